What follows belongs to an exercise in optimizing a design on an open flow for small area; a production flow would make more cautious choices.
Function was checked by simulation only, so behaviour that the tests miss may differ from the original.
Runs are listed by start time; runs that overlapped did not see each other's results, and the first one shown may already differ from the original design.
Not every run is shown, and edits may drop behaviour that the tests do not exercise.
Power is estimated from default activity; no workload was simulated.

`config.mk`:
```
export PLATFORM = sky130hd
export DESIGN_NAME = rsb_pixel_top
export DESIGN_NICKNAME = rsb_pixel_top
export VERILOG_FILES = /design/flow/design.v
export SDC_FILE = /design/flow/constraint.sdc
export NUM_CORES = 4
export LEC_CHECK = 0
export CAP_MARGIN = 20
export CORE_MARGIN = 2
export CORE_UTILIZATION = 40
export SLEW_MARGIN = 20
```
`design.v`:
```
module Video_Engine (
    input      [7:0] x,
    input      [8:0] y,
    input      [5:0] st,
    output reg [2:0] ci
);
    reg cA, cB, cG, kt, kb, w17, gtxt; reg [3:0] gsid;
    always @* begin
        cA = 1'b0; cB = 1'b0; cG = 1'b0; kt = 1'b0; kb = 1'b0; w17 = 1'b0; gtxt = 1'b0; gsid = 4'd6;
        case (st)
        6'd1: cA = 1'b1;
        6'd2, 6'd3: cB = 1'b1;
        6'd4, 6'd20: begin cG = 1'b1; gsid = 4'd5; gtxt = 1'b1; end
        6'd6, 6'd22: begin cG = 1'b1; gsid = 4'd0; gtxt = 1'b1; end
        6'd8, 6'd24: begin cG = 1'b1; gsid = 4'd1; gtxt = 1'b1; end
        6'd10, 6'd26: begin cG = 1'b1; gsid = 4'd2; gtxt = 1'b1; end
        6'd5, 6'd7, 6'd9, 6'd21, 6'd23, 6'd25: cG = 1'b1;
        6'd11, 6'd27: begin cG = 1'b1; kt = 1'b1; end
        6'd12, 6'd28: begin cG = 1'b1; kb = 1'b1; end
        6'd13, 6'd29: begin cG = 1'b1; kt = 1'b1; kb = 1'b1; end
        6'd14, 6'd30: begin cG = 1'b1; kt = 1'b1; gtxt = 1'b1; end
        6'd15, 6'd31: begin cG = 1'b1; kb = 1'b1; gtxt = 1'b1; end
        6'd16, 6'd32: begin cG = 1'b1; kt = 1'b1; kb = 1'b1; gtxt = 1'b1; end
        6'd17, 6'd33: begin cG = 1'b1; w17 = 1'b1; gsid = 4'd7; gtxt = 1'b1; end
        6'd18, 6'd34: begin cG = 1'b1; w17 = 1'b1; gsid = 4'd8; gtxt = 1'b1; end
        default: ;
        endcase
    end
    wire bgw = cB || cG;                 
    reg [7:0] gx0; reg [8:0] gy0; reg gmag;
    always @* begin
        gx0 = 8'd111; gy0 = 9'd50; gmag = 1'b0;
        if (cA) begin
            gy0 = 9'd200;
            if (x[7]) begin gx0 = 8'd141; gmag = 1'b1; end
            else gx0 = 8'd81;
        end
        else if (cB) begin
            gy0 = 9'd150;
            if (x < 8'd96) gx0 = 8'd46;
            else if (x < 8'd160) begin gx0 = 8'd126; gmag = 1'b1; end
            else begin gx0 = 8'd166; gmag = 1'b1; end
        end
        else if (y[8] || y[7]) gy0 = 9'd250;
        else gmag = 1'b1;
    end
    wire [7:0] gdx = x - gx0;
    wire [8:0] gdy = y - gy0;
    wire gin = (cA || cB || cG) && (gdx < 8'd26) && (gdy < 9'd34);
    wire [4:0] dx = gdx[4:0];
    wire [5:0] dy = gdy[5:0];
    wire [2:0] spr; wire exm;
    spr_rom SPR (.dy(dy), .dx(dx), .spr(spr));
    ex_rom  EXP (.dy(dy[3:0]), .dx(dx), .exm(exm));
    wire hat = (dy <= 6'd10);
    wire kil = cG && (gmag ? kt : kb);
    reg [7:0] tx0; reg [8:0] ty0; reg [3:0] sid;
    always @* begin
        tx0 = 8'd105; ty0 = 9'd150; sid = gsid;
        if (cA) begin
            if (y < 9'd148) begin ty0 = 9'd130; tx0 = 8'd100; sid = 4'd0; end
            else if (y < 9'd168) begin ty0 = 9'd150; tx0 = 8'd95; sid = 4'd1; end
            else begin ty0 = 9'd170; tx0 = 8'd105; sid = 4'd2; end
        end
        else if (cB) begin
            ty0 = 9'd120;
            if (x >= 8'd150) begin tx0 = 8'd150; sid = 4'd4; end
            else begin tx0 = 8'd53; sid = 4'd3; end
        end
        else if (w17) tx0 = 8'd80;
    end
    wire [7:0] xr = x - tx0;
    wire [8:0] yr = y - ty0;
    wire tv = (cA || cB || gtxt) && (xr < 8'd90) && (yr < 9'd16);
    wire [3:0] k, cx; wire [4:0] code; wire gp;
    div10     DIV (.xr(xr[6:0]), .k(k), .cx(cx));
    str_rom   STR (.sid(sid), .k(k), .code(code));
    glyph_rom GLY (.code(code), .cy(yr[3:0]), .cx(cx), .gp(gp));
    wire txt = tv && gp;
    wire boxv = st[0] ? (x == 8'd122 || x == 8'd196) : (x == 8'd42 || x == 8'd76);
    wire boxh = st[0] ? (x >= 8'd122 && x <= 8'd196) : (x >= 8'd42 && x <= 8'd76);
    wire box  = cB && ((boxv && y >= 9'd145 && y <= 9'd188) || (boxh && (y == 9'd145 || y == 9'd188)));
    always @* begin
        if (gin && kil && hat) ci = exm ? 3'd5 : {3{bgw}};
        else if (gin) begin
            case (spr)
            3'd1: ci = {3{~bgw}};
            3'd2: ci = gmag ? 3'd6 : 3'd2;
            3'd3: ci = 3'd3;
            3'd4: ci = 3'd4;
            3'd5: ci = 3'd1;
            default: ci = {3{bgw}};
            endcase
        end
        else if (txt || box) ci = {3{~bgw}};
        else ci = {3{bgw}};
    end
endmodule
module spr_rom (
  input  [5:0] dy,
  input  [4:0] dx,
  output [2:0] spr
);
  wire new_n15, new_n16, new_n17, new_n18, new_n19, new_n20, new_n21,
    new_n22, new_n23, new_n24, new_n25, new_n26, new_n27, new_n28, new_n29,
    new_n30, new_n31, new_n32, new_n33, new_n34, new_n35, new_n36, new_n37,
    new_n38, new_n39, new_n40, new_n41, new_n42, new_n43, new_n44, new_n45,
    new_n46, new_n47, new_n48, new_n49, new_n50, new_n51, new_n52, new_n53,
    new_n54, new_n55, new_n56, new_n57, new_n58, new_n59, new_n60, new_n61,
    new_n62, new_n63, new_n64, new_n65, new_n66, new_n67, new_n68, new_n69,
    new_n70, new_n71, new_n72, new_n73, new_n74, new_n75, new_n76, new_n77,
    new_n78, new_n79, new_n80, new_n81, new_n82, new_n83, new_n84, new_n85,
    new_n86, new_n87, new_n88, new_n89, new_n90, new_n91, new_n92, new_n93,
    new_n94, new_n95, new_n96, new_n97, new_n98, new_n99, new_n100,
    new_n101, new_n102, new_n103, new_n104, new_n105, new_n106, new_n107,
    new_n108, new_n109, new_n110, new_n111, new_n112, new_n113, new_n114,
    new_n115, new_n116, new_n117, new_n118, new_n119, new_n120, new_n121,
    new_n122, new_n123, new_n124, new_n125, new_n126, new_n127, new_n128,
    new_n129, new_n130, new_n131, new_n132, new_n133, new_n134, new_n135,
    new_n136, new_n137, new_n138, new_n139, new_n140, new_n141, new_n142,
    new_n143, new_n144, new_n145, new_n146, new_n147, new_n148, new_n149,
    new_n150, new_n151, new_n152, new_n153, new_n154, new_n155, new_n156,
    new_n157, new_n158, new_n159, new_n160, new_n161, new_n162, new_n163,
    new_n164, new_n165, new_n166, new_n167, new_n168, new_n169, new_n170,
    new_n171, new_n172, new_n173, new_n174, new_n175, new_n176, new_n177,
    new_n178, new_n179, new_n180, new_n181, new_n182, new_n183, new_n184,
    new_n185, new_n186, new_n187, new_n188, new_n189, new_n190, new_n191,
    new_n192, new_n193, new_n194, new_n195, new_n196, new_n197, new_n198,
    new_n199, new_n200, new_n201, new_n202, new_n203, new_n204, new_n205,
    new_n206, new_n207, new_n208, new_n209, new_n210, new_n211, new_n212,
    new_n213, new_n214, new_n215, new_n216, new_n217, new_n218, new_n219,
    new_n220, new_n221, new_n222, new_n223, new_n224, new_n225, new_n226,
    new_n227, new_n228, new_n229, new_n230, new_n231, new_n232, new_n233,
    new_n234, new_n235, new_n236, new_n237, new_n238, new_n239, new_n240,
    new_n241, new_n242, new_n243, new_n244, new_n245, new_n246, new_n247,
    new_n248, new_n249, new_n250, new_n251, new_n252, new_n253, new_n254,
    new_n255, new_n256, new_n257, new_n258, new_n259, new_n260, new_n261,
    new_n262, new_n263, new_n264, new_n265, new_n266, new_n267, new_n268,
    new_n269, new_n270, new_n271, new_n272, new_n273, new_n274, new_n275,
    new_n276, new_n277, new_n278, new_n279, new_n280, new_n281, new_n282,
    new_n283, new_n284, new_n285, new_n286, new_n287, new_n288, new_n289,
    new_n290, new_n291, new_n292, new_n293, new_n294, new_n295, new_n296,
    new_n297, new_n298, new_n299, new_n300, new_n301, new_n302, new_n303,
    new_n304, new_n305, new_n306, new_n307, new_n308, new_n309, new_n311,
    new_n312, new_n313, new_n315, new_n316;
  assign new_n15 = dx[4]  & dx[1];
  assign new_n16 = dx[2]  & new_n15;
  assign new_n17 = dx[4]  & dx[2];
  assign new_n18 = dx[1]  & new_n17;
  assign new_n19 = ~dy[3]  & ~dy[2];
  assign new_n20 = dy[1]  & dy[0];
  assign new_n21 = ~dy[1]  & ~dy[0];
  assign new_n22 = ~new_n20 & ~new_n21;
  assign new_n23 = new_n19 & new_n22;
  assign new_n24 = new_n297 & ~new_n23;
  assign new_n25 = dy[4]  & dy[0];
  assign new_n26 = dy[2]  & dy[1];
  assign new_n27 = new_n25 & new_n26;
  assign new_n28 = ~dy[3]  & new_n27;
  assign new_n29 = ~dy[2]  & ~dy[0];
  assign new_n30 = dy[4]  & new_n29;
  assign new_n31 = dy[4]  & ~dy[0];
  assign new_n32 = ~dy[2]  & new_n31;
  assign new_n33 = ~dy[1]  & new_n298;
  assign new_n34 = ~dy[2]  & ~dy[1];
  assign new_n35 = new_n31 & new_n34;
  assign new_n36 = ~new_n28 & ~new_n299;
  assign new_n37 = dx[4]  & new_n36;
  assign new_n38 = new_n19 & ~new_n20;
  assign new_n39 = dy[0]  & new_n34;
  assign new_n40 = ~new_n38 & ~new_n39;
  assign new_n41 = ~dx[4]  & new_n40;
  assign new_n42 = ~dx[4]  & ~new_n39;
  assign new_n43 = ~new_n38 & new_n42;
  assign new_n44 = ~dx[2]  & ~dx[1];
  assign new_n45 = ~dx[3]  & new_n44;
  assign new_n46 = ~new_n300 & new_n45;
  assign new_n47 = ~new_n37 & new_n46;
  assign new_n48 = ~dx[4]  & ~dx[3];
  assign new_n49 = dx[2]  & new_n48;
  assign new_n50 = ~dx[2]  & new_n15;
  assign new_n51 = dx[4]  & ~dx[2];
  assign new_n52 = dx[1]  & new_n51;
  assign new_n53 = ~new_n49 & ~new_n301;
  assign new_n54 = new_n19 & ~new_n53;
  assign new_n55 = dy[2]  & dx[1];
  assign new_n56 = dx[2]  & ~dx[1];
  assign new_n57 = ~new_n55 & ~new_n56;
  assign new_n58 = ~dy[0]  & ~dx[3];
  assign new_n59 = ~new_n57 & new_n58;
  assign new_n60 = dy[4]  & new_n59;
  assign new_n61 = ~dx[3]  & new_n31;
  assign new_n62 = ~new_n57 & new_n61;
  assign new_n63 = new_n29 & new_n48;
  assign new_n64 = ~dx[1]  & new_n63;
  assign new_n65 = ~dx[1]  & new_n48;
  assign new_n66 = new_n29 & new_n65;
  assign new_n67 = ~new_n302 & ~new_n303;
  assign new_n68 = ~new_n54 & new_n67;
  assign new_n69 = dy[1]  & ~new_n68;
  assign new_n70 = ~new_n47 & ~new_n69;
  assign new_n71 = ~new_n24 & new_n70;
  assign new_n72 = ~dy[3]  & new_n22;
  assign new_n73 = ~dx[2]  & new_n48;
  assign new_n74 = ~new_n72 & new_n73;
  assign new_n75 = dx[1]  & new_n74;
  assign new_n76 = dx[1]  & new_n73;
  assign new_n77 = ~new_n72 & new_n76;
  assign new_n78 = dx[3]  & new_n299;
  assign new_n79 = ~dx[4]  & new_n78;
  assign new_n80 = dx[1]  & ~new_n26;
  assign new_n81 = ~dy[4]  & ~new_n20;
  assign new_n82 = ~new_n80 & new_n81;
  assign new_n83 = dy[3]  & dx[3];
  assign new_n84 = ~new_n44 & new_n83;
  assign new_n85 = ~new_n82 & new_n84;
  assign new_n86 = dx[3]  & dx[1];
  assign new_n87 = ~dy[2]  & new_n86;
  assign new_n88 = new_n31 & new_n87;
  assign new_n89 = new_n298 & new_n86;
  assign new_n90 = new_n19 & new_n56;
  assign new_n91 = dx[3]  & new_n90;
  assign new_n92 = ~new_n305 & ~new_n91;
  assign new_n93 = ~new_n85 & new_n92;
  assign new_n94 = ~new_n79 & new_n93;
  assign new_n95 = dx[4]  & ~new_n29;
  assign new_n96 = ~dy[3]  & dx[3];
  assign new_n97 = ~dx[4]  & ~new_n27;
  assign new_n98 = new_n96 & ~new_n97;
  assign new_n99 = ~new_n95 & new_n98;
  assign new_n100 = new_n34 & new_n86;
  assign new_n101 = ~dy[4]  & ~dx[3];
  assign new_n102 = ~new_n44 & new_n101;
  assign new_n103 = ~dy[5]  & ~dy[1];
  assign new_n104 = new_n102 & new_n103;
  assign new_n105 = dx[4]  & dx[3];
  assign new_n106 = ~dy[2]  & new_n105;
  assign new_n107 = new_n22 & new_n106;
  assign new_n108 = ~new_n104 & ~new_n107;
  assign new_n109 = ~new_n100 & new_n108;
  assign new_n110 = ~new_n99 & new_n109;
  assign new_n111 = new_n94 & new_n110;
  assign new_n112 = ~new_n304 & new_n111;
  assign new_n113 = new_n25 & ~new_n53;
  assign new_n114 = ~dx[3]  & new_n55;
  assign new_n115 = ~new_n113 & ~new_n114;
  assign new_n116 = ~dy[3]  & ~new_n115;
  assign new_n117 = ~dy[4]  & dx[2];
  assign new_n118 = dx[4]  & new_n117;
  assign new_n119 = ~dy[4]  & new_n17;
  assign new_n120 = ~new_n116 & ~new_n306;
  assign new_n121 = ~dy[1]  & ~new_n120;
  assign new_n122 = new_n25 & ~new_n57;
  assign new_n123 = dy[0]  & ~dx[1];
  assign new_n124 = new_n26 & ~new_n123;
  assign new_n125 = ~dx[2]  & ~new_n124;
  assign new_n126 = ~dy[4]  & new_n125;
  assign new_n127 = ~dy[4]  & ~dx[2];
  assign new_n128 = ~new_n124 & new_n127;
  assign new_n129 = ~new_n122 & ~new_n307;
  assign new_n130 = dy[3]  & ~new_n129;
  assign new_n131 = ~new_n73 & ~new_n105;
  assign new_n132 = dy[3]  & ~new_n29;
  assign new_n133 = dy[4]  & ~new_n132;
  assign new_n134 = ~new_n131 & ~new_n133;
  assign new_n135 = ~dy[0]  & dx[3];
  assign new_n136 = dy[4]  & new_n135;
  assign new_n137 = dy[2]  & ~new_n96;
  assign new_n138 = ~new_n136 & ~new_n137;
  assign new_n139 = dy[0]  & dx[4];
  assign new_n140 = ~dx[0]  & new_n101;
  assign new_n141 = ~new_n139 & ~new_n140;
  assign new_n142 = new_n138 & new_n141;
  assign new_n143 = ~new_n136 & ~new_n139;
  assign new_n144 = ~new_n137 & ~new_n140;
  assign new_n145 = new_n143 & new_n144;
  assign new_n146 = ~dy[1]  & new_n56;
  assign new_n147 = ~new_n308 & new_n146;
  assign new_n148 = dy[4]  & dx[1];
  assign new_n149 = ~dy[2]  & dy[1];
  assign new_n150 = ~new_n148 & new_n149;
  assign new_n151 = ~new_n44 & new_n150;
  assign new_n152 = ~dx[3]  & new_n151;
  assign new_n153 = ~new_n44 & ~new_n148;
  assign new_n154 = ~dx[3]  & new_n149;
  assign new_n155 = new_n153 & new_n154;
  assign new_n156 = ~dx[3]  & ~new_n44;
  assign new_n157 = new_n150 & new_n156;
  assign new_n158 = ~new_n147 & ~new_n309;
  assign new_n159 = ~new_n134 & new_n158;
  assign new_n160 = ~new_n130 & new_n159;
  assign new_n161 = ~new_n121 & new_n160;
  assign new_n162 = new_n112 & new_n161;
  assign new_n163 = new_n71 & new_n162;
  assign new_n164 = ~new_n100 & ~new_n107;
  assign new_n165 = ~new_n104 & ~new_n309;
  assign new_n166 = new_n164 & new_n165;
  assign new_n167 = ~new_n147 & new_n166;
  assign new_n168 = ~new_n24 & ~new_n305;
  assign new_n169 = ~new_n130 & new_n168;
  assign new_n170 = new_n167 & new_n169;
  assign new_n171 = ~new_n85 & ~new_n134;
  assign new_n172 = ~new_n304 & new_n171;
  assign new_n173 = ~new_n69 & new_n172;
  assign new_n174 = new_n170 & new_n173;
  assign new_n175 = ~dx[4]  & ~new_n36;
  assign new_n176 = ~dy[0]  & dx[4];
  assign new_n177 = ~new_n56 & ~new_n176;
  assign new_n178 = new_n19 & ~new_n177;
  assign new_n179 = ~new_n175 & ~new_n178;
  assign new_n180 = dx[3]  & ~new_n179;
  assign new_n181 = ~new_n47 & ~new_n180;
  assign new_n182 = ~new_n121 & new_n181;
  assign new_n183 = new_n174 & new_n182;
  assign new_n184 = ~new_n24 & ~new_n85;
  assign new_n185 = dy[3]  & ~new_n57;
  assign new_n186 = new_n25 & new_n185;
  assign new_n187 = ~new_n304 & ~new_n186;
  assign new_n188 = new_n184 & new_n187;
  assign new_n189 = ~new_n69 & new_n188;
  assign new_n190 = ~new_n47 & new_n189;
  assign new_n191 = ~new_n305 & ~new_n104;
  assign new_n192 = ~dy[4]  & dy[3];
  assign new_n193 = ~dx[2]  & new_n192;
  assign new_n194 = ~new_n124 & new_n193;
  assign new_n195 = ~new_n309 & ~new_n194;
  assign new_n196 = new_n191 & new_n195;
  assign new_n197 = ~new_n134 & new_n164;
  assign new_n198 = new_n196 & new_n197;
  assign new_n199 = ~new_n147 & new_n198;
  assign new_n200 = ~new_n180 & new_n199;
  assign new_n201 = new_n190 & new_n200;
  assign new_n202 = ~new_n121 & new_n201;
  assign new_n203 = dy[2]  & dy[0];
  assign new_n204 = dy[4]  & ~new_n83;
  assign new_n205 = ~new_n203 & ~new_n204;
  assign new_n206 = dy[2]  & dx[3];
  assign new_n207 = ~new_n44 & ~new_n206;
  assign new_n208 = new_n25 & ~new_n207;
  assign new_n209 = ~new_n205 & ~new_n208;
  assign new_n210 = ~dy[1]  & new_n19;
  assign new_n211 = new_n44 & ~new_n210;
  assign new_n212 = ~dy[0]  & new_n211;
  assign new_n213 = ~dy[0]  & new_n44;
  assign new_n214 = ~new_n210 & new_n213;
  assign new_n215 = new_n96 & new_n203;
  assign new_n216 = ~new_n311 & ~new_n215;
  assign new_n217 = new_n209 & new_n216;
  assign new_n218 = ~dy[3]  & ~new_n44;
  assign new_n219 = ~dx[1]  & ~new_n34;
  assign new_n220 = ~new_n218 & ~new_n219;
  assign new_n221 = ~dy[0]  & ~new_n220;
  assign new_n222 = ~dy[3]  & dx[1];
  assign new_n223 = ~new_n123 & ~new_n222;
  assign new_n224 = ~dy[2]  & ~new_n223;
  assign new_n225 = ~dy[2]  & new_n123;
  assign new_n226 = dx[1]  & new_n19;
  assign new_n227 = ~new_n225 & ~new_n226;
  assign new_n228 = dy[3]  & dy[0];
  assign new_n229 = ~new_n57 & new_n228;
  assign new_n230 = new_n312 & ~new_n229;
  assign new_n231 = ~new_n221 & new_n230;
  assign new_n232 = ~new_n221 & new_n312;
  assign new_n233 = ~new_n229 & new_n232;
  assign new_n234 = ~dx[3]  & ~new_n313;
  assign new_n235 = new_n86 & new_n149;
  assign new_n236 = ~dy[3]  & new_n44;
  assign new_n237 = ~new_n235 & ~new_n236;
  assign new_n238 = dy[0]  & ~new_n237;
  assign new_n239 = ~new_n102 & ~new_n238;
  assign new_n240 = new_n55 & new_n135;
  assign new_n241 = new_n131 & ~new_n240;
  assign new_n242 = dy[2]  & new_n22;
  assign new_n243 = ~new_n297 & ~new_n242;
  assign new_n244 = new_n241 & new_n243;
  assign new_n245 = new_n239 & new_n244;
  assign new_n246 = ~new_n234 & new_n245;
  assign new_n247 = new_n217 & new_n246;
  assign new_n248 = ~new_n205 & ~new_n242;
  assign new_n249 = ~new_n311 & new_n248;
  assign new_n250 = ~new_n102 & ~new_n215;
  assign new_n251 = ~new_n208 & new_n250;
  assign new_n252 = ~new_n238 & new_n251;
  assign new_n253 = new_n249 & new_n252;
  assign new_n254 = ~new_n297 & ~new_n240;
  assign new_n255 = new_n131 & new_n254;
  assign new_n256 = ~new_n234 & new_n255;
  assign new_n257 = new_n253 & new_n256;
  assign new_n258 = ~dx[3]  & new_n185;
  assign new_n259 = new_n237 & ~new_n258;
  assign new_n260 = dy[0]  & ~new_n259;
  assign new_n261 = ~dx[3]  & ~new_n232;
  assign new_n262 = ~new_n297 & ~new_n102;
  assign new_n263 = new_n131 & new_n262;
  assign new_n264 = ~new_n205 & ~new_n311;
  assign new_n265 = new_n263 & new_n264;
  assign new_n266 = dx[3]  & new_n25;
  assign new_n267 = ~new_n22 & ~new_n266;
  assign new_n268 = dy[2]  & ~new_n267;
  assign new_n269 = new_n25 & new_n44;
  assign new_n270 = ~new_n215 & ~new_n240;
  assign new_n271 = ~new_n269 & new_n270;
  assign new_n272 = ~new_n268 & new_n271;
  assign new_n273 = new_n265 & new_n272;
  assign new_n274 = ~new_n261 & new_n273;
  assign new_n275 = ~new_n260 & new_n274;
  assign new_n276 = dy[4]  & dy[3];
  assign new_n277 = ~new_n27 & ~new_n276;
  assign new_n278 = new_n44 & ~new_n277;
  assign new_n279 = dy[5]  & ~new_n86;
  assign new_n280 = ~dx[2]  & new_n279;
  assign new_n281 = dy[5]  & ~dx[2];
  assign new_n282 = ~new_n86 & new_n281;
  assign new_n283 = ~new_n278 & ~new_n315;
  assign new_n284 = ~new_n48 & ~new_n105;
  assign new_n285 = ~new_n283 & new_n284;
  assign new_n286 = new_n299 & new_n83;
  assign new_n287 = new_n27 & new_n96;
  assign new_n288 = ~new_n286 & ~new_n287;
  assign new_n289 = ~new_n44 & ~new_n288;
  assign new_n290 = ~dx[1]  & ~dx[0];
  assign new_n291 = new_n49 & ~new_n290;
  assign new_n292 = dy[5]  & new_n291;
  assign new_n293 = dy[5]  & ~new_n290;
  assign new_n294 = new_n49 & new_n293;
  assign new_n295 = ~new_n289 & ~new_n316;
  assign new_n296 = ~new_n285 & new_n295;
  assign new_n297 = new_n18 | new_n16;
  assign new_n298 = new_n32 | new_n30;
  assign new_n299 = new_n35 | new_n33;
  assign new_n300 = new_n43 | new_n41;
  assign new_n301 = new_n52 | new_n50;
  assign new_n302 = new_n62 | new_n60;
  assign new_n303 = new_n66 | new_n64;
  assign new_n304 = new_n77 | new_n75;
  assign new_n305 = new_n89 | new_n88;
  assign new_n306 = new_n119 | new_n118;
  assign new_n307 = new_n128 | new_n126;
  assign new_n308 = new_n145 | new_n142;
  assign new_n309 = new_n152 | new_n157 | new_n155;
  assign spr[0]  = new_n163 | new_n202 | new_n183;
  assign new_n311 = new_n214 | new_n212;
  assign new_n312 = new_n227 | ~new_n224;
  assign new_n313 = new_n233 | new_n231;
  assign spr[1]  = new_n247 | new_n275 | new_n257;
  assign new_n315 = new_n282 | new_n280;
  assign new_n316 = new_n294 | new_n292;
  assign spr[2]  = ~new_n296;
endmodule
module ex_rom (
  input  [3:0] dy,
  input  [4:0] dx,
  output exm
);
  wire new_n11, new_n12, new_n13, new_n14, new_n15, new_n16, new_n17,
    new_n18, new_n19, new_n20, new_n21, new_n22, new_n23, new_n24, new_n25,
    new_n26, new_n27, new_n28, new_n29, new_n30, new_n31, new_n32, new_n33,
    new_n34, new_n35, new_n36, new_n37;
  assign new_n11 = dy[1]  & dy[0];
  assign new_n12 = dy[2]  & ~new_n11;
  assign new_n13 = dx[1]  & ~new_n12;
  assign new_n14 = dx[2]  & new_n13;
  assign new_n15 = ~dx[2]  & ~dx[1];
  assign new_n16 = dx[3]  & new_n15;
  assign new_n17 = ~new_n14 & ~new_n16;
  assign new_n18 = dx[0]  & ~new_n17;
  assign new_n19 = ~dx[2]  & ~dx[0];
  assign new_n20 = ~new_n11 & ~new_n19;
  assign new_n21 = dx[3]  & ~new_n12;
  assign new_n22 = ~new_n20 & new_n21;
  assign new_n23 = ~new_n18 & ~new_n22;
  assign new_n24 = ~dx[4]  & ~new_n23;
  assign new_n25 = new_n13 & new_n19;
  assign new_n26 = dx[0]  & new_n12;
  assign new_n27 = ~dx[3]  & new_n15;
  assign new_n28 = ~new_n26 & new_n27;
  assign new_n29 = ~new_n25 & ~new_n28;
  assign new_n30 = dx[4]  & ~new_n29;
  assign new_n31 = dx[3]  & ~new_n15;
  assign new_n32 = dy[2]  & new_n31;
  assign new_n33 = dy[2]  & dx[3];
  assign new_n34 = ~new_n15 & new_n33;
  assign new_n35 = ~new_n30 & ~new_n37;
  assign new_n36 = ~new_n24 & new_n35;
  assign new_n37 = new_n34 | new_n32;
  assign exm = ~new_n36;
endmodule
module div10 (
  input  [6:0] xr,
  output [3:0] k,
  output [3:0] cx
);
  wire new_n16, new_n17, new_n18, new_n19, new_n20, new_n21, new_n22,
    new_n23, new_n24, new_n25, new_n26, new_n27, new_n28, new_n29, new_n30,
    new_n31, new_n32, new_n33, new_n34, new_n35, new_n36, new_n37, new_n38,
    new_n39, new_n40, new_n41, new_n42, new_n43, new_n44, new_n45, new_n46,
    new_n47, new_n48, new_n49, new_n50, new_n51, new_n52, new_n53, new_n54,
    new_n55, new_n56, new_n57, new_n58, new_n59, new_n60, new_n61, new_n63,
    new_n64, new_n65, new_n66, new_n67, new_n68, new_n69, new_n70, new_n71,
    new_n72, new_n73, new_n74, new_n75, new_n76, new_n77, new_n78, new_n79,
    new_n80, new_n81, new_n82, new_n83, new_n84, new_n85, new_n86, new_n87,
    new_n88, new_n89, new_n90, new_n91, new_n92, new_n93, new_n94, new_n95,
    new_n96, new_n97, new_n98, new_n99, new_n100, new_n101, new_n102,
    new_n103, new_n104, new_n105, new_n106, new_n107, new_n108, new_n109,
    new_n110, new_n111, new_n112, new_n113, new_n114, new_n115, new_n116,
    new_n117, new_n118, new_n119, new_n120, new_n121, new_n122, new_n123,
    new_n124, new_n125, new_n126, new_n127, new_n128, new_n129, new_n130,
    new_n131, new_n132, new_n133, new_n134, new_n135, new_n136, new_n137,
    new_n138, new_n139, new_n140, new_n141, new_n142, new_n143, new_n144,
    new_n145, new_n146, new_n147, new_n148, new_n149, new_n150, new_n151,
    new_n152, new_n153, new_n154, new_n155, new_n156, new_n157, new_n158,
    new_n159, new_n160, new_n161, new_n162, new_n163, new_n164, new_n165,
    new_n166, new_n168, new_n169, new_n170, new_n171, new_n172, new_n173,
    new_n174, new_n175;
  assign new_n16 = xr[6]  & xr[2];
  assign new_n17 = xr[1]  & new_n16;
  assign new_n18 = ~xr[4]  & new_n17;
  assign new_n19 = xr[4]  & ~xr[2];
  assign new_n20 = ~xr[5]  & ~new_n19;
  assign new_n21 = ~xr[6]  & ~xr[5];
  assign new_n22 = new_n19 & ~new_n21;
  assign new_n23 = ~new_n20 & ~new_n22;
  assign new_n24 = ~xr[3]  & ~new_n23;
  assign new_n25 = ~xr[4]  & xr[2];
  assign new_n26 = ~xr[1]  & ~new_n25;
  assign new_n27 = new_n20 & ~new_n26;
  assign new_n28 = xr[5]  & ~xr[2];
  assign new_n29 = xr[4]  & new_n28;
  assign new_n30 = xr[5]  & new_n19;
  assign new_n31 = xr[6]  & ~xr[4];
  assign new_n32 = ~new_n160 & ~new_n31;
  assign new_n33 = xr[3]  & new_n32;
  assign new_n34 = xr[3]  & ~new_n31;
  assign new_n35 = ~new_n160 & new_n34;
  assign new_n36 = ~new_n27 & new_n161;
  assign new_n37 = ~new_n24 & ~new_n36;
  assign new_n38 = ~xr[3]  & xr[1];
  assign new_n39 = xr[5]  & new_n38;
  assign new_n40 = ~new_n37 & ~new_n39;
  assign new_n41 = ~new_n18 & new_n40;
  assign new_n42 = ~new_n18 & ~new_n39;
  assign new_n43 = ~new_n37 & new_n42;
  assign new_n44 = ~xr[3]  & ~xr[2];
  assign new_n45 = xr[4]  & ~new_n44;
  assign new_n46 = new_n21 & new_n45;
  assign new_n47 = xr[4]  & new_n21;
  assign new_n48 = ~new_n44 & new_n47;
  assign new_n49 = xr[4]  & xr[2];
  assign new_n50 = xr[3]  & new_n49;
  assign new_n51 = ~xr[4]  & ~xr[3];
  assign new_n52 = xr[5]  & new_n51;
  assign new_n53 = ~new_n50 & ~new_n52;
  assign new_n54 = ~new_n163 & new_n53;
  assign new_n55 = ~new_n31 & new_n54;
  assign new_n56 = ~new_n31 & new_n53;
  assign new_n57 = ~new_n31 & ~new_n52;
  assign new_n58 = ~new_n50 & new_n57;
  assign new_n59 = ~new_n163 & new_n164;
  assign new_n60 = xr[5]  & ~new_n51;
  assign new_n61 = ~new_n31 & ~new_n60;
  assign k[3]  = xr[6]  & xr[4];
  assign new_n63 = xr[3]  & ~xr[1];
  assign new_n64 = new_n160 & ~new_n63;
  assign new_n65 = new_n19 & new_n38;
  assign new_n66 = ~xr[4]  & ~xr[2];
  assign new_n67 = new_n63 & new_n66;
  assign new_n68 = ~new_n65 & ~new_n67;
  assign new_n69 = ~xr[6]  & ~new_n68;
  assign new_n70 = ~new_n64 & ~new_n69;
  assign new_n71 = ~xr[3]  & ~xr[1];
  assign new_n72 = xr[6]  & new_n71;
  assign new_n73 = ~new_n39 & ~new_n72;
  assign new_n74 = ~xr[5]  & ~xr[4];
  assign new_n75 = ~new_n28 & ~new_n74;
  assign new_n76 = new_n63 & new_n75;
  assign new_n77 = new_n63 & ~new_n74;
  assign new_n78 = ~new_n28 & new_n77;
  assign new_n79 = xr[3]  & xr[1];
  assign new_n80 = ~new_n71 & ~new_n79;
  assign new_n81 = new_n20 & ~new_n80;
  assign new_n82 = ~new_n166 & ~new_n81;
  assign new_n83 = ~new_n18 & new_n82;
  assign new_n84 = new_n73 & new_n83;
  assign new_n85 = new_n70 & new_n84;
  assign new_n86 = ~new_n18 & ~new_n69;
  assign new_n87 = new_n73 & ~new_n166;
  assign new_n88 = ~new_n64 & ~new_n81;
  assign new_n89 = new_n87 & new_n88;
  assign new_n90 = new_n86 & new_n89;
  assign new_n91 = ~new_n64 & ~new_n166;
  assign new_n92 = new_n73 & new_n91;
  assign new_n93 = ~new_n18 & ~new_n81;
  assign new_n94 = ~new_n69 & new_n93;
  assign new_n95 = new_n92 & new_n94;
  assign new_n96 = ~new_n16 & ~new_n160;
  assign new_n97 = new_n63 & ~new_n96;
  assign new_n98 = new_n21 & new_n25;
  assign new_n99 = xr[1]  & new_n98;
  assign new_n100 = xr[1]  & new_n21;
  assign new_n101 = new_n25 & new_n100;
  assign new_n102 = ~xr[6]  & ~xr[1];
  assign new_n103 = ~new_n79 & ~new_n102;
  assign new_n104 = ~xr[5]  & new_n19;
  assign new_n105 = ~new_n103 & new_n104;
  assign new_n106 = ~new_n168 & ~new_n105;
  assign new_n107 = ~new_n97 & new_n106;
  assign new_n108 = ~xr[2]  & ~new_n79;
  assign new_n109 = ~xr[3]  & new_n102;
  assign new_n110 = xr[5]  & xr[3];
  assign new_n111 = new_n25 & ~new_n110;
  assign new_n112 = ~new_n109 & new_n111;
  assign new_n113 = ~xr[6]  & ~new_n25;
  assign new_n114 = ~new_n112 & ~new_n113;
  assign new_n115 = ~new_n108 & new_n114;
  assign new_n116 = xr[6]  & new_n79;
  assign new_n117 = ~new_n16 & ~new_n25;
  assign new_n118 = ~new_n116 & new_n117;
  assign new_n119 = ~new_n108 & ~new_n113;
  assign new_n120 = ~new_n112 & new_n169;
  assign new_n121 = new_n31 & new_n44;
  assign new_n122 = ~new_n49 & ~new_n66;
  assign new_n123 = ~new_n19 & ~new_n25;
  assign new_n124 = new_n39 & new_n171;
  assign new_n125 = ~new_n121 & ~new_n124;
  assign new_n126 = ~new_n170 & new_n125;
  assign new_n127 = new_n107 & new_n126;
  assign new_n128 = ~new_n170 & ~new_n124;
  assign new_n129 = ~new_n105 & ~new_n121;
  assign new_n130 = ~new_n168 & new_n129;
  assign new_n131 = ~new_n97 & new_n130;
  assign new_n132 = new_n128 & new_n131;
  assign new_n133 = ~new_n168 & ~new_n121;
  assign new_n134 = ~new_n105 & ~new_n124;
  assign new_n135 = new_n133 & new_n134;
  assign new_n136 = ~new_n97 & ~new_n170;
  assign new_n137 = new_n135 & new_n136;
  assign new_n138 = new_n21 & ~new_n68;
  assign new_n139 = ~new_n38 & new_n64;
  assign new_n140 = new_n160 & ~new_n80;
  assign new_n141 = ~new_n138 & ~new_n173;
  assign new_n142 = new_n49 & new_n63;
  assign new_n143 = ~xr[5]  & new_n142;
  assign new_n144 = ~xr[5]  & new_n63;
  assign new_n145 = new_n49 & new_n144;
  assign new_n146 = ~xr[5]  & new_n49;
  assign new_n147 = new_n63 & new_n146;
  assign new_n148 = ~new_n17 & ~k[3];
  assign new_n149 = xr[3]  & ~new_n148;
  assign new_n150 = new_n25 & ~new_n73;
  assign new_n151 = ~new_n149 & ~new_n150;
  assign new_n152 = ~new_n174 & new_n151;
  assign new_n153 = new_n141 & new_n152;
  assign new_n154 = ~new_n138 & ~new_n149;
  assign new_n155 = ~new_n173 & ~new_n174;
  assign new_n156 = ~new_n150 & new_n155;
  assign new_n157 = new_n154 & new_n156;
  assign new_n158 = ~new_n138 & new_n155;
  assign new_n159 = new_n151 & new_n158;
  assign new_n160 = new_n30 | new_n29;
  assign new_n161 = new_n35 | new_n33;
  assign new_n162 = new_n43 | new_n41;
  assign new_n163 = new_n48 | new_n46;
  assign new_n164 = new_n58 | new_n56;
  assign new_n165 = new_n59 | new_n55;
  assign new_n166 = new_n78 | new_n76;
  assign cx[1]  = new_n85 | new_n95 | new_n90;
  assign new_n168 = new_n101 | new_n99;
  assign new_n169 = new_n119 | ~new_n118;
  assign new_n170 = new_n120 | new_n115;
  assign new_n171 = new_n123 | ~new_n122;
  assign new_n172 = new_n127 | new_n137 | new_n132;
  assign new_n173 = new_n140 | new_n139;
  assign new_n174 = new_n143 | new_n147 | new_n145;
  assign new_n175 = new_n153 | new_n159 | new_n157;
  assign k[0]  = ~new_n162;
  assign k[1]  = ~new_n165;
  assign k[2]  = ~new_n61;
  assign cx[0]  = xr[0];
  assign cx[2]  = ~new_n172;
  assign cx[3]  = ~new_n175;
endmodule
module str_rom (
  input  [3:0] sid,
  input  [3:0] k,
  output [4:0] code
);
  wire new_n14, new_n15, new_n16, new_n17, new_n18, new_n19, new_n20,
    new_n21, new_n22, new_n23, new_n24, new_n25, new_n26, new_n27, new_n28,
    new_n29, new_n30, new_n31, new_n32, new_n33, new_n34, new_n35, new_n36,
    new_n37, new_n38, new_n39, new_n40, new_n41, new_n42, new_n43, new_n44,
    new_n45, new_n46, new_n47, new_n48, new_n49, new_n50, new_n51, new_n52,
    new_n53, new_n54, new_n55, new_n56, new_n57, new_n58, new_n59, new_n60,
    new_n61, new_n62, new_n63, new_n64, new_n65, new_n66, new_n67, new_n68,
    new_n69, new_n70, new_n71, new_n72, new_n73, new_n74, new_n75, new_n76,
    new_n77, new_n78, new_n79, new_n80, new_n81, new_n82, new_n83, new_n84,
    new_n85, new_n86, new_n87, new_n88, new_n89, new_n90, new_n91, new_n92,
    new_n93, new_n94, new_n95, new_n96, new_n97, new_n98, new_n99,
    new_n100, new_n101, new_n102, new_n103, new_n104, new_n105, new_n106,
    new_n107, new_n108, new_n109, new_n110, new_n111, new_n112, new_n113,
    new_n114, new_n115, new_n116, new_n117, new_n118, new_n119, new_n120,
    new_n121, new_n122, new_n123, new_n124, new_n125, new_n126, new_n127,
    new_n128, new_n129, new_n130, new_n131, new_n132, new_n133, new_n134,
    new_n135, new_n136, new_n137, new_n138, new_n139, new_n140, new_n141,
    new_n142, new_n143, new_n144, new_n145, new_n146, new_n147, new_n148,
    new_n149, new_n150, new_n151, new_n152, new_n153, new_n154, new_n155,
    new_n156, new_n157, new_n158, new_n159, new_n160, new_n161, new_n162,
    new_n163, new_n164, new_n165, new_n166, new_n167, new_n168, new_n169,
    new_n170, new_n171, new_n172, new_n173, new_n174, new_n175, new_n176,
    new_n177, new_n178, new_n179, new_n180, new_n181, new_n182, new_n183,
    new_n184, new_n185, new_n186, new_n187, new_n188, new_n189, new_n190,
    new_n191, new_n192, new_n193, new_n194, new_n195, new_n196, new_n197,
    new_n198, new_n199, new_n200, new_n201, new_n202, new_n203, new_n204,
    new_n205, new_n206, new_n207, new_n208, new_n209, new_n210, new_n211,
    new_n212, new_n213, new_n214, new_n215, new_n216, new_n217, new_n218,
    new_n219, new_n220, new_n221, new_n222, new_n224, new_n225, new_n226,
    new_n227;
  assign new_n14 = ~k[2]  & ~k[1];
  assign new_n15 = ~sid[2]  & sid[0];
  assign new_n16 = ~new_n14 & ~new_n15;
  assign new_n17 = ~sid[1]  & sid[0];
  assign new_n18 = new_n14 & ~new_n17;
  assign new_n19 = ~new_n16 & ~new_n18;
  assign new_n20 = ~new_n14 & new_n15;
  assign new_n21 = new_n14 & new_n17;
  assign new_n22 = ~new_n20 & ~new_n21;
  assign new_n23 = ~sid[2]  & sid[1];
  assign new_n24 = ~sid[0]  & new_n23;
  assign new_n25 = sid[3]  & ~k[3];
  assign new_n26 = ~k[1]  & ~new_n25;
  assign new_n27 = ~new_n24 & new_n26;
  assign new_n28 = sid[2]  & ~sid[0];
  assign new_n29 = k[1]  & ~new_n28;
  assign new_n30 = ~new_n27 & ~new_n29;
  assign new_n31 = new_n209 & ~new_n30;
  assign new_n32 = k[1]  & new_n28;
  assign new_n33 = ~new_n24 & ~new_n25;
  assign new_n34 = ~k[1]  & ~new_n33;
  assign new_n35 = new_n209 & ~new_n34;
  assign new_n36 = ~new_n32 & new_n35;
  assign new_n37 = ~k[2]  & new_n17;
  assign new_n38 = ~new_n25 & ~new_n37;
  assign new_n39 = ~new_n24 & new_n38;
  assign new_n40 = ~k[1]  & ~new_n39;
  assign new_n41 = ~new_n20 & ~new_n32;
  assign new_n42 = ~new_n40 & new_n41;
  assign new_n43 = ~k[0]  & ~new_n210;
  assign new_n44 = sid[1]  & ~sid[0];
  assign new_n45 = sid[2]  & k[0];
  assign new_n46 = ~sid[1]  & new_n45;
  assign new_n47 = ~k[1]  & ~new_n46;
  assign new_n48 = ~new_n44 & new_n47;
  assign new_n49 = ~k[1]  & ~new_n44;
  assign new_n50 = ~new_n46 & new_n49;
  assign new_n51 = k[2]  & ~new_n211;
  assign new_n52 = k[3]  & new_n15;
  assign new_n53 = k[2]  & new_n28;
  assign new_n54 = ~new_n52 & ~new_n53;
  assign new_n55 = ~sid[3]  & ~sid[0];
  assign new_n56 = k[3]  & new_n55;
  assign new_n57 = k[2]  & ~k[0];
  assign new_n58 = sid[1]  & new_n57;
  assign new_n59 = ~new_n56 & ~new_n58;
  assign new_n60 = new_n54 & new_n59;
  assign new_n61 = ~new_n51 & new_n60;
  assign new_n62 = ~new_n43 & new_n61;
  assign new_n63 = ~k[1]  & new_n28;
  assign new_n64 = ~k[3]  & ~new_n63;
  assign new_n65 = ~sid[1]  & new_n55;
  assign new_n66 = ~sid[0]  & ~k[1];
  assign new_n67 = new_n23 & ~new_n66;
  assign new_n68 = ~new_n65 & ~new_n67;
  assign new_n69 = new_n64 & new_n68;
  assign new_n70 = k[0]  & ~new_n69;
  assign new_n71 = sid[2]  & sid[0];
  assign new_n72 = ~k[3]  & new_n14;
  assign new_n73 = ~k[0]  & new_n72;
  assign new_n74 = ~k[0]  & new_n14;
  assign new_n75 = ~k[3]  & new_n74;
  assign new_n76 = new_n71 & new_n212;
  assign new_n77 = ~k[3]  & new_n71;
  assign new_n78 = new_n74 & new_n77;
  assign new_n79 = ~new_n70 & ~new_n213;
  assign new_n80 = new_n62 & new_n79;
  assign new_n81 = ~new_n51 & ~new_n213;
  assign new_n82 = new_n60 & ~new_n70;
  assign new_n83 = new_n81 & new_n82;
  assign new_n84 = ~new_n44 & ~new_n46;
  assign new_n85 = k[2]  & ~new_n84;
  assign new_n86 = k[2]  & k[1];
  assign new_n87 = ~new_n58 & ~new_n86;
  assign new_n88 = ~new_n56 & new_n87;
  assign new_n89 = new_n54 & ~new_n213;
  assign new_n90 = new_n88 & new_n89;
  assign new_n91 = ~new_n85 & new_n90;
  assign new_n92 = ~new_n70 & new_n91;
  assign new_n93 = ~new_n43 & new_n214;
  assign new_n94 = k[0]  & new_n72;
  assign new_n95 = ~k[1]  & new_n57;
  assign new_n96 = ~new_n94 & ~new_n95;
  assign new_n97 = new_n17 & ~new_n96;
  assign new_n98 = sid[1]  & new_n71;
  assign new_n99 = ~sid[3]  & ~new_n98;
  assign new_n100 = k[0]  & ~new_n99;
  assign new_n101 = new_n86 & new_n100;
  assign new_n102 = ~new_n97 & ~new_n101;
  assign new_n103 = ~sid[2]  & ~k[0];
  assign new_n104 = ~new_n45 & ~new_n103;
  assign new_n105 = new_n17 & new_n104;
  assign new_n106 = new_n17 & ~new_n103;
  assign new_n107 = ~new_n45 & new_n106;
  assign new_n108 = new_n17 & ~new_n45;
  assign new_n109 = ~new_n103 & new_n108;
  assign new_n110 = ~sid[2]  & new_n65;
  assign new_n111 = sid[2]  & new_n44;
  assign new_n112 = k[0]  & new_n111;
  assign new_n113 = new_n44 & new_n45;
  assign new_n114 = ~new_n110 & ~new_n217;
  assign new_n115 = ~new_n216 & new_n114;
  assign new_n116 = ~new_n216 & ~new_n217;
  assign new_n117 = ~new_n110 & new_n116;
  assign new_n118 = ~k[2]  & k[1];
  assign new_n119 = ~new_n218 & new_n118;
  assign new_n120 = ~new_n23 & ~new_n46;
  assign new_n121 = new_n72 & ~new_n120;
  assign new_n122 = ~new_n25 & ~new_n98;
  assign new_n123 = ~k[2]  & ~k[0];
  assign new_n124 = ~new_n122 & new_n123;
  assign new_n125 = ~k[1]  & new_n124;
  assign new_n126 = new_n74 & ~new_n122;
  assign new_n127 = ~new_n121 & ~new_n219;
  assign new_n128 = ~new_n119 & new_n127;
  assign new_n129 = new_n102 & new_n128;
  assign new_n130 = ~new_n101 & new_n127;
  assign new_n131 = ~new_n119 & new_n130;
  assign new_n132 = ~new_n97 & new_n131;
  assign new_n133 = ~new_n97 & new_n130;
  assign new_n134 = ~new_n119 & new_n133;
  assign new_n135 = ~sid[1]  & ~new_n28;
  assign new_n136 = ~sid[3]  & new_n135;
  assign new_n137 = k[2]  & ~new_n136;
  assign new_n138 = sid[1]  & ~new_n64;
  assign new_n139 = ~new_n137 & ~new_n138;
  assign new_n140 = ~k[3]  & ~new_n23;
  assign new_n141 = sid[0]  & ~new_n140;
  assign new_n142 = new_n15 & new_n57;
  assign new_n143 = k[1]  & ~new_n111;
  assign new_n144 = ~new_n142 & ~new_n143;
  assign new_n145 = ~new_n141 & new_n144;
  assign new_n146 = ~new_n141 & ~new_n143;
  assign new_n147 = ~new_n142 & new_n146;
  assign new_n148 = ~k[2]  & new_n110;
  assign new_n149 = k[2]  & k[0];
  assign new_n150 = ~k[3]  & ~new_n149;
  assign new_n151 = sid[2]  & ~new_n150;
  assign new_n152 = k[0]  & ~new_n17;
  assign new_n153 = ~k[1]  & new_n152;
  assign new_n154 = ~k[1]  & k[0];
  assign new_n155 = ~new_n17 & new_n154;
  assign new_n156 = ~new_n151 & ~new_n222;
  assign new_n157 = ~new_n148 & new_n156;
  assign new_n158 = new_n221 & new_n157;
  assign new_n159 = new_n139 & new_n158;
  assign new_n160 = ~new_n137 & new_n221;
  assign new_n161 = ~new_n138 & ~new_n148;
  assign new_n162 = new_n156 & new_n161;
  assign new_n163 = new_n160 & new_n162;
  assign new_n164 = ~new_n142 & ~new_n222;
  assign new_n165 = ~new_n151 & new_n164;
  assign new_n166 = new_n146 & new_n165;
  assign new_n167 = ~new_n137 & new_n161;
  assign new_n168 = new_n166 & new_n167;
  assign new_n169 = k[1]  & new_n100;
  assign new_n170 = new_n44 & new_n118;
  assign new_n171 = ~new_n169 & ~new_n170;
  assign new_n172 = ~k[2]  & new_n44;
  assign new_n173 = ~new_n100 & ~new_n172;
  assign new_n174 = k[1]  & ~new_n173;
  assign new_n175 = new_n28 & new_n212;
  assign new_n176 = ~new_n99 & new_n123;
  assign new_n177 = sid[1]  & ~new_n15;
  assign new_n178 = ~new_n135 & ~new_n177;
  assign new_n179 = new_n72 & new_n178;
  assign new_n180 = ~new_n176 & ~new_n179;
  assign new_n181 = ~new_n175 & new_n180;
  assign new_n182 = ~new_n175 & ~new_n179;
  assign new_n183 = ~k[0]  & new_n28;
  assign new_n184 = ~new_n178 & ~new_n183;
  assign new_n185 = new_n72 & ~new_n184;
  assign new_n186 = ~new_n176 & ~new_n225;
  assign new_n187 = ~new_n224 & new_n226;
  assign new_n188 = ~k[3]  & ~new_n86;
  assign new_n189 = new_n17 & ~new_n188;
  assign new_n190 = new_n54 & ~new_n189;
  assign new_n191 = ~new_n57 & ~new_n178;
  assign new_n192 = k[1]  & ~new_n191;
  assign new_n193 = new_n190 & ~new_n192;
  assign new_n194 = new_n14 & new_n100;
  assign new_n195 = k[2]  & ~new_n120;
  assign new_n196 = new_n55 & ~new_n150;
  assign new_n197 = ~new_n195 & ~new_n196;
  assign new_n198 = ~new_n194 & new_n197;
  assign new_n199 = new_n193 & new_n198;
  assign new_n200 = ~new_n189 & ~new_n194;
  assign new_n201 = new_n54 & ~new_n196;
  assign new_n202 = ~new_n195 & new_n201;
  assign new_n203 = ~new_n192 & new_n202;
  assign new_n204 = new_n200 & new_n203;
  assign new_n205 = new_n190 & ~new_n196;
  assign new_n206 = ~new_n195 & new_n205;
  assign new_n207 = ~new_n192 & ~new_n194;
  assign new_n208 = new_n206 & new_n207;
  assign new_n209 = new_n22 | ~new_n19;
  assign new_n210 = new_n31 | new_n42 | new_n36;
  assign new_n211 = new_n50 | new_n48;
  assign new_n212 = new_n75 | new_n73;
  assign new_n213 = new_n78 | new_n76;
  assign new_n214 = new_n92 | new_n83;
  assign new_n215 = new_n93 | new_n80;
  assign new_n216 = new_n105 | new_n109 | new_n107;
  assign new_n217 = new_n113 | new_n112;
  assign new_n218 = new_n117 | new_n115;
  assign new_n219 = new_n126 | new_n125;
  assign new_n220 = new_n129 | new_n134 | new_n132;
  assign new_n221 = new_n147 | new_n145;
  assign new_n222 = new_n155 | new_n153;
  assign code[2]  = new_n159 | new_n168 | new_n163;
  assign new_n224 = new_n174 | ~new_n171;
  assign new_n225 = new_n185 | ~new_n182;
  assign new_n226 = new_n186 | new_n181;
  assign new_n227 = new_n199 | new_n208 | new_n204;
  assign code[0]  = ~new_n215;
  assign code[1]  = ~new_n220;
  assign code[3]  = ~new_n187;
  assign code[4]  = ~new_n227;
endmodule
module glyph_rom (
  input  [4:0] code,
  input  [3:0] cy,
  input  [3:0] cx,
  output gp
);
  wire new_n15, new_n16, new_n17, new_n18, new_n19, new_n20, new_n21,
    new_n22, new_n23, new_n24, new_n25, new_n26, new_n27, new_n28, new_n29,
    new_n30, new_n31, new_n32, new_n33, new_n34, new_n35, new_n36, new_n37,
    new_n38, new_n39, new_n40, new_n41, new_n42, new_n43, new_n44, new_n45,
    new_n46, new_n47, new_n48, new_n49, new_n50, new_n51, new_n52, new_n53,
    new_n54, new_n55, new_n56, new_n57, new_n58, new_n59, new_n60, new_n61,
    new_n62, new_n63, new_n64, new_n65, new_n66, new_n67, new_n68, new_n69,
    new_n70, new_n71, new_n72, new_n73, new_n74, new_n75, new_n76, new_n77,
    new_n78, new_n79, new_n80, new_n81, new_n82, new_n83, new_n84, new_n85,
    new_n86, new_n87, new_n88, new_n89, new_n90, new_n91, new_n92, new_n93,
    new_n94, new_n95, new_n96, new_n97, new_n98, new_n99, new_n100,
    new_n101, new_n102, new_n103, new_n104, new_n105, new_n106, new_n107,
    new_n108, new_n109, new_n110, new_n111, new_n112, new_n113, new_n114,
    new_n115, new_n116, new_n117, new_n118, new_n119, new_n120, new_n121,
    new_n122, new_n123, new_n124, new_n125, new_n126, new_n127, new_n128,
    new_n129, new_n130, new_n131, new_n132, new_n133, new_n134, new_n135,
    new_n136, new_n137, new_n138, new_n139, new_n140, new_n141, new_n142,
    new_n143, new_n144, new_n145, new_n146, new_n147, new_n148, new_n149,
    new_n150, new_n151, new_n152, new_n153, new_n154, new_n155, new_n156,
    new_n157, new_n158, new_n159, new_n160, new_n161, new_n162, new_n163,
    new_n164, new_n165, new_n166, new_n167, new_n168, new_n169, new_n170,
    new_n171, new_n172, new_n173, new_n174, new_n175, new_n176, new_n177,
    new_n178, new_n179, new_n180, new_n181, new_n182, new_n183, new_n184,
    new_n185, new_n186, new_n187, new_n188, new_n189, new_n190, new_n191,
    new_n192, new_n193, new_n194, new_n195, new_n196, new_n197, new_n198,
    new_n199, new_n200, new_n201, new_n202, new_n203, new_n204, new_n205,
    new_n206, new_n207, new_n208, new_n209, new_n210, new_n211, new_n212,
    new_n213, new_n214, new_n215, new_n216, new_n217, new_n218, new_n219,
    new_n220, new_n221, new_n222, new_n223, new_n224, new_n225, new_n226,
    new_n227, new_n228, new_n229, new_n230, new_n231, new_n232, new_n233,
    new_n234, new_n235, new_n236, new_n237, new_n238, new_n239, new_n240,
    new_n241, new_n242, new_n243, new_n244, new_n245, new_n246, new_n247,
    new_n248, new_n249, new_n250, new_n251, new_n252, new_n253, new_n254,
    new_n255, new_n256, new_n257, new_n258, new_n259, new_n260, new_n261,
    new_n262, new_n263, new_n264, new_n265, new_n266, new_n267, new_n268,
    new_n269, new_n270, new_n271, new_n272, new_n273, new_n274, new_n275,
    new_n276, new_n277, new_n278, new_n279, new_n280, new_n281, new_n282,
    new_n283, new_n284, new_n285, new_n286, new_n287, new_n288, new_n289,
    new_n290, new_n291, new_n292, new_n293, new_n294, new_n295, new_n296,
    new_n297, new_n298, new_n299, new_n300, new_n301, new_n302, new_n303,
    new_n304, new_n305, new_n306, new_n307, new_n308, new_n309, new_n310,
    new_n311, new_n312, new_n313, new_n314, new_n315, new_n316, new_n317,
    new_n318, new_n319, new_n320, new_n321, new_n322, new_n323, new_n324,
    new_n325, new_n326, new_n327, new_n328, new_n329, new_n330, new_n331,
    new_n332, new_n333, new_n334, new_n335, new_n336, new_n337, new_n338,
    new_n339, new_n340, new_n341, new_n342, new_n343, new_n344, new_n345,
    new_n346, new_n347, new_n348, new_n349, new_n350, new_n351, new_n352,
    new_n353, new_n354, new_n355, new_n356, new_n357, new_n358, new_n359,
    new_n360, new_n361, new_n362, new_n363, new_n364, new_n365, new_n366,
    new_n367, new_n368, new_n369, new_n370, new_n371, new_n372, new_n373,
    new_n374, new_n375, new_n376, new_n377, new_n378, new_n379, new_n380,
    new_n381, new_n382, new_n383, new_n384, new_n385, new_n386, new_n387,
    new_n388, new_n389, new_n390, new_n391, new_n392, new_n393, new_n394,
    new_n395, new_n396, new_n397, new_n398, new_n399, new_n400, new_n401,
    new_n402, new_n403, new_n404, new_n405, new_n406, new_n407, new_n408,
    new_n409, new_n410, new_n411, new_n412, new_n413, new_n414, new_n415,
    new_n416, new_n417, new_n418, new_n419, new_n420, new_n421, new_n422,
    new_n423, new_n424, new_n425, new_n426, new_n427, new_n428, new_n429,
    new_n430, new_n431, new_n432, new_n433, new_n434, new_n435, new_n436,
    new_n437, new_n438, new_n439, new_n440, new_n441, new_n442, new_n443,
    new_n444, new_n445, new_n446, new_n447, new_n448, new_n449, new_n450,
    new_n451, new_n452, new_n453, new_n454, new_n455, new_n456, new_n457,
    new_n458, new_n459, new_n460, new_n461, new_n462, new_n463, new_n464,
    new_n465, new_n466, new_n467, new_n468, new_n469, new_n470, new_n471,
    new_n472, new_n473, new_n474;
  assign new_n15 = cx[2]  & cx[0];
  assign new_n16 = code[1]  & new_n15;
  assign new_n17 = code[0]  & new_n16;
  assign new_n18 = code[1]  & code[0];
  assign new_n19 = new_n15 & new_n18;
  assign new_n20 = ~code[2]  & cy[2];
  assign new_n21 = ~code[3]  & ~new_n20;
  assign new_n22 = new_n435 & ~new_n21;
  assign new_n23 = ~cy[3]  & new_n22;
  assign new_n24 = ~cy[3]  & new_n435;
  assign new_n25 = ~new_n21 & new_n24;
  assign new_n26 = cy[3]  & new_n15;
  assign new_n27 = ~code[3]  & ~code[1];
  assign new_n28 = code[2]  & new_n27;
  assign new_n29 = cy[1]  & cy[0];
  assign new_n30 = cy[2]  & new_n29;
  assign new_n31 = ~code[4]  & ~code[1];
  assign new_n32 = new_n30 & new_n31;
  assign new_n33 = ~new_n28 & ~new_n32;
  assign new_n34 = new_n26 & ~new_n33;
  assign new_n35 = ~code[3]  & ~code[2];
  assign new_n36 = code[1]  & new_n35;
  assign new_n37 = cy[3]  & ~cy[2];
  assign new_n38 = code[0]  & ~new_n37;
  assign new_n39 = new_n15 & ~new_n38;
  assign new_n40 = new_n36 & new_n39;
  assign new_n41 = new_n16 & new_n35;
  assign new_n42 = ~new_n38 & new_n41;
  assign new_n43 = code[3]  & cy[3];
  assign new_n44 = ~code[2]  & new_n43;
  assign new_n45 = code[3]  & ~code[2];
  assign new_n46 = cy[3]  & new_n45;
  assign new_n47 = ~code[1]  & new_n15;
  assign new_n48 = new_n438 & new_n47;
  assign new_n49 = ~code[1]  & new_n26;
  assign new_n50 = new_n45 & new_n49;
  assign new_n51 = ~new_n437 & ~new_n439;
  assign new_n52 = ~new_n34 & new_n51;
  assign new_n53 = ~new_n436 & new_n52;
  assign new_n54 = ~new_n436 & new_n51;
  assign new_n55 = ~new_n436 & ~new_n439;
  assign new_n56 = ~new_n437 & new_n55;
  assign new_n57 = ~new_n34 & new_n440;
  assign new_n58 = cx[1]  & ~new_n441;
  assign new_n59 = cy[2]  & ~cy[1];
  assign new_n60 = cy[0]  & ~cx[1];
  assign new_n61 = new_n59 & new_n60;
  assign new_n62 = ~cy[1]  & cy[0];
  assign new_n63 = cy[2]  & ~cx[1];
  assign new_n64 = new_n62 & new_n63;
  assign new_n65 = ~code[1]  & ~code[0];
  assign new_n66 = ~code[4]  & new_n35;
  assign new_n67 = cy[3]  & new_n66;
  assign new_n68 = new_n65 & new_n67;
  assign new_n69 = cy[3]  & new_n35;
  assign new_n70 = ~code[4]  & new_n65;
  assign new_n71 = new_n69 & new_n70;
  assign new_n72 = new_n442 & new_n443;
  assign new_n73 = ~cy[2]  & new_n29;
  assign new_n74 = ~cy[3]  & new_n59;
  assign new_n75 = ~new_n73 & ~new_n74;
  assign new_n76 = code[3]  & ~code[1];
  assign new_n77 = code[2]  & code[0];
  assign new_n78 = ~cx[1]  & new_n77;
  assign new_n79 = new_n76 & new_n78;
  assign new_n80 = ~new_n75 & new_n79;
  assign new_n81 = ~new_n72 & ~new_n80;
  assign new_n82 = new_n15 & ~new_n81;
  assign new_n83 = cx[1]  & new_n77;
  assign new_n84 = cx[2]  & ~cx[0];
  assign new_n85 = new_n83 & new_n84;
  assign new_n86 = ~cx[3]  & ~cx[2];
  assign new_n87 = ~cx[1]  & new_n86;
  assign new_n88 = cx[0]  & new_n87;
  assign new_n89 = new_n77 & new_n88;
  assign new_n90 = ~new_n85 & ~new_n89;
  assign new_n91 = new_n43 & new_n59;
  assign new_n92 = ~cy[1]  & ~cy[0];
  assign new_n93 = ~cy[3]  & ~cy[2];
  assign new_n94 = new_n76 & new_n93;
  assign new_n95 = ~new_n92 & new_n94;
  assign new_n96 = ~new_n92 & new_n93;
  assign new_n97 = new_n76 & new_n96;
  assign new_n98 = new_n76 & ~new_n92;
  assign new_n99 = new_n93 & new_n98;
  assign new_n100 = ~new_n91 & ~new_n444;
  assign new_n101 = ~new_n90 & ~new_n100;
  assign new_n102 = ~cy[3]  & new_n30;
  assign new_n103 = code[0]  & cx[2];
  assign new_n104 = ~cx[3]  & new_n18;
  assign new_n105 = ~new_n103 & ~new_n104;
  assign new_n106 = new_n45 & ~new_n105;
  assign new_n107 = code[1]  & ~code[0];
  assign new_n108 = new_n35 & new_n107;
  assign new_n109 = ~code[4]  & new_n27;
  assign new_n110 = ~new_n108 & ~new_n109;
  assign new_n111 = ~cx[3]  & ~new_n110;
  assign new_n112 = ~new_n106 & ~new_n111;
  assign new_n113 = new_n102 & ~new_n112;
  assign new_n114 = ~new_n101 & ~new_n113;
  assign new_n115 = ~new_n82 & new_n114;
  assign new_n116 = ~new_n58 & new_n115;
  assign new_n117 = cy[1]  & ~cy[0];
  assign new_n118 = cy[2]  & new_n84;
  assign new_n119 = cx[1]  & new_n443;
  assign new_n120 = new_n118 & new_n119;
  assign new_n121 = new_n35 & new_n93;
  assign new_n122 = new_n435 & new_n121;
  assign new_n123 = ~cx[1]  & new_n122;
  assign new_n124 = ~new_n120 & ~new_n123;
  assign new_n125 = ~cx[1]  & new_n435;
  assign new_n126 = new_n121 & new_n125;
  assign new_n127 = ~new_n120 & ~new_n126;
  assign new_n128 = new_n117 & ~new_n445;
  assign new_n129 = ~cx[1]  & new_n84;
  assign new_n130 = ~new_n43 & new_n129;
  assign new_n131 = cx[2]  & new_n27;
  assign new_n132 = ~cx[3]  & new_n65;
  assign new_n133 = ~new_n131 & ~new_n132;
  assign new_n134 = ~new_n130 & new_n133;
  assign new_n135 = code[2]  & ~new_n134;
  assign new_n136 = ~code[2]  & new_n31;
  assign new_n137 = code[0]  & ~cx[3];
  assign new_n138 = new_n136 & new_n137;
  assign new_n139 = cy[3]  & new_n138;
  assign new_n140 = cy[3]  & new_n137;
  assign new_n141 = new_n136 & new_n140;
  assign new_n142 = ~new_n135 & ~new_n446;
  assign new_n143 = new_n30 & ~new_n142;
  assign new_n144 = cy[2]  & ~new_n92;
  assign new_n145 = ~cy[3]  & new_n144;
  assign new_n146 = cx[1]  & new_n65;
  assign new_n147 = new_n45 & new_n146;
  assign new_n148 = new_n145 & new_n147;
  assign new_n149 = cx[0]  & new_n148;
  assign new_n150 = cx[0]  & new_n147;
  assign new_n151 = new_n145 & new_n150;
  assign new_n152 = cx[0]  & new_n145;
  assign new_n153 = new_n147 & new_n152;
  assign new_n154 = code[3]  & ~cx[0];
  assign new_n155 = new_n107 & new_n154;
  assign new_n156 = ~code[0]  & ~cx[3];
  assign new_n157 = ~new_n27 & new_n156;
  assign new_n158 = ~new_n155 & ~new_n157;
  assign new_n159 = new_n92 & new_n93;
  assign new_n160 = ~cy[1]  & new_n93;
  assign new_n161 = ~cy[2]  & ~cy[1];
  assign new_n162 = ~cy[3]  & new_n161;
  assign new_n163 = ~cy[0]  & new_n448;
  assign new_n164 = code[2]  & new_n449;
  assign new_n165 = ~new_n158 & new_n164;
  assign new_n166 = cx[1]  & new_n18;
  assign new_n167 = new_n29 & new_n84;
  assign new_n168 = new_n166 & new_n167;
  assign new_n169 = new_n121 & new_n168;
  assign new_n170 = ~new_n165 & ~new_n169;
  assign new_n171 = ~new_n447 & new_n170;
  assign new_n172 = ~new_n143 & new_n171;
  assign new_n173 = ~new_n128 & new_n172;
  assign new_n174 = new_n116 & new_n173;
  assign new_n175 = new_n65 & new_n87;
  assign new_n176 = new_n37 & new_n62;
  assign new_n177 = new_n66 & new_n176;
  assign new_n178 = new_n175 & new_n177;
  assign new_n179 = ~code[2]  & ~code[0];
  assign new_n180 = ~new_n77 & ~new_n179;
  assign new_n181 = new_n161 & ~new_n180;
  assign new_n182 = new_n43 & new_n181;
  assign new_n183 = new_n43 & new_n161;
  assign new_n184 = ~new_n180 & new_n183;
  assign new_n185 = ~new_n31 & ~new_n66;
  assign new_n186 = ~new_n102 & ~new_n185;
  assign new_n187 = ~code[0]  & ~new_n186;
  assign new_n188 = new_n18 & new_n117;
  assign new_n189 = new_n65 & new_n92;
  assign new_n190 = ~new_n188 & ~new_n189;
  assign new_n191 = cy[2]  & new_n69;
  assign new_n192 = ~new_n190 & new_n191;
  assign new_n193 = cy[0]  & new_n448;
  assign new_n194 = new_n62 & new_n93;
  assign new_n195 = new_n18 & new_n451;
  assign new_n196 = new_n35 & new_n195;
  assign new_n197 = new_n18 & new_n35;
  assign new_n198 = new_n451 & new_n197;
  assign new_n199 = ~new_n192 & ~new_n452;
  assign new_n200 = ~new_n187 & new_n199;
  assign new_n201 = ~new_n450 & new_n200;
  assign new_n202 = ~new_n450 & ~new_n452;
  assign new_n203 = ~new_n192 & new_n202;
  assign new_n204 = ~new_n187 & new_n203;
  assign new_n205 = new_n129 & ~new_n453;
  assign new_n206 = ~new_n178 & ~new_n205;
  assign new_n207 = new_n435 & new_n442;
  assign new_n208 = new_n118 & new_n166;
  assign new_n209 = new_n92 & new_n208;
  assign new_n210 = ~new_n207 & ~new_n209;
  assign new_n211 = new_n92 & new_n166;
  assign new_n212 = new_n118 & new_n211;
  assign new_n213 = ~new_n207 & ~new_n212;
  assign new_n214 = new_n69 & ~new_n454;
  assign new_n215 = cx[0]  & new_n29;
  assign new_n216 = cy[1]  & cx[0];
  assign new_n217 = cy[0]  & new_n216;
  assign new_n218 = ~cx[0]  & new_n117;
  assign new_n219 = ~new_n455 & ~new_n218;
  assign new_n220 = ~cy[2]  & ~new_n219;
  assign new_n221 = new_n119 & new_n220;
  assign new_n222 = new_n76 & new_n83;
  assign new_n223 = ~new_n147 & ~new_n222;
  assign new_n224 = ~cx[0]  & new_n74;
  assign new_n225 = ~new_n223 & new_n224;
  assign new_n226 = ~new_n221 & ~new_n225;
  assign new_n227 = ~cx[2]  & ~new_n226;
  assign new_n228 = ~new_n214 & ~new_n227;
  assign new_n229 = new_n206 & new_n228;
  assign new_n230 = new_n174 & new_n229;
  assign new_n231 = new_n76 & new_n145;
  assign new_n232 = ~new_n102 & ~new_n231;
  assign new_n233 = cx[0]  & ~new_n232;
  assign new_n234 = ~cy[2]  & new_n43;
  assign new_n235 = code[3]  & new_n37;
  assign new_n236 = ~cx[0]  & new_n92;
  assign new_n237 = ~new_n216 & ~new_n236;
  assign new_n238 = new_n456 & new_n237;
  assign new_n239 = ~new_n233 & ~new_n238;
  assign new_n240 = ~cx[2]  & ~new_n239;
  assign new_n241 = ~new_n43 & ~new_n76;
  assign new_n242 = new_n73 & ~new_n241;
  assign new_n243 = ~cx[0]  & new_n242;
  assign new_n244 = ~cx[0]  & new_n73;
  assign new_n245 = ~new_n241 & new_n244;
  assign new_n246 = code[1]  & ~cy[3];
  assign new_n247 = new_n154 & ~new_n246;
  assign new_n248 = new_n73 & new_n247;
  assign new_n249 = new_n15 & new_n448;
  assign new_n250 = code[3]  & new_n249;
  assign new_n251 = code[3]  & new_n448;
  assign new_n252 = new_n15 & new_n251;
  assign new_n253 = ~new_n457 & ~new_n458;
  assign new_n254 = cy[3]  & new_n144;
  assign new_n255 = new_n47 & new_n254;
  assign new_n256 = new_n49 & new_n144;
  assign new_n257 = ~new_n29 & new_n93;
  assign new_n258 = ~new_n144 & ~new_n161;
  assign new_n259 = ~new_n257 & new_n258;
  assign new_n260 = ~new_n144 & ~new_n257;
  assign new_n261 = ~new_n161 & new_n260;
  assign new_n262 = ~code[3]  & ~new_n460;
  assign new_n263 = new_n16 & ~new_n262;
  assign new_n264 = ~new_n459 & ~new_n263;
  assign new_n265 = new_n253 & new_n264;
  assign new_n266 = ~new_n458 & ~new_n459;
  assign new_n267 = ~new_n457 & ~new_n263;
  assign new_n268 = new_n266 & new_n267;
  assign new_n269 = ~new_n16 & ~new_n249;
  assign new_n270 = code[3]  & ~new_n269;
  assign new_n271 = ~new_n93 & ~new_n161;
  assign new_n272 = ~new_n29 & ~new_n271;
  assign new_n273 = new_n16 & ~new_n144;
  assign new_n274 = ~new_n272 & new_n273;
  assign new_n275 = ~new_n457 & ~new_n459;
  assign new_n276 = ~new_n274 & new_n275;
  assign new_n277 = ~new_n270 & new_n276;
  assign new_n278 = ~new_n240 & new_n461;
  assign new_n279 = new_n83 & ~new_n278;
  assign new_n280 = new_n45 & new_n93;
  assign new_n281 = ~cx[2]  & cx[1];
  assign new_n282 = ~cx[0]  & new_n281;
  assign new_n283 = ~new_n88 & ~new_n282;
  assign new_n284 = new_n29 & ~new_n283;
  assign new_n285 = code[1]  & new_n281;
  assign new_n286 = new_n237 & new_n285;
  assign new_n287 = ~new_n284 & ~new_n286;
  assign new_n288 = new_n280 & ~new_n287;
  assign new_n289 = ~code[0]  & new_n288;
  assign new_n290 = ~code[0]  & new_n280;
  assign new_n291 = ~new_n287 & new_n290;
  assign new_n292 = ~new_n86 & ~new_n129;
  assign new_n293 = ~code[3]  & new_n77;
  assign new_n294 = ~new_n292 & new_n293;
  assign new_n295 = ~code[0]  & cx[2];
  assign new_n296 = ~new_n86 & ~new_n295;
  assign new_n297 = new_n66 & ~new_n296;
  assign new_n298 = ~new_n28 & ~new_n136;
  assign new_n299 = new_n103 & ~new_n298;
  assign new_n300 = new_n45 & new_n137;
  assign new_n301 = ~new_n299 & ~new_n300;
  assign new_n302 = ~new_n297 & new_n301;
  assign new_n303 = ~new_n297 & ~new_n300;
  assign new_n304 = ~new_n299 & new_n303;
  assign new_n305 = ~new_n294 & new_n463;
  assign new_n306 = ~new_n294 & new_n303;
  assign new_n307 = ~new_n299 & new_n306;
  assign new_n308 = new_n449 & ~new_n464;
  assign new_n309 = new_n37 & new_n92;
  assign new_n310 = cy[2]  & new_n117;
  assign new_n311 = ~new_n451 & ~new_n310;
  assign new_n312 = ~new_n309 & new_n311;
  assign new_n313 = ~new_n309 & ~new_n310;
  assign new_n314 = ~new_n451 & new_n313;
  assign new_n315 = ~code[3]  & new_n16;
  assign new_n316 = ~new_n465 & new_n315;
  assign new_n317 = ~cx[3]  & new_n455;
  assign new_n318 = new_n456 & new_n317;
  assign new_n319 = new_n455 & new_n456;
  assign new_n320 = ~cx[3]  & new_n319;
  assign new_n321 = ~cx[3]  & new_n456;
  assign new_n322 = new_n455 & new_n321;
  assign new_n323 = ~new_n316 & ~new_n466;
  assign new_n324 = new_n78 & ~new_n323;
  assign new_n325 = ~new_n308 & ~new_n324;
  assign new_n326 = ~new_n462 & new_n325;
  assign new_n327 = ~code[4]  & new_n15;
  assign new_n328 = ~cy[3]  & new_n327;
  assign new_n329 = ~code[4]  & ~cy[3];
  assign new_n330 = new_n15 & new_n329;
  assign new_n331 = ~new_n59 & ~new_n73;
  assign new_n332 = cx[2]  & new_n438;
  assign new_n333 = ~new_n331 & new_n332;
  assign new_n334 = ~new_n467 & ~new_n333;
  assign new_n335 = new_n146 & ~new_n334;
  assign new_n336 = new_n62 & ~new_n93;
  assign new_n337 = new_n93 & new_n117;
  assign new_n338 = ~new_n336 & ~new_n337;
  assign new_n339 = new_n85 & ~new_n338;
  assign new_n340 = code[1]  & new_n339;
  assign new_n341 = code[1]  & new_n85;
  assign new_n342 = ~new_n338 & new_n341;
  assign new_n343 = cy[3]  & new_n18;
  assign new_n344 = ~new_n77 & ~new_n343;
  assign new_n345 = new_n30 & ~new_n344;
  assign new_n346 = new_n86 & new_n345;
  assign new_n347 = new_n30 & new_n86;
  assign new_n348 = ~new_n344 & new_n347;
  assign new_n349 = ~new_n468 & ~new_n469;
  assign new_n350 = ~code[3]  & ~new_n349;
  assign new_n351 = ~new_n335 & ~new_n350;
  assign new_n352 = ~cy[3]  & new_n28;
  assign new_n353 = ~new_n136 & ~new_n352;
  assign new_n354 = code[0]  & ~new_n144;
  assign new_n355 = new_n43 & ~new_n107;
  assign new_n356 = ~new_n354 & new_n355;
  assign new_n357 = new_n77 & new_n448;
  assign new_n358 = ~new_n18 & ~new_n36;
  assign new_n359 = ~new_n357 & new_n358;
  assign new_n360 = ~new_n356 & new_n359;
  assign new_n361 = new_n353 & new_n360;
  assign new_n362 = new_n77 & new_n161;
  assign new_n363 = ~new_n28 & ~new_n362;
  assign new_n364 = ~cy[3]  & ~new_n363;
  assign new_n365 = ~new_n18 & ~new_n136;
  assign new_n366 = ~new_n36 & new_n365;
  assign new_n367 = ~new_n364 & new_n366;
  assign new_n368 = ~new_n356 & new_n367;
  assign new_n369 = ~cx[0]  & new_n87;
  assign new_n370 = ~new_n470 & new_n369;
  assign new_n371 = new_n175 & new_n280;
  assign new_n372 = ~code[2]  & new_n65;
  assign new_n373 = ~new_n78 & ~new_n372;
  assign new_n374 = new_n15 & new_n456;
  assign new_n375 = ~new_n373 & new_n374;
  assign new_n376 = ~new_n371 & ~new_n375;
  assign new_n377 = ~new_n92 & ~new_n376;
  assign new_n378 = cx[3]  & cx[0];
  assign new_n379 = new_n30 & new_n438;
  assign new_n380 = ~new_n378 & new_n379;
  assign new_n381 = new_n30 & ~new_n378;
  assign new_n382 = new_n438 & new_n381;
  assign new_n383 = new_n45 & new_n88;
  assign new_n384 = new_n74 & new_n383;
  assign new_n385 = ~new_n471 & ~new_n384;
  assign new_n386 = new_n45 & new_n74;
  assign new_n387 = new_n88 & new_n386;
  assign new_n388 = ~new_n471 & ~new_n387;
  assign new_n389 = new_n107 & ~new_n472;
  assign new_n390 = ~new_n377 & ~new_n389;
  assign new_n391 = ~new_n370 & new_n390;
  assign new_n392 = new_n351 & new_n391;
  assign new_n393 = new_n326 & new_n392;
  assign new_n394 = ~new_n279 & new_n393;
  assign new_n395 = new_n230 & new_n394;
  assign new_n396 = ~new_n335 & ~new_n389;
  assign new_n397 = ~new_n377 & new_n396;
  assign new_n398 = ~new_n205 & new_n397;
  assign new_n399 = ~new_n58 & new_n398;
  assign new_n400 = ~new_n279 & new_n399;
  assign new_n401 = ~new_n350 & ~new_n370;
  assign new_n402 = ~new_n82 & ~new_n101;
  assign new_n403 = ~new_n128 & new_n402;
  assign new_n404 = new_n401 & new_n403;
  assign new_n405 = ~new_n143 & ~new_n227;
  assign new_n406 = new_n121 & new_n166;
  assign new_n407 = new_n167 & new_n406;
  assign new_n408 = ~new_n178 & ~new_n407;
  assign new_n409 = ~new_n447 & new_n408;
  assign new_n410 = ~new_n169 & ~new_n178;
  assign new_n411 = ~new_n447 & new_n410;
  assign new_n412 = ~new_n165 & new_n473;
  assign new_n413 = ~new_n113 & ~new_n214;
  assign new_n414 = new_n412 & new_n413;
  assign new_n415 = new_n405 & new_n414;
  assign new_n416 = new_n404 & new_n415;
  assign new_n417 = new_n326 & new_n416;
  assign new_n418 = new_n400 & new_n417;
  assign new_n419 = ~new_n101 & ~new_n214;
  assign new_n420 = ~new_n82 & ~new_n335;
  assign new_n421 = new_n419 & new_n420;
  assign new_n422 = ~new_n143 & new_n412;
  assign new_n423 = new_n421 & new_n422;
  assign new_n424 = ~new_n113 & ~new_n389;
  assign new_n425 = ~new_n377 & new_n424;
  assign new_n426 = ~new_n58 & new_n425;
  assign new_n427 = new_n423 & new_n426;
  assign new_n428 = ~new_n128 & ~new_n462;
  assign new_n429 = ~new_n205 & ~new_n227;
  assign new_n430 = new_n428 & new_n429;
  assign new_n431 = new_n325 & new_n401;
  assign new_n432 = new_n430 & new_n431;
  assign new_n433 = new_n427 & new_n432;
  assign new_n434 = ~new_n279 & new_n433;
  assign new_n435 = new_n19 | new_n17;
  assign new_n436 = new_n25 | new_n23;
  assign new_n437 = new_n42 | new_n40;
  assign new_n438 = new_n46 | new_n44;
  assign new_n439 = new_n50 | new_n48;
  assign new_n440 = new_n56 | new_n54;
  assign new_n441 = new_n57 | new_n53;
  assign new_n442 = new_n64 | new_n61;
  assign new_n443 = new_n71 | new_n68;
  assign new_n444 = new_n95 | new_n99 | new_n97;
  assign new_n445 = new_n127 | new_n124;
  assign new_n446 = new_n141 | new_n139;
  assign new_n447 = new_n149 | new_n153 | new_n151;
  assign new_n448 = new_n162 | new_n160;
  assign new_n449 = new_n163 | new_n159;
  assign new_n450 = new_n184 | new_n182;
  assign new_n451 = new_n194 | new_n193;
  assign new_n452 = new_n198 | new_n196;
  assign new_n453 = new_n204 | new_n201;
  assign new_n454 = new_n213 | new_n210;
  assign new_n455 = new_n217 | new_n215;
  assign new_n456 = new_n235 | new_n234;
  assign new_n457 = new_n243 | new_n248 | new_n245;
  assign new_n458 = new_n252 | new_n250;
  assign new_n459 = new_n256 | new_n255;
  assign new_n460 = new_n261 | new_n259;
  assign new_n461 = new_n265 | new_n277 | new_n268;
  assign new_n462 = new_n291 | new_n289;
  assign new_n463 = new_n304 | new_n302;
  assign new_n464 = new_n307 | new_n305;
  assign new_n465 = new_n314 | new_n312;
  assign new_n466 = new_n318 | new_n322 | new_n320;
  assign new_n467 = new_n330 | new_n328;
  assign new_n468 = new_n342 | new_n340;
  assign new_n469 = new_n348 | new_n346;
  assign new_n470 = new_n368 | new_n361;
  assign new_n471 = new_n382 | new_n380;
  assign new_n472 = new_n388 | new_n385;
  assign new_n473 = new_n411 | new_n409;
  assign new_n474 = new_n395 | new_n434 | new_n418;
  assign gp = ~new_n474;
endmodule
module rsb_pixel_top (
    input             clock,
    input             reset,         
    input             pixel_ready,   
    input      [ 7:0] x_addr,
    input      [ 8:0] y_addr,
    input      [ 5:0] game_state,
    output reg [15:0] pixel_data
);
    wire [2:0] ci;
    Video_Engine VIDEO_GENERATOR (.x(x_addr), .y(y_addr), .st(game_state), .ci(ci));
    reg [2:0] pix;
    always @ (posedge clock or posedge reset) begin
        if (reset)
            pix <= 3'd0;
        else if (pixel_ready)
            pix <= ci;
    end
    always @* begin
        case (pix)
        3'd0: pixel_data = 16'h0000;
        3'd1: pixel_data = 16'h001F;
        3'd2: pixel_data = 16'h07E0;
        3'd3: pixel_data = 16'hA516;
        3'd4: pixel_data = 16'hDA22;
        3'd5: pixel_data = 16'hF800;
        3'd6: pixel_data = 16'hF81F;
        default: pixel_data = 16'hFFFF;
        endcase
    end
endmodule
```
`constraint.sdc`:
```
create_clock -name core_clock -period 10.0 [get_ports {clock}]
set_input_delay 2.0000 -clock core_clock [delete_from_list [all_inputs] [get_ports {clock}]]
set_output_delay 2.0000 -clock core_clock [all_outputs]
set_load 0.01 [all_outputs]
```
`run.sh`:
```
#!/bin/bash
# synth_recipe.tcl (not shown) runs the flow's synth.tcl, then flattens the netlist and writes it again
# the make line also repeats each setting of config.mk as NAME=value (left out here)
make -C /OpenROAD-flow-scripts/flow DESIGN_CONFIG=/design/flow/config.mk WORK_HOME=/design/flow/orfs CLKGATE_MAP_FILE= SYNTH_SCRIPT=/design/flow/synth_recipe.tcl finish
```
==> impl_metrics.toml, run 1 <==
[clock_tree]
hold_buffers = 0
clk_pin_slew_ns = 0.03
cts-root-buf = "clkbuf_16"
clock-sinks = 3
numCtsBuffers = 3
cts_tree = "built"
cts.repair.resized = 0
htreeDepth = 1
clk_latency_ns = 0.23
post_cts_buffers = 0
cts_max_path_buffers = 2

[timing]
fin_crit_ns = 9.50
setup_viol = 0
min_period_over_period_pct = 95.0
final.setup_skew_ns = 0
rsz0062_at_grt = "false"
setup_tns_ns = 0
hold_violations = 0
slew_headroom_pct = 37.9
tightest_slew_ns = 0.928
maxSlewViolCount = 0
fmax_ghz = 0.105

[power]
clock_power_share_pct = 9.5
switching_share_pct = 57.8
power.density_mw_per_mm2 = 109
p_switching_w = 0.000398
p_seq_share_pct = 2.5
internal_power_w = 0.000290
combinationalPowerShare_pct = 88.1
leakage_nw = 2.38
peakVddDrop_mv = 0.0671

[min_path]
hold_path_depth = 2
hp-class = "reg2reg"
hold_end = "pix[0]"
worstHoldStart = "pix[0]"

[detailed_routing]
via_per_inst = 6.62
detail_route.wl_per_cell_um = 18.3
wirelength_um = 19500
num_vias = 7066
postRouteAntennaNets = 0
drt_iter0_markers = 959
drc_errors = 0
dr.pass1.iters = 9

[synthesis]
postSynthCellCount = 874
synth_nets = 952
yosysSeqAreaShare_pct = 1.33
ys_top_cells_by_area = "ha_1 11%, nand2_1 6.1%, nor2_1 5.7%"
yosysTopAreaCell = "ha_1"
ys_ff_latch = 3
synth_edf_count = 0
ys_types = 93
yosys_warnings = 2
async_flop_share_pct = 100
netlist_area_mm2 = 0.00564
synth_top_cell_area_share_pct = 10.7
synthFlopType = "dfrtp_1"
avgSynthCellArea_um2 = 6.45

[setup_path]
worstPathArrival_ns = 9.63
end_kind = "register"
startpoint_type = "input pin"
crit_path_max_fanout = 23
ff2ff_path_depth = 2
path_class = "in2reg"
critPathSlowestCell = "clkdlybuf4s50_1"
reg2reg_slack_ns = 9.14
crit_required_ns = 10.14
critical_path.max_stage_delay_ns = 0.63
r2r-start = "pix[1]"
cpMostUsedCell = "ha_1"
r2r_end = "pix[1]"

[floorplanning]
coreArea_mm2 = 0.0138
start_util_pct = 40.8
rows = 43
pin_count = 42
fp.dieH_um = 123
die_x_um = 123
die-area_mm2 = 0.0151

[finish]
top_register = "pix"
diodes = 0
fin_cells = 1068
fin_nets = 967
areaGrowthSynthToFinish_pct = 11.9
final_layout_size_suffix_gt1_share_pct = 7.66
largest_reg_flops = 3
reg.largest.list = "pix x3"

[global_routing]
grt_max_degree = 27
grt_pass1_wl_um = 31200
grtUsageMet3_pct = 2.04
met2_usage_pct = 42.5
antenna_found_initial = 0
grtUsageTotal_pct = 24.9
grt.busiest_layer = "met2"
use_met1_pct = 33.4
grt-ovfl-total = 0
grt_pass1_vias = 6244

[placement]
io_buffers = 41
finalWeightedCongestion = 0.959
hpwlAfterDp_um = 14700
post-place-cells = 1064

[run_status]
status = "finished clean"

[run]
cap_viol_max_count = 0
[power by group through the flow]
| stage | logic, W | registers (W) | clock network [W] |
|---|---|---|---|
| final | 0.000606 | 0.0000169 | 0.0000650 |
| after global routing | 0.000656 | 0.0000174 | 0.0000664 |
| after CTS | 0.000590 | 0.0000169 | 0.0000651 |
| after detailed placement | 0.000587 | 0.0000170 | 0 |
| after global placement | 0.000593 | 0.0000169 | 0 |
| after floorplan | 0.000431 | 0.0000151 | 0 |
[layer usage]
layer  part of all wire (%)  wire length, um
met4                    2.1              417
met3                    7.9             1540
met1                     43             8470
met5                      0                0
met2                     47             9100
[how the worst max path moves through the flow]
stage | from | to | slack (ns) | cells after the start
6_report | game_state[1] | pix[2] | 0.50 | 30
5_1_grt | game_state[1] | pix[2] | 0.005 | 30
4_1_cts | game_state[1] | pix[2] | 0.63 | 30
3_5_place_dp | game_state[1] | pix[2] | 0.46 | 30
3_3_place_gp | game_state[1] | pix[2] | 0.67 | 28
2_1_floorplan | game_state[4] | pix[2] | 1.31 | 31
[critical path: cells and delay by family]
kind                     cells  cell delay (ns)
AO/OA/AOI/OAI                9             2.10
adder cells (fa/ha/maj)      4             1.37
buffers and inverters        6             1.64
multiplexers                 2             0.59
AND/OR/NAND/NOR              9             1.91
[layout make-up]
class / count / area, um^2
Clock buffer: 4 / 78.8
Fill cell: 1432 / 7510
Inverter: 34 / 130
Multi-Input combinational cell: 772 / 5140
Sequential cell: 3 / 75.1
Tap cell: 180 / 225
Timing Repair Buffer: 75 / 666
[Yosys cell counts (all sizes together) (13+ instances only)]
master,count
clkbuf,43
buf,22
a21oi,59
nor3,44
nand2b,13
xor2,13
ha,48
xnor2,14
o21ai,62
inv,33
nand3,39
a211oi,18
nand2,91
nor2,87
o211ai,19
a31oi,16
[placed cells by master (no fill, tap or decap), types with 6 or more instances in the layout]
| cell | count |
|---|---|
| o22ai_1 | 7 |
| o211ai_1 | 18 |
| nor4_1 | 10 |
| nor3_1 | 42 |
| nand3b_1 | 6 |
| nand4_1 | 11 |
| or3_1 | 8 |
| a22oi_1 | 8 |
| nor2_1 | 86 |
| a41oi_1 | 6 |
| xnor2_1 | 13 |
| a211oi_1 | 17 |
| o21a_1 | 9 |
| a21o_1 | 10 |
| ha_1 | 48 |
| a21oi_1 | 59 |
| a311oi_1 | 6 |
| and2_1 | 9 |
| o311ai_0 | 6 |
| nand2_1 | 91 |
| o21ai_0 | 60 |
| o31ai_1 | 12 |
| mux2i_1 | 6 |
| a221oi_1 | 6 |
| and3_1 | 8 |
| nand2b_1 | 13 |
| o2111ai_1 | 8 |
| nor2b_1 | 11 |
| xor2_1 | 13 |
| clkdlybuf4s50_1 | 41 |
| buf_4 | 34 |
| nand3_1 | 39 |
| inv_1 | 31 |
| o32ai_1 | 6 |
| a31oi_1 | 16 |
[kinds of logic after synthesis]
group / share of synthesized area, %
AOI/OAI and AO/OA: 40.2
xor gates and xnor gates: 4.33
adders and majority gates: 12.1
buffers and inverters: 7.70
DFF: 1.33
muxes: 2.00
and+or+nand+nor: 32.4
[through the flow]
stage	utilization, %	worst slack, ns	power, W	hold slack, ns	instance area [um^2]
after floorplan	-	1.31	0.000446	0.615	5640
after global placement	45.1	0.670	0.000610	0.681	6230
after detailed placement	45.1	0.463	0.000604	0.691	6230
after CTS	45.7	0.630	0.000672	0.695	6310
after global routing	45.7	0.00497	0.000740	0.764	6310
final	45.7	0.505	0.000688	0.697	6310
==> inputs of run 2 (changes only) <==
==> flow/run.sh (new file) <==
#!/bin/bash
# Layout flow: the standard synthesis, then an area-oriented re-mapping of the
# combinational logic (flip-flops kept as the standard synthesis made them), then the
# standard ORFS flow from floorplan to finish.
set -euo pipefail
WORK=$(pwd)
R=$WORK/orfs/results/$FLOW_PLATFORM/rsb_pixel_top/base
YOSYS=$(command -v yosys || echo "$FLOW_HOME/../tools/install/yosys/bin/yosys")

bash standard.sh synth > "$WORK/log_1_standard_synth.log" 2>&1

cp "$R/1_2_yosys.v" "$WORK/standard_synth.v"
SEQ=$(grep -oE '^ *sky130_fd_sc_hd__(df|edf|sdf|dl|sdl|lpflow_inputisolatch)[a-z0-9_]*' "$WORK/standard_synth.v" | sort -u | tr '\n' ' ')
sed -e "s#@IN@#$WORK/standard_synth.v#" -e "s#@OUT@#$WORK/remapped.v#" \
    -e "s#@ABC@#$WORK/flow/remap.abc#" -e "s#@TOP@#$FLOW_TOP#" \
    -e "s#@LIB@#$FLOW_HOME/platforms/sky130hd/lib/sky130_fd_sc_hd__tt_025C_1v80.lib#g" \
    -e "s#@DONTUSE@#$(cat flow/dont_use.txt | tr '\n' ' ')#" \
    -e "s#@SEQ@#$SEQ#" \
    flow/remap.ys.in > "$WORK/remap.ys"
"$YOSYS" -l "$WORK/log_2_remap.log" -s "$WORK/remap.ys" > /dev/null 2>&1

# the remapped netlist replaces the synthesis result; make rebuilds 1_synth.odb from it
cp "$WORK/remapped.v" "$R/1_2_yosys.v"
rm -f "$R/1_synth.odb" "$R/1_synth.sdc"
bash standard.sh > "$WORK/log_3_standard_layout.log" 2>&1
test -s "$FLOW_OUT/final.def"
==> flow/dont_use.txt (new file) <==
-dont_use sky130_fd_sc_hd__lpflow_bleeder_1
-dont_use sky130_fd_sc_hd__lpflow_clkbufkapwr_1
-dont_use sky130_fd_sc_hd__lpflow_clkbufkapwr_16
-dont_use sky130_fd_sc_hd__lpflow_clkbufkapwr_2
-dont_use sky130_fd_sc_hd__lpflow_clkbufkapwr_4
-dont_use sky130_fd_sc_hd__lpflow_clkbufkapwr_8
-dont_use sky130_fd_sc_hd__lpflow_clkinvkapwr_1
-dont_use sky130_fd_sc_hd__lpflow_clkinvkapwr_16
-dont_use sky130_fd_sc_hd__lpflow_clkinvkapwr_2
-dont_use sky130_fd_sc_hd__lpflow_clkinvkapwr_4
-dont_use sky130_fd_sc_hd__lpflow_clkinvkapwr_8
-dont_use sky130_fd_sc_hd__lpflow_decapkapwr_12
-dont_use sky130_fd_sc_hd__lpflow_decapkapwr_3
-dont_use sky130_fd_sc_hd__lpflow_decapkapwr_4
-dont_use sky130_fd_sc_hd__lpflow_decapkapwr_6
-dont_use sky130_fd_sc_hd__lpflow_decapkapwr_8
-dont_use sky130_fd_sc_hd__lpflow_inputiso0n_1
-dont_use sky130_fd_sc_hd__lpflow_inputiso0p_1
-dont_use sky130_fd_sc_hd__lpflow_inputiso1n_1
-dont_use sky130_fd_sc_hd__lpflow_inputiso1p_1
-dont_use sky130_fd_sc_hd__lpflow_inputisolatch_1
-dont_use sky130_fd_sc_hd__lpflow_isobufsrc_1
-dont_use sky130_fd_sc_hd__lpflow_isobufsrc_16
-dont_use sky130_fd_sc_hd__lpflow_isobufsrc_2
-dont_use sky130_fd_sc_hd__lpflow_isobufsrc_4
-dont_use sky130_fd_sc_hd__lpflow_isobufsrc_8
-dont_use sky130_fd_sc_hd__lpflow_isobufsrckapwr_16
-dont_use sky130_fd_sc_hd__lpflow_lsbuf_lh_hl_isowell_tap_1
-dont_use sky130_fd_sc_hd__lpflow_lsbuf_lh_hl_isowell_tap_2
-dont_use sky130_fd_sc_hd__lpflow_lsbuf_lh_hl_isowell_tap_4
-dont_use sky130_fd_sc_hd__lpflow_lsbuf_lh_isowell_4
-dont_use sky130_fd_sc_hd__lpflow_lsbuf_lh_isowell_tap_1
-dont_use sky130_fd_sc_hd__lpflow_lsbuf_lh_isowell_tap_2
-dont_use sky130_fd_sc_hd__lpflow_lsbuf_lh_isowell_tap_4
-dont_use sky130_fd_sc_hd__probe_p_8
-dont_use sky130_fd_sc_hd__probec_p_8
==> flow/remap.abc (new file) <==
strash
&get -n
&deepsyn -T 300 -S 1
&put
dch
map -a
topo
==> flow/remap.ys.in (new file) <==
# Area-oriented re-mapping of the standard synthesis's combinational logic.
read_liberty -ignore_miss_func @LIB@
read_verilog @IN@
hierarchy -top @TOP@
# the flip-flops stay as they are: same cells, same instance names
blackbox @SEQ@
flatten
hierarchy -top @TOP@
opt_clean -purge
stat
abc -liberty @LIB@ @DONTUSE@ -script @ABC@
# cell port directions for the checks below
read_liberty -lib -overwrite @LIB@
opt_clean -purge
hilomap -singleton -hicell sky130_fd_sc_hd__conb_1 HI -locell sky130_fd_sc_hd__conb_1 LO
insbuf -buf sky130_fd_sc_hd__buf_4 A X
splitnets
rename -hide w:*
opt_clean -purge
check -assert
stat -liberty @LIB@
write_verilog -noattr -nohex -nodec @OUT@
==> standard.sh (new file) <==
#!/bin/bash
# synth_recipe.tcl (not shown) runs the flow's synth.tcl, then flattens the netlist and writes it again
# the make line also repeats each setting of config.mk as NAME=value (left out here)
make -C /OpenROAD-flow-scripts/flow DESIGN_CONFIG=/design/flow/config.mk WORK_HOME=/design/flow/orfs CLKGATE_MAP_FILE= SYNTH_SCRIPT=/design/flow/synth_recipe.tcl "${@:-finish}"
removed: run.sh
==> impl_metrics.toml, run 2 <==
[setup_path]
startpoint_type = "input pin"
r2r_end = "pix[2]"
critical_path.max_stage_delay_ns = 0.47
worstPathArrival_ns = 9.76
ff2ff_path_depth = 2
crit_path_max_fanout = 5
end_kind = "register"
r2r-start = "pix[2]"
path_class = "in2reg"
crit_required_ns = 10.14
cpMostUsedCell = "nor2_2"
reg2reg_slack_ns = 9.13
critPathSlowestCell = "o41ai_1"

[finish]
top_register = "pix"
final_cell_mix = "134 x nor2_1, 130 x buf_4, 104 x nand2_1"
diodes = 0
largest_reg_flops = 3
final_layout_size_suffix_gt1_share_pct = 26.7
areaGrowthSynthToFinish_pct = 53.2
mostFrequentLayoutCell = "nor2_1"
reg.largest.list = "pix x3"
fin_nets = 867

[clock_tree]
cts_tree = "built"
htreeDepth = 1
clk_latency_ns = 0.22
cts-root-buf = "clkbuf_8"
cts_max_path_buffers = 2
clk_pin_slew_ns = 0.03
clock-sinks = 3
numCtsBuffers = 3

[detailed_routing]
drt_iter0_markers = 386
via_per_inst = 5.83
dr.pass1.iters = 5
drc_errors = 0
wirelength_um = 15200
detail_route.wl_per_cell_um = 16.1
num_vias = 5507
postRouteAntennaNets = 0

[power]
power.density_mw_per_mm2 = 119
internal_power_w = 0.000285
switching_share_pct = 52.4
peakVddDrop_mv = 0.0901
p_switching_w = 0.000314
power_w = 0.000600
p_seq_share_pct = 2.6
leakage_nw = 2.14
combinationalPowerShare_pct = 91.2
clock_power_share_pct = 6.2

[run]
cap_viol_max_count = 0

[timing]
fin_crit_ns = 9.63
min_period_over_period_pct = 96.3
maxSlewViolCount = 0
setup_viol = 0
hold_violations = 0
fmax_ghz = 0.104
setup_tns_ns = 0
tightest_slew_ns = 0.903
slew_headroom_pct = 39.3
final.setup_skew_ns = 0

[global_routing]
grt_max_degree = 13
grt_pass1_vias = 5055
grt-ovfl-total = 0
grtUsageTotal_pct = 32.9
grt_pass1_wl_um = 23900
antenna_found_initial = 0

[placement]
finalWeightedCongestion = 1.00
io_buffers = 41
hpwlAfterDp_um = 12100

[floorplanning]
die_x_um = 94.8
rows = 33
start_util_pct = 40.8
die-area_mm2 = 0.00899
pin_count = 42
fp.dieH_um = 94.8
coreArea_mm2 = 0.00809

[min_path]
hp-class = "reg2reg"
hold_path_depth = 2
hold_end = "pix[0]"
worstHoldStart = "pix[0]"

[synthesis]
avgSynthCellArea_um2 = 4.86
synth_nets = 705
yosys_warnings = 2
postSynthCellCount = 679
netlist_area_mm2 = 0.00330

[run_status]
status = "finished clean"
-- run 2: area by class of cell --
type,count,area (um^2)
timing repair buffer,173,1410
sequential,3,75.1
inverter,122,459
multi-input combinational,538,2930
clock buffer,4,45.0
fill,815,3040
tap,105,131
-- run 2: routing by layer --
metal / up-vias / routed length [um] / share of wire, % / GRT usage (%)
li1: 2649 / - / - / -
met1: 2480 / 6170 / 41 / 41.7
met2: 315 / 7140 / 47 / 57.4
met3: 63 / 1180 / 7.8 / 2.31
met4: 0 / 737 / 4.8 / 14.0
met5: - / 0 / 0 / 0
-- run 2: what timing repair did --
| action | 4_1_cts | 5_1_grt |
|---|---|---|
| endpoints found under the setup margin | 3 | 3 |
| pin swaps | 2 | 33 |
| resized for setup | 9 | 95 |
| hold buffers | 0 | 0 |
| setup buffers | 2 | 14 |
-- run 2: metrics by stage --
stage | cells | hold WS, ns | cell area (um^2) | worst slack [ns] | util (%)
5_1_grt | 945 | 0.601 | 5050 | -0.179 | 62.4
6_report | 945 | 0.563 | 5050 | 0.372 | 62.4
3_3_place_gp | 925 | 0.559 | 4610 | -0.263 | 57.0
4_1_cts | 931 | 0.567 | 4700 | 0.00607 | 58.0
3_5_place_dp | 925 | 0.557 | 4610 | -0.523 | 57.0
2_1_floorplan | 679 | 0.517 | 3320 | 0.0505 | -
-- run 2: power by group through the flow --
stage               clock network (W)  logic, W  registers [W]
finish                      0.0000370  0.000547      0.0000158
global route                0.0000375  0.000594      0.0000162
CTS                         0.0000372  0.000481      0.0000158
detailed placement                  0  0.000472      0.0000159
global placement                    0  0.000472      0.0000159
floorplan                           0  0.000254      0.0000153
-- run 2: worst max path at each step --
| stage | from | endpoint | slack, ns | cells past startpoint |
|---|---|---|---|---|
| 6_report | game_state[4] | pix[0] | 0.37 | 55 |
| 5_1_grt | game_state[4] | pix[2] | -0.18 | 60 |
| 4_1_cts | game_state[2] | pix[0] | 0.006 | 66 |
| 3_5_place_dp | game_state[5] | pix[1] | -0.52 | 66 |
| 3_3_place_gp | game_state[2] | pix[1] | -0.26 | 66 |
| 2_1_floorplan | game_state[5] | pix[2] | 0.05 | 64 |
-- run 2: worst max-delay path, delay by kind of cell --
family / cells / cell delay (ns)
compound gates: 21 / 3.17
simple gates: 22 / 2.91
buf+inv: 12 / 1.66
==> inputs of run 3 (changes only) <==
--- a/config.mk
+++ b/config.mk
@@ -10,2 +10,3 @@
 export CORE_UTILIZATION = 40
+export GPL_TIMING_DRIVEN = 0
 export SLEW_MARGIN = 20
==> impl_metrics.toml, run 3 <==
[setup_path]
critPathSlowestCell = "nor4_4"
worstPathArrival_ns = 9.91
crit_required_ns = 10.14
startpoint_type = "input pin"
critical_path.max_stage_delay_ns = 0.34
end_kind = "register"
crit_buf_inv = 18
cpMostUsedCell = "buf_4"
critical-path-top-delay-family = "compound AO/OA/AOI/OAI gates"
path_class = "in2reg"
cp-startpoint = "game_state[3]"
r2r-start = "pix[2]"
crit_path_max_fanout = 5

[clock_tree]
cts-root-buf = "clkbuf_8"
hold_buffers = 0
clk_pin_slew_ns = 0.03
clk_latency_ns = 0.22
numCtsBuffers = 3
htreeDepth = 1
clock-sinks = 3
cts_max_path_buffers = 2
cts_tree = "built"

[detailed_routing]
num_vias = 5362
dr.pass1.iters = 5
detail_route.wl_per_cell_um = 17.6
postRouteAntennaNets = 0
wirelength_um = 15700
drc_errors = 0
via_per_inst = 6.00
drt_iter0_markers = 486

[floorplanning]
coreArea_mm2 = 0.00809
pin_count = 42
die_x_um = 94.8
fp.dieH_um = 94.8
rows = 33
start_util_pct = 40.8
die-area_mm2 = 0.00899

[min_path]
worstHoldStart = "pix[0]"
hp-class = "reg2reg"

[run]
cap_viol_max_count = 0

[finish]
final_layout_size_suffix_gt1_share_pct = 27.7
top_register = "pix"
areaGrowthSynthToFinish_pct = 50.6
fin_nets = 815
design_area_mm2 = 0.00497
mostFrequentLayoutCell = "nor2_1"
diodes = 0
reg.largest.list = "pix x3"
largest_reg_flops = 3
final_cell_mix = "123 x nor2_1, 100 x nand2_1, 91 x clkinv_1"

[power]
peakVddDrop_mv = 0.0944
leakage_nw = 2.00
power_w = 0.000607
power.density_mw_per_mm2 = 122

[global_routing]
grt-ovfl-total = 0
grt_pass1_vias = 4773
grtUsageTotal_pct = 33.0
antenna_found_initial = 0
grt_max_degree = 13
grt_pass1_wl_um = 23700

[placement]
place_ws_ns = -3.40
io_buffers = 41
dpl_cell_area_mm2 = 0.00386
hpwlAfterDp_um = 11000
finalWeightedCongestion = 0.991

[timing]
maxSlewViolCount = 0
tightest_slew_ns = 0.714
fin_crit_ns = 9.77
fin_ws_ns = 0.229
final.setup_skew_ns = 0
min_period_over_period_pct = 97.7
setup_viol = 0
slew_headroom_pct = 52.0
hold_ws_ns = 0.571
hold_violations = 0
fmax_ghz = 0.102

[synthesis]
postSynthCellCount = 679
yosys_warnings = 2
netlist_area_mm2 = 0.00330
synth_nets = 705
avgSynthCellArea_um2 = 4.86

[run_status]
status = "finished clean"
## run 3: cell count changes in the layout (fill, tap and decap cells not counted), sizes merged
cell           delta
buf              -48
clkbuf            +2
clkdlybuf4s50     -8
clkinv            +4
dlymetal6s2s      +2
inv               -4
## run 3: tightest hold or removal path, delay by kind of cell, from the launching register on
kind | cells | cell delay, ns
compound gates | 1 | 0.07
buf+inv | 1 | 0.09
flops | 1 | 0.37
## run 3: layout make-up
class	count	area, um^2
Buffer	16	120
Clock buffer	4	45.0
Fill cell	778	3120
Inverter	122	510
Multi-Input combinational cell	538	3170
Sequential cell	3	75.1
Tap cell	105	131
Timing Repair Buffer	105	912
## run 3: where the power goes
| part | total (W) | switching (W) | internal (W) |
|---|---|---|---|
| Sequential | 0.0000158 | 0.00000198 | 0.0000138 |
| Combinational | 0.000554 | 0.000332 | 0.000222 |
| Clock | 0.0000371 | 0.00000979 | 0.0000273 |
| Total | 0.000607 | 0.000343 | 0.000263 |
## run 3: final timing paths
path | end | depth (start not counted) | slack, ns
worst min-delay path | pix[0] | 2 | 0.57
worst max-delay path | pix[1] | 64 | 0.23
min in group asynchronous | pix[1] | 2 | 1.93
worst max register to register | pix[2] | 2 | 9.10
worst min register to register | pix[0] | 2 | 0.57
max in group asynchronous | pix[0] | 2 | 7.96
## run 3: repair_timing
action,CTS,global route
gates resized for setup,105,109
endpoints found under the hold margin,0,0
endpoints found under the setup margin,3,3
pin swaps,25,46
setup buffers,33,33
## run 3: metal layers
metal	GRT usage, %	part of all wire (%)	vias up
li1	-	-	2540
met5	0	0	-
met3	1.68	8.1	90
met4	15.1	5.6	0
met1	41.4	39	2415
met2	57.9	47	317
## run 3: metrics by stage
step	util [%]	cells	TNS [ns]
6_report	61.4	893	0
5_1_grt	61.4	893	-0.562
3_5_place_dp	47.8	825	-10.18
3_3_place_gp	47.7	825	-10.44
2_1_floorplan	-	679	0
4_1_cts	55.6	862	0
==> inputs of run 4 (changes only) <==
--- a/config.mk
+++ b/config.mk
@@ -9,3 +9,3 @@
 export CORE_MARGIN = 2
-export CORE_UTILIZATION = 40
+export CORE_UTILIZATION = 60
 export GPL_TIMING_DRIVEN = 0
==> impl_metrics.toml, run 4 <==
[global_routing]
grt-ovfl-total = 86
grt_max_degree = 13
grt_pass1_vias = 6949
grt_pass1_wl_um = 35700
grtUsageTotal_pct = 73.0

[clock_tree]
htreeDepth = 1
numCtsBuffers = 3
cts-root-buf = "clkbuf_8"
cts_max_path_buffers = 2

[synthesis]
netlist_area_mm2 = 0.00330
yosys_warnings = 2
synth_nets = 705
postSynthCellCount = 679
avgSynthCellArea_um2 = 4.86

[placement]
hpwlAfterDp_um = 10100
io_buffers = 41
finalWeightedCongestion = 1.09
place_ws_ns = -3.11

[run_status]
status = "stopped before the end"
failed_stage = "5_1_grt"
error_line = "[ERROR GRT-0116] Global routing finished with congestion. Check the congestion regions in the DRC Viewer."

[floorplanning]
fp.dieH_um = 78.1
die_x_um = 78.1
pin_count = 42
rows = 26
start_util_pct = 63.4
run 4: worst min-delay path by stage:
stage / endpoint / from / slack, ns
4_1_cts: pix[0] / pix[0] / 0.58
3_5_place_dp: pix[0] / pix[0] / 0.56
3_3_place_gp: pix[0] / pix[0] / 0.55
2_1_floorplan: pix[0] / pix[0] / 0.52
run 4: layer usage:
metal | overflow | GRT usage [%]
met2 | 57 | 97.5
met4 | 28 | 73.3
met5 | 0 | 9.09
met1 | 1 | 72.4
met3 | 0 | 49.3
run 4: through the flow:
step	total power, W	std cells	cell area [um^2]
after floorplan	0.000269	679	3320
after CTS	0.000523	874	4780
after global placement	0.000371	790	3810
after detailed placement	0.000378	790	3810
run 4: power by group through the flow:
stage	clock network, W	registers (W)	logic (W)
after floorplan	0	0.0000153	0.000254
after detailed placement	0	0.0000158	0.000362
after global placement	0	0.0000158	0.000355
after CTS	0.0000370	0.0000157	0.000470
run 4: timing repair:
item                                    4_1_cts
endpoints found under the setup margin        3
hold buffers                                  0
resized for setup                           107
setup buffers                                80
pin swaps                                    28
endpoints found under the hold margin         0
==> inputs of run 5 (changes only) <==
==> flow/remap.abc (replaced) <==
strash
&get -n
&deepsyn -T 300 -S 1
&put
dch
map -D 5000
topo
--- a/config.mk
+++ b/config.mk
@@ -9,3 +9,3 @@
 export CORE_MARGIN = 2
-export CORE_UTILIZATION = 60
+export CORE_UTILIZATION = 40
 export GPL_TIMING_DRIVEN = 0
==> impl_metrics.toml, run 5 <==
[synthesis]
avgSynthCellArea_um2 = 4.97
yosys_warnings = 2
netlist_area_mm2 = 0.00341
postSynthCellCount = 686
synth_nets = 712

[power]
peakVddDrop_mv = 0.0823
clock_power_share_pct = 6.9
combinationalPowerShare_pct = 90.0
p_switching_w = 0.000311
switching_share_pct = 59.0
internal_power_w = 0.000216
power.density_mw_per_mm2 = 122
leakage_nw = 1.65
p_seq_share_pct = 3.1

[setup_path]
crit_path_max_fanout = 14
worstPathArrival_ns = 9.64
critPathSlowestCell = "clkdlybuf4s50_1"
critical-path-top-delay-family = "simple AND/OR/NAND/NOR gates"
crit_required_ns = 10.13
cpMostUsedCell = "nand2_1"
critical_path.max_stage_delay_ns = 0.53
startpoint_type = "input pin"
path_class = "in2reg"
crit_buf_inv = 5
end_kind = "register"

[detailed_routing]
postRouteAntennaNets = 0
num_vias = 5233
detail_route.wl_per_cell_um = 17.3
drc_errors = 0
dr.pass1.iters = 5
via_per_inst = 6.16
wirelength_um = 14700
drt_iter0_markers = 482

[finish]
reg.largest.list = "pix x3"
fin_nets = 771
largest_reg_flops = 3
final_util_pct = 52.4
final_cell_mix = "122 x nor2_1, 117 x nand2_1, 99 x clkinv_1"
final_layout_size_suffix_gt1_share_pct = 12.6
areaGrowthSynthToFinish_pct = 26.7
mostFrequentLayoutCell = "nor2_1"
top_register = "pix"
diodes = 0

[placement]
hpwlAfterDp_um = 11400
place_ws_ns = -2.10
finalWeightedCongestion = 1.01
io_buffers = 41

[floorplanning]
start_util_pct = 41.3
coreArea_mm2 = 0.00826
die-area_mm2 = 0.00929
rows = 33
die_x_um = 96.4
fp.dieH_um = 96.4
pin_count = 42

[clock_tree]
numCtsBuffers = 3
cts_max_path_buffers = 2
clk_pin_slew_ns = 0.03
htreeDepth = 1
cts-root-buf = "clkbuf_8"
clock-sinks = 3
clk_latency_ns = 0.22
hold_buffers = 0
cts_tree = "built"

[timing]
final.setup_skew_ns = 0
tightest_slew_ns = 0.992
fin_ws_ns = 0.489
maxSlewViolCount = 0
hold_violations = 0
slew_headroom_pct = 33.2
fin_crit_ns = 9.51
fmax_ghz = 0.105
setup_viol = 0
min_period_over_period_pct = 95.1

[global_routing]
grt_pass1_wl_um = 23300
grt_max_degree = 15
grtUsageTotal_pct = 31.5
antenna_found_initial = 0
grt-ovfl-total = 0
grt_pass1_vias = 4778

[min_path]
hp-class = "reg2reg"

[run]
cap_viol_max_count = 0

[run_status]
status = "finished clean"
-- run 5: layer usage --
layer	share of wire, %	global-route usage [%]	vias to the layer above
met1	40	39.5	2351
met4	3.9	12.4	0
met3	8.5	1.33	58
li1	-	-	2502
met5	0	0	-
met2	48	56.1	322
-- run 5: worst paths after layout --
kind                                from  endpoint  slack, ns  depth (start not counted)
setup / recovery           game_state[5]    pix[1]       0.49                         47
hold / removal                    pix[0]    pix[0]       0.64                          2
setup reg to reg                  pix[2]    pix[2]       9.14                          2
hold reg to reg                   pix[0]    pix[0]       0.64                          2
max in group asynchronous          reset    pix[1]       7.94                          2
min in group asynchronous          reset    pix[2]       1.94                          2
-- run 5: stage by stage --
step	hold WS (ns)	setup TNS, ns	instances	area [um^2]	total power, W
after global placement	0.638	-6.43	832	3950	0.000413
final	0.644	0	849	4320	0.000526
after global routing	0.705	-0.282	849	4320	0.000569
after floorplan	0.570	0	686	3410	0.000291
after CTS	0.654	0	842	4170	0.000487
after detailed placement	0.648	-6.29	832	3950	0.000413
-- run 5: cell type report --
type                            count  area (um^2)
Tap cell                          105          131
Buffer                             16          120
Multi-Input combinational cell    561         3040
Timing Repair Buffer               53          498
Inverter                          107          412
Sequential cell                     3         75.1
Clock buffer                        4         45.0
Fill cell                         893         3930
-- run 5: repair_timing --
action                     4_1_cts  5_1_grt
gates cloned                     1        0
gates resized for setup         37       42
pin swaps                        6        8
buffers inserted                 5        7
setup endpoints to repair        3        3
-- run 5: power by group through the flow --
stage          clock network (W)  registers [W]  logic [W]
6_report               0.0000361      0.0000164   0.000474
5_1_grt                0.0000397      0.0000167   0.000513
4_1_cts                0.0000378      0.0000165   0.000433
3_5_place_dp                   0      0.0000164   0.000397
3_3_place_gp                   0      0.0000166   0.000397
2_1_floorplan                  0      0.0000155   0.000275
-- run 5: tightest hold or removal path: stages (launching register included) --
cell and delay (ns):
dfrtp_1 0.40, o21ai_0 0.15, a31oi_1 0.05
==> inputs of run 6 (changes only) <==
--- a/flow/run.sh
+++ b/flow/run.sh
@@ -24,3 +24,3 @@
 rm -f "$R/1_synth.odb" "$R/1_synth.sdc"
-bash standard.sh > "$WORK/log_3_standard_layout.log" 2>&1
+bash standard.sh BUFFER_PORTS_ARGS="-buffer_cell sky130_fd_sc_hd__buf_1" finish > "$WORK/log_3_standard_layout.log" 2>&1
 test -s "$FLOW_OUT/final.def"
==> impl_metrics.toml, run 6 <==
[synthesis]
postSynthCellCount = 686
yosys_warnings = 2
netlist_area_mm2 = 0.00341
avgSynthCellArea_um2 = 4.97
synth_nets = 712

[floorplanning]
pin_count = 42
coreArea_mm2 = 0.00826
die-area_mm2 = 0.00929
rows = 33
fp.dieH_um = 96.4
die_x_um = 96.4
start_util_pct = 41.3

[finish]
final_cell_mix = "125 x nor2_1, 121 x nand2_1, 101 x clkinv_1"
fin_nets = 770
largest_reg_flops = 3
reg.largest.list = "pix x3"
areaGrowthSynthToFinish_pct = 17.0
diodes = 0
top_register = "pix"
mostFrequentLayoutCell = "nor2_1"
final_layout_size_suffix_gt1_share_pct = 11.0

[timing]
fmax_ghz = 0.106
fin_ws_ns = 0.574
maxSlewViolCount = 0
final.setup_skew_ns = 0
setup_viol = 0
setup_tns_ns = 0
tightest_slew_ns = 1.01
slew_headroom_pct = 32.4
fin_crit_ns = 9.43
hold_violations = 0
hold_ws_ns = 0.670
min_period_over_period_pct = 94.3

[setup_path]
crit_required_ns = 10.13
critical_path.max_stage_delay_ns = 0.30
critPathSlowestCell = "a32o_1"
worstPathArrival_ns = 9.56
cpMostUsedCell = "nand2_1"
path_class = "in2reg"
crit_path_max_fanout = 14
startpoint_type = "input pin"
end_kind = "register"

[detailed_routing]
postRouteAntennaNets = 0
drt_iter0_markers = 439
drc_errors = 0
wirelength_um = 13800
via_per_inst = 6.11
num_vias = 5185
detail_route.wl_per_cell_um = 16.3
dr.pass1.iters = 5

[power]
peakVddDrop_mv = 0.137
leakage_nw = 1.51
power.density_mw_per_mm2 = 123

[global_routing]
grt_pass1_wl_um = 21700
grt_pass1_vias = 4459
grtUsageTotal_pct = 29.2
grt-ovfl-total = 0
antenna_found_initial = 0
grt_max_degree = 15

[clock_tree]
cts_max_path_buffers = 2
cts_tree = "built"
numCtsBuffers = 3
htreeDepth = 1
hold_buffers = 0
clock-sinks = 3
clk_pin_slew_ns = 0.03
clk_latency_ns = 0.22
cts-root-buf = "clkbuf_8"

[min_path]
hp-class = "reg2reg"

[placement]
place_ws_ns = -1.97
finalWeightedCongestion = 1.03
hpwlAfterDp_um = 11000
io_buffers = 41

[run]
cap_viol_max_count = 0

[run_status]
status = "finished clean"
run 6: metrics by stage:
stage	power, W	instance area, um^2	instances	utilization [%]
floorplan	0.000291	3410	686	-
global placement	0.000390	3700	832	44.8
detailed placement	0.000391	3700	832	44.8
CTS	0.000450	3840	841	46.5
global route	0.000534	3990	848	48.3
finish	0.000491	3990	848	48.3
run 6: path summary, 6_finish.rpt:
check / start / to / slack, ns / cells after the start
worst min register to register: pix[0] / pix[0] / 0.67 / 2
worst min-delay path: pix[0] / pix[0] / 0.67 / 2
worst max register to register: pix[1] / pix[1] / 9.17 / 2
max in group asynchronous: reset / pix[0] / 8.29 / 2
worst max-delay path: game_state[3] / pix[0] / 0.57 / 51
min in group asynchronous: reset / pix[1] / 1.61 / 2
run 6: repair_timing:
action,4_1_cts,5_1_grt
resized for setup,21,35
setup endpoints to repair,3,3
buffers inserted,5,7
pin swaps,4,6
run 6: per-layer routing:
metal	global-route usage [%]	wire, um	up-vias
li1	-	-	2500
met4	9.74	478	0
met1	39.7	5600	2311
met5	0	0	-
met3	0.783	1390	49
met2	49.7	6310	325
run 6: report_power, final:
group	switching [W]	total (W)	internal, W	leakage [nW]
sequential	0.00000242	0.0000162	0.0000138	0.0341
clock	0.00000805	0.0000352	0.0000272	0.0228
combinational	0.000289	0.000440	0.000151	1.45
total	0.000300	0.000491	0.000192	1.51
run 6: worst max-delay path: cells and delay by family:
kind / cells / cell delay (ns)
AND/OR/NAND/NOR: 28 / 3.57
AO/OA/AOI/OAI: 18 / 3.27
buffers and inverters: 5 / 0.69
run 6: cell type report:
class,count,area (um^2)
Timing Repair Buffer,53,246
Fill cell,942,4270
Multi-Input combinational cell,560,2960
Clock buffer,4,45.0
Sequential cell,3,75.1
Tap cell,105,131
Inverter,107,412
Buffer,16,120
==> inputs of run 7 (changes only) <==
==> design.v (replaced) <==
module Video_Engine (
    input      [7:0] x,
    input      [8:0] y,
    input      [5:0] st,
    output reg [2:0] ci
);
    reg cA, cB, cG, kt, kb, w17, gtxt; reg [3:0] gsid; reg [7:0] gX0;
    always @* begin
        cA = 1'b0; cB = 1'b0; cG = 1'b0; kt = 1'b0; kb = 1'b0; w17 = 1'b0; gtxt = 1'b0; gsid = 4'd6; gX0 = 8'd105;
        case (st)
        6'd1: cA = 1'b1;
        6'd2, 6'd3: cB = 1'b1;
        6'd4, 6'd20: begin cG = 1'b1; gsid = 4'd4; gtxt = 1'b1; end
        6'd6, 6'd22: begin cG = 1'b1; gsid = 4'd7; gtxt = 1'b1; gX0 = 8'd95; end
        6'd8, 6'd24: begin cG = 1'b1; gsid = 4'd1; gtxt = 1'b1; end
        6'd10, 6'd26: begin cG = 1'b1; gsid = 4'd2; gtxt = 1'b1; end
        6'd5, 6'd7, 6'd9, 6'd21, 6'd23, 6'd25: cG = 1'b1;
        6'd11, 6'd27: begin cG = 1'b1; kt = 1'b1; end
        6'd12, 6'd28: begin cG = 1'b1; kb = 1'b1; end
        6'd13, 6'd29: begin cG = 1'b1; kt = 1'b1; kb = 1'b1; end
        6'd14, 6'd30: begin cG = 1'b1; kt = 1'b1; gtxt = 1'b1; end
        6'd15, 6'd31: begin cG = 1'b1; kb = 1'b1; gtxt = 1'b1; end
        6'd16, 6'd32: begin cG = 1'b1; kt = 1'b1; kb = 1'b1; gtxt = 1'b1; end
        6'd17, 6'd33: begin cG = 1'b1; w17 = 1'b1; gsid = 4'd0; gtxt = 1'b1; gX0 = 8'd80; end
        6'd18, 6'd34: begin cG = 1'b1; w17 = 1'b1; gsid = 4'd8; gtxt = 1'b1; gX0 = 8'd80; end
        default: ;
        endcase
    end
    wire bgw = cB || cG;                 
    reg [7:0] X0; reg [8:0] Y0; reg gmag, isg; reg [3:0] sid;
    always @* begin
        X0 = 8'd105; Y0 = 9'd150; gmag = 1'b0; isg = 1'b0; sid = gsid;
        if (cA) begin
            if (y >= 9'd192) begin
                isg = 1'b1; Y0 = 9'd200;
                if (x[7]) begin X0 = 8'd138; gmag = 1'b1; end
                else X0 = 8'd78;
            end
            else if (y < 9'd148) begin Y0 = 9'd130; X0 = 8'd90; sid = 4'd7; end
            else if (y < 9'd168) begin Y0 = 9'd150; X0 = 8'd95; sid = 4'd1; end
            else begin Y0 = 9'd170; X0 = 8'd105; sid = 4'd2; end
        end
        else if (cB) begin
            if (y >= 9'd144) begin
                isg = 1'b1; Y0 = 9'd150;
                if (x < 8'd96) X0 = 8'd43;
                else if (x < 8'd160) begin X0 = 8'd123; gmag = 1'b1; end
                else begin X0 = 8'd163; gmag = 1'b1; end
            end
            else begin
                Y0 = 9'd120;
                if (x[7]) begin X0 = 8'd150; sid = 4'd14; end
                else begin X0 = 8'd53; sid = 4'd9; end
            end
        end
        else begin
            if (y < 9'd128) begin isg = 1'b1; Y0 = 9'd50; X0 = 8'd108; gmag = 1'b1; end
            else if (y >= 9'd192) begin isg = 1'b1; Y0 = 9'd250; X0 = 8'd108; end
            else X0 = gX0;
        end
    end
    wire [7:0] xo = x - X0;
    wire [8:0] yo = y - Y0;
    wire       side = xo[4];
    wire [3:0] f = side ? ~xo[3:0] : xo[3:0];
    wire gin = isg && (cA || cB || cG) && (xo[7:5] == 3'd0) && (f >= 4'd3) && (yo < 9'd34);
    wire [5:0] dy = yo[5:0];
    wire [2:0] sprf; wire exm;
    spr_rom SPR (.dy(dy), .f(f), .spr(sprf));
    ex_rom  EXP (.dy(dy[3:0]), .f(f), .exm(exm));
    wire [2:0] spr = (side && f == 4'd8 && dy[5]) ? 3'd0 : sprf;
    wire hat = (dy <= 6'd10);
    wire kil = cG && (gmag ? kt : kb);
    wire tv = !isg && (cA || cB || gtxt) && (xo < 8'd90) && (yo < 9'd16);
    wire [3:0] k, cx; wire [4:0] code; wire gp;
    div10     DIV (.xr(xo[6:0]), .k(k), .cx(cx));
    str_rom   STR (.sid(sid), .k(k), .code(code));
    glyph_rom GLY (.code(code), .cy(yo[3:0]), .cx(cx), .gp(gp));
    wire txt = tv && gp;
    wire boxv = st[0] ? (x == 8'd122 || x == 8'd196) : (x == 8'd42 || x == 8'd76);
    wire boxh = st[0] ? (x >= 8'd122 && x <= 8'd196) : (x >= 8'd42 && x <= 8'd76);
    wire box  = cB && ((boxv && y >= 9'd145 && y <= 9'd188) || (boxh && (y == 9'd145 || y == 9'd188)));
    always @* begin
        if (gin && kil && hat) ci = exm ? 3'd5 : {3{bgw}};
        else if (gin) begin
            case (spr)
            3'd1: ci = {3{~bgw}};
            3'd2: ci = gmag ? 3'd6 : 3'd2;
            3'd3: ci = 3'd3;
            3'd4: ci = 3'd4;
            3'd5: ci = 3'd1;
            default: ci = {3{bgw}};
            endcase
        end
        else if (txt || box) ci = {3{~bgw}};
        else ci = {3{bgw}};
    end
endmodule
module spr_rom (
  input  [5:0] dy,
  input  [3:0] f,
  output [2:0] spr
);
  wire new_n14, new_n15, new_n16, new_n17, new_n18, new_n19, new_n20,
    new_n21, new_n22, new_n23, new_n24, new_n25, new_n26, new_n27, new_n28,
    new_n29, new_n30, new_n31, new_n32, new_n33, new_n34, new_n35, new_n36,
    new_n37, new_n38, new_n39, new_n40, new_n41, new_n42, new_n43, new_n44,
    new_n45, new_n46, new_n47, new_n48, new_n49, new_n50, new_n51, new_n52,
    new_n53, new_n54, new_n55, new_n56, new_n57, new_n58, new_n59, new_n60,
    new_n61, new_n62, new_n63, new_n64, new_n65, new_n66, new_n67, new_n68,
    new_n69, new_n70, new_n71, new_n72, new_n73, new_n74, new_n75, new_n76,
    new_n77, new_n78, new_n79, new_n80, new_n81, new_n82, new_n83, new_n84,
    new_n85, new_n86, new_n87, new_n88, new_n89, new_n90, new_n91, new_n92,
    new_n93, new_n94, new_n95, new_n96, new_n97, new_n98, new_n99,
    new_n100, new_n101, new_n102, new_n103, new_n104, new_n105, new_n106,
    new_n107, new_n108, new_n109, new_n110, new_n111, new_n112, new_n113,
    new_n114, new_n115, new_n116, new_n117, new_n118, new_n119, new_n120,
    new_n121, new_n122, new_n123, new_n124, new_n125, new_n126, new_n127,
    new_n128, new_n129, new_n130, new_n131, new_n132, new_n133, new_n134,
    new_n135, new_n136, new_n137, new_n138, new_n139, new_n140, new_n141,
    new_n142, new_n143, new_n144, new_n145, new_n146, new_n147, new_n148,
    new_n149, new_n150, new_n151, new_n152, new_n153, new_n154, new_n155,
    new_n156, new_n157, new_n158, new_n159, new_n160, new_n161, new_n162,
    new_n163, new_n164, new_n165, new_n166, new_n167, new_n168, new_n169,
    new_n170, new_n171, new_n172, new_n173, new_n174, new_n175, new_n176,
    new_n177, new_n178, new_n179, new_n180, new_n181, new_n182, new_n183,
    new_n184, new_n185, new_n186, new_n187, new_n188, new_n189, new_n190,
    new_n191, new_n192, new_n193, new_n194, new_n195, new_n196, new_n197,
    new_n198, new_n199, new_n200, new_n201, new_n202, new_n203, new_n204,
    new_n205, new_n206, new_n207, new_n208, new_n209, new_n210, new_n211,
    new_n212, new_n213, new_n214, new_n215, new_n216, new_n217, new_n218,
    new_n219, new_n220, new_n221;
  assign new_n14 = ~dy[3]  & f[3];
  assign new_n15 = ~f[1]  & ~f[0];
  assign new_n16 = f[2]  & ~new_n15;
  assign new_n17 = f[1]  & f[0];
  assign new_n18 = ~f[2]  & ~new_n17;
  assign new_n19 = ~new_n16 & ~new_n18;
  assign new_n20 = ~dy[4]  & new_n19;
  assign new_n21 = dy[1]  & ~dy[0];
  assign new_n22 = dy[4]  & ~new_n21;
  assign new_n23 = dy[2]  & ~new_n22;
  assign new_n24 = ~dy[2]  & f[2];
  assign new_n25 = dy[2]  & dy[1];
  assign new_n26 = dy[0]  & ~new_n25;
  assign new_n27 = ~new_n24 & new_n26;
  assign new_n28 = dy[0]  & ~new_n24;
  assign new_n29 = ~new_n25 & new_n28;
  assign new_n30 = ~new_n23 & ~new_n200;
  assign new_n31 = new_n17 & ~new_n30;
  assign new_n32 = ~new_n20 & ~new_n31;
  assign new_n33 = new_n14 & ~new_n32;
  assign new_n34 = ~dy[2]  & ~dy[0];
  assign new_n35 = new_n17 & ~new_n34;
  assign new_n36 = ~new_n24 & new_n35;
  assign new_n37 = ~new_n20 & ~new_n36;
  assign new_n38 = ~dy[1]  & ~dy[0];
  assign new_n39 = dy[1]  & dy[0];
  assign new_n40 = dy[2]  & new_n39;
  assign new_n41 = dy[0]  & new_n25;
  assign new_n42 = ~new_n38 & ~new_n201;
  assign new_n43 = dy[4]  & ~new_n42;
  assign new_n44 = new_n14 & ~new_n43;
  assign new_n45 = ~new_n37 & new_n44;
  assign new_n46 = ~dy[2]  & ~new_n39;
  assign new_n47 = ~dy[2]  & ~dy[1];
  assign new_n48 = ~new_n34 & ~new_n47;
  assign new_n49 = new_n16 & new_n203;
  assign new_n50 = ~new_n15 & ~new_n17;
  assign new_n51 = ~new_n38 & new_n50;
  assign new_n52 = ~new_n203 & ~new_n51;
  assign new_n53 = dy[4]  & ~dy[3];
  assign new_n54 = ~new_n52 & new_n53;
  assign new_n55 = ~new_n49 & new_n54;
  assign new_n56 = ~new_n49 & new_n53;
  assign new_n57 = ~new_n52 & new_n56;
  assign new_n58 = dy[4]  & ~dy[0];
  assign new_n59 = new_n47 & new_n58;
  assign new_n60 = ~dy[0]  & new_n47;
  assign new_n61 = ~dy[2]  & new_n38;
  assign new_n62 = ~dy[1]  & new_n34;
  assign new_n63 = dy[4]  & new_n205;
  assign new_n64 = dy[3]  & new_n206;
  assign new_n65 = dy[4]  & dy[3];
  assign new_n66 = new_n205 & new_n65;
  assign new_n67 = ~new_n50 & new_n207;
  assign new_n68 = ~new_n204 & ~new_n67;
  assign new_n69 = ~f[3]  & ~new_n68;
  assign new_n70 = ~new_n202 & ~new_n69;
  assign new_n71 = f[3]  & new_n19;
  assign new_n72 = new_n65 & new_n71;
  assign new_n73 = f[2]  & new_n14;
  assign new_n74 = ~dy[1]  & new_n73;
  assign new_n75 = new_n15 & new_n74;
  assign new_n76 = ~dy[1]  & new_n15;
  assign new_n77 = new_n73 & new_n76;
  assign new_n78 = ~new_n72 & ~new_n208;
  assign new_n79 = dy[0]  & ~new_n78;
  assign new_n80 = ~dy[0]  & ~new_n47;
  assign new_n81 = dy[4]  & new_n80;
  assign new_n82 = ~new_n47 & new_n58;
  assign new_n83 = new_n71 & new_n209;
  assign new_n84 = f[2]  & new_n17;
  assign new_n85 = ~f[3]  & new_n84;
  assign new_n86 = ~new_n18 & ~new_n85;
  assign new_n87 = ~dy[3]  & new_n201;
  assign new_n88 = ~dy[4]  & dy[1];
  assign new_n89 = dy[2]  & new_n88;
  assign new_n90 = ~dy[4]  & new_n25;
  assign new_n91 = ~new_n87 & ~new_n210;
  assign new_n92 = ~new_n206 & new_n91;
  assign new_n93 = ~new_n206 & ~new_n87;
  assign new_n94 = ~new_n210 & new_n93;
  assign new_n95 = ~new_n206 & ~new_n210;
  assign new_n96 = ~new_n87 & new_n95;
  assign new_n97 = ~new_n86 & ~new_n211;
  assign new_n98 = ~new_n83 & ~new_n97;
  assign new_n99 = ~new_n201 & new_n203;
  assign new_n100 = ~new_n88 & ~new_n99;
  assign new_n101 = ~new_n17 & new_n73;
  assign new_n102 = ~new_n100 & new_n101;
  assign new_n103 = dy[5]  & new_n18;
  assign new_n104 = ~new_n21 & ~new_n47;
  assign new_n105 = ~dy[4]  & f[3];
  assign new_n106 = dy[3]  & new_n105;
  assign new_n107 = new_n84 & new_n106;
  assign new_n108 = ~new_n104 & new_n107;
  assign new_n109 = ~new_n103 & ~new_n108;
  assign new_n110 = dy[2]  & ~new_n38;
  assign new_n111 = ~f[2]  & ~new_n110;
  assign new_n112 = new_n50 & new_n65;
  assign new_n113 = new_n111 & new_n112;
  assign new_n114 = ~new_n15 & new_n65;
  assign new_n115 = new_n18 & ~new_n110;
  assign new_n116 = new_n114 & new_n115;
  assign new_n117 = ~f[2]  & new_n65;
  assign new_n118 = new_n50 & new_n117;
  assign new_n119 = ~new_n110 & new_n118;
  assign new_n120 = new_n25 & new_n105;
  assign new_n121 = ~dy[0]  & new_n120;
  assign new_n122 = ~dy[0]  & new_n105;
  assign new_n123 = new_n25 & new_n122;
  assign new_n124 = ~dy[0]  & new_n25;
  assign new_n125 = new_n105 & new_n124;
  assign new_n126 = ~new_n212 & ~new_n213;
  assign new_n127 = new_n109 & new_n126;
  assign new_n128 = ~new_n102 & new_n127;
  assign new_n129 = new_n98 & new_n128;
  assign new_n130 = ~new_n79 & new_n129;
  assign new_n131 = new_n70 & new_n130;
  assign new_n132 = ~new_n83 & new_n109;
  assign new_n133 = ~new_n102 & new_n126;
  assign new_n134 = ~new_n97 & new_n133;
  assign new_n135 = ~new_n202 & new_n134;
  assign new_n136 = new_n132 & new_n135;
  assign new_n137 = ~new_n103 & ~new_n212;
  assign new_n138 = ~new_n83 & new_n137;
  assign new_n139 = ~new_n107 & ~new_n213;
  assign new_n140 = ~new_n104 & ~new_n139;
  assign new_n141 = ~new_n102 & ~new_n140;
  assign new_n142 = new_n138 & new_n141;
  assign new_n143 = ~new_n202 & ~new_n97;
  assign new_n144 = new_n142 & new_n143;
  assign new_n145 = ~new_n69 & ~new_n79;
  assign new_n146 = new_n214 & new_n145;
  assign new_n147 = new_n53 & ~new_n86;
  assign new_n148 = ~new_n18 & new_n106;
  assign new_n149 = ~new_n147 & ~new_n148;
  assign new_n150 = new_n201 & ~new_n149;
  assign new_n151 = new_n84 & ~new_n110;
  assign new_n152 = new_n16 & ~new_n203;
  assign new_n153 = ~new_n18 & new_n205;
  assign new_n154 = ~new_n152 & ~new_n153;
  assign new_n155 = ~new_n151 & new_n154;
  assign new_n156 = ~new_n84 & ~new_n153;
  assign new_n157 = ~new_n110 & ~new_n156;
  assign new_n158 = ~new_n205 & ~new_n84;
  assign new_n159 = ~new_n18 & ~new_n110;
  assign new_n160 = ~new_n158 & new_n159;
  assign new_n161 = ~new_n152 & ~new_n216;
  assign new_n162 = f[3]  & new_n53;
  assign new_n163 = ~new_n217 & new_n162;
  assign new_n164 = ~f[2]  & ~f[0];
  assign new_n165 = ~new_n85 & ~new_n164;
  assign new_n166 = new_n207 & ~new_n165;
  assign new_n167 = ~new_n212 & ~new_n166;
  assign new_n168 = ~new_n163 & new_n167;
  assign new_n169 = ~new_n150 & new_n168;
  assign new_n170 = ~new_n163 & ~new_n166;
  assign new_n171 = ~new_n212 & ~new_n150;
  assign new_n172 = new_n170 & new_n171;
  assign new_n173 = f[3]  & ~new_n217;
  assign new_n174 = new_n201 & ~new_n86;
  assign new_n175 = ~new_n173 & ~new_n174;
  assign new_n176 = new_n53 & ~new_n175;
  assign new_n177 = ~new_n18 & new_n201;
  assign new_n178 = new_n106 & new_n177;
  assign new_n179 = ~new_n212 & ~new_n178;
  assign new_n180 = ~new_n166 & new_n179;
  assign new_n181 = ~new_n176 & new_n180;
  assign new_n182 = f[3]  & ~f[2];
  assign new_n183 = new_n17 & new_n182;
  assign new_n184 = ~new_n73 & ~new_n183;
  assign new_n185 = dy[4]  & new_n201;
  assign new_n186 = ~new_n184 & new_n185;
  assign new_n187 = dy[3]  & f[2];
  assign new_n188 = dy[4]  & f[3];
  assign new_n189 = ~new_n187 & new_n188;
  assign new_n190 = new_n177 & new_n189;
  assign new_n191 = f[2]  & new_n207;
  assign new_n192 = new_n206 & new_n187;
  assign new_n193 = dy[5]  & ~new_n16;
  assign new_n194 = ~new_n220 & ~new_n193;
  assign new_n195 = f[3]  & ~new_n194;
  assign new_n196 = ~new_n72 & ~new_n195;
  assign new_n197 = ~new_n219 & new_n196;
  assign new_n198 = ~new_n72 & ~new_n219;
  assign new_n199 = ~new_n195 & new_n198;
  assign new_n200 = new_n29 | new_n27;
  assign new_n201 = new_n41 | new_n40;
  assign new_n202 = new_n45 | new_n33;
  assign new_n203 = new_n48 | ~new_n46;
  assign new_n204 = new_n57 | new_n55;
  assign new_n205 = new_n60 | new_n62 | new_n61;
  assign new_n206 = new_n63 | new_n59;
  assign new_n207 = new_n66 | new_n64;
  assign new_n208 = new_n77 | new_n75;
  assign new_n209 = new_n82 | new_n81;
  assign new_n210 = new_n90 | new_n89;
  assign new_n211 = new_n92 | new_n96 | new_n94;
  assign new_n212 = new_n113 | new_n119 | new_n116;
  assign new_n213 = new_n121 | new_n125 | new_n123;
  assign new_n214 = new_n144 | new_n136;
  assign new_n215 = new_n146 | new_n131;
  assign new_n216 = new_n160 | new_n157;
  assign new_n217 = new_n161 | new_n155;
  assign new_n218 = new_n169 | new_n181 | new_n172;
  assign new_n219 = new_n190 | new_n186;
  assign new_n220 = new_n192 | new_n191;
  assign new_n221 = new_n199 | new_n197;
  assign spr[0]  = ~new_n215;
  assign spr[1]  = ~new_n218;
  assign spr[2]  = ~new_n221;
endmodule
module ex_rom (
  input  [3:0] dy,
  input  [3:0] f,
  output exm
);
  wire new_n10, new_n11, new_n12, new_n13, new_n14, new_n15, new_n16,
    new_n17, new_n18, new_n19, new_n20, new_n21, new_n22, new_n24, new_n25;
  assign new_n10 = ~dy[2]  & f[1];
  assign new_n11 = f[2]  & ~new_n10;
  assign new_n12 = dy[1]  & f[1];
  assign new_n13 = dy[0]  & new_n12;
  assign new_n14 = dy[1]  & dy[0];
  assign new_n15 = f[1]  & new_n14;
  assign new_n16 = ~f[2]  & new_n10;
  assign new_n17 = ~new_n24 & ~new_n16;
  assign new_n18 = ~new_n11 & new_n17;
  assign new_n19 = f[2]  & new_n10;
  assign new_n20 = ~f[2]  & ~new_n10;
  assign new_n21 = ~new_n19 & ~new_n20;
  assign new_n22 = ~new_n24 & ~new_n21;
  assign exm = f[3]  & ~new_n25;
  assign new_n24 = new_n15 | new_n13;
  assign new_n25 = new_n22 | new_n18;
endmodule
module div10 (
  input  [6:0] xr,
  output [3:0] k,
  output [3:0] cx
);
  wire new_n16, new_n17, new_n18, new_n19, new_n20, new_n21, new_n22,
    new_n23, new_n24, new_n25, new_n26, new_n27, new_n28, new_n29, new_n30,
    new_n31, new_n32, new_n33, new_n34, new_n35, new_n36, new_n37, new_n38,
    new_n39, new_n40, new_n41, new_n42, new_n43, new_n44, new_n45, new_n46,
    new_n47, new_n48, new_n49, new_n50, new_n51, new_n52, new_n53, new_n54,
    new_n55, new_n56, new_n57, new_n58, new_n59, new_n60, new_n61, new_n63,
    new_n64, new_n65, new_n66, new_n67, new_n68, new_n69, new_n70, new_n71,
    new_n72, new_n73, new_n74, new_n75, new_n76, new_n77, new_n78, new_n79,
    new_n80, new_n81, new_n82, new_n83, new_n84, new_n85, new_n86, new_n87,
    new_n88, new_n89, new_n90, new_n91, new_n92, new_n93, new_n94, new_n95,
    new_n96, new_n97, new_n98, new_n99, new_n100, new_n101, new_n102,
    new_n103, new_n104, new_n105, new_n106, new_n107, new_n108, new_n109,
    new_n110, new_n111, new_n112, new_n113, new_n114, new_n115, new_n116,
    new_n117, new_n118, new_n119, new_n120, new_n121, new_n122, new_n123,
    new_n124, new_n125, new_n126, new_n127, new_n128, new_n129, new_n130,
    new_n131, new_n132, new_n133, new_n134, new_n135, new_n136, new_n137,
    new_n138, new_n139, new_n140, new_n141, new_n142, new_n143, new_n144,
    new_n145, new_n146, new_n147, new_n148, new_n149, new_n150, new_n151,
    new_n152, new_n153, new_n154, new_n155, new_n156, new_n157, new_n158,
    new_n159, new_n160, new_n161, new_n162, new_n163, new_n164, new_n165,
    new_n166, new_n168, new_n169, new_n170, new_n171, new_n172, new_n173,
    new_n174, new_n175;
  assign new_n16 = xr[6]  & xr[2];
  assign new_n17 = xr[1]  & new_n16;
  assign new_n18 = ~xr[4]  & new_n17;
  assign new_n19 = xr[4]  & ~xr[2];
  assign new_n20 = ~xr[5]  & ~new_n19;
  assign new_n21 = ~xr[6]  & ~xr[5];
  assign new_n22 = new_n19 & ~new_n21;
  assign new_n23 = ~new_n20 & ~new_n22;
  assign new_n24 = ~xr[3]  & ~new_n23;
  assign new_n25 = ~xr[4]  & xr[2];
  assign new_n26 = ~xr[1]  & ~new_n25;
  assign new_n27 = new_n20 & ~new_n26;
  assign new_n28 = xr[5]  & ~xr[2];
  assign new_n29 = xr[4]  & new_n28;
  assign new_n30 = xr[5]  & new_n19;
  assign new_n31 = xr[6]  & ~xr[4];
  assign new_n32 = ~new_n160 & ~new_n31;
  assign new_n33 = xr[3]  & new_n32;
  assign new_n34 = xr[3]  & ~new_n31;
  assign new_n35 = ~new_n160 & new_n34;
  assign new_n36 = ~new_n27 & new_n161;
  assign new_n37 = ~new_n24 & ~new_n36;
  assign new_n38 = ~xr[3]  & xr[1];
  assign new_n39 = xr[5]  & new_n38;
  assign new_n40 = ~new_n37 & ~new_n39;
  assign new_n41 = ~new_n18 & new_n40;
  assign new_n42 = ~new_n18 & ~new_n39;
  assign new_n43 = ~new_n37 & new_n42;
  assign new_n44 = ~xr[3]  & ~xr[2];
  assign new_n45 = xr[4]  & ~new_n44;
  assign new_n46 = new_n21 & new_n45;
  assign new_n47 = xr[4]  & new_n21;
  assign new_n48 = ~new_n44 & new_n47;
  assign new_n49 = xr[4]  & xr[2];
  assign new_n50 = xr[3]  & new_n49;
  assign new_n51 = ~xr[4]  & ~xr[3];
  assign new_n52 = xr[5]  & new_n51;
  assign new_n53 = ~new_n50 & ~new_n52;
  assign new_n54 = ~new_n163 & new_n53;
  assign new_n55 = ~new_n31 & new_n54;
  assign new_n56 = ~new_n31 & new_n53;
  assign new_n57 = ~new_n31 & ~new_n52;
  assign new_n58 = ~new_n50 & new_n57;
  assign new_n59 = ~new_n163 & new_n164;
  assign new_n60 = xr[5]  & ~new_n51;
  assign new_n61 = ~new_n31 & ~new_n60;
  assign k[3]  = xr[6]  & xr[4];
  assign new_n63 = xr[3]  & ~xr[1];
  assign new_n64 = new_n160 & ~new_n63;
  assign new_n65 = new_n19 & new_n38;
  assign new_n66 = ~xr[4]  & ~xr[2];
  assign new_n67 = new_n63 & new_n66;
  assign new_n68 = ~new_n65 & ~new_n67;
  assign new_n69 = ~xr[6]  & ~new_n68;
  assign new_n70 = ~new_n64 & ~new_n69;
  assign new_n71 = ~xr[3]  & ~xr[1];
  assign new_n72 = xr[6]  & new_n71;
  assign new_n73 = ~new_n39 & ~new_n72;
  assign new_n74 = ~xr[5]  & ~xr[4];
  assign new_n75 = ~new_n28 & ~new_n74;
  assign new_n76 = new_n63 & new_n75;
  assign new_n77 = new_n63 & ~new_n74;
  assign new_n78 = ~new_n28 & new_n77;
  assign new_n79 = xr[3]  & xr[1];
  assign new_n80 = ~new_n71 & ~new_n79;
  assign new_n81 = new_n20 & ~new_n80;
  assign new_n82 = ~new_n166 & ~new_n81;
  assign new_n83 = ~new_n18 & new_n82;
  assign new_n84 = new_n73 & new_n83;
  assign new_n85 = new_n70 & new_n84;
  assign new_n86 = ~new_n18 & ~new_n69;
  assign new_n87 = new_n73 & ~new_n166;
  assign new_n88 = ~new_n64 & ~new_n81;
  assign new_n89 = new_n87 & new_n88;
  assign new_n90 = new_n86 & new_n89;
  assign new_n91 = ~new_n64 & ~new_n166;
  assign new_n92 = new_n73 & new_n91;
  assign new_n93 = ~new_n18 & ~new_n81;
  assign new_n94 = ~new_n69 & new_n93;
  assign new_n95 = new_n92 & new_n94;
  assign new_n96 = ~new_n16 & ~new_n160;
  assign new_n97 = new_n63 & ~new_n96;
  assign new_n98 = new_n21 & new_n25;
  assign new_n99 = xr[1]  & new_n98;
  assign new_n100 = xr[1]  & new_n21;
  assign new_n101 = new_n25 & new_n100;
  assign new_n102 = ~xr[6]  & ~xr[1];
  assign new_n103 = ~new_n79 & ~new_n102;
  assign new_n104 = ~xr[5]  & new_n19;
  assign new_n105 = ~new_n103 & new_n104;
  assign new_n106 = ~new_n168 & ~new_n105;
  assign new_n107 = ~new_n97 & new_n106;
  assign new_n108 = ~xr[2]  & ~new_n79;
  assign new_n109 = ~xr[3]  & new_n102;
  assign new_n110 = xr[5]  & xr[3];
  assign new_n111 = new_n25 & ~new_n110;
  assign new_n112 = ~new_n109 & new_n111;
  assign new_n113 = ~xr[6]  & ~new_n25;
  assign new_n114 = ~new_n112 & ~new_n113;
  assign new_n115 = ~new_n108 & new_n114;
  assign new_n116 = xr[6]  & new_n79;
  assign new_n117 = ~new_n16 & ~new_n25;
  assign new_n118 = ~new_n116 & new_n117;
  assign new_n119 = ~new_n108 & ~new_n113;
  assign new_n120 = ~new_n112 & new_n169;
  assign new_n121 = new_n31 & new_n44;
  assign new_n122 = ~new_n49 & ~new_n66;
  assign new_n123 = ~new_n19 & ~new_n25;
  assign new_n124 = new_n39 & new_n171;
  assign new_n125 = ~new_n121 & ~new_n124;
  assign new_n126 = ~new_n170 & new_n125;
  assign new_n127 = new_n107 & new_n126;
  assign new_n128 = ~new_n170 & ~new_n124;
  assign new_n129 = ~new_n105 & ~new_n121;
  assign new_n130 = ~new_n168 & new_n129;
  assign new_n131 = ~new_n97 & new_n130;
  assign new_n132 = new_n128 & new_n131;
  assign new_n133 = ~new_n168 & ~new_n121;
  assign new_n134 = ~new_n105 & ~new_n124;
  assign new_n135 = new_n133 & new_n134;
  assign new_n136 = ~new_n97 & ~new_n170;
  assign new_n137 = new_n135 & new_n136;
  assign new_n138 = new_n21 & ~new_n68;
  assign new_n139 = ~new_n38 & new_n64;
  assign new_n140 = new_n160 & ~new_n80;
  assign new_n141 = ~new_n138 & ~new_n173;
  assign new_n142 = new_n49 & new_n63;
  assign new_n143 = ~xr[5]  & new_n142;
  assign new_n144 = ~xr[5]  & new_n63;
  assign new_n145 = new_n49 & new_n144;
  assign new_n146 = ~xr[5]  & new_n49;
  assign new_n147 = new_n63 & new_n146;
  assign new_n148 = ~new_n17 & ~k[3];
  assign new_n149 = xr[3]  & ~new_n148;
  assign new_n150 = new_n25 & ~new_n73;
  assign new_n151 = ~new_n149 & ~new_n150;
  assign new_n152 = ~new_n174 & new_n151;
  assign new_n153 = new_n141 & new_n152;
  assign new_n154 = ~new_n138 & ~new_n149;
  assign new_n155 = ~new_n173 & ~new_n174;
  assign new_n156 = ~new_n150 & new_n155;
  assign new_n157 = new_n154 & new_n156;
  assign new_n158 = ~new_n138 & new_n155;
  assign new_n159 = new_n151 & new_n158;
  assign new_n160 = new_n30 | new_n29;
  assign new_n161 = new_n35 | new_n33;
  assign new_n162 = new_n43 | new_n41;
  assign new_n163 = new_n48 | new_n46;
  assign new_n164 = new_n58 | new_n56;
  assign new_n165 = new_n59 | new_n55;
  assign new_n166 = new_n78 | new_n76;
  assign cx[1]  = new_n85 | new_n95 | new_n90;
  assign new_n168 = new_n101 | new_n99;
  assign new_n169 = new_n119 | ~new_n118;
  assign new_n170 = new_n120 | new_n115;
  assign new_n171 = new_n123 | ~new_n122;
  assign new_n172 = new_n127 | new_n137 | new_n132;
  assign new_n173 = new_n140 | new_n139;
  assign new_n174 = new_n143 | new_n147 | new_n145;
  assign new_n175 = new_n153 | new_n159 | new_n157;
  assign k[0]  = ~new_n162;
  assign k[1]  = ~new_n165;
  assign k[2]  = ~new_n61;
  assign cx[0]  = xr[0];
  assign cx[2]  = ~new_n172;
  assign cx[3]  = ~new_n175;
endmodule
module str_rom (
  input  [3:0] sid,
  input  [3:0] k,
  output [4:0] code
);
  wire new_n14, new_n15, new_n16, new_n17, new_n18, new_n19, new_n20,
    new_n21, new_n22, new_n23, new_n24, new_n25, new_n26, new_n27, new_n28,
    new_n29, new_n30, new_n31, new_n32, new_n33, new_n34, new_n35, new_n36,
    new_n37, new_n38, new_n39, new_n40, new_n41, new_n42, new_n43, new_n44,
    new_n45, new_n46, new_n47, new_n48, new_n49, new_n50, new_n51, new_n52,
    new_n53, new_n54, new_n55, new_n56, new_n57, new_n58, new_n59, new_n60,
    new_n61, new_n62, new_n63, new_n64, new_n65, new_n66, new_n67, new_n68,
    new_n69, new_n70, new_n71, new_n72, new_n73, new_n74, new_n75, new_n76,
    new_n77, new_n78, new_n79, new_n80, new_n81, new_n82, new_n83, new_n84,
    new_n85, new_n86, new_n87, new_n88, new_n89, new_n90, new_n91, new_n92,
    new_n93, new_n94, new_n95, new_n96, new_n97, new_n98, new_n99,
    new_n100, new_n101, new_n102, new_n103, new_n104, new_n105, new_n106,
    new_n107, new_n108, new_n109, new_n110, new_n111, new_n112, new_n113,
    new_n114, new_n115, new_n116, new_n117, new_n118, new_n119, new_n120,
    new_n121, new_n122, new_n123, new_n124, new_n125, new_n126, new_n127,
    new_n128, new_n129, new_n130, new_n131, new_n132, new_n133, new_n134,
    new_n135, new_n136, new_n137, new_n138, new_n139, new_n140, new_n141,
    new_n142, new_n143, new_n144, new_n145, new_n146, new_n147, new_n148,
    new_n149, new_n150, new_n151, new_n152, new_n153, new_n154, new_n155,
    new_n156, new_n157, new_n158, new_n159, new_n160, new_n161, new_n162,
    new_n163, new_n164, new_n165, new_n166, new_n167, new_n169;
  assign new_n14 = sid[1]  & k[0];
  assign new_n15 = ~sid[2]  & new_n14;
  assign new_n16 = ~k[2]  & ~new_n15;
  assign new_n17 = k[1]  & ~new_n16;
  assign new_n18 = ~sid[2]  & ~sid[1];
  assign new_n19 = ~sid[1]  & ~k[0];
  assign new_n20 = ~sid[0]  & ~new_n19;
  assign new_n21 = k[2]  & new_n20;
  assign new_n22 = ~new_n18 & new_n21;
  assign new_n23 = k[2]  & ~new_n18;
  assign new_n24 = ~new_n19 & new_n23;
  assign new_n25 = ~sid[0]  & new_n24;
  assign new_n26 = ~sid[0]  & k[2];
  assign new_n27 = ~new_n18 & ~new_n19;
  assign new_n28 = new_n26 & new_n27;
  assign new_n29 = ~k[3]  & ~new_n158;
  assign new_n30 = k[1]  & ~k[0];
  assign new_n31 = ~k[1]  & k[0];
  assign new_n32 = ~new_n30 & ~new_n31;
  assign new_n33 = sid[0]  & k[0];
  assign new_n34 = sid[2]  & sid[1];
  assign new_n35 = ~new_n33 & new_n34;
  assign new_n36 = ~new_n32 & new_n35;
  assign new_n37 = ~k[2]  & ~k[1];
  assign new_n38 = ~sid[1]  & new_n37;
  assign new_n39 = sid[0]  & ~k[0];
  assign new_n40 = ~new_n38 & new_n39;
  assign new_n41 = ~new_n36 & ~new_n40;
  assign new_n42 = ~new_n32 & new_n34;
  assign new_n43 = sid[0]  & ~new_n38;
  assign new_n44 = ~new_n42 & ~new_n43;
  assign new_n45 = ~new_n33 & ~new_n44;
  assign new_n46 = sid[3]  & sid[1];
  assign new_n47 = sid[3]  & sid[0];
  assign new_n48 = ~new_n46 & ~new_n47;
  assign new_n49 = ~sid[2]  & ~sid[0];
  assign new_n50 = ~k[0]  & new_n49;
  assign new_n51 = ~k[1]  & new_n50;
  assign new_n52 = new_n48 & ~new_n51;
  assign new_n53 = ~new_n159 & new_n52;
  assign new_n54 = new_n29 & new_n53;
  assign new_n55 = ~new_n17 & new_n54;
  assign new_n56 = new_n29 & new_n52;
  assign new_n57 = ~new_n17 & ~new_n159;
  assign new_n58 = new_n56 & new_n57;
  assign new_n59 = ~new_n17 & new_n56;
  assign new_n60 = ~new_n159 & new_n59;
  assign new_n61 = ~sid[3]  & new_n34;
  assign new_n62 = ~sid[0]  & ~k[2];
  assign new_n63 = k[1]  & new_n62;
  assign new_n64 = new_n61 & new_n63;
  assign new_n65 = k[0]  & new_n64;
  assign new_n66 = sid[2]  & new_n19;
  assign new_n67 = ~sid[3]  & new_n39;
  assign new_n68 = ~new_n66 & ~new_n67;
  assign new_n69 = ~k[1]  & ~new_n68;
  assign new_n70 = k[1]  & k[0];
  assign new_n71 = ~sid[0]  & new_n70;
  assign new_n72 = new_n18 & new_n71;
  assign new_n73 = ~sid[1]  & new_n70;
  assign new_n74 = new_n49 & new_n73;
  assign new_n75 = ~new_n69 & ~new_n161;
  assign new_n76 = k[2]  & ~new_n75;
  assign new_n77 = ~new_n65 & ~new_n76;
  assign new_n78 = new_n38 & new_n50;
  assign new_n79 = ~k[3]  & new_n37;
  assign new_n80 = ~sid[3]  & new_n14;
  assign new_n81 = new_n79 & ~new_n80;
  assign new_n82 = ~new_n61 & new_n81;
  assign new_n83 = ~new_n61 & ~new_n80;
  assign new_n84 = new_n79 & new_n83;
  assign new_n85 = ~new_n78 & ~new_n162;
  assign new_n86 = new_n77 & new_n85;
  assign new_n87 = ~new_n65 & ~new_n162;
  assign new_n88 = ~new_n78 & new_n87;
  assign new_n89 = ~new_n76 & new_n88;
  assign new_n90 = new_n18 & new_n26;
  assign new_n91 = new_n70 & new_n90;
  assign new_n92 = ~new_n78 & ~new_n91;
  assign new_n93 = ~new_n65 & new_n92;
  assign new_n94 = k[2]  & ~k[1];
  assign new_n95 = ~new_n68 & new_n94;
  assign new_n96 = ~new_n162 & ~new_n95;
  assign new_n97 = new_n93 & new_n96;
  assign new_n98 = ~new_n14 & new_n49;
  assign new_n99 = new_n79 & new_n98;
  assign new_n100 = new_n19 & new_n79;
  assign new_n101 = k[2]  & new_n31;
  assign new_n102 = sid[0]  & new_n101;
  assign new_n103 = k[2]  & new_n33;
  assign new_n104 = ~k[1]  & new_n103;
  assign new_n105 = new_n33 & new_n94;
  assign new_n106 = ~new_n100 & ~new_n164;
  assign new_n107 = ~sid[3]  & ~new_n106;
  assign new_n108 = ~new_n64 & ~new_n107;
  assign new_n109 = ~new_n99 & new_n108;
  assign new_n110 = ~new_n64 & ~new_n99;
  assign new_n111 = ~new_n107 & new_n110;
  assign new_n112 = new_n31 & new_n48;
  assign new_n113 = sid[3]  & new_n19;
  assign new_n114 = k[3]  & ~new_n113;
  assign new_n115 = ~new_n112 & ~new_n114;
  assign new_n116 = k[2]  & ~new_n70;
  assign new_n117 = k[1]  & new_n46;
  assign new_n118 = sid[0]  & ~new_n31;
  assign new_n119 = ~new_n117 & ~new_n118;
  assign new_n120 = ~new_n116 & new_n119;
  assign new_n121 = ~new_n116 & ~new_n118;
  assign new_n122 = ~new_n117 & new_n121;
  assign new_n123 = ~sid[2]  & ~k[1];
  assign new_n124 = ~k[2]  & ~new_n123;
  assign new_n125 = sid[1]  & new_n124;
  assign new_n126 = sid[1]  & ~k[2];
  assign new_n127 = ~new_n123 & new_n126;
  assign new_n128 = ~new_n18 & ~new_n167;
  assign new_n129 = new_n166 & ~new_n128;
  assign new_n130 = new_n115 & new_n129;
  assign new_n131 = ~new_n112 & ~new_n128;
  assign new_n132 = ~new_n114 & new_n166;
  assign new_n133 = new_n131 & new_n132;
  assign new_n134 = ~new_n114 & ~new_n128;
  assign new_n135 = ~new_n112 & new_n134;
  assign new_n136 = new_n166 & new_n135;
  assign new_n137 = new_n14 & new_n123;
  assign new_n138 = new_n29 & ~new_n137;
  assign new_n139 = ~new_n30 & ~new_n47;
  assign new_n140 = k[2]  & ~new_n139;
  assign new_n141 = ~k[2]  & new_n66;
  assign new_n142 = ~sid[3]  & ~new_n37;
  assign new_n143 = new_n39 & ~new_n142;
  assign new_n144 = ~new_n33 & ~new_n46;
  assign new_n145 = ~new_n31 & ~new_n144;
  assign new_n146 = ~new_n143 & ~new_n145;
  assign new_n147 = ~new_n141 & new_n146;
  assign new_n148 = ~new_n140 & new_n147;
  assign new_n149 = new_n138 & new_n148;
  assign new_n150 = ~new_n137 & ~new_n140;
  assign new_n151 = new_n29 & new_n147;
  assign new_n152 = new_n150 & new_n151;
  assign new_n153 = ~new_n140 & ~new_n143;
  assign new_n154 = ~new_n141 & new_n153;
  assign new_n155 = ~new_n137 & ~new_n145;
  assign new_n156 = new_n29 & new_n155;
  assign new_n157 = new_n154 & new_n156;
  assign new_n158 = new_n22 | new_n28 | new_n25;
  assign new_n159 = new_n45 | ~new_n41;
  assign new_n160 = new_n55 | new_n60 | new_n58;
  assign new_n161 = new_n74 | new_n72;
  assign new_n162 = new_n84 | new_n82;
  assign new_n163 = new_n86 | new_n97 | new_n89;
  assign new_n164 = new_n102 | new_n105 | new_n104;
  assign new_n165 = new_n111 | new_n109;
  assign new_n166 = new_n122 | new_n120;
  assign new_n167 = new_n127 | new_n125;
  assign code[3]  = new_n130 | new_n136 | new_n133;
  assign new_n169 = new_n149 | new_n157 | new_n152;
  assign code[0]  = ~new_n160;
  assign code[1]  = ~new_n163;
  assign code[2]  = ~new_n165;
  assign code[4]  = ~new_n169;
endmodule
module glyph_rom (
  input  [4:0] code,
  input  [3:0] cy,
  input  [3:0] cx,
  output gp
);
  wire new_n15, new_n16, new_n17, new_n18, new_n19, new_n20, new_n21,
    new_n22, new_n23, new_n24, new_n25, new_n26, new_n27, new_n28, new_n29,
    new_n30, new_n31, new_n32, new_n33, new_n34, new_n35, new_n36, new_n37,
    new_n38, new_n39, new_n40, new_n41, new_n42, new_n43, new_n44, new_n45,
    new_n46, new_n47, new_n48, new_n49, new_n50, new_n51, new_n52, new_n53,
    new_n54, new_n55, new_n56, new_n57, new_n58, new_n59, new_n60, new_n61,
    new_n62, new_n63, new_n64, new_n65, new_n66, new_n67, new_n68, new_n69,
    new_n70, new_n71, new_n72, new_n73, new_n74, new_n75, new_n76, new_n77,
    new_n78, new_n79, new_n80, new_n81, new_n82, new_n83, new_n84, new_n85,
    new_n86, new_n87, new_n88, new_n89, new_n90, new_n91, new_n92, new_n93,
    new_n94, new_n95, new_n96, new_n97, new_n98, new_n99, new_n100,
    new_n101, new_n102, new_n103, new_n104, new_n105, new_n106, new_n107,
    new_n108, new_n109, new_n110, new_n111, new_n112, new_n113, new_n114,
    new_n115, new_n116, new_n117, new_n118, new_n119, new_n120, new_n121,
    new_n122, new_n123, new_n124, new_n125, new_n126, new_n127, new_n128,
    new_n129, new_n130, new_n131, new_n132, new_n133, new_n134, new_n135,
    new_n136, new_n137, new_n138, new_n139, new_n140, new_n141, new_n142,
    new_n143, new_n144, new_n145, new_n146, new_n147, new_n148, new_n149,
    new_n150, new_n151, new_n152, new_n153, new_n154, new_n155, new_n156,
    new_n157, new_n158, new_n159, new_n160, new_n161, new_n162, new_n163,
    new_n164, new_n165, new_n166, new_n167, new_n168, new_n169, new_n170,
    new_n171, new_n172, new_n173, new_n174, new_n175, new_n176, new_n177,
    new_n178, new_n179, new_n180, new_n181, new_n182, new_n183, new_n184,
    new_n185, new_n186, new_n187, new_n188, new_n189, new_n190, new_n191,
    new_n192, new_n193, new_n194, new_n195, new_n196, new_n197, new_n198,
    new_n199, new_n200, new_n201, new_n202, new_n203, new_n204, new_n205,
    new_n206, new_n207, new_n208, new_n209, new_n210, new_n211, new_n212,
    new_n213, new_n214, new_n215, new_n216, new_n217, new_n218, new_n219,
    new_n220, new_n221, new_n222, new_n223, new_n224, new_n225, new_n226,
    new_n227, new_n228, new_n229, new_n230, new_n231, new_n232, new_n233,
    new_n234, new_n235, new_n236, new_n237, new_n238, new_n239, new_n240,
    new_n241, new_n242, new_n243, new_n244, new_n245, new_n246, new_n247,
    new_n248, new_n249, new_n250, new_n251, new_n252, new_n253, new_n254,
    new_n255, new_n256, new_n257, new_n258, new_n259, new_n260, new_n261,
    new_n262, new_n263, new_n264, new_n265, new_n266, new_n267, new_n268,
    new_n269, new_n270, new_n271, new_n272, new_n273, new_n274, new_n275,
    new_n276, new_n277, new_n278, new_n279, new_n280, new_n281, new_n282,
    new_n283, new_n284, new_n285, new_n286, new_n287, new_n288, new_n289,
    new_n290, new_n291, new_n292, new_n293, new_n294, new_n295, new_n296,
    new_n297, new_n298, new_n299, new_n300, new_n301, new_n302, new_n303,
    new_n304, new_n305, new_n306, new_n307, new_n308, new_n309, new_n310,
    new_n311, new_n312, new_n313, new_n314, new_n315, new_n316, new_n317,
    new_n318, new_n319, new_n320, new_n321, new_n322, new_n323, new_n324,
    new_n325, new_n326, new_n327, new_n328, new_n329, new_n330, new_n331,
    new_n332, new_n333, new_n334, new_n335, new_n336, new_n337, new_n338,
    new_n339, new_n340, new_n341, new_n342, new_n343, new_n344, new_n345,
    new_n346, new_n347, new_n348, new_n349, new_n350, new_n351, new_n352,
    new_n353, new_n354, new_n355, new_n356, new_n357, new_n358, new_n359,
    new_n360, new_n361, new_n362, new_n363, new_n364, new_n365, new_n366,
    new_n367, new_n368, new_n369, new_n370, new_n371, new_n372, new_n373,
    new_n374, new_n375, new_n376, new_n377, new_n378, new_n379, new_n380,
    new_n381, new_n382, new_n383, new_n384, new_n385, new_n386, new_n387,
    new_n388, new_n389, new_n390, new_n391, new_n392, new_n393, new_n394,
    new_n395, new_n396, new_n397, new_n398, new_n399, new_n400, new_n401,
    new_n402, new_n403, new_n404, new_n405, new_n406, new_n407, new_n408,
    new_n409, new_n410, new_n411, new_n412, new_n413, new_n414, new_n415,
    new_n416, new_n417, new_n418, new_n419, new_n420, new_n421, new_n422,
    new_n423, new_n424, new_n425, new_n426, new_n427, new_n428, new_n429,
    new_n430;
  assign new_n15 = cy[1]  & cy[0];
  assign new_n16 = code[2]  & cy[2];
  assign new_n17 = cx[2]  & ~cx[0];
  assign new_n18 = ~cx[1]  & new_n17;
  assign new_n19 = cx[2]  & ~cx[1];
  assign new_n20 = ~cx[0]  & new_n19;
  assign new_n21 = ~cx[3]  & ~cx[2];
  assign new_n22 = code[0]  & new_n21;
  assign new_n23 = ~new_n392 & ~new_n22;
  assign new_n24 = new_n16 & ~new_n23;
  assign new_n25 = new_n15 & new_n24;
  assign new_n26 = new_n15 & new_n16;
  assign new_n27 = ~new_n23 & new_n26;
  assign new_n28 = cx[2]  & cx[0];
  assign new_n29 = code[2]  & code[0];
  assign new_n30 = ~cx[1]  & new_n29;
  assign new_n31 = new_n28 & new_n30;
  assign new_n32 = cx[0]  & new_n30;
  assign new_n33 = cx[2]  & new_n32;
  assign new_n34 = ~cy[1]  & cy[0];
  assign new_n35 = ~cy[3]  & ~cy[2];
  assign new_n36 = new_n34 & new_n35;
  assign new_n37 = ~cy[1]  & ~cy[0];
  assign new_n38 = cy[3]  & ~cy[2];
  assign new_n39 = new_n37 & new_n38;
  assign new_n40 = cy[1]  & ~cy[0];
  assign new_n41 = cy[2]  & new_n40;
  assign new_n42 = ~new_n39 & ~new_n41;
  assign new_n43 = ~new_n36 & new_n42;
  assign new_n44 = ~new_n36 & ~new_n39;
  assign new_n45 = ~new_n41 & new_n44;
  assign new_n46 = ~new_n36 & ~new_n41;
  assign new_n47 = ~new_n39 & new_n46;
  assign new_n48 = new_n394 & ~new_n395;
  assign new_n49 = cx[1]  & ~cx[0];
  assign new_n50 = new_n29 & new_n49;
  assign new_n51 = cx[2]  & new_n50;
  assign new_n52 = new_n34 & ~new_n35;
  assign new_n53 = new_n51 & new_n52;
  assign new_n54 = ~new_n48 & ~new_n53;
  assign new_n55 = ~new_n393 & new_n54;
  assign new_n56 = ~new_n393 & ~new_n53;
  assign new_n57 = ~new_n48 & new_n56;
  assign new_n58 = ~code[3]  & ~new_n396;
  assign new_n59 = cx[1]  & new_n28;
  assign new_n60 = code[3]  & code[1];
  assign new_n61 = code[0]  & new_n60;
  assign new_n62 = ~code[2]  & cy[3];
  assign new_n63 = new_n61 & ~new_n62;
  assign new_n64 = code[4]  & ~code[0];
  assign new_n65 = cy[3]  & new_n64;
  assign new_n66 = ~code[1]  & ~code[0];
  assign new_n67 = cy[2]  & new_n15;
  assign new_n68 = new_n62 & ~new_n67;
  assign new_n69 = new_n66 & ~new_n68;
  assign new_n70 = ~new_n65 & ~new_n69;
  assign new_n71 = ~code[2]  & code[0];
  assign new_n72 = ~code[4]  & new_n71;
  assign new_n73 = ~cy[3]  & cy[2];
  assign new_n74 = ~code[3]  & new_n38;
  assign new_n75 = ~new_n73 & ~new_n74;
  assign new_n76 = new_n72 & ~new_n75;
  assign new_n77 = code[1]  & new_n76;
  assign new_n78 = new_n70 & ~new_n77;
  assign new_n79 = cy[2]  & new_n37;
  assign new_n80 = ~cy[2]  & new_n15;
  assign new_n81 = cy[1]  & new_n38;
  assign new_n82 = ~new_n80 & ~new_n81;
  assign new_n83 = ~new_n79 & new_n82;
  assign new_n84 = ~new_n79 & ~new_n80;
  assign new_n85 = ~new_n81 & new_n84;
  assign new_n86 = ~cy[2]  & ~cy[1];
  assign new_n87 = ~new_n37 & ~new_n38;
  assign new_n88 = ~new_n86 & ~new_n87;
  assign new_n89 = ~new_n80 & ~new_n88;
  assign new_n90 = new_n29 & ~new_n397;
  assign new_n91 = code[1]  & new_n90;
  assign new_n92 = new_n78 & ~new_n91;
  assign new_n93 = ~new_n63 & new_n92;
  assign new_n94 = ~new_n76 & ~new_n90;
  assign new_n95 = code[1]  & ~new_n94;
  assign new_n96 = ~new_n63 & ~new_n69;
  assign new_n97 = ~new_n63 & ~new_n66;
  assign new_n98 = ~new_n68 & ~new_n97;
  assign new_n99 = ~new_n65 & ~new_n398;
  assign new_n100 = ~new_n95 & new_n99;
  assign new_n101 = new_n59 & ~new_n399;
  assign new_n102 = ~cx[3]  & new_n15;
  assign new_n103 = new_n16 & new_n66;
  assign new_n104 = ~code[3]  & code[1];
  assign new_n105 = ~code[4]  & ~code[3];
  assign new_n106 = ~code[2]  & code[1];
  assign new_n107 = ~new_n105 & ~new_n106;
  assign new_n108 = ~new_n104 & ~new_n107;
  assign new_n109 = ~new_n64 & ~new_n108;
  assign new_n110 = new_n73 & ~new_n109;
  assign new_n111 = ~code[1]  & ~new_n72;
  assign new_n112 = cy[3]  & cy[2];
  assign new_n113 = ~code[4]  & code[1];
  assign new_n114 = new_n112 & ~new_n113;
  assign new_n115 = ~new_n111 & new_n114;
  assign new_n116 = ~new_n110 & ~new_n115;
  assign new_n117 = ~new_n103 & new_n116;
  assign new_n118 = ~new_n103 & ~new_n115;
  assign new_n119 = ~new_n110 & new_n118;
  assign new_n120 = new_n102 & ~new_n400;
  assign new_n121 = code[3]  & new_n66;
  assign new_n122 = ~new_n37 & new_n121;
  assign new_n123 = cx[1]  & new_n122;
  assign new_n124 = ~code[1]  & ~new_n37;
  assign new_n125 = ~new_n15 & ~new_n124;
  assign new_n126 = ~cx[2]  & cx[1];
  assign new_n127 = new_n29 & new_n126;
  assign new_n128 = ~new_n125 & new_n127;
  assign new_n129 = ~new_n123 & ~new_n128;
  assign new_n130 = cx[0]  & new_n73;
  assign new_n131 = ~new_n129 & new_n130;
  assign new_n132 = ~new_n120 & ~new_n131;
  assign new_n133 = ~new_n101 & new_n132;
  assign new_n134 = ~new_n58 & new_n133;
  assign new_n135 = ~cx[1]  & new_n21;
  assign new_n136 = new_n122 & new_n135;
  assign new_n137 = new_n21 & new_n32;
  assign new_n138 = cx[0]  & new_n135;
  assign new_n139 = new_n29 & new_n138;
  assign new_n140 = ~new_n51 & ~new_n401;
  assign new_n141 = new_n124 & ~new_n140;
  assign new_n142 = new_n40 & new_n51;
  assign new_n143 = ~code[3]  & new_n142;
  assign new_n144 = ~new_n141 & ~new_n143;
  assign new_n145 = ~new_n136 & new_n144;
  assign new_n146 = ~code[3]  & new_n40;
  assign new_n147 = new_n51 & new_n146;
  assign new_n148 = ~new_n136 & ~new_n147;
  assign new_n149 = ~new_n141 & new_n148;
  assign new_n150 = new_n35 & ~new_n402;
  assign new_n151 = ~code[3]  & ~code[2];
  assign new_n152 = cy[3]  & new_n79;
  assign new_n153 = new_n37 & new_n112;
  assign new_n154 = new_n151 & new_n403;
  assign new_n155 = ~code[1]  & ~new_n154;
  assign new_n156 = ~code[4]  & ~code[0];
  assign new_n157 = ~new_n155 & new_n156;
  assign new_n158 = new_n15 & new_n73;
  assign new_n159 = ~cy[3]  & new_n67;
  assign new_n160 = code[3]  & new_n38;
  assign new_n161 = ~cy[1]  & new_n160;
  assign new_n162 = ~new_n404 & ~new_n161;
  assign new_n163 = ~new_n71 & ~new_n162;
  assign new_n164 = new_n40 & new_n112;
  assign new_n165 = ~new_n36 & ~new_n164;
  assign new_n166 = new_n104 & ~new_n165;
  assign new_n167 = ~code[2]  & new_n166;
  assign new_n168 = new_n151 & ~new_n165;
  assign new_n169 = code[1]  & new_n168;
  assign new_n170 = code[1]  & new_n151;
  assign new_n171 = ~new_n165 & new_n170;
  assign new_n172 = ~new_n163 & ~new_n405;
  assign new_n173 = ~new_n157 & new_n172;
  assign new_n174 = ~new_n157 & ~new_n405;
  assign new_n175 = ~new_n156 & ~new_n405;
  assign new_n176 = ~new_n155 & ~new_n175;
  assign new_n177 = ~new_n163 & ~new_n406;
  assign new_n178 = new_n392 & ~new_n407;
  assign new_n179 = ~new_n150 & ~new_n178;
  assign new_n180 = cy[1]  & cx[0];
  assign new_n181 = code[0]  & new_n104;
  assign new_n182 = code[4]  & new_n181;
  assign new_n183 = new_n35 & new_n182;
  assign new_n184 = new_n29 & new_n160;
  assign new_n185 = ~new_n183 & ~new_n184;
  assign new_n186 = ~cx[0]  & new_n37;
  assign new_n187 = ~new_n185 & ~new_n186;
  assign new_n188 = ~new_n180 & new_n187;
  assign new_n189 = ~new_n180 & ~new_n186;
  assign new_n190 = ~cx[0]  & ~new_n37;
  assign new_n191 = ~cy[1]  & cx[0];
  assign new_n192 = ~new_n190 & ~new_n191;
  assign new_n193 = ~new_n185 & ~new_n408;
  assign new_n194 = ~code[2]  & new_n66;
  assign new_n195 = new_n105 & new_n194;
  assign new_n196 = new_n15 & new_n38;
  assign new_n197 = new_n195 & new_n196;
  assign new_n198 = cx[0]  & new_n197;
  assign new_n199 = ~new_n409 & ~new_n198;
  assign new_n200 = cy[0]  & cx[0];
  assign new_n201 = new_n81 & new_n200;
  assign new_n202 = cx[0]  & new_n15;
  assign new_n203 = new_n38 & new_n202;
  assign new_n204 = new_n195 & new_n410;
  assign new_n205 = ~new_n409 & ~new_n204;
  assign new_n206 = new_n126 & ~new_n411;
  assign new_n207 = ~code[1]  & cx[2];
  assign new_n208 = ~code[0]  & cx[1];
  assign new_n209 = new_n207 & new_n208;
  assign new_n210 = cx[2]  & cx[1];
  assign new_n211 = new_n66 & new_n210;
  assign new_n212 = ~new_n50 & ~new_n412;
  assign new_n213 = new_n15 & ~new_n212;
  assign new_n214 = ~new_n30 & ~new_n66;
  assign new_n215 = new_n28 & ~new_n214;
  assign new_n216 = ~new_n37 & new_n215;
  assign new_n217 = new_n28 & ~new_n37;
  assign new_n218 = ~new_n214 & new_n217;
  assign new_n219 = new_n32 & new_n102;
  assign new_n220 = ~new_n413 & ~new_n219;
  assign new_n221 = ~new_n213 & new_n220;
  assign new_n222 = ~cx[3]  & new_n32;
  assign new_n223 = new_n212 & ~new_n222;
  assign new_n224 = new_n15 & ~new_n223;
  assign new_n225 = ~new_n213 & ~new_n219;
  assign new_n226 = ~new_n413 & new_n414;
  assign new_n227 = new_n160 & ~new_n415;
  assign new_n228 = ~cy[1]  & new_n73;
  assign new_n229 = new_n15 & new_n35;
  assign new_n230 = ~new_n228 & ~new_n229;
  assign new_n231 = new_n121 & ~new_n230;
  assign new_n232 = ~cx[2]  & new_n231;
  assign new_n233 = ~cx[2]  & new_n121;
  assign new_n234 = ~new_n230 & new_n233;
  assign new_n235 = ~cx[2]  & ~new_n38;
  assign new_n236 = cx[2]  & ~new_n112;
  assign new_n237 = ~new_n235 & ~new_n236;
  assign new_n238 = cx[2]  & new_n112;
  assign new_n239 = ~cx[2]  & new_n38;
  assign new_n240 = ~new_n238 & ~new_n239;
  assign new_n241 = new_n40 & ~new_n417;
  assign new_n242 = new_n195 & new_n241;
  assign new_n243 = ~new_n416 & ~new_n242;
  assign new_n244 = new_n195 & ~new_n417;
  assign new_n245 = new_n40 & new_n244;
  assign new_n246 = ~new_n416 & ~new_n245;
  assign new_n247 = new_n40 & new_n195;
  assign new_n248 = ~new_n417 & new_n247;
  assign new_n249 = ~new_n416 & ~new_n248;
  assign new_n250 = new_n49 & ~new_n418;
  assign new_n251 = ~new_n227 & ~new_n250;
  assign new_n252 = ~new_n206 & new_n251;
  assign new_n253 = new_n179 & new_n252;
  assign new_n254 = new_n134 & new_n253;
  assign new_n255 = ~cy[1]  & new_n35;
  assign new_n256 = ~cy[3]  & new_n86;
  assign new_n257 = ~new_n37 & new_n112;
  assign new_n258 = ~new_n419 & ~new_n257;
  assign new_n259 = ~code[1]  & new_n258;
  assign new_n260 = new_n29 & ~new_n259;
  assign new_n261 = cy[3]  & new_n61;
  assign new_n262 = ~new_n194 & ~new_n261;
  assign new_n263 = ~cy[3]  & ~new_n113;
  assign new_n264 = ~code[0]  & new_n263;
  assign new_n265 = ~code[0]  & ~cy[3];
  assign new_n266 = ~new_n113 & new_n265;
  assign new_n267 = ~new_n72 & ~new_n420;
  assign new_n268 = new_n262 & new_n267;
  assign new_n269 = ~new_n72 & ~new_n194;
  assign new_n270 = ~new_n261 & new_n269;
  assign new_n271 = ~new_n420 & new_n270;
  assign new_n272 = ~new_n420 & new_n269;
  assign new_n273 = ~new_n261 & new_n272;
  assign new_n274 = ~new_n260 & new_n421;
  assign new_n275 = ~cx[0]  & new_n21;
  assign new_n276 = ~new_n274 & new_n275;
  assign new_n277 = new_n72 & new_n104;
  assign new_n278 = new_n28 & new_n112;
  assign new_n279 = new_n277 & new_n278;
  assign new_n280 = new_n21 & new_n38;
  assign new_n281 = ~new_n278 & ~new_n280;
  assign new_n282 = new_n195 & ~new_n281;
  assign new_n283 = ~new_n279 & ~new_n282;
  assign new_n284 = new_n34 & ~new_n283;
  assign new_n285 = new_n35 & new_n40;
  assign new_n286 = new_n28 & new_n285;
  assign new_n287 = new_n28 & new_n35;
  assign new_n288 = new_n40 & new_n287;
  assign new_n289 = new_n277 & new_n422;
  assign new_n290 = ~new_n284 & ~new_n289;
  assign new_n291 = ~new_n276 & new_n290;
  assign new_n292 = ~cx[1]  & ~new_n291;
  assign new_n293 = code[4]  & ~cx[0];
  assign new_n294 = ~new_n21 & ~new_n293;
  assign new_n295 = new_n15 & new_n181;
  assign new_n296 = ~new_n294 & new_n295;
  assign new_n297 = new_n15 & ~new_n294;
  assign new_n298 = new_n181 & new_n297;
  assign new_n299 = new_n21 & new_n181;
  assign new_n300 = ~cx[0]  & new_n182;
  assign new_n301 = ~new_n299 & ~new_n300;
  assign new_n302 = new_n15 & ~new_n301;
  assign new_n303 = new_n140 & ~new_n412;
  assign new_n304 = code[3]  & ~cy[1];
  assign new_n305 = ~new_n303 & new_n304;
  assign new_n306 = ~new_n423 & ~new_n305;
  assign new_n307 = new_n112 & ~new_n306;
  assign new_n308 = ~new_n392 & ~new_n21;
  assign new_n309 = new_n29 & ~new_n308;
  assign new_n310 = ~code[3]  & new_n309;
  assign new_n311 = ~code[3]  & new_n29;
  assign new_n312 = ~new_n308 & new_n311;
  assign new_n313 = ~new_n21 & ~new_n207;
  assign new_n314 = new_n72 & ~new_n313;
  assign new_n315 = code[3]  & new_n71;
  assign new_n316 = ~new_n64 & ~new_n315;
  assign new_n317 = ~new_n60 & ~new_n151;
  assign new_n318 = ~code[0]  & ~new_n317;
  assign new_n319 = new_n316 & ~new_n318;
  assign new_n320 = ~code[0]  & ~cx[0];
  assign new_n321 = new_n60 & new_n320;
  assign new_n322 = cx[3]  & ~new_n321;
  assign new_n323 = ~new_n319 & ~new_n322;
  assign new_n324 = cx[3]  & cx[0];
  assign new_n325 = new_n60 & ~new_n324;
  assign new_n326 = ~cx[3]  & new_n151;
  assign new_n327 = ~new_n325 & ~new_n326;
  assign new_n328 = ~code[0]  & ~new_n327;
  assign new_n329 = ~cx[3]  & ~new_n316;
  assign new_n330 = ~new_n328 & ~new_n329;
  assign new_n331 = ~new_n314 & new_n425;
  assign new_n332 = ~new_n424 & new_n331;
  assign new_n333 = ~new_n424 & ~new_n314;
  assign new_n334 = new_n425 & new_n333;
  assign new_n335 = new_n419 & ~new_n426;
  assign new_n336 = ~cy[0]  & new_n335;
  assign new_n337 = ~cy[0]  & new_n419;
  assign new_n338 = new_n35 & new_n37;
  assign new_n339 = ~new_n426 & new_n427;
  assign new_n340 = cx[2]  & ~new_n80;
  assign new_n341 = new_n50 & ~new_n340;
  assign new_n342 = ~new_n394 & ~new_n341;
  assign new_n343 = ~new_n80 & ~new_n228;
  assign new_n344 = ~new_n342 & ~new_n343;
  assign new_n345 = code[2]  & ~new_n258;
  assign new_n346 = ~new_n62 & ~new_n345;
  assign new_n347 = new_n59 & ~new_n151;
  assign new_n348 = ~new_n346 & new_n347;
  assign new_n349 = ~new_n344 & ~new_n348;
  assign new_n350 = ~code[1]  & ~new_n349;
  assign new_n351 = new_n135 & ~new_n230;
  assign new_n352 = cx[0]  & new_n351;
  assign new_n353 = new_n138 & ~new_n230;
  assign new_n354 = ~new_n392 & ~new_n429;
  assign new_n355 = new_n182 & ~new_n354;
  assign new_n356 = new_n404 & new_n315;
  assign new_n357 = ~new_n403 & ~new_n229;
  assign new_n358 = new_n49 & new_n277;
  assign new_n359 = ~new_n357 & new_n358;
  assign new_n360 = ~new_n356 & ~new_n359;
  assign new_n361 = cx[2]  & ~new_n360;
  assign new_n362 = ~new_n355 & ~new_n361;
  assign new_n363 = ~new_n350 & new_n362;
  assign new_n364 = ~new_n428 & new_n363;
  assign new_n365 = ~new_n307 & new_n364;
  assign new_n366 = ~new_n292 & new_n365;
  assign new_n367 = new_n254 & new_n366;
  assign new_n368 = ~new_n178 & ~new_n350;
  assign new_n369 = ~new_n250 & ~new_n361;
  assign new_n370 = ~new_n150 & new_n369;
  assign new_n371 = new_n368 & new_n370;
  assign new_n372 = ~new_n292 & new_n371;
  assign new_n373 = ~new_n101 & ~new_n307;
  assign new_n374 = ~new_n206 & ~new_n227;
  assign new_n375 = ~new_n131 & ~new_n355;
  assign new_n376 = ~new_n58 & new_n375;
  assign new_n377 = ~new_n120 & ~new_n428;
  assign new_n378 = new_n376 & new_n377;
  assign new_n379 = new_n374 & new_n378;
  assign new_n380 = new_n373 & new_n379;
  assign new_n381 = new_n372 & new_n380;
  assign new_n382 = ~new_n292 & new_n373;
  assign new_n383 = ~new_n150 & ~new_n350;
  assign new_n384 = ~new_n178 & ~new_n206;
  assign new_n385 = new_n383 & new_n384;
  assign new_n386 = ~new_n227 & ~new_n428;
  assign new_n387 = ~new_n120 & new_n386;
  assign new_n388 = new_n369 & new_n376;
  assign new_n389 = new_n387 & new_n388;
  assign new_n390 = new_n385 & new_n389;
  assign new_n391 = new_n382 & new_n390;
  assign new_n392 = new_n20 | new_n18;
  assign new_n393 = new_n27 | new_n25;
  assign new_n394 = new_n33 | new_n31;
  assign new_n395 = new_n43 | new_n47 | new_n45;
  assign new_n396 = new_n57 | new_n55;
  assign new_n397 = new_n83 | new_n89 | new_n85;
  assign new_n398 = new_n98 | ~new_n96;
  assign new_n399 = new_n100 | new_n93;
  assign new_n400 = new_n119 | new_n117;
  assign new_n401 = new_n139 | new_n137;
  assign new_n402 = new_n149 | new_n145;
  assign new_n403 = new_n153 | new_n152;
  assign new_n404 = new_n159 | new_n158;
  assign new_n405 = new_n167 | new_n171 | new_n169;
  assign new_n406 = new_n176 | ~new_n174;
  assign new_n407 = new_n177 | new_n173;
  assign new_n408 = new_n192 | ~new_n189;
  assign new_n409 = new_n193 | new_n188;
  assign new_n410 = new_n203 | new_n201;
  assign new_n411 = new_n205 | new_n199;
  assign new_n412 = new_n211 | new_n209;
  assign new_n413 = new_n218 | new_n216;
  assign new_n414 = new_n225 | ~new_n224;
  assign new_n415 = new_n226 | new_n221;
  assign new_n416 = new_n234 | new_n232;
  assign new_n417 = new_n240 | ~new_n237;
  assign new_n418 = new_n243 | new_n249 | new_n246;
  assign new_n419 = new_n256 | new_n255;
  assign new_n420 = new_n266 | new_n264;
  assign new_n421 = new_n268 | new_n273 | new_n271;
  assign new_n422 = new_n288 | new_n286;
  assign new_n423 = new_n296 | new_n302 | new_n298;
  assign new_n424 = new_n312 | new_n310;
  assign new_n425 = new_n330 | ~new_n323;
  assign new_n426 = new_n334 | new_n332;
  assign new_n427 = new_n338 | new_n337;
  assign new_n428 = new_n339 | new_n336;
  assign new_n429 = new_n353 | new_n352;
  assign new_n430 = new_n367 | new_n391 | new_n381;
  assign gp = ~new_n430;
endmodule
module rsb_pixel_top (
    input             clock,
    input             reset,         
    input             pixel_ready,   
    input      [ 7:0] x_addr,
    input      [ 8:0] y_addr,
    input      [ 5:0] game_state,
    output reg [15:0] pixel_data
);
    wire [2:0] ci;
    Video_Engine VIDEO_GENERATOR (.x(x_addr), .y(y_addr), .st(game_state), .ci(ci));
    reg [2:0] pix;
    always @ (posedge clock or posedge reset) begin
        if (reset)
            pix <= 3'd0;
        else if (pixel_ready)
            pix <= ci;
    end
    always @* begin
        case (pix)
        3'd0: pixel_data = 16'h0000;
        3'd1: pixel_data = 16'h001F;
        3'd2: pixel_data = 16'h07E0;
        3'd3: pixel_data = 16'hA516;
        3'd4: pixel_data = 16'hDA22;
        3'd5: pixel_data = 16'hF800;
        3'd6: pixel_data = 16'hF81F;
        default: pixel_data = 16'hFFFF;
        endcase
    end
endmodule
==> flow/remap.abc (replaced) <==
strash
&get -n
&deepsyn -T 600 -S 1
&put
dch
map -D 5000
topo
==> impl_metrics.toml, run 7 <==
[power]
p_seq_share_pct = 3.6
combinationalPowerShare_pct = 88.2
power.density_mw_per_mm2 = 134
internal_power_w = 0.000173
p_switching_w = 0.000278
switching_share_pct = 61.6
leakage_nw = 1.23
power_w = 0.000451
clock_power_share_pct = 8.2
peakVddDrop_mv = 0.0741

[floorplanning]
coreArea_mm2 = 0.00691
pin_count = 42
fp.dieH_um = 89.0
rows = 30
die_x_um = 89.0
start_util_pct = 41.8
die-area_mm2 = 0.00791

[timing]
setup_viol = 0
tightest_slew_ns = 0.957
fmax_ghz = 0.107
fin_crit_ns = 9.39
slew_headroom_pct = 35.7
fin_ws_ns = 0.611
setup_tns_ns = 0
min_period_over_period_pct = 93.9
hold_ws_ns = 0.664
hold_violations = 0
maxSlewViolCount = 0
final.setup_skew_ns = 0

[finish]
fillers = 785
mostFrequentLayoutCell = "nand2_1"
largest_reg_flops = 3
regArea_um2 = 75.1
diodes = 0
final_layout_size_suffix_gt1_share_pct = 9.13
reg.largest.list = "pix x3"
fin_nets = 662
fin_cells = 731
top_register = "pix"
areaGrowthSynthToFinish_pct = 16.7
final_cell_mix = "116 x nand2_1, 108 x nor2_1, 98 x clkinv_1"
multi_input_area_mm2 = 0.00245

[clock_tree]
clock-sinks = 3
cts_tree = "built"
clk_pin_slew_ns = 0.03
clk_latency_ns = 0.22
htreeDepth = 1
hold_buffers = 0
cts-root-buf = "clkbuf_8"
numCtsBuffers = 3
cts_max_path_buffers = 2

[placement]
hpwlAfterDp_um = 8560
place_ws_ns = -1.18
post-place-cells = 723
io_buffers = 41
finalWeightedCongestion = 0.966

[global_routing]
met2_usage_pct = 45.1
grt_pass1_vias = 3653
grt-ovfl-total = 0
grt.busiest_layer = "met2"
antenna_found_initial = 0
grtUsageMet3_pct = 2.77
grt_max_degree = 19
grtUsageTotal_pct = 26.6
grt_pass1_wl_um = 17000
use_met1_pct = 37.0

[detailed_routing]
drc_errors = 0
postRouteAntennaNets = 0
wirelength_um = 10500
detail_route.wl_per_cell_um = 14.3
num_vias = 4227
drt_iter0_markers = 348
via_per_inst = 5.78
dr.pass1.iters = 7

[setup_path]
ff2ff_path_depth = 2
r2r_end = "pix[2]"
critPathSlowestCell = "o31ai_1"
critical_path.max_stage_delay_ns = 0.37
cpMostUsedCell = "nand2_1"
reg2reg_slack_ns = 9.15
crit_required_ns = 10.10
worstPathArrival_ns = 9.49
cp-startpoint = "game_state[3]"
crit_path_max_fanout = 6
r2r-start = "pix[2]"
path_class = "in2reg"
startpoint_type = "input pin"
cp-endpoint = "pix[1]"
end_kind = "register"

[synthesis]
yosys_warnings = 2
postSynthCellCount = 586
avgSynthCellArea_um2 = 4.93
synth_nets = 612
netlist_area_mm2 = 0.00289

[run_status]
status = "finished clean"

[run]
cap_viol_max_count = 0

[min_path]
hp-class = "reg2reg"
hold_path_depth = 2
-- run 7: cell count changes in the layout (fill, tap and decap cells not counted), sizes merged, moves of 7 or more --
cell | previous run | this run
nor2 | 134 | 117
nor3 | 28 | 13
nand3 | 35 | 22
a21oi | 57 | 47
o22ai | 12 | 3
buf | 68 | 61
-- run 7: final cells by class --
cell class                 count  area share [%]
buffer                        16            3.56
clock buffer                   4            1.34
inverter                      99            11.0
multi-input combinational    468            72.8
sequential                     3            2.23
tap                           96            3.56
timing repair buffer          45            5.46
-- run 7: through the flow --
step | cell area [um^2] | utilization, %
2_1_floorplan | 2890 | -
3_3_place_gp | 3160 | 45.8
3_5_place_dp | 3160 | 45.8
4_1_cts | 3240 | 46.9
5_1_grt | 3370 | 48.8
6_report | 3370 | 48.8
-- run 7: repair_timing --
item	in CTS	in global routing
buffers inserted	0	4
resized for setup	9	26
setup endpoints to repair	3	3
pin swaps	0	1
-- run 7: routing by layer --
metal / part of all wire (%) / wire length, um
met1: 44 / 4600
met2: 47 / 4870
met3: 8.0 / 837
met4: 1.3 / 139
met5: 0 / 0
-- run 7: power by group through the flow --
stage | clock network, W | logic [W] | registers (W)
after global routing | 0.0000388 | 0.000438 | 0.0000166
after floorplan | 0 | 0.000266 | 0.0000156
final | 0.0000369 | 0.000398 | 0.0000162
after global placement | 0 | 0.000356 | 0.0000162
after CTS | 0.0000373 | 0.000360 | 0.0000162
after detailed placement | 0 | 0.000355 | 0.0000164
-- run 7: worst min-delay path by stage --
stage,to,from
floorplan,pix[0],pix[0]
global placement,pix[1],pix[1]
detailed placement,pix[1],pix[1]
CTS,pix[1],pix[1]
global route,pix[1],pix[1]
finish,pix[1],pix[1]
-- run 7: worst max-delay path: cells and delay by family --
kind	cells	cell delay (ns)
buf+inv	4	0.55
xor+xnor	1	0.36
simple gates	22	3.00
compound gates	19	3.60
==> inputs of run 8 (changes only) <==
==> flow/remap.abc (replaced) <==
strash
&get -n
&deepsyn -T 600 -S 1
&put
dch
map -D 4000
topo
==> impl_metrics.toml, run 8 <==
[run_status]
status = "finished clean"

[clock_tree]
clk_latency_ns = 0.22
clock-sinks = 3
numCtsBuffers = 3
htreeDepth = 1
clk_pin_slew_ns = 0.03
hold_buffers = 0
cts_tree = "built"
cts_max_path_buffers = 2
cts-root-buf = "clkbuf_8"

[setup_path]
startpoint_type = "input pin"
ff2ff_path_depth = 2
path_class = "in2reg"
critical_path.max_stage_delay_ns = 0.33
r2r_end = "pix[2]"
end_kind = "register"
cp-endpoint = "pix[2]"
cp-startpoint = "game_state[5]"
critPathSlowestCell = "nand3_1"
crit_required_ns = 10.08
reg2reg_slack_ns = 9.12
worstPathArrival_ns = 9.32
cpMostUsedCell = "nand2_1"
crit_path_max_fanout = 10
r2r-start = "pix[2]"

[floorplanning]
start_util_pct = 40.7
die-area_mm2 = 0.00846
rows = 32
die_x_um = 92.0
fp.dieH_um = 92.0
coreArea_mm2 = 0.00761
pin_count = 42

[synthesis]
netlist_area_mm2 = 0.00310
avgSynthCellArea_um2 = 4.89
postSynthCellCount = 633
synth_nets = 659
yosys_warnings = 2

[power]
power.density_mw_per_mm2 = 132
leakage_nw = 1.33
peakVddDrop_mv = 0.101

[detailed_routing]
postRouteAntennaNets = 0
detail_route.wl_per_cell_um = 14.9
wirelength_um = 11600
num_vias = 4590
drt_iter0_markers = 424
via_per_inst = 5.88
dr.pass1.iters = 5
drc_errors = 0

[finish]
regArea_um2 = 75.1
fin_nets = 705
final_util_pct = 45.2
top_register = "pix"
final_layout_size_suffix_gt1_share_pct = 4.57
final_cell_mix = "138 x nand2_1, 104 x nor2_1, 103 x clkinv_1"
largest_reg_flops = 3
multi_input_area_mm2 = 0.00253
fillers = 906
areaGrowthSynthToFinish_pct = 11.1
diodes = 0
mostFrequentLayoutCell = "nand2_1"
reg.largest.list = "pix x3"

[placement]
finalWeightedCongestion = 0.943
hpwlAfterDp_um = 9720
io_buffers = 41

[timing]
hold_violations = 0
setup_tns_ns = 0
min_period_over_period_pct = 92.4
maxSlewViolCount = 0
setup_viol = 0
fmax_ghz = 0.108
tightest_slew_ns = 1.02
final.setup_skew_ns = 0
slew_headroom_pct = 31.3
fin_crit_ns = 9.24
rsz0062_at_grt = "false"

[run]
cap_viol_max_count = 0

[global_routing]
met2_usage_pct = 45.0
grtUsageMet3_pct = 1.56
grt_max_degree = 14
grt_pass1_wl_um = 18600
grtUsageTotal_pct = 26.7
antenna_found_initial = 0
grt-ovfl-total = 0
use_met1_pct = 35.8
grt.busiest_layer = "met2"
grt_pass1_vias = 4026

[min_path]
hp-class = "reg2reg"
-- run 8: what timing repair did --
item	in CTS	in global routing
resized for setup	0	6
setup buffers	0	0
endpoints found under the setup margin	0	3
-- run 8: routing by layer --
layer | vias up | share of wire, % | wire length, um
met5 | - | 0 | 0
met4 | 0 | 3.2 | 376
met3 | 35 | 7.3 | 850
met2 | 211 | 46 | 5330
met1 | 2071 | 44 | 5080
li1 | 2273 | - | -
-- run 8: through the flow --
step	cell area [um^2]	cells	power, W	setup WS, ns	hold slack (ns)
2_1_floorplan	3100	633	0.000306	2.29	0.579
5_1_grt	3440	780	0.000502	0.0354	0.699
6_report	3440	780	0.000454	0.762	0.652
4_1_cts	3420	780	0.000443	0.387	0.668
3_3_place_gp	3380	776	0.000402	0.180	0.650
3_5_place_dp	3380	776	0.000406	0.180	0.657
-- run 8: area by class of cell --
class                   instances  share of cell area, %
inverters                     103                   11.2
clock buffers                   4                   1.31
plain buffers                  16                   3.49
well taps                     102                   3.71
repair buffers                 41                   4.47
multi-input cells             511                   73.6
flip-flops and latches          3                   2.18
-- run 8: how the worst min path moves through the flow --
stage / startpoint / to / slack [ns] / cells past startpoint
CTS: pix[1] / pix[1] / 0.67 / 2
finish: pix[0] / pix[0] / 0.65 / 2
floorplan: pix[0] / pix[0] / 0.58 / 2
global route: pix[0] / pix[0] / 0.70 / 2
detailed placement: pix[0] / pix[0] / 0.66 / 2
global placement: pix[1] / pix[1] / 0.65 / 2
-- run 8: where the power goes --
part           internal, W  switching [W]
clock network    0.0000272     0.00000793
logic             0.000125       0.000278
registers        0.0000138     0.00000241
-- run 8: worst max-delay path, delay by kind of cell --
family / cells / cell delay, ns
compound gates: 12 / 2.36
buf+inv: 4 / 0.70
simple gates: 23 / 4.22
==> inputs of run 9 (changes only) <==
==> flow/remap.abc (replaced) <==
strash
&get -n
&deepsyn -T 600 -S 1
&put
dch
map -D 6000
topo
==> impl_metrics.toml, run 9 <==
[run_status]
status = "finished clean"

[timing]
min_period_over_period_pct = 93.7
setup_viol = 0
setup_tns_ns = 0
fin_crit_ns = 9.37
fmax_ghz = 0.107
tightest_slew_ns = 0.691
slew_headroom_pct = 53.8
hold_violations = 0
maxSlewViolCount = 0
final.setup_skew_ns = 0

[setup_path]
cp-startpoint = "game_state[2]"
end_kind = "register"
cp-endpoint = "pix[2]"
ff2ff_path_depth = 2
startpoint_type = "input pin"
critical_path.max_stage_delay_ns = 0.41
r2r_end = "pix[2]"
critPathSlowestCell = "o32ai_1"
crit_path_max_fanout = 8
path_class = "in2reg"
reg2reg_slack_ns = 8.97
critical-path-top-delay-family = "simple AND/OR/NAND/NOR gates"
cpMostUsedCell = "nand2_1"
crit_required_ns = 10.11
worstPathArrival_ns = 9.48
r2r-start = "pix[2]"
crit_buf_inv = 5
worst-path-stages = 48

[detailed_routing]
dr.pass1.iters = 8
drc_errors = 0
via_per_inst = 5.61
detail_route.wl_per_cell_um = 14.1
wirelength_um = 10700
postRouteAntennaNets = 0
drt_iter0_markers = 412
num_vias = 4255

[synthesis]
yosys_warnings = 2
postSynthCellCount = 598
synth_nets = 624
avgSynthCellArea_um2 = 4.87
netlist_area_mm2 = 0.00291

[global_routing]
grt-ovfl-total = 0
grt_max_degree = 18
grt_pass1_vias = 3742
grtUsageTotal_pct = 27.1
antenna_found_initial = 0
grt_pass1_wl_um = 17400

[floorplanning]
die_x_um = 89.3
die-area_mm2 = 0.00798
pin_count = 42
start_util_pct = 40.8
coreArea_mm2 = 0.00714
fp.dieH_um = 89.3
rows = 31

[finish]
diodes = 0
top_register = "pix"
reg.largest.list = "pix x3"
fillers = 800
final_layout_size_suffix_gt1_share_pct = 14.1
areaGrowthSynthToFinish_pct = 22.3
final_cell_mix = "124 x nor2_1, 107 x clkinv_1, 101 x nand2_1"
fin_nets = 686
design_area_mm2 = 0.00356
largest_reg_flops = 3
mostFrequentLayoutCell = "nor2_1"

[power]
power.density_mw_per_mm2 = 129
peakVddDrop_mv = 0.0496
power_w = 0.000460
leakage_nw = 1.34

[placement]
hpwlAfterDp_um = 8660
io_buffers = 41
finalWeightedCongestion = 1.01
dpl_cell_area_mm2 = 0.00319

[clock_tree]
cts_tree = "built"
clk_latency_ns = 0.21
cts_max_path_buffers = 2
htreeDepth = 1
clk_pin_slew_ns = 0.03
cts-root-buf = "clkbuf_8"
clock-sinks = 3
hold_buffers = 0
numCtsBuffers = 3

[run]
cap_viol_max_count = 0

[min_path]
hp-class = "reg2reg"
-- run 9: metrics by stage --
stage / hold slack [ns] / util (%) / setup WS, ns / instances
finish: 0.630 / 49.9 / 0.630 / 758
global route: 0.696 / 49.9 / -0.102 / 758
CTS: 0.642 / 47.0 / 0.00525 / 749
detailed placement: 0.635 / 44.7 / -2.15 / 738
global placement: 0.624 / 44.7 / -1.98 / 738
floorplan: 0.567 / - / 0.507 / 598
-- run 9: worst min-delay path by stage --
| stage | from | end | slack (ns) | cells after the start |
|---|---|---|---|---|
| floorplan | pix[0] | pix[0] | 0.57 | 2 |
| global placement | pix[1] | pix[1] | 0.62 | 2 |
| detailed placement | pix[1] | pix[1] | 0.64 | 2 |
| CTS | pix[1] | pix[1] | 0.64 | 2 |
| global route | pix[1] | pix[1] | 0.70 | 2 |
| finish | pix[1] | pix[1] | 0.63 | 2 |
-- run 9: timing repair --
| action | 4_1_cts | 5_1_grt |
|---|---|---|
| endpoints found under the setup margin | 3 | 3 |
| gates resized for setup | 20 | 45 |
| pin swaps | 4 | 4 |
| buffers inserted | 7 | 9 |
| endpoints found under the hold margin | 0 | 0 |
| cloned | 0 | 0 |
-- run 9: worst min-delay path, stage by stage (launching register included) --
cell and delay, ns:
dfrtp_1 0.38, o22ai_1 0.10, nor2_1 0.10
-- run 9: final cells by class --
class                           count  area (um^2)  share of cell area (%)
Buffer                             16          120                    3.37
Tap cell                           99          124                    3.48
Sequential cell                     3         75.1                    2.11
Inverter                          118          454                    12.8
Multi-Input combinational cell    461         2460                    69.1
Timing Repair Buffer               57          280                    7.87
Clock buffer                        4         45.0                    1.27
-- run 9: power breakdown --
part	internal [W]	switching, W
combinational	0.000139	0.000270
clock	0.0000272	0.00000781
sequential	0.0000138	0.00000238
-- run 9: per-layer routing --
layer  GRT usage (%)  routed length, um  share of wire, %
met5               0                  0                 0
met4            6.65                217               2.0
met3            1.75                671               6.3
met2            46.2               4990                47
met1            37.2               4790                45
==> inputs of run 10 (changes only) <==
==> flow/remap.abc (replaced) <==
strash
&get -n
&deepsyn -T 600 -S 1
&put
dch
map -D 3000
topo
==> impl_metrics.toml, run 10 <==
[run_status]
status = "finished clean"

[global_routing]
antenna_found_initial = 0
grt.busiest_layer = "met2"
grt_pass1_vias = 4288
grtUsageMet3_pct = 2.89
grt_pass1_wl_um = 20400
use_met1_pct = 39.3
grt-ovfl-total = 0
grtUsageTotal_pct = 28.1
grt_max_degree = 17
met2_usage_pct = 45.3

[timing]
fmax_ghz = 0.110
fin_crit_ns = 9.08
rsz0062_at_grt = "false"
hold_ws_ns = 0.647
setup_viol = 0
tightest_slew_ns = 1.05
hold_violations = 0
maxSlewViolCount = 0
setup_tns_ns = 0
min_period_over_period_pct = 90.8
slew_headroom_pct = 29.7
final.setup_skew_ns = 0

[detailed_routing]
num_vias = 4835
wirelength_um = 12200
dr.pass1.iters = 5
drc_errors = 0
drt_iter0_markers = 473
postRouteAntennaNets = 0
detail_route.wl_per_cell_um = 15.4
via_per_inst = 6.13

[floorplanning]
die-area_mm2 = 0.00878
pin_count = 42
rows = 32
coreArea_mm2 = 0.00777
start_util_pct = 41.4
fp.dieH_um = 93.7
die_x_um = 93.7

[clock_tree]
post_cts_buffers = 0
cts.repair.resized = 0
htreeDepth = 1
cts_tree = "built"
clk_latency_ns = 0.22
numCtsBuffers = 3
cts_max_path_buffers = 2
clk_pin_slew_ns = 0.03
hold_buffers = 0
clock-sinks = 3
cts-root-buf = "clkbuf_8"

[setup_path]
startpoint_type = "input pin"
crit_buf_inv = 2
cpMostUsedCell = "nand2_1"
critical_path.max_stage_delay_ns = 0.77
worstPathArrival_ns = 9.16
critPathSlowestCell = "nor3_1"
end_kind = "register"
r2r-start = "pix[2]"
crit_required_ns = 10.09
cp-startpoint = "y_addr[7]"
critical-path-top-delay-family = "compound AO/OA/AOI/OAI gates"
path_class = "in2reg"
crit_path_max_fanout = 11

[placement]
finalWeightedCongestion = 1.01
io_buffers = 41
hpwlAfterDp_um = 10100

[finish]
areaGrowthSynthToFinish_pct = 10.3
final_layout_size_suffix_gt1_share_pct = 4.22
top_register = "pix"
mostFrequentLayoutCell = "nand2_1"
final_cell_mix = "145 x nand2_1, 96 x clkinv_1, 78 x nor2_1"
diodes = 0
reg.largest.list = "pix x3"
largest_reg_flops = 3
fin_nets = 714

[synthesis]
netlist_area_mm2 = 0.00322
postSynthCellCount = 642
synth_nets = 668
yosys_warnings = 2
avgSynthCellArea_um2 = 5.01

[power]
peakVddDrop_mv = 0.0430
leakage_nw = 1.39
power.density_mw_per_mm2 = 124

[min_path]
worstHoldStart = "pix[1]"
hp-class = "reg2reg"

[run]
cap_viol_max_count = 0
run 10: cell count changes in the layout (fill, tap and decap cells not counted), moves of 8 or more:
cell      previous run  this run
nor2_1             124        78
buf_4               32        16
clkinv_1           107        96
a31oi_1              8        16
nor2_4               9         0
nand4_1              6        26
a21oi_1             38        53
nand2_1            101       145
o21ai_0             37        55
nand3_1             22        52
run 10: power breakdown:
group | total [W] | switching (W) | internal (W)
sequential | 0.0000159 | 0.00000217 | 0.0000137
clock | 0.0000351 | 0.00000795 | 0.0000272
combinational | 0.000389 | 0.000268 | 0.000121
run 10: per-layer routing:
layer	share of wire, %	vias up
met4	2.7	0
met5	0	-
li1	-	2351
met2	44	267
met1	44	2180
met3	9.3	37
run 10: worst register-to-register path: stages, from the launching register on:
cell and delay (ns):
dfrtp_1 0.45, o21ai_0 0.22, a21oi_1 0.06
run 10: path summary, 6_finish.rpt:
| path | to | slack (ns) | cells after the start |
|---|---|---|---|
| max in group asynchronous | pix[2] | 8.29 | 2 |
| worst max-delay path | pix[2] | 0.92 | 29 |
| worst min-delay path | pix[1] | 0.65 | 2 |
| min in group asynchronous | pix[0] | 1.60 | 2 |
| worst max register to register | pix[2] | 9.14 | 2 |
| worst min register to register | pix[1] | 0.65 | 2 |
run 10: final cells by class:
type / count / area [um^2]
Tap cell: 102 / 128
Inverter: 96 / 360
Timing Repair Buffer: 41 / 154
Fill cell: 863 / 4220
Sequential cell: 3 / 75.1
Buffer: 16 / 120
Multi-Input combinational cell: 527 / 2670
Clock buffer: 4 / 45.0
run 10: stage by stage:
stage          area [um^2]  setup slack, ns  power [W]  instances  util [%]
6_report              3550            0.922   0.000440        789      45.7
5_1_grt               3550           0.0751   0.000486        789      45.7
4_1_cts               3550            0.801   0.000428        789      45.7
3_5_place_dp          3500            0.589   0.000392        785      45.1
3_3_place_gp          3500            0.550   0.000391        785      45.1
2_1_floorplan         3220             2.62   0.000294        642         -
==> inputs of run 11 (changes only) <==
==> flow/remap.abc (replaced) <==
strash
&get -n
&deepsyn -T 600 -S 1
&put
dch
map -D 3500
topo
==> impl_metrics.toml, run 11 <==
[finish]
fillers = 877
final_util_pct = 45.7
reg.largest.list = "pix x3"
top_register = "pix"
design_area_mm2 = 0.00353
final_layout_size_suffix_gt1_share_pct = 4.25
largest_reg_flops = 3
areaGrowthSynthToFinish_pct = 10.7
fin_nets = 710
diodes = 0
final_cell_mix = "143 x nand2_1, 95 x clkinv_1, 88 x nor2_1"
mostFrequentLayoutCell = "nand2_1"

[detailed_routing]
wirelength_um = 12000
dr.pass1.iters = 5
drc_errors = 0
via_per_inst = 6.02
drt_iter0_markers = 451
num_vias = 4725
postRouteAntennaNets = 0
detail_route.wl_per_cell_um = 15.2

[timing]
hold_ws_ns = 0.662
rsz0062_at_grt = "false"
slew_headroom_pct = 27.4
fmax_ghz = 0.109
fin_ws_ns = 0.788
final.setup_skew_ns = 0
setup_viol = 0
hold_violations = 0
tightest_slew_ns = 1.08
fin_crit_ns = 9.21
setup_tns_ns = 0
min_period_over_period_pct = 92.1
maxSlewViolCount = 0

[placement]
dpl_cell_area_mm2 = 0.00348
io_buffers = 41
finalWeightedCongestion = 1.01
place_ws_ns = 0.195
hpwlAfterDp_um = 9920

[setup_path]
end_kind = "register"
critical_path.max_stage_delay_ns = 0.47
critical-path-top-delay-family = "simple AND/OR/NAND/NOR gates"
startpoint_type = "input pin"
crit_required_ns = 10.14
critPathSlowestCell = "a21oi_1"
path_class = "in2reg"
worstPathArrival_ns = 9.35
crit_buf_inv = 3
cpMostUsedCell = "nand2_1"
crit_path_max_fanout = 10

[global_routing]
grt_pass1_wl_um = 19600
grt_pass1_vias = 4047
grt_max_degree = 17
antenna_found_initial = 0
grt-ovfl-total = 0
grtUsageTotal_pct = 27.6

[power]
combinationalPowerShare_pct = 88.8
internal_power_w = 0.000167
clock_power_share_pct = 7.7
peakVddDrop_mv = 0.0464
p_seq_share_pct = 3.5
leakage_nw = 1.37
p_switching_w = 0.000291
power.density_mw_per_mm2 = 129
switching_share_pct = 63.6

[clock_tree]
cts.repair.resized = 0
numCtsBuffers = 3
clk_pin_slew_ns = 0.03
cts_tree = "built"
cts-root-buf = "clkbuf_8"
cts_max_path_buffers = 2
clock-sinks = 3
post_cts_buffers = 0
clk_latency_ns = 0.22
htreeDepth = 1
hold_buffers = 0

[floorplanning]
start_util_pct = 41.3
rows = 32
die_x_um = 93.4
coreArea_mm2 = 0.00773
pin_count = 42
die-area_mm2 = 0.00872
fp.dieH_um = 93.4

[synthesis]
netlist_area_mm2 = 0.00319
yosys_warnings = 2
synth_nets = 664
avgSynthCellArea_um2 = 5.01
postSynthCellCount = 638

[run_status]
status = "finished clean"

[min_path]
hp-class = "reg2reg"

[run]
cap_viol_max_count = 0
## run 11: final timing paths
kind	startpoint	endpoint	slack, ns	cells after the start
max	game_state[5]	pix[1]	0.79	33
min	pix[1]	pix[1]	0.66	2
max reg2reg	pix[2]	pix[2]	9.14	2
min reg2reg	pix[1]	pix[1]	0.66	2
max in group asynchronous	reset	pix[2]	8.29	2
min in group asynchronous	reset	pix[0]	1.60	2
## run 11: metal layers
layer	share of wire (%)	routed length, um	up-vias	track usage, %
li1	-	-	2310	-
met2	44	5320	253	44.1
met5	0	0	-	0
met3	8.8	1060	31	2.90
met4	3.8	450	0	9.93
met1	43	5140	2131	38.3
## run 11: power groups by stage
stage	logic, W	clock network [W]	registers (W)
6_report	0.000406	0.0000353	0.0000161
5_1_grt	0.000450	0.0000368	0.0000165
4_1_cts	0.000394	0.0000362	0.0000161
3_5_place_dp	0.000392	0	0.0000162
3_3_place_gp	0.000391	0	0.0000161
2_1_floorplan	0.000292	0	0.0000155
## run 11: stage by stage
step	instances	power (W)
floorplan	638	0.000307
global placement	781	0.000407
detailed placement	781	0.000408
CTS	785	0.000446
global route	785	0.000503
finish	785	0.000458
## run 11: cell type report
type	instances	area, um^2	area share (%)
multi-input cells	524	2660	75.2
inverters	95	357	10.1
repair buffers	41	154	4.35
well taps	102	128	3.61
plain buffers	16	120	3.40
flip-flops and latches	3	75.1	2.12
clock buffers	4	45.0	1.27
## run 11: tightest hold or removal path, cell delays in order (launching register included)
cell	delay (ns)
dfrtp_1	0.39
o22ai_1	0.11
a21oi_1	0.11
==> inputs of run 12 (changes only) <==
--- a/design.v
+++ b/design.v
@@ -85,10 +85,5 @@
         else if (gin) begin
-            case (spr)
-            3'd1: ci = {3{~bgw}};
-            3'd2: ci = gmag ? 3'd6 : 3'd2;
-            3'd3: ci = 3'd3;
-            3'd4: ci = 3'd4;
-            3'd5: ci = 3'd1;
-            default: ci = {3{bgw}};
-            endcase
+            if (spr == 3'd0 || spr == 3'd7) ci = spr ^ {3{bgw}};
+            else if (spr == 3'd2 && gmag) ci = 3'd6;
+            else ci = spr;
         end
@@ -131,214 +126,246 @@
     new_n212, new_n213, new_n214, new_n215, new_n216, new_n217, new_n218,
-    new_n219, new_n220, new_n221;
-  assign new_n14 = ~dy[3]  & f[3];
-  assign new_n15 = ~f[1]  & ~f[0];
-  assign new_n16 = f[2]  & ~new_n15;
-  assign new_n17 = f[1]  & f[0];
-  assign new_n18 = ~f[2]  & ~new_n17;
-  assign new_n19 = ~new_n16 & ~new_n18;
-  assign new_n20 = ~dy[4]  & new_n19;
-  assign new_n21 = dy[1]  & ~dy[0];
-  assign new_n22 = dy[4]  & ~new_n21;
-  assign new_n23 = dy[2]  & ~new_n22;
-  assign new_n24 = ~dy[2]  & f[2];
-  assign new_n25 = dy[2]  & dy[1];
-  assign new_n26 = dy[0]  & ~new_n25;
-  assign new_n27 = ~new_n24 & new_n26;
-  assign new_n28 = dy[0]  & ~new_n24;
-  assign new_n29 = ~new_n25 & new_n28;
-  assign new_n30 = ~new_n23 & ~new_n200;
-  assign new_n31 = new_n17 & ~new_n30;
-  assign new_n32 = ~new_n20 & ~new_n31;
-  assign new_n33 = new_n14 & ~new_n32;
-  assign new_n34 = ~dy[2]  & ~dy[0];
-  assign new_n35 = new_n17 & ~new_n34;
-  assign new_n36 = ~new_n24 & new_n35;
-  assign new_n37 = ~new_n20 & ~new_n36;
-  assign new_n38 = ~dy[1]  & ~dy[0];
-  assign new_n39 = dy[1]  & dy[0];
-  assign new_n40 = dy[2]  & new_n39;
-  assign new_n41 = dy[0]  & new_n25;
-  assign new_n42 = ~new_n38 & ~new_n201;
-  assign new_n43 = dy[4]  & ~new_n42;
-  assign new_n44 = new_n14 & ~new_n43;
-  assign new_n45 = ~new_n37 & new_n44;
-  assign new_n46 = ~dy[2]  & ~new_n39;
-  assign new_n47 = ~dy[2]  & ~dy[1];
-  assign new_n48 = ~new_n34 & ~new_n47;
-  assign new_n49 = new_n16 & new_n203;
-  assign new_n50 = ~new_n15 & ~new_n17;
-  assign new_n51 = ~new_n38 & new_n50;
-  assign new_n52 = ~new_n203 & ~new_n51;
-  assign new_n53 = dy[4]  & ~dy[3];
-  assign new_n54 = ~new_n52 & new_n53;
-  assign new_n55 = ~new_n49 & new_n54;
-  assign new_n56 = ~new_n49 & new_n53;
-  assign new_n57 = ~new_n52 & new_n56;
-  assign new_n58 = dy[4]  & ~dy[0];
-  assign new_n59 = new_n47 & new_n58;
-  assign new_n60 = ~dy[0]  & new_n47;
-  assign new_n61 = ~dy[2]  & new_n38;
-  assign new_n62 = ~dy[1]  & new_n34;
-  assign new_n63 = dy[4]  & new_n205;
-  assign new_n64 = dy[3]  & new_n206;
-  assign new_n65 = dy[4]  & dy[3];
-  assign new_n66 = new_n205 & new_n65;
-  assign new_n67 = ~new_n50 & new_n207;
-  assign new_n68 = ~new_n204 & ~new_n67;
-  assign new_n69 = ~f[3]  & ~new_n68;
-  assign new_n70 = ~new_n202 & ~new_n69;
-  assign new_n71 = f[3]  & new_n19;
-  assign new_n72 = new_n65 & new_n71;
-  assign new_n73 = f[2]  & new_n14;
-  assign new_n74 = ~dy[1]  & new_n73;
-  assign new_n75 = new_n15 & new_n74;
-  assign new_n76 = ~dy[1]  & new_n15;
-  assign new_n77 = new_n73 & new_n76;
-  assign new_n78 = ~new_n72 & ~new_n208;
-  assign new_n79 = dy[0]  & ~new_n78;
-  assign new_n80 = ~dy[0]  & ~new_n47;
-  assign new_n81 = dy[4]  & new_n80;
-  assign new_n82 = ~new_n47 & new_n58;
-  assign new_n83 = new_n71 & new_n209;
-  assign new_n84 = f[2]  & new_n17;
-  assign new_n85 = ~f[3]  & new_n84;
-  assign new_n86 = ~new_n18 & ~new_n85;
-  assign new_n87 = ~dy[3]  & new_n201;
-  assign new_n88 = ~dy[4]  & dy[1];
-  assign new_n89 = dy[2]  & new_n88;
-  assign new_n90 = ~dy[4]  & new_n25;
-  assign new_n91 = ~new_n87 & ~new_n210;
-  assign new_n92 = ~new_n206 & new_n91;
-  assign new_n93 = ~new_n206 & ~new_n87;
-  assign new_n94 = ~new_n210 & new_n93;
-  assign new_n95 = ~new_n206 & ~new_n210;
-  assign new_n96 = ~new_n87 & new_n95;
-  assign new_n97 = ~new_n86 & ~new_n211;
-  assign new_n98 = ~new_n83 & ~new_n97;
-  assign new_n99 = ~new_n201 & new_n203;
-  assign new_n100 = ~new_n88 & ~new_n99;
-  assign new_n101 = ~new_n17 & new_n73;
-  assign new_n102 = ~new_n100 & new_n101;
-  assign new_n103 = dy[5]  & new_n18;
-  assign new_n104 = ~new_n21 & ~new_n47;
-  assign new_n105 = ~dy[4]  & f[3];
-  assign new_n106 = dy[3]  & new_n105;
-  assign new_n107 = new_n84 & new_n106;
-  assign new_n108 = ~new_n104 & new_n107;
-  assign new_n109 = ~new_n103 & ~new_n108;
-  assign new_n110 = dy[2]  & ~new_n38;
-  assign new_n111 = ~f[2]  & ~new_n110;
-  assign new_n112 = new_n50 & new_n65;
-  assign new_n113 = new_n111 & new_n112;
-  assign new_n114 = ~new_n15 & new_n65;
-  assign new_n115 = new_n18 & ~new_n110;
-  assign new_n116 = new_n114 & new_n115;
-  assign new_n117 = ~f[2]  & new_n65;
-  assign new_n118 = new_n50 & new_n117;
-  assign new_n119 = ~new_n110 & new_n118;
-  assign new_n120 = new_n25 & new_n105;
-  assign new_n121 = ~dy[0]  & new_n120;
-  assign new_n122 = ~dy[0]  & new_n105;
-  assign new_n123 = new_n25 & new_n122;
-  assign new_n124 = ~dy[0]  & new_n25;
-  assign new_n125 = new_n105 & new_n124;
-  assign new_n126 = ~new_n212 & ~new_n213;
-  assign new_n127 = new_n109 & new_n126;
-  assign new_n128 = ~new_n102 & new_n127;
-  assign new_n129 = new_n98 & new_n128;
-  assign new_n130 = ~new_n79 & new_n129;
-  assign new_n131 = new_n70 & new_n130;
-  assign new_n132 = ~new_n83 & new_n109;
-  assign new_n133 = ~new_n102 & new_n126;
-  assign new_n134 = ~new_n97 & new_n133;
-  assign new_n135 = ~new_n202 & new_n134;
-  assign new_n136 = new_n132 & new_n135;
-  assign new_n137 = ~new_n103 & ~new_n212;
-  assign new_n138 = ~new_n83 & new_n137;
-  assign new_n139 = ~new_n107 & ~new_n213;
-  assign new_n140 = ~new_n104 & ~new_n139;
-  assign new_n141 = ~new_n102 & ~new_n140;
-  assign new_n142 = new_n138 & new_n141;
-  assign new_n143 = ~new_n202 & ~new_n97;
-  assign new_n144 = new_n142 & new_n143;
-  assign new_n145 = ~new_n69 & ~new_n79;
-  assign new_n146 = new_n214 & new_n145;
-  assign new_n147 = new_n53 & ~new_n86;
-  assign new_n148 = ~new_n18 & new_n106;
-  assign new_n149 = ~new_n147 & ~new_n148;
-  assign new_n150 = new_n201 & ~new_n149;
-  assign new_n151 = new_n84 & ~new_n110;
-  assign new_n152 = new_n16 & ~new_n203;
-  assign new_n153 = ~new_n18 & new_n205;
-  assign new_n154 = ~new_n152 & ~new_n153;
-  assign new_n155 = ~new_n151 & new_n154;
-  assign new_n156 = ~new_n84 & ~new_n153;
-  assign new_n157 = ~new_n110 & ~new_n156;
-  assign new_n158 = ~new_n205 & ~new_n84;
-  assign new_n159 = ~new_n18 & ~new_n110;
-  assign new_n160 = ~new_n158 & new_n159;
-  assign new_n161 = ~new_n152 & ~new_n216;
-  assign new_n162 = f[3]  & new_n53;
-  assign new_n163 = ~new_n217 & new_n162;
-  assign new_n164 = ~f[2]  & ~f[0];
-  assign new_n165 = ~new_n85 & ~new_n164;
-  assign new_n166 = new_n207 & ~new_n165;
-  assign new_n167 = ~new_n212 & ~new_n166;
-  assign new_n168 = ~new_n163 & new_n167;
-  assign new_n169 = ~new_n150 & new_n168;
-  assign new_n170 = ~new_n163 & ~new_n166;
-  assign new_n171 = ~new_n212 & ~new_n150;
-  assign new_n172 = new_n170 & new_n171;
-  assign new_n173 = f[3]  & ~new_n217;
-  assign new_n174 = new_n201 & ~new_n86;
-  assign new_n175 = ~new_n173 & ~new_n174;
-  assign new_n176 = new_n53 & ~new_n175;
-  assign new_n177 = ~new_n18 & new_n201;
-  assign new_n178 = new_n106 & new_n177;
-  assign new_n179 = ~new_n212 & ~new_n178;
-  assign new_n180 = ~new_n166 & new_n179;
-  assign new_n181 = ~new_n176 & new_n180;
-  assign new_n182 = f[3]  & ~f[2];
-  assign new_n183 = new_n17 & new_n182;
-  assign new_n184 = ~new_n73 & ~new_n183;
-  assign new_n185 = dy[4]  & new_n201;
-  assign new_n186 = ~new_n184 & new_n185;
-  assign new_n187 = dy[3]  & f[2];
-  assign new_n188 = dy[4]  & f[3];
-  assign new_n189 = ~new_n187 & new_n188;
-  assign new_n190 = new_n177 & new_n189;
-  assign new_n191 = f[2]  & new_n207;
-  assign new_n192 = new_n206 & new_n187;
-  assign new_n193 = dy[5]  & ~new_n16;
-  assign new_n194 = ~new_n220 & ~new_n193;
-  assign new_n195 = f[3]  & ~new_n194;
-  assign new_n196 = ~new_n72 & ~new_n195;
-  assign new_n197 = ~new_n219 & new_n196;
-  assign new_n198 = ~new_n72 & ~new_n219;
-  assign new_n199 = ~new_n195 & new_n198;
-  assign new_n200 = new_n29 | new_n27;
-  assign new_n201 = new_n41 | new_n40;
-  assign new_n202 = new_n45 | new_n33;
-  assign new_n203 = new_n48 | ~new_n46;
-  assign new_n204 = new_n57 | new_n55;
-  assign new_n205 = new_n60 | new_n62 | new_n61;
-  assign new_n206 = new_n63 | new_n59;
-  assign new_n207 = new_n66 | new_n64;
-  assign new_n208 = new_n77 | new_n75;
-  assign new_n209 = new_n82 | new_n81;
-  assign new_n210 = new_n90 | new_n89;
-  assign new_n211 = new_n92 | new_n96 | new_n94;
-  assign new_n212 = new_n113 | new_n119 | new_n116;
-  assign new_n213 = new_n121 | new_n125 | new_n123;
-  assign new_n214 = new_n144 | new_n136;
-  assign new_n215 = new_n146 | new_n131;
-  assign new_n216 = new_n160 | new_n157;
-  assign new_n217 = new_n161 | new_n155;
-  assign new_n218 = new_n169 | new_n181 | new_n172;
-  assign new_n219 = new_n190 | new_n186;
-  assign new_n220 = new_n192 | new_n191;
-  assign new_n221 = new_n199 | new_n197;
-  assign spr[0]  = ~new_n215;
-  assign spr[1]  = ~new_n218;
-  assign spr[2]  = ~new_n221;
+    new_n219, new_n220, new_n221, new_n222, new_n223, new_n224, new_n225,
+    new_n226, new_n227, new_n228, new_n229, new_n230, new_n231, new_n232,
+    new_n233, new_n234, new_n235, new_n236, new_n237, new_n238, new_n239,
+    new_n240, new_n241, new_n242, new_n243, new_n244, new_n245, new_n246,
+    new_n247, new_n248, new_n249;
+  assign new_n14 = dy[1]  & dy[0];
+  assign new_n15 = dy[2]  & new_n14;
+  assign new_n16 = dy[2]  & dy[1];
+  assign new_n17 = dy[0]  & new_n16;
+  assign new_n18 = f[1]  & f[0];
+  assign new_n19 = f[3]  & f[2];
+  assign new_n20 = ~dy[3]  & new_n19;
+  assign new_n21 = ~dy[3]  & f[3];
+  assign new_n22 = f[2]  & new_n21;
+  assign new_n23 = ~new_n18 & new_n224;
+  assign new_n24 = ~dy[2]  & ~new_n14;
+  assign new_n25 = new_n23 & ~new_n24;
+  assign new_n26 = ~new_n223 & new_n25;
+  assign new_n27 = ~dy[3]  & ~f[3];
+  assign new_n28 = ~dy[1]  & dy[0];
+  assign new_n29 = dy[1]  & ~dy[0];
+  assign new_n30 = ~new_n28 & ~new_n29;
+  assign new_n31 = ~dy[1]  & ~dy[0];
+  assign new_n32 = ~new_n14 & ~new_n31;
+  assign new_n33 = ~f[1]  & ~f[0];
+  assign new_n34 = ~new_n18 & ~new_n33;
+  assign new_n35 = dy[4]  & ~dy[2];
+  assign new_n36 = new_n34 & new_n35;
+  assign new_n37 = new_n225 & new_n36;
+  assign new_n38 = new_n225 & new_n35;
+  assign new_n39 = new_n34 & new_n38;
+  assign new_n40 = new_n27 & new_n226;
+  assign new_n41 = dy[3]  & f[3];
+  assign new_n42 = f[2]  & new_n18;
+  assign new_n43 = dy[2]  & ~dy[1];
+  assign new_n44 = ~new_n14 & ~new_n43;
+  assign new_n45 = new_n42 & new_n44;
+  assign new_n46 = new_n41 & new_n45;
+  assign new_n47 = new_n41 & ~new_n43;
+  assign new_n48 = ~new_n14 & new_n42;
+  assign new_n49 = new_n47 & new_n48;
+  assign new_n50 = new_n41 & new_n44;
+  assign new_n51 = new_n42 & new_n50;
+  assign new_n52 = ~f[2]  & ~new_n18;
+  assign new_n53 = ~f[3]  & new_n42;
+  assign new_n54 = ~new_n52 & ~new_n53;
+  assign new_n55 = ~dy[0]  & f[3];
+  assign new_n56 = new_n54 & ~new_n55;
+  assign new_n57 = dy[2]  & ~new_n56;
+  assign new_n58 = ~new_n23 & ~new_n57;
+  assign new_n59 = dy[1]  & ~new_n58;
+  assign new_n60 = ~new_n227 & ~new_n59;
+  assign new_n61 = new_n16 & ~new_n56;
+  assign new_n62 = dy[1]  & new_n23;
+  assign new_n63 = ~new_n227 & ~new_n62;
+  assign new_n64 = ~new_n61 & new_n63;
+  assign new_n65 = ~dy[4]  & ~new_n228;
+  assign new_n66 = ~new_n40 & ~new_n65;
+  assign new_n67 = ~dy[3]  & ~new_n54;
+  assign new_n68 = new_n223 & new_n67;
+  assign new_n69 = f[2]  & ~new_n33;
+  assign new_n70 = dy[4]  & ~new_n24;
+  assign new_n71 = new_n27 & new_n70;
+  assign new_n72 = ~new_n69 & new_n71;
+  assign new_n73 = new_n27 & ~new_n69;
+  assign new_n74 = new_n70 & new_n73;
+  assign new_n75 = ~new_n68 & ~new_n229;
+  assign new_n76 = ~new_n52 & ~new_n69;
+  assign new_n77 = ~dy[3]  & new_n76;
+  assign new_n78 = ~f[3]  & ~new_n34;
+  assign new_n79 = ~new_n52 & ~new_n78;
+  assign new_n80 = dy[4]  & ~dy[0];
+  assign new_n81 = ~dy[1]  & new_n80;
+  assign new_n82 = ~dy[2]  & new_n81;
+  assign new_n83 = ~dy[2]  & ~dy[1];
+  assign new_n84 = new_n80 & new_n83;
+  assign new_n85 = ~new_n79 & new_n230;
+  assign new_n86 = ~new_n77 & new_n85;
+  assign new_n87 = ~new_n35 & ~new_n81;
+  assign new_n88 = ~f[2]  & new_n34;
+  assign new_n89 = ~new_n87 & new_n88;
+  assign new_n90 = dy[3]  & new_n89;
+  assign new_n91 = dy[3]  & ~new_n33;
+  assign new_n92 = new_n52 & new_n91;
+  assign new_n93 = ~new_n87 & new_n92;
+  assign new_n94 = ~new_n86 & ~new_n231;
+  assign new_n95 = new_n75 & new_n94;
+  assign new_n96 = ~new_n229 & ~new_n231;
+  assign new_n97 = ~new_n68 & new_n96;
+  assign new_n98 = ~new_n86 & new_n97;
+  assign new_n99 = f[3]  & new_n77;
+  assign new_n100 = new_n21 & new_n76;
+  assign new_n101 = ~dy[4]  & new_n233;
+  assign new_n102 = f[3]  & new_n80;
+  assign new_n103 = ~new_n83 & new_n102;
+  assign new_n104 = new_n80 & ~new_n83;
+  assign new_n105 = f[3]  & new_n104;
+  assign new_n106 = f[3]  & ~new_n83;
+  assign new_n107 = new_n80 & new_n106;
+  assign new_n108 = dy[4]  & dy[0];
+  assign new_n109 = new_n41 & new_n108;
+  assign new_n110 = ~new_n234 & ~new_n109;
+  assign new_n111 = new_n76 & ~new_n110;
+  assign new_n112 = ~new_n101 & ~new_n111;
+  assign new_n113 = ~dy[4]  & new_n21;
+  assign new_n114 = ~new_n109 & ~new_n113;
+  assign new_n115 = ~new_n234 & new_n114;
+  assign new_n116 = new_n76 & ~new_n115;
+  assign new_n117 = ~dy[0]  & ~new_n16;
+  assign new_n118 = ~new_n223 & ~new_n117;
+  assign new_n119 = ~dy[4]  & dy[2];
+  assign new_n120 = ~new_n118 & ~new_n119;
+  assign new_n121 = new_n18 & new_n21;
+  assign new_n122 = ~dy[2]  & f[2];
+  assign new_n123 = new_n121 & ~new_n122;
+  assign new_n124 = ~new_n120 & new_n123;
+  assign new_n125 = dy[4]  & dy[2];
+  assign new_n126 = ~new_n225 & new_n125;
+  assign new_n127 = dy[0]  & ~f[2];
+  assign new_n128 = ~dy[2]  & ~new_n127;
+  assign new_n129 = new_n121 & ~new_n128;
+  assign new_n130 = ~new_n126 & new_n129;
+  assign new_n131 = dy[5]  & new_n52;
+  assign new_n132 = new_n224 & new_n28;
+  assign new_n133 = new_n33 & new_n132;
+  assign new_n134 = new_n28 & new_n33;
+  assign new_n135 = new_n224 & new_n134;
+  assign new_n136 = ~new_n131 & ~new_n237;
+  assign new_n137 = ~new_n236 & new_n136;
+  assign new_n138 = ~new_n235 & new_n137;
+  assign new_n139 = new_n232 & new_n138;
+  assign new_n140 = new_n66 & new_n139;
+  assign new_n141 = ~new_n26 & new_n140;
+  assign new_n142 = ~new_n236 & ~new_n131;
+  assign new_n143 = ~new_n101 & new_n142;
+  assign new_n144 = ~new_n26 & ~new_n111;
+  assign new_n145 = ~new_n237 & new_n144;
+  assign new_n146 = new_n143 & new_n145;
+  assign new_n147 = ~new_n26 & new_n138;
+  assign new_n148 = new_n232 & new_n238;
+  assign new_n149 = new_n66 & new_n148;
+  assign new_n150 = ~new_n16 & ~new_n227;
+  assign new_n151 = ~f[3]  & ~new_n42;
+  assign new_n152 = ~dy[4]  & ~new_n151;
+  assign new_n153 = ~new_n150 & new_n152;
+  assign new_n154 = ~dy[3]  & new_n226;
+  assign new_n155 = f[2]  & new_n154;
+  assign new_n156 = ~dy[3]  & f[2];
+  assign new_n157 = new_n226 & new_n156;
+  assign new_n158 = ~new_n153 & ~new_n240;
+  assign new_n159 = ~new_n43 & ~new_n80;
+  assign new_n160 = new_n224 & ~new_n159;
+  assign new_n161 = ~dy[2]  & dy[1];
+  assign new_n162 = new_n23 & new_n161;
+  assign new_n163 = ~dy[2]  & new_n62;
+  assign new_n164 = ~new_n160 & ~new_n241;
+  assign new_n165 = new_n158 & new_n164;
+  assign new_n166 = ~dy[1]  & new_n233;
+  assign new_n167 = ~dy[5]  & new_n166;
+  assign new_n168 = ~dy[5]  & ~dy[1];
+  assign new_n169 = new_n233 & new_n168;
+  assign new_n170 = ~new_n29 & ~new_n161;
+  assign new_n171 = ~f[2]  & ~new_n170;
+  assign new_n172 = ~new_n35 & ~new_n171;
+  assign new_n173 = new_n121 & ~new_n172;
+  assign new_n174 = dy[1]  & ~f[2];
+  assign new_n175 = ~new_n35 & ~new_n174;
+  assign new_n176 = dy[2]  & dy[0];
+  assign new_n177 = new_n121 & ~new_n176;
+  assign new_n178 = ~new_n175 & new_n177;
+  assign new_n179 = ~new_n242 & ~new_n243;
+  assign new_n180 = new_n232 & new_n179;
+  assign new_n181 = new_n165 & new_n180;
+  assign new_n182 = ~new_n160 & ~new_n243;
+  assign new_n183 = ~new_n241 & new_n182;
+  assign new_n184 = ~new_n242 & new_n183;
+  assign new_n185 = new_n232 & new_n184;
+  assign new_n186 = new_n158 & new_n185;
+  assign new_n187 = ~new_n242 & new_n182;
+  assign new_n188 = ~new_n240 & ~new_n241;
+  assign new_n189 = new_n187 & new_n188;
+  assign new_n190 = ~new_n153 & new_n189;
+  assign new_n191 = new_n232 & new_n190;
+  assign new_n192 = new_n70 & new_n77;
+  assign new_n193 = ~new_n81 & new_n121;
+  assign new_n194 = dy[2]  & new_n193;
+  assign new_n195 = dy[2]  & ~new_n81;
+  assign new_n196 = new_n121 & new_n195;
+  assign new_n197 = ~new_n25 & ~new_n245;
+  assign new_n198 = ~new_n192 & new_n197;
+  assign new_n199 = ~new_n19 & ~new_n76;
+  assign new_n200 = dy[3]  & ~new_n199;
+  assign new_n201 = ~f[3]  & new_n69;
+  assign new_n202 = dy[3]  & ~new_n201;
+  assign new_n203 = ~new_n52 & new_n202;
+  assign new_n204 = dy[3]  & new_n76;
+  assign new_n205 = new_n41 & ~new_n52;
+  assign new_n206 = ~new_n204 & ~new_n205;
+  assign new_n207 = ~new_n67 & new_n246;
+  assign new_n208 = new_n230 & ~new_n207;
+  assign new_n209 = ~dy[5]  & ~dy[4];
+  assign new_n210 = ~new_n108 & ~new_n209;
+  assign new_n211 = dy[5]  & ~dy[4];
+  assign new_n212 = ~new_n80 & ~new_n211;
+  assign new_n213 = ~dy[1]  & ~new_n247;
+  assign new_n214 = new_n233 & ~new_n213;
+  assign new_n215 = ~new_n208 & ~new_n214;
+  assign new_n216 = new_n198 & new_n215;
+  assign new_n217 = ~new_n245 & ~new_n214;
+  assign new_n218 = ~new_n25 & new_n217;
+  assign new_n219 = ~new_n192 & new_n218;
+  assign new_n220 = new_n198 & ~new_n214;
+  assign new_n221 = ~new_n208 & new_n248;
+  assign new_n222 = new_n66 & new_n249;
+  assign new_n223 = new_n17 | new_n15;
+  assign new_n224 = new_n22 | new_n20;
+  assign new_n225 = new_n32 | ~new_n30;
+  assign new_n226 = new_n39 | new_n37;
+  assign new_n227 = new_n46 | new_n51 | new_n49;
+  assign new_n228 = new_n64 | new_n60;
+  assign new_n229 = new_n74 | new_n72;
+  assign new_n230 = new_n84 | new_n82;
+  assign new_n231 = new_n93 | new_n90;
+  assign new_n232 = new_n98 | new_n95;
+  assign new_n233 = new_n100 | new_n99;
+  assign new_n234 = new_n103 | new_n107 | new_n105;
+  assign new_n235 = new_n116 | ~new_n112;
+  assign new_n236 = new_n130 | new_n124;
+  assign new_n237 = new_n135 | new_n133;
+  assign new_n238 = new_n147 | new_n146;
+  assign new_n239 = new_n149 | new_n141;
+  assign new_n240 = new_n157 | new_n155;
+  assign new_n241 = new_n163 | new_n162;
+  assign new_n242 = new_n169 | new_n167;
+  assign new_n243 = new_n178 | new_n173;
+  assign new_n244 = new_n181 | new_n191 | new_n186;
+  assign new_n245 = new_n196 | new_n194;
+  assign new_n246 = ~new_n200 | new_n206 | ~new_n203;
+  assign new_n247 = new_n212 | ~new_n210;
+  assign new_n248 = new_n220 | new_n219;
+  assign new_n249 = new_n221 | new_n216;
+  assign spr[0]  = ~new_n239;
+  assign spr[1]  = ~new_n244;
+  assign spr[2]  = ~new_n222;
 endmodule
==> flow/remap.abc (replaced) <==
strash
&get -n
&deepsyn -T 600 -S 1
&put
dch
map -D 5000
topo
--- a/flow/remap.ys.in
+++ b/flow/remap.ys.in
@@ -8,2 +8,4 @@
 hierarchy -top @TOP@
+# internal net names go private, so the output ports keep their own nets
+rename -hide w:*
 opt_clean -purge
@@ -15,3 +17,3 @@
 hilomap -singleton -hicell sky130_fd_sc_hd__conb_1 HI -locell sky130_fd_sc_hd__conb_1 LO
-insbuf -buf sky130_fd_sc_hd__buf_4 A X
+insbuf -buf sky130_fd_sc_hd__buf_1 A X
 splitnets
==> impl_metrics.toml, run 12 <==
[global_routing]
grt_max_degree = 13
grt_pass1_wl_um = 16500
grt-ovfl-total = 0
grt_pass1_vias = 3539
grtUsageTotal_pct = 27.3
antenna_found_initial = 0

[finish]
reg.largest.list = "pix x3"
diodes = 0
mostFrequentLayoutCell = "nor2_1"
multi_input_area_mm2 = 0.00227
final_cell_mix = "119 x nor2_1, 102 x clkinv_1, 67 x nand2_1"
top_register = "pix"
fin_nets = 620
largest_reg_flops = 3
areaGrowthSynthToFinish_pct = 16.9
regArea_um2 = 75.1
final_layout_size_suffix_gt1_share_pct = 7.76
final_util_pct = 48.5
fillers = 700

[timing]
rsz0062_at_grt = "false"
setup_viol = 0
slew_headroom_pct = 21.3
fmax_ghz = 0.105
tightest_slew_ns = 1.17
final.setup_skew_ns = 0
fin_crit_ns = 9.49
hold_violations = 0
maxSlewViolCount = 0
min_period_over_period_pct = 94.9

[setup_path]
critical_path.max_stage_delay_ns = 0.49
ff2ff_path_depth = 2
crit_required_ns = 10.12
cpMostUsedCell = "clkinv_1"
path_class = "in2reg"
startpoint_type = "input pin"
critical-path-top-delay-family = "simple AND/OR/NAND/NOR gates"
r2r-start = "pix[2]"
critPathSlowestCell = "o41ai_1"
worstPathArrival_ns = 9.60
cp-startpoint = "game_state[2]"
worst-path-stages = 43
reg2reg_slack_ns = 8.99
r2r_end = "pix[2]"
crit_path_max_fanout = 9
end_kind = "register"
crit_buf_inv = 8

[floorplanning]
rows = 29
start_util_pct = 41.5
fp.dieH_um = 85.4
die_x_um = 85.4
pin_count = 42
coreArea_mm2 = 0.00639
die-area_mm2 = 0.00729

[clock_tree]
cts_tree = "built"
clk_pin_slew_ns = 0.03
hold_buffers = 0
clk_latency_ns = 0.22
cts_max_path_buffers = 2
clock-sinks = 3
htreeDepth = 1
numCtsBuffers = 3
cts-root-buf = "clkbuf_8"

[run_status]
status = "finished clean"

[synthesis]
synth_nets = 570
avgSynthCellArea_um2 = 4.87
yosys_warnings = 2
netlist_area_mm2 = 0.00265
postSynthCellCount = 544

[detailed_routing]
postRouteAntennaNets = 0
num_vias = 4047
drt_iter0_markers = 342
dr.pass1.iters = 5
wirelength_um = 10300
detail_route.wl_per_cell_um = 15.4
drc_errors = 0
via_per_inst = 6.04

[placement]
io_buffers = 41
hpwlAfterDp_um = 8340
finalWeightedCongestion = 0.996

[power]
leakage_nw = 1.10
power_w = 0.000347
power.density_mw_per_mm2 = 112
peakVddDrop_mv = 0.120

[min_path]
hold_path_depth = 2
worstHoldStart = "pix[0]"
hp-class = "reg2reg"
hold_end = "pix[0]"

[run]
cap_viol_max_count = 0
-- run 12: what timing repair did --
item | CTS | global route
pin swaps | 0 | 4
resized for setup | 8 | 28
hold endpoints to repair | 0 | 0
buffers inserted | 0 | 4
setup endpoints to repair | 3 | 3
-- run 12: area by class of cell --
cell class / instances / area share (%)
Sequential cell: 3 / 2.43
Inverter: 106 / 12.9
Timing Repair Buffer: 45 / 5.98
Multi-Input combinational cell: 428 / 73.2
Clock buffer: 4 / 1.46
Tap cell: 77 / 3.11
Buffer: 7 / 0.849
-- run 12: worst register-to-register path, stage by stage (launching register included) --
cell      delay (ns)
dfrtp_1         0.44
clkinv_1        0.15
a221oi_1        0.30
-- run 12: per-stage QoR --
step / area (um^2) / setup slack [ns] / cells / TNS [ns] / hold WS (ns)
CTS: 2970 / 0.0196 / 666 / 0 / 0.634
global placement: 2900 / -1.01 / 662 / -2.83 / 0.628
detailed placement: 2900 / -1.04 / 662 / -2.88 / 0.626
floorplan: 2650 / 1.33 / 544 / 0 / 0.586
global route: 3100 / 0.0522 / 670 / 0 / 0.658
finish: 3100 / 0.514 / 670 / 0 / 0.636
-- run 12: routing by layer --
layer	vias up	routed length [um]	global-route usage [%]	part of all wire (%)
met4	0	205	6.64	2.0
met5	-	0	0	0
li1	1966	-	-	-
met2	205	4860	48.4	47
met3	23	787	1.95	7.6
met1	1853	4480	35.9	43
-- run 12: how the worst max path moves through the flow --
stage / end
finish: pix[1]
CTS: pix[1]
detailed placement: pix[0]
floorplan: pix[0]
global route: pix[0]
global placement: pix[0]
-- run 12: power breakdown --
group / total [W] / leakage, nW / internal (W) / switching [W]
Combinational: 0.000295 / 1.05 / 0.0000894 / 0.000206
Clock: 0.0000359 / 0.0228 / 0.0000272 / 0.00000871
Sequential: 0.0000161 / 0.0332 / 0.0000137 / 0.00000244
Total: 0.000347 / 1.10 / 0.000130 / 0.000217
==> inputs of run 13 (changes only) <==
==> flow/remap.abc (replaced) <==
strash
&get -n
&deepsyn -T 600 -S 1
&put
dch
map -D 4000
topo
==> impl_metrics.toml, run 13 <==
[run_status]
status = "finished clean"

[timing]
min_period_over_period_pct = 93.6
tightest_slew_ns = 0.876
maxSlewViolCount = 0
slew_headroom_pct = 41.0
fmax_ghz = 0.107
fin_crit_ns = 9.36
hold_violations = 0
final.setup_skew_ns = 0
setup_viol = 0

[detailed_routing]
wirelength_um = 10200
drc_errors = 0
drt_iter0_markers = 329
dr.pass1.iters = 7
num_vias = 4065
via_per_inst = 6.00
detail_route.wl_per_cell_um = 15.0
postRouteAntennaNets = 0

[floorplanning]
fp.dieH_um = 86.4
coreArea_mm2 = 0.00668
die_x_um = 86.4
die-area_mm2 = 0.00747
rows = 30
start_util_pct = 40.7
pin_count = 42

[power]
peakVddDrop_mv = 0.0304
power.density_mw_per_mm2 = 115
internal_power_w = 0.000131
switching_share_pct = 62.4
p_seq_share_pct = 4.8
leakage_nw = 1.09
clock_power_share_pct = 10.0
power_w = 0.000348
combinationalPowerShare_pct = 85.3
p_switching_w = 0.000217

[finish]
final_util_pct = 45.3
reg.largest.list = "pix x3"
final_layout_size_suffix_gt1_share_pct = 2.51
mostFrequentLayoutCell = "nor2_1"
largest_reg_flops = 3
final_cell_mix = "117 x nor2_1, 91 x clkinv_1, 89 x nand2_1"
top_register = "pix"
areaGrowthSynthToFinish_pct = 11.5
design_area_mm2 = 0.00303
diodes = 0
fin_nets = 625

[run]
cap_viol_max_count = 0

[clock_tree]
cts-root-buf = "clkbuf_8"
cts_tree = "built"
post_cts_buffers = 0
clk_pin_slew_ns = 0.03
cts_max_path_buffers = 2
htreeDepth = 1
clock-sinks = 3
numCtsBuffers = 3
clk_latency_ns = 0.21

[setup_path]
cpMostUsedCell = "nor2_1"
startpoint_type = "input pin"
critical_path.max_stage_delay_ns = 0.72
worstPathArrival_ns = 9.47
crit_buf_inv = 4
critical-path-top-delay-family = "compound AO/OA/AOI/OAI gates"
path_class = "in2reg"
end_kind = "register"
crit_path_max_fanout = 9
critPathSlowestCell = "o21ai_0"
crit_required_ns = 10.11

[global_routing]
antenna_found_initial = 0
grt-ovfl-total = 0
grt_pass1_vias = 3619
grtUsageTotal_pct = 27.5
grt_max_degree = 16
grt_pass1_wl_um = 17000

[synthesis]
postSynthCellCount = 553
yosys_warnings = 2
avgSynthCellArea_um2 = 4.91
synth_nets = 579
netlist_area_mm2 = 0.00272

[placement]
dpl_cell_area_mm2 = 0.00297
finalWeightedCongestion = 0.952
hpwlAfterDp_um = 8410
io_buffers = 41

[min_path]
hp-class = "reg2reg"
## run 13: layer usage
| metal | routed length (um) | track usage, % | vias to the layer above | part of all wire, % |
|---|---|---|---|---|
| met5 | 0 | 0 | - | 0 |
| met4 | 347 | 9.23 | 0 | 3.4 |
| met3 | 795 | 1.33 | 25 | 7.8 |
| met2 | 4580 | 46.7 | 202 | 45 |
| met1 | 4450 | 37.2 | 1819 | 44 |
| li1 | - | - | 2019 | - |
## run 13: layout make-up
cell class / count / area [um^2]
Buffer: 7 / 26.3
Clock buffer: 4 / 45.0
Fill cell: 769 / 3650
Inverter: 91 / 342
Multi-Input combinational cell: 452 / 2290
Sequential cell: 3 / 75.1
Tap cell: 80 / 100
Timing Repair Buffer: 41 / 154
## run 13: metrics by stage
stage          hold slack (ns)  setup TNS, ns  setup slack [ns]  cells
2_1_floorplan            0.629              0              2.27    553
3_3_place_gp             0.671         -0.136           -0.0788    674
3_5_place_dp             0.699         -0.619            -0.249    674
4_1_cts                  0.707              0             0.166    678
5_1_grt                  0.754       -0.00924          -0.00800    678
6_report                 0.715              0             0.636    678
## run 13: worst paths after layout
check / start / end / slack (ns) / cells past startpoint
worst max-delay path: game_state[1] / pix[0] / 0.64 / 33
worst min-delay path: pix[0] / pix[0] / 0.72 / 2
worst max register to register: pix[1] / pix[1] / 9.09 / 2
worst min register to register: pix[0] / pix[0] / 0.72 / 2
max in group asynchronous: reset / pix[1] / 8.29 / 2
min in group asynchronous: reset / pix[0] / 1.60 / 2
## run 13: repair_timing
| action | CTS | global route |
|---|---|---|
| pin swaps | 0 | 0 |
| hold buffers | 0 | 0 |
| resized for setup | 1 | 4 |
| endpoints found under the setup margin | 2 | 3 |
## run 13: power by group through the flow
stage	registers, W	logic [W]	clock network, W
2_1_floorplan	0.0000161	0.000211	0
3_3_place_gp	0.0000165	0.000284	0
3_5_place_dp	0.0000168	0.000287	0
4_1_cts	0.0000167	0.000289	0.0000354
5_1_grt	0.0000170	0.000332	0.0000360
6_report	0.0000165	0.000297	0.0000347
## run 13: tightest hold or removal path, delay by kind of cell, from the launching register on
| kind | cells | cell delay (ns) |
|---|---|---|
| flip-flops | 1 | 0.42 |
| AO/OA/AOI/OAI | 2 | 0.25 |
==> inputs of run 14 (changes only) <==
==> flow/remap.abc (replaced) <==
strash
&get -n
&deepsyn -T 1500 -S 1
&put
dch
map -D 4000
topo
==> impl_metrics.toml, run 14 <==
[clock_tree]
cts_tree = "built"
post_cts_buffers = 0
clk_pin_slew_ns = 0.03
htreeDepth = 1
numCtsBuffers = 3
clk_latency_ns = 0.23
hold_buffers = 0
cts.repair.resized = 0
clock-sinks = 3
cts-root-buf = "clkbuf_8"
cts_max_path_buffers = 2

[placement]
post-place-cells = 715
place_ws_ns = 0.290
io_buffers = 41
hpwlAfterDp_um = 9530
finalWeightedCongestion = 1.07

[setup_path]
path_class = "in2reg"
crit_required_ns = 10.13
cpMostUsedCell = "nand2_1"
worstPathArrival_ns = 9.26
startpoint_type = "input pin"
end_kind = "register"
reg2reg_slack_ns = 9.19
crit_path_max_fanout = 9
critPathSlowestCell = "o21ai_0"
critical_path.max_stage_delay_ns = 0.41

[global_routing]
grtUsageMet3_pct = 1.77
grt_max_degree = 15
grtUsageTotal_pct = 29.7
antenna_found_initial = 0
grt-ovfl-total = 0
grt_pass1_vias = 3693
grt_pass1_wl_um = 18100
grt.busiest_layer = "met2"
use_met1_pct = 41.3
met2_usage_pct = 49.0

[finish]
final_util_pct = 46.6
mostFrequentLayoutCell = "nand2_1"
top_register = "pix"
final_layout_size_suffix_gt1_share_pct = 3.53
final_cell_mix = "142 x nand2_1, 97 x clkinv_1, 86 x nor2_1"
fin_cells = 719
largest_reg_flops = 3
diodes = 0
reg.largest.list = "pix x3"
fin_nets = 650
areaGrowthSynthToFinish_pct = 11.9

[detailed_routing]
wirelength_um = 11600
drt_iter0_markers = 398
drc_errors = 0
dr.pass1.iters = 5
postRouteAntennaNets = 0
via_per_inst = 5.92
detail_route.wl_per_cell_um = 16.1
num_vias = 4254

[synthesis]
avgSynthCellArea_um2 = 4.92
yosys_warnings = 2
synth_nets = 604
netlist_area_mm2 = 0.00285
postSynthCellCount = 578

[min_path]
hp-class = "reg2reg"

[timing]
setup_tns_ns = 0
rsz0062_at_grt = "false"
fmax_ghz = 0.110
final.setup_skew_ns = 0
slew_headroom_pct = 46.7
setup_viol = 0
fin_crit_ns = 9.13
tightest_slew_ns = 0.791
hold_violations = 0
fin_ws_ns = 0.870
min_period_over_period_pct = 91.3
maxSlewViolCount = 0

[floorplanning]
fp.dieH_um = 88.4
pin_count = 42
start_util_pct = 41.7
rows = 30
die-area_mm2 = 0.00781
die_x_um = 88.4
coreArea_mm2 = 0.00683

[run_status]
status = "finished clean"

[power]
power_w = 0.000353
peakVddDrop_mv = 0.0352
power.density_mw_per_mm2 = 111
leakage_nw = 1.22

[run]
cap_viol_max_count = 0
-- run 14: cell count changes in the layout (fill, tap and decap cells not counted), moves of 4 or more --
cell / previous run / this run
nand3_1: 29 / 37
o21bai_1: 2 / 8
o21ai_0: 55 / 37
nand2_1: 89 / 142
clkinv_1: 91 / 97
a22oi_1: 4 / 8
nor2_1: 117 / 86
a32oi_1: 2 / 6
nor3_1: 17 / 10
-- run 14: area by class of cell --
type                       instances  area (um^2)
buffer                             7         26.3
clock buffer                       4         45.0
fill                             800         3650
inverter                          97          364
multi-input combinational        471         2400
sequential                         3         75.1
tap                               96          120
timing repair buffer              41          154
-- run 14: worst paths after layout --
path	startpoint	endpoint	cells past startpoint
min in group asynchronous	reset	pix[2]	2
hold reg to reg	pix[0]	pix[0]	2
setup reg to reg	pix[2]	pix[2]	2
max in group asynchronous	reset	pix[0]	2
hold / removal	pix[0]	pix[0]	2
setup / recovery	game_state[2]	pix[1]	37
-- run 14: power breakdown --
part	internal [W]	switching, W
combinational	0.0000893	0.000210
sequential	0.0000137	0.00000199
clock	0.0000274	0.0000106
total	0.000130	0.000223
-- run 14: stage by stage --
step	hold WS, ns	cell area, um^2
4_1_cts	0.659	3170
3_5_place_dp	0.656	3120
5_1_grt	0.699	3180
2_1_floorplan	0.603	2850
6_report	0.660	3180
3_3_place_gp	0.635	3120
-- run 14: worst max-delay path: cells and delay by family --
kind,cells,cell delay (ns)
compound gates,18,3.88
buf+inv,2,0.25
simple gates,17,3.11
-- run 14: layer usage --
| layer | vias up | share of wire [%] |
|---|---|---|
| met5 | - | 0 |
| met4 | 0 | 3.6 |
| met3 | 36 | 7.6 |
| met2 | 247 | 45 |
| met1 | 1884 | 44 |
| li1 | 2087 | - |
==> inputs of run 15 (changes only) <==
==> flow/remap.abc (replaced) <==
strash
&get -n
&deepsyn -T 1500 -S 1
&put
dch
map -D 4500
topo
==> impl_metrics.toml, run 15 <==
[synthesis]
synth_nets = 588
avgSynthCellArea_um2 = 4.89
yosys_warnings = 2
netlist_area_mm2 = 0.00275
postSynthCellCount = 562

[finish]
top_register = "pix"
diodes = 0
mostFrequentLayoutCell = "nand2_1"
reg.largest.list = "pix x3"
fillers = 777
multi_input_area_mm2 = 0.00231
fin_cells = 687
fin_nets = 634
final_util_pct = 45.9
regArea_um2 = 75.1
final_cell_mix = "120 x nand2_1, 101 x clkinv_1, 92 x nor2_1"
largest_reg_flops = 3
final_layout_size_suffix_gt1_share_pct = 3.95
areaGrowthSynthToFinish_pct = 12.3

[global_routing]
antenna_found_initial = 0
grt-ovfl-total = 0
grt_pass1_vias = 3531
grtUsageTotal_pct = 27.7
grt_max_degree = 14
grt_pass1_wl_um = 16800

[detailed_routing]
drc_errors = 0
postRouteAntennaNets = 0
detail_route.wl_per_cell_um = 15.3
wirelength_um = 10500
drt_iter0_markers = 511
via_per_inst = 5.99
dr.pass1.iters = 5
num_vias = 4112

[floorplanning]
coreArea_mm2 = 0.00672
die-area_mm2 = 0.00755
rows = 30
pin_count = 42
fp.dieH_um = 86.9
die_x_um = 86.9
start_util_pct = 40.9

[power]
leakage_nw = 1.16
internal_power_w = 0.000127
p_seq_share_pct = 4.6
p_switching_w = 0.000211
combinationalPowerShare_pct = 84.9
clock_power_share_pct = 10.5
peakVddDrop_mv = 0.0498
switching_share_pct = 62.4
power.density_mw_per_mm2 = 109

[setup_path]
crit_required_ns = 10.11
path_class = "in2reg"
crit_buf_inv = 3
worstPathArrival_ns = 9.48
critical-path-top-delay-family = "compound AO/OA/AOI/OAI gates"
crit_path_max_fanout = 8
critical_path.max_stage_delay_ns = 0.32
critPathSlowestCell = "and3_2"
cpMostUsedCell = "nand2_1"
end_kind = "register"
startpoint_type = "input pin"

[timing]
final.setup_skew_ns = 0
tightest_slew_ns = 0.640
slew_headroom_pct = 57.2
fin_ws_ns = 0.637
hold_violations = 0
fin_crit_ns = 9.36
fmax_ghz = 0.107
min_period_over_period_pct = 93.6
maxSlewViolCount = 0
setup_viol = 0
setup_tns_ns = 0
rsz0062_at_grt = "false"

[clock_tree]
cts-root-buf = "clkbuf_8"
htreeDepth = 1
post_cts_buffers = 0
cts_tree = "built"
clock-sinks = 3
numCtsBuffers = 3
hold_buffers = 0
clk_latency_ns = 0.21
clk_pin_slew_ns = 0.03
cts_max_path_buffers = 2

[min_path]
hp-class = "reg2reg"

[placement]
place_ws_ns = -0.186
post-place-cells = 683
finalWeightedCongestion = 1.03
hpwlAfterDp_um = 8680
io_buffers = 41

[run]
cap_viol_max_count = 0

[run_status]
status = "finished clean"
run 15: changes by cell type in the layout (fill, tap and decap cells not counted), moves of 3 or more:
cell,change
a22oi_1,-5
clkinv_1,+4
nand2_1,-22
nor2_1,+6
o211ai_1,+3
o21bai_1,-4
run 15: routing by layer:
layer	wire length, um	track usage, %	share of wire [%]
met1	4600	38.4	44
met2	4600	43.0	44
met3	922	3.13	8.8
met4	384	11.8	3.7
met5	0	0	0
run 15: power groups by stage:
stage / clock (W) / combinational (W) / sequential, W
floorplan: 0 / 0.000197 / 0.0000154
global placement: 0 / 0.000270 / 0.0000158
detailed placement: 0 / 0.000271 / 0.0000157
CTS: 0.0000356 / 0.000273 / 0.0000156
global route: 0.0000371 / 0.000316 / 0.0000158
finish: 0.0000353 / 0.000287 / 0.0000156
run 15: layout make-up:
cell class                 instances  share of cell area (%)
sequential                         3                    2.43
multi-input combinational        451                    74.7
timing repair buffer              41                    5.03
buffer                             7                   0.851
tap                               80                    3.24
clock buffer                       4                    1.46
inverter                         101                    12.3
run 15: what timing repair did:
item,4_1_cts,5_1_grt
setup endpoints to repair,1,3
endpoints found under the hold margin,0,0
pin swaps,0,0
gates resized for setup,1,16
run 15: worst paths after layout:
check / start / end / slack (ns) / cells past startpoint
max: game_state[2] / pix[0] / 0.64 / 39
min: pix[2] / pix[2] / 0.71 / 2
max reg2reg: pix[1] / pix[1] / 9.14 / 2
min reg2reg: pix[2] / pix[2] / 0.71 / 2
max in group asynchronous: reset / pix[0] / 8.29 / 2
min in group asynchronous: reset / pix[2] / 1.60 / 2
run 15: stage by stage:
| step | total power [W] | instance area, um^2 | hold WS (ns) |
|---|---|---|---|
| global route | 0.000369 | 3090 | 0.744 |
| floorplan | 0.000212 | 2750 | 0.603 |
| detailed placement | 0.000287 | 3000 | 0.698 |
| global placement | 0.000286 | 3000 | 0.661 |
| CTS | 0.000324 | 3050 | 0.707 |
| finish | 0.000338 | 3090 | 0.706 |
run 15: worst register-to-register path: cells and delay by family, from the launching register on:
family | cells | cell delay [ns]
DFF | 1 | 0.42
AOI/OAI and AO/OA | 2 | 0.31

-- static timing again, ports no longer ideal --
No port has a modelled driver above. Below, the same layouts with a new extraction and two added sets of constraints. Step 1, drivers: a clkbuf_16 drives clock and a buf_2 each remaining input, both assumed. Step 2 times the ports against the registers' clock, not the clock port: input delays grow and output delays shrink by t, the midpoint of the rising clock arrivals with the driver on. Slacks: no drivers / after step 1 / after step 2; pairs: no drivers / after step 1.
run	t, ns	slack for setup (ns)	latest minus earliest clock arrival (ns)	pins driven straight from the clock port
run 1	0.252	0.505 / 0.507 / 0.255	0.002 / 0.001	1
run 2	0.242	0.372 / 0.368 / 0.126	0.004 / 0.004	1
run 3	0.243	0.229 / 0.226 / -0.017	0.002 / 0.002	1
run 5	0.233	0.489 / 0.479 / 0.246	0.003 / 0.003	1
run 6	0.233	0.574 / 0.556 / 0.323	0.000 / 0.000	1
run 7	0.240	0.611 / 0.609 / 0.368	0.000 / 0.001	1
run 8	0.232	0.762 / 0.760 / 0.529	0.004 / 0.003	1
run 9	0.233	0.630 / 0.627 / 0.394	0.001 / 0.001	1
run 10	0.233	0.922 / 0.921 / 0.688	0.003 / 0.003	1
run 11	0.236	0.788 / 0.789 / 0.553	0.006 / 0.006	1
run 12	0.238	0.514 / 0.511 / 0.272	0.004 / 0.003	1
run 13	0.232	0.636 / 0.633 / 0.401	0.002 / 0.001	1
run 14	0.242	0.870 / 0.862 / 0.619	0.001 / 0.001	1
run 15	0.233	0.637 / 0.634 / 0.401	0.003 / 0.004	1
With both steps, setup timing fails in run 3, where it was met with ideal ports.
